This is an optimization exercise on Yosys and OpenROAD, whose aim is small area, a short achievable clock period and few clock cycles per item, not a production implementation.
RTL that was checked went through simulation tests only; none was proved equivalent to the original.
Order is by start time. A run may have started before the one above it ended, and the first run may already hold edits.
The series may have gaps, and a smaller design here may also do less where the tests do not look.
Only the layout flow was run in runs 1 to 10, 12 to 16, 21, 22, 26 and 30; the RTL was not checked for function there.
Power is estimated from default activity; no workload was simulated.

[flow/design.v]
module non_rest #(parameter n=16, s=16) (output wire [s-1:0] QUOTIENT, REMAINDER, output wire done,
    input wire [n-1:0] x, y, input wire clk, reset, start);
    reg [s-1:0] Q, M;
    reg [s:0] R;
    integer count;
    reg finish_tk;
    assign QUOTIENT = Q;
    assign REMAINDER = R[s-1:0];
    assign done = finish_tk;
    always @(posedge clk, posedge reset) 
		begin
			if (reset) 
				begin 
					count = 0; finish_tk = 1'b0; Q = 0; R = 0; 
				end
			else if (start) 
				begin 
					Q = x; M = y; R = 0; count = 1; finish_tk = 1'b0; 
				end 
			else if (count > 0) 
				begin 
					if (R[s] == 1) 
						begin  
							R = R << 1;             
							R[0] = Q[s-1];          
							Q = Q << 1;             
							R = R + M; 
						end
					else 
						begin    
							R = R << 1;           
							R[0] = Q[s-1];        
							Q = Q << 1;           
							R = R - M;  
						end
			if (R[s] == 1) 
				begin 
					Q[0] = 0; 
				end 
			else 
				begin 
					Q[0] = 1; 
				end             
			 count = count + 1; 
			 if (count==s+1) 
    begin 
		count = 0;
		if (R[s] == 1) 
			begin 
				R = R + M; 
			end  
		finish_tk = 1'b1;
	end
	end
    end
endmodule
[flow/run.sh]
#!/bin/bash
# synth_recipe.tcl (not shown) runs the flow's synth.tcl, then flattens the netlist and writes it again
# the make line also repeats each setting of config.mk as NAME=value (left out here)
make -C /OpenROAD-flow-scripts/flow DESIGN_CONFIG=/design/flow/config.mk WORK_HOME=/design/flow/orfs CLKGATE_MAP_FILE= SYNTH_SCRIPT=/design/flow/synth_recipe.tcl finish
[flow/config.mk]
export PLATFORM = sky130hd
export DESIGN_NAME = non_rest
export DESIGN_NICKNAME = non_rest
export VERILOG_FILES = /design/flow/design.v
export SDC_FILE = /design/flow/constraint.sdc
export NUM_CORES = 4
export LEC_CHECK = 0
export CAP_MARGIN = 20
export CORE_MARGIN = 2
export CORE_UTILIZATION = 40
export SLEW_MARGIN = 20
[flow/constraint.sdc]
create_clock -name core_clock -period 6.0 [get_ports {clk}]
set_input_delay 1.2000 -clock core_clock [delete_from_list [all_inputs] [get_ports {clk}]]
set_output_delay 1.2000 -clock core_clock [all_outputs]
set_load 0.01 [all_outputs]
==> flow_summary.yaml, run 1 <==
outcome:
  outcome: "timing/DRC/antenna clean"
drt:
  route.detailed.vias_per_inst: 6.08
  detailedRoute.firstPassIterationCount: 6
  ant_nets: 0
  drtIter0Drc: 545
  totalWireLength_um: 19700
  via_count: 6255
  remaining_drc_errors: 0
  wl_per_cell_um: 19.2
critical_path:
  critical_path.max_stage_delay_ns: 0.49
  worstPathRequired_ns: 6.26
  crit_path_frequent_cell: "ha_1"
  worst-path-max-fanout: 5
  worst_setup_path_start_kind: "flop"
  worst_setup_path_end_kind: "flop"
  critPathSlowestCell: "or3b_2"
  crit_path_cell_trace: "inv_1 -> ha_1 -> or3b_2 -> nor3_1 -> nor2_1 -> xnor2_1 -> ha_1 -> and2_1 -> a22o_1 -> a31oi_1 -> a21boi_0 -> ha_1 -> a2111o_1 -> o2111ai_1 -> a21oi_1 -> o31ai_1 -> a21o_1 -> a21oi_1 -> a211oi_1"
  worst_ep_arrival_time_ns: 5.66
  classification_of_the_worst_setup_path: "flop to flop"
layout:
  fillers: 1610
  finalNonFillerCells: 1028
  mostFrequentLayoutCells: "clkdlybuf4s50_1, dfrtp_1, nand2_1, nor2_1, o21ai_0"
  postLayoutCoreUtil_pct: 46.4
  area_delta_synth_final_pct: 13.7
  final_cell_area_um2: 7660
  nets: 878
  antennaDiodeCount: 0
  final_layout_size_suffix_gt1_share_pct: 6.81
  final_common_cell: "clkdlybuf4s50_1"
logic_synthesis:
  synth-seq-cells: 82
  syn_area_per_cell_um2: 8.57
  synth_edf_count: 16
  synth_ff_type: "dfrtp_1"
  async_set_or_reset_flop_fraction_in_the_synthesized_netlist_pct: 80.5
  synth_top_cells_by_area: "dfrtp_1, edfxtp_1, ha_1"
  synth.yosys.seq_area_share_pct: 31.6
  yosys.area.top_type: "dfrtp_1"
  synth-warning-count: 1
  syn-num-nets: 861
  mappedNetlistArea_um2: 6740
  number_of_distinct_library_cells_after_synthesis: 73
  synth_largest_type_area_fraction_pct: 24.5
  post_synthesis_cells: 786
sta:
  report.final.slew_viol_count: 0
  period_minus_slack_ns: 5.40
  final_hold_vios: 0
  fin_tns_setup_ns: 0
  count_of_final_setup_violators: 0
  timing.final.crit_share_pct: 90.0
  timing_worst_slew_pin_value_ns: 1.02
  post-route-worst-setup-slack_ns: 0.599
  unrepaired_setup_endpoints_after_global_routing: "false"
  timing.slew.headroom_pct: 32.2
  finClkSkew_ns: 0.00890
  max_freq_mhz: 185
placement:
  gpl.final_weighted_congestion: 0.949
  port_buffers: 67
  place.detailed.instances: 1012
  total_cell_area_at_the_placement_stage_um2: 7370
  place_ws_ns: 0.529
  detailed_place_hpwl_um: 14000
clock_network:
  post-cts-setup-buffers: 0
  clock_sinks: 82
  cts_made_buffers: 9
  clock_slew_at_the_register_clock_pins_of_the_worst_setup_and_hold_paths_ns: 0.07
  htree_levels: 3
  cts_tree: "done"
  cts_root_buffer: "clkbuf_16"
  worstSkewPairLatency_ns: 0.36
  cts_max_path_buffers: 2
floorplanning:
  floorplan.die.height_um: 134
  num_io_pins: 68
  placement_rows: 47
  coreArea_um2: 16500
  initial_core_util_pct: 40.8
  die-width_um: 134
  die_area_um2: 17900
hold_path:
  timing.hold.worst.class: "flop to flop"
flow_run:
  max_cap_violations: 0
grt:
  grt_first_pass_wirelength_um: 32200
  grtUsageTotal_pct: 22.5
  pin_count_of_the_biggest_net_entering_global_routing: 46
  number_of_antenna_violations_at_the_first_check_in_global_routing: 0
  global_route.overflow_total: 0
  number_of_global_route_vias_before_repair: 6051
pwr:
  power_per_cell_area_nw_per_um2: 497
  worst_ir_drop_vdd_mv: 0.242
  power.static_leakage_nw: 3.03
[cells by family (layout without fill, tap and decap cells)]
logic type,after synthesis,after routing,share of synthesized area (%)
buf+inv,93,115,6.83
fa+ha+maj,40,40,7.65
mux,17,17,2.54
flops,82,82,31.6
simple gates,296,296,23.9
xor+xnor,47,47,6.11
compound gates,211,211,21.3
[Yosys cell counts (7+ instances only)]
| master | n |
|---|---|
| nand2b_1 | 8 |
| a211oi_1 | 12 |
| a21oi_1 | 25 |
| and4_1 | 8 |
| nor2_1 | 59 |
| nor4_1 | 12 |
| and3_1 | 11 |
| nand2_1 | 64 |
| clkbuf_1 | 35 |
| or4_1 | 10 |
| or3_1 | 10 |
| a21o_1 | 13 |
| xnor2_1 | 27 |
| a31oi_1 | 27 |
| o21a_1 | 7 |
| nand3_1 | 26 |
| inv_1 | 25 |
| xor2_1 | 20 |
| o2111ai_1 | 7 |
| buf_2 | 7 |
| nand4_1 | 19 |
| o21ai_0 | 54 |
| dfrtp_1 | 66 |
| o211ai_1 | 10 |
| nor3_1 | 32 |
| buf_4 | 19 |
| o31ai_1 | 12 |
| ha_1 | 38 |
| edfxtp_1 | 16 |
| mux2i_1 | 16 |
| a311oi_1 | 7 |
[metal layers]
layer  global-route usage [%]  part of all wire, %  vias to the layer above
met5                        0                    0                        -
met4                     8.57                  2.0                        0
met3                     3.25                  6.2                       25
met2                     35.5                   45                      231
met1                     31.4                   47                     3024
li1                         -                    -                     2975
[per-stage QoR]
step	power (W)	hold WS (ns)
after global placement	0.00316	0.489
after CTS	0.00378	0.513
final	0.00381	0.505
after detailed placement	0.00322	0.497
after floorplan	0.00263	0.497
after global routing	0.00411	0.554
[worst max-delay path, delay by kind of cell, from the launching register on]
family | cells | cell delay (ns)
adders and majority gates | 3 | 0.87
buffers and inverters | 1 | 0.14
AOI/OAI and AO/OA | 10 | 2.74
and+or+nand+nor | 4 | 0.96
xor gates and xnor gates | 1 | 0.15
DFF | 1 | 0.44
[flip-flops by register name, indices dropped and copies added, names as in the netlist]
| name | cells |
|---|---|
| M | 16 |
| Q | 16 |
| R | 17 |
| count | 32 |
| finish_tk | 1 |
[where the power goes]
| group | leakage, nW | switching [W] | internal [W] | total [W] |
|---|---|---|---|---|
| logic | 1.88 | 0.00141 | 0.00106 | 0.00247 |
| registers | 1.02 | 0.000132 | 0.000661 | 0.000794 |
| clock network | 0.138 | 0.000260 | 0.000286 | 0.000546 |
[area by class of cell]
| class | instances | area, um^2 | area share (%) |
|---|---|---|---|
| Timing Repair Buffer | 74 | 723 | 9.44 |
| Sequential cell | 82 | 2130 | 27.8 |
| Tap cell | 220 | 275 | 3.59 |
| Clock inverter | 6 | 48.8 | 0.637 |
| Inverter | 25 | 93.8 | 1.23 |
| Clock buffer | 10 | 229 | 2.99 |
| Multi-Input combinational cell | 611 | 4160 | 54.3 |
[final timing paths]
| check | from | to | slack [ns] | depth (start not counted) |
|---|---|---|---|---|
| min in group asynchronous | reset | count[3]$_DFFE_PP0P_ | 1.26 | 2 |
| max reg2reg | M[1]$_DFFE_PP_ | R[14]$_DFFE_PP0P_ | 0.60 | 19 |
| max in group asynchronous | reset | Q[7]$_DFFE_PP0P_ | 3.73 | 3 |
| min reg2reg | finish_tk$_DFFE_PP0P_ | finish_tk$_DFFE_PP0P_ | 0.50 | 2 |
| min | finish_tk$_DFFE_PP0P_ | finish_tk$_DFFE_PP0P_ | 0.50 | 2 |
| max | M[1]$_DFFE_PP_ | R[14]$_DFFE_PP0P_ | 0.60 | 19 |
[what timing repair did]
action | 4_1_cts | 5_1_grt
gates resized for setup | 0 | 1
setup endpoints to repair | 0 | 1
hold buffers | 0 | 0
==> run 2: changes to the inputs <==
==> flow/design.v (replaced) <==
module non_rest #(parameter n=16, s=16) (output wire [s-1:0] QUOTIENT, REMAINDER, output wire done,
    input wire [n-1:0] x, y, input wire clk, reset, start);
    reg [15:0] Q, R, M;
    reg [3:0]  cnt;
    reg        fin;
    assign QUOTIENT  = Q;
    assign REMAINDER = R;
    assign done      = fin;
    wire        busy = |cnt;
    wire [16:0] T    = {R, Q[15]};
    wire [17:0] D    = {1'b0, T} - {2'b0, M};
    wire        qb   = ~D[17];
    wire y_le1 = ~|y[15:1];
    wire q0    = y_le1 & (~y[0] | x[15]);
    wire r0    = x[15] & ~(y_le1 & y[0]);
    always @(posedge clk, posedge reset)
        if (reset) begin
            cnt <= 4'd0; fin <= 1'b0;
        end else if (start) begin
            cnt <= 4'd15; fin <= 1'b0;
        end else if (busy) begin
            cnt <= cnt - 4'd1;
            if (cnt == 4'd1) fin <= 1'b1;
        end
    always @(posedge clk)
        if (start) begin
            M <= y;
            R <= {15'd0, r0};
            Q <= {x[14:0], q0};
        end else if (busy) begin
            R <= qb ? D[15:0] : T[15:0];
            Q <= {Q[14:0], qb};
        end
endmodule
==> run 2 against run 1 <==
Compared with the run above: critical endpoint is now Q[8]$_DFFE_PP_; still clean; area after synthesis is 51% lower; worst hold slack better by 0.0024 ns; global-route usage is 4.0 points lower; core utilization is 3.9 points higher.
==> flow_summary.yaml, run 2 <==
outcome:
  outcome: "timing/DRC/antenna clean"
sta:
  report.final.slew_viol_count: 0
  fin_tns_setup_ns: 0
  timing.final.crit_share_pct: 47.5
  finClkSkew_ns: 0.0123
  timing_worst_slew_pin_value_ns: 0.982
  period_minus_slack_ns: 2.85
  final_hold_vios: 0
  count_of_final_setup_violators: 0
  timing.slew.headroom_pct: 34.5
  max_freq_mhz: 351
  unrepaired_setup_endpoints_after_global_routing: "false"
pwr:
  total_switching_power_w: 0.000380
  netSwitchingFraction_pct: 34.9
  seq_power_share_pct: 43.0
  pwr-share-comb_pct: 37.3
  worst_ir_drop_vdd_mv: 0.118
  power.share.clock_pct: 19.7
  power.total_w: 0.00109
  power_per_cell_area_nw_per_um2: 267
  intPower_w: 0.000711
  power.static_leakage_nw: 1.60
drt:
  totalWireLength_um: 8170
  route.detailed.vias_per_inst: 5.58
  wl_per_cell_um: 16.5
  via_count: 2767
  detailedRoute.firstPassIterationCount: 4
  remaining_drc_errors: 0
  ant_nets: 0
  drtIter0Drc: 142
clock_network:
  cts_made_buffers: 5
  cts_resized: 0
  cts_tree: "done"
  clock_slew_at_the_register_clock_pins_of_the_worst_setup_and_hold_paths_ns: 0.10
  cts_root_buffer: "clkbuf_8"
  htree_levels: 2
  hold_buffers: 0
  worstSkewPairLatency_ns: 0.32
  clock_sinks: 53
  post-cts-setup-buffers: 0
  cts_max_path_buffers: 2
floorplanning:
  coreArea_um2: 8130
  placement_rows: 33
  die-width_um: 95.0
  initial_core_util_pct: 40.7
  die_area_um2: 9020
  num_io_pins: 68
  floorplan.die.height_um: 95.0
logic_synthesis:
  post_synthesis_cells: 335
  synth.yosys.seq_area_share_pct: 42.8
  async_set_or_reset_flop_fraction_in_the_synthesized_netlist_pct: 9.43
  number_of_distinct_library_cells_after_synthesis: 63
  synth-seq-cells: 53
  synth-warning-count: 1
  most_common_cell_in_the_synthesized_netlist: "edfxtp_1"
  synth_ff_type: "edfxtp_1"
  syn-num-nets: 390
  yosys.area.top_type: "edfxtp_1"
  post_synth_most_frequent_cells: "edfxtp_1, inv_1, o21ai_0"
  synth_largest_type_area_fraction_pct: 29.9
  mappedNetlistArea_um2: 3310
  synth_top_cells_by_area: "edfxtp_1, dfxtp_1, ha_1"
  syn_area_per_cell_um2: 9.88
  synth_edf_count: 33
layout:
  antennaDiodeCount: 0
  fillers: 756
  final_cell_area_um2: 4090
  final_layout_size_suffix_gt1_share_pct: 9.21
  mostFrequentLayoutCells: "clkdlybuf4s50_1, edfxtp_1, inv_1, o21ai_0"
  nets: 445
  multi_input_area_um2: 1680
  final_common_cell: "clkdlybuf4s50_1"
  register_area_um2: 1420
  area_delta_synth_final_pct: 23.5
  postLayoutCoreUtil_pct: 50.2
grt:
  grt_first_pass_wirelength_um: 12900
  global_route.overflow_total: 0
  grtUsageTotal_pct: 18.5
  number_of_global_route_vias_before_repair: 2522
  number_of_antenna_violations_at_the_first_check_in_global_routing: 0
  pin_count_of_the_biggest_net_entering_global_routing: 43
critical_path:
  worst_setup_path_end_kind: "flop"
  worst_ep_arrival_time_ns: 2.80
  worst_setup_path_start_kind: "input port"
  worst-path-max-fanout: 42
  classification_of_the_worst_setup_path: "input port to flop"
  worstPathRequired_ns: 5.96
placement:
  gpl.final_weighted_congestion: 0.877
  port_buffers: 67
  total_cell_area_at_the_placement_stage_um2: 4000
  detailed_place_hpwl_um: 5950
hold_path:
  timing.hold.worst.class: "flop to flop"
flow_run:
  max_cap_violations: 0
-- run 2: path summary, 6_finish.rpt --
| check | start | end | slack (ns) | cells past startpoint |
|---|---|---|---|---|
| setup / recovery | start | Q[8]$_DFFE_PP_ | 3.15 | 4 |
| hold / removal | R[15]$_SDFFE_PP0P_ | R[15]$_SDFFE_PP0P_ | 0.51 | 2 |
| setup reg to reg | R[9]$_SDFFE_PP0P_ | R[8]$_SDFFE_PP0P_ | 3.31 | 7 |
| hold reg to reg | R[15]$_SDFFE_PP0P_ | R[15]$_SDFFE_PP0P_ | 0.51 | 2 |
| max in group asynchronous | reset | cnt[1]$_DFFE_PP0P_ | 4.75 | 2 |
| min in group asynchronous | reset | cnt[2]$_DFFE_PP0P_ | 1.07 | 2 |
-- run 2: area by class of cell --
cell class | count | share of cell area [%]
clock buffer | 6 | 1.78
clock inverter | 2 | 0.337
inverter | 27 | 2.48
multi-input combinational | 235 | 41.1
sequential | 53 | 34.7
tap | 105 | 3.21
timing repair buffer | 68 | 16.5
-- run 2: metrics by stage --
| stage | instances | hold WS (ns) | worst slack (ns) |
|---|---|---|---|
| 3_3_place_gp | 488 | 0.495 | 2.87 |
| 2_1_floorplan | 335 | 0.499 | 3.43 |
| 6_report | 496 | 0.507 | 3.15 |
| 5_1_grt | 496 | 0.563 | 2.99 |
| 4_1_cts | 496 | 0.511 | 3.15 |
| 3_5_place_dp | 488 | 0.495 | 2.80 |
-- run 2: worst max-delay path, cell delays in order --
cell and delay (ns):
buf_2 0.07, buf_4 0.45, inv_1 0.41, nand2_1 0.64
-- run 2: metal layers --
metal  share of wire [%]  global-route usage [%]  up-vias
met2                  48                    30.7       62
li1                    -                       -     1358
met5                   0                       0        -
met4                 1.4                    4.71        0
met3                 3.5                    2.95        9
met1                  47                    25.2     1338
-- run 2: kinds of logic after synthesis --
group | after synthesis | share of synthesized area, %
flops | 53 | 42.8
mux | 17 | 5.71
fa+ha+maj | 20 | 7.79
buf+inv | 47 | 6.50
compound gates | 106 | 22.3
simple gates | 85 | 13.1
xor+xnor | 7 | 1.85
-- run 2: power by group through the flow --
stage | Combinational, W | Sequential [W] | Clock (W)
5_1_grt | 0.000448 | 0.000475 | 0.000235
2_1_floorplan | 0.000256 | 0.000479 | 0
4_1_cts | 0.000407 | 0.000470 | 0.000221
3_5_place_dp | 0.000404 | 0.000477 | 0
6_report | 0.000407 | 0.000469 | 0.000215
3_3_place_gp | 0.000398 | 0.000478 | 0
==> run 3: changes to the inputs <==
--- a/flow/design.v
+++ b/flow/design.v
@@ -2,4 +2,4 @@
     input wire [n-1:0] x, y, input wire clk, reset, start);
-    reg [15:0] Q, R, M;
-    reg [3:0]  cnt;
+    reg [15:0] Q, R, M;    
+    reg [3:0]  cnt;        
     reg        fin;
@@ -12,2 +12,6 @@
     wire        qb   = ~D[17];
+    wire        z4   = (cnt >= 4'd4) & ({R, Q[15:12]} < {4'd0, M});
+    wire        z2   = (cnt >= 4'd2) & ({R, Q[15:14]} < {2'd0, M});
+    wire l4    = ({12'd0, x[15:12]} < y);
+    wire l2    = ({14'd0, x[15:14]} < y);
     wire y_le1 = ~|y[15:1];
@@ -19,6 +23,7 @@
         end else if (start) begin
-            cnt <= 4'd15; fin <= 1'b0;
+            cnt <= l4 ? 4'd12 : l2 ? 4'd14 : 4'd15;
+            fin <= 1'b0;
         end else if (busy) begin
-            cnt <= cnt - 4'd1;
-            if (cnt == 4'd1) fin <= 1'b1;
+            cnt <= cnt - (z4 ? 4'd4 : z2 ? 4'd2 : 4'd1);
+            if (cnt == 4'd1 || (z2 && cnt == 4'd2) || (z4 && cnt == 4'd4)) fin <= 1'b1;
         end
@@ -27,7 +32,18 @@
             M <= y;
-            R <= {15'd0, r0};
-            Q <= {x[14:0], q0};
+            if (l4) begin
+                R <= {12'd0, x[15:12]}; Q <= {x[11:0], 4'd0};
+            end else if (l2) begin
+                R <= {14'd0, x[15:14]}; Q <= {x[13:0], 2'd0};
+            end else begin
+                R <= {15'd0, r0};       Q <= {x[14:0], q0};
+            end
         end else if (busy) begin
-            R <= qb ? D[15:0] : T[15:0];
-            Q <= {Q[14:0], qb};
+            if (z4) begin
+                R <= {R[11:0], Q[15:12]}; Q <= {Q[11:0], 4'd0};
+            end else if (z2) begin
+                R <= {R[13:0], Q[15:14]}; Q <= {Q[13:0], 2'd0};
+            end else begin
+                R <= qb ? D[15:0] : T[15:0];
+                Q <= {Q[14:0], qb};
+            end
         end
==> run 3 against run 2 <==
Compared with the run above: fmax down 20%; design area up 40%; clock skew down 0.0030 ns; core utilization down 0.46 points; critical endpoint is now R[3]$_DFFE_PP_; wire length up 58%; clock power up 57%; non-clock buffer count up 6; worst hold slack better by 0.0047 ns; largest cell class unchanged; count of clock-buffer cells in the layout unchanged; sequential cell count unchanged.
==> flow_summary.yaml, run 3 <==
placement:
  detailed_place_hpwl_um: 9720
  place_ws_ns: 2.15
  gpl.final_weighted_congestion: 0.816
  port_buffers: 67
hold_path:
  hold_path_depth: 1
  min_delay_worst_endpoint: "fin$_DFFE_PP0P_"
  timing.hold.worst.class: "flop to flop"
  worst_hold_startpoint: "fin$_DFFE_PP0P_"
floorplanning:
  die_area_um2: 12800
  placement_rows: 39
  die-width_um: 113
  num_io_pins: 68
  floorplan.die.height_um: 113
  initial_core_util_pct: 41.3
  coreArea_um2: 11500
sta:
  period_minus_slack_ns: 3.56
  final_hold_vios: 0
  fin_tns_setup_ns: 0
  post-route-worst-setup-slack_ns: 2.44
  count_of_final_setup_violators: 0
  finClkSkew_ns: 0.00931
  report.final.slew_viol_count: 0
  unrepaired_setup_endpoints_after_global_routing: "false"
  timing_worst_slew_pin_value_ns: 0.818
  max_freq_mhz: 281
  timing.final.crit_share_pct: 59.3
  timing.slew.headroom_pct: 45.1
drt:
  totalWireLength_um: 12900
  via_count: 4114
  detailedRoute.firstPassIterationCount: 15
  route.detailed.vias_per_inst: 5.83
  ant_nets: 0
  drtIter0Drc: 254
  wl_per_cell_um: 18.3
  remaining_drc_errors: 0
critical_path:
  regToRegStartpoint: "R[6]$_SDFFCE_PP0P_"
  critPathSlowestCell: "nor3_1"
  worst-path-max-fanout: 45
  reg2reg_setup_slack_ns: 2.44
  crit_path_cell_trace: "ha_1 -> nand4_1 -> nor4_1 -> a21oi_1 -> a21oi_4 -> buf_4 -> nand2_1 -> nor3_1 -> a32oi_1"
  critPathBufInv: 1
  classification_of_the_worst_setup_path: "flop to flop"
  worstRegToRegCells: 9
  critical_path.max_stage_delay_ns: 0.68
  worst_ep_arrival_time_ns: 3.57
  worstReg2RegEnd: "R[3]$_DFFE_PP_"
  cp_top_family: "simple AND/OR/NAND/NOR gates"
  worstPathRequired_ns: 6.01
  worst_setup_path_start_kind: "flop"
  worst_setup_path_end_kind: "flop"
layout:
  final_common_cell: "clkdlybuf4s50_1"
  nets: 652
  mostFrequentLayoutCells: "clkdlybuf4s50_1, ha_1, edfxtp_1, nand2_1, mux2i_1"
  register_area_um2: 1570
  fillers: 1110
  multi_input_area_um2: 2970
  antennaDiodeCount: 0
  final_layout_size_suffix_gt1_share_pct: 5.51
  area_delta_synth_final_pct: 20.6
logic_synthesis:
  synth_ff_type: "edfxtp_1"
  synth-warning-count: 1
  mappedNetlistArea_um2: 4750
  post_synthesis_cells: 500
  synthXorXnorAreaFrac_pct: 2.03
  syn_area_per_cell_um2: 9.51
  synth_top_cells_by_area: "edfxtp_1, ha_1, mux2i_1"
  most_common_cell_in_the_synthesized_netlist: "ha_1"
  synth.yosys.seq_area_share_pct: 33.0
  area_share_of_fa_ha_maj_cells_after_synthesis_pct: 14.8
  muxShareOfSynthArea_pct: 8.79
  synth_edf_count: 48
  yosys.area.top_type: "edfxtp_1"
  syn-num-nets: 590
  synthSimpleGateAreaFrac_pct: 14.8
  post_synth_most_frequent_cells: "ha_1, edfxtp_1, nand2_1, mux2i_1, nor2_1"
  number_of_distinct_library_cells_after_synthesis: 71
  async_set_or_reset_flop_fraction_in_the_synthesized_netlist_pct: 9.43
  synth-seq-cells: 53
  share_of_the_synthesized_area_in_compound_gates_ao_oa_aoi_oai_pct: 21.7
  synth_top_family_by_area: "compound AO/OA/AOI/OAI gates"
  synth_largest_type_area_fraction_pct: 30.3
pwr:
  worst_ir_drop_vdd_mv: 0.264
  power.static_leakage_nw: 2.34
  power_per_cell_area_nw_per_um2: 541
outcome:
  outcome: "timing/DRC/antenna clean"
clock_network:
  cts_max_path_buffers: 2
  cts_root_buffer: "clkbuf_16"
  cts_tree: "done"
  worstSkewPairLatency_ns: 0.30
  post-cts-setup-buffers: 0
  clock_sinks: 53
  htree_levels: 2
  cts_made_buffers: 5
  clock_slew_at_the_register_clock_pins_of_the_worst_setup_and_hold_paths_ns: 0.08
  hold_buffers: 0
  cts_resized: 0
grt:
  pin_count_of_the_biggest_net_entering_global_routing: 48
  grtUsageTotal_pct: 20.7
  grt_first_pass_wirelength_um: 21200
  number_of_global_route_vias_before_repair: 4043
  number_of_antenna_violations_at_the_first_check_in_global_routing: 0
  global_route.overflow_total: 0
flow_run:
  max_cap_violations: 0
==> run 3: changes by cell type in the layout (fill, tap and decap cells not counted), moves of 13 or more <==
cell and delta:
mux2_2 -13, edfxtp_1 +15, nor2_1 +18, a211o_1 +14, dfxtp_1 -15, mux2i_1 +36
nand2_1 +28, ha_1 +34
==> run 3: cell families after synthesis <==
family                   after synthesis
buffers and inverters                 55
multiplexers                          41
adder cells (fa/ha/maj)               55
XOR/XNOR                              11
flip-flops                            53
AND/OR/NAND/NOR                      143
AO/OA/AOI/OAI                        142
==> run 3: per-stage QoR <==
stage / area (um^2) / std cells / util [%] / hold WS [ns] / power [W]
2_1_floorplan: 4750 / 500 / - / 0.532 / 0.00215
3_3_place_gp: 5560 / 698 / 48.3 / 0.501 / 0.00272
3_5_place_dp: 5560 / 698 / 48.3 / 0.502 / 0.00275
4_1_cts: 5730 / 706 / 49.8 / 0.524 / 0.00310
5_1_grt: 5730 / 706 / 49.8 / 0.567 / 0.00336
6_report: 5730 / 706 / 49.8 / 0.512 / 0.00310
==> run 3: layout make-up <==
type | instances | share of cell area [%]
Clock buffer | 6 | 2.25
Timing Repair Buffer | 74 | 12.5
Tap cell | 143 | 3.12
Sequential cell | 53 | 27.3
Inverter | 36 | 2.36
Multi-Input combinational cell | 392 | 51.7
Clock inverter | 2 | 0.677
==> run 3: routing by layer <==
layer	global-route usage, %	wire length, um
met5	0	0
met4	7.07	229
met3	2.25	528
met2	34.3	6150
met1	28.3	5990
==> run 3: worst max path at each step <==
| stage | startpoint | to | slack, ns | cells past startpoint |
|---|---|---|---|---|
| global placement | R[5]$_SDFFCE_PP0P_ | cnt[3]$_DFFE_PP0P_ | 2.24 | 11 |
| detailed placement | R[5]$_SDFFCE_PP0P_ | cnt[3]$_DFFE_PP0P_ | 2.15 | 11 |
| global route | R[6]$_SDFFCE_PP0P_ | R[15]$_SDFFCE_PP0P_ | 2.14 | 10 |
| CTS | R[5]$_SDFFCE_PP0P_ | cnt[3]$_DFFE_PP0P_ | 2.14 | 11 |
| floorplan | y[1] | Q[12]$_DFFE_PP_ | 2.74 | 10 |
| finish | R[6]$_SDFFCE_PP0P_ | R[3]$_DFFE_PP_ | 2.44 | 9 |
==> run 3: power by group <==
part           switching, W  internal, W  leakage [nW]
logic               0.00110     0.000910          1.67
clock network      0.000139     0.000198        0.0810
registers          0.000184     0.000572         0.582
total               0.00142      0.00168          2.34
==> run 4: changes to the inputs <==
==> flow/design.v (replaced) <==
module non_rest #(parameter n=16, s=16) (output wire [s-1:0] QUOTIENT, REMAINDER, output wire done,
    input wire [n-1:0] x, y, input wire clk, reset, start);
    reg [15:0] Q, R, M;
    reg [3:0]  cnt;
    reg        fin;
    assign QUOTIENT  = Q;
    assign REMAINDER = R;
    assign done      = fin;
    wire        busy = |cnt;
    wire [16:0] T    = {R, Q[15]};
    wire [17:0] D    = {1'b0, T} - {2'b0, M};
    wire        qb   = ~D[17];
    wire y_le1 = ~|y[15:1];
    wire q0    = y_le1 & (~y[0] | x[15]);
    wire r0    = x[15] & ~(y_le1 & y[0]);
    always @(posedge clk, posedge reset)
        if (reset) begin
            cnt <= 4'd0; fin <= 1'b0;
        end else if (start) begin
            cnt <= 4'd15; fin <= 1'b0;
        end else if (busy) begin
            cnt <= cnt - 4'd1;
            if (cnt == 4'd1) fin <= 1'b1;
        end
    always @(posedge clk)
        if (start) begin
            M <= y;
            R <= {15'd0, r0};
            Q <= {x[14:0], q0};
        end else if (busy) begin
            R <= qb ? D[15:0] : T[15:0];
            Q <= {Q[14:0], qb};
        end
endmodule
--- a/flow/config.mk
+++ b/flow/config.mk
@@ -10,2 +10,3 @@
 export CORE_UTILIZATION = 40
+export SETUP_SLACK_MARGIN = 3.5
 export SLEW_MARGIN = 20
==> run 4 against run 3 <==
Compared with the run above: non-clock buffer count fell by 1; via count fell by 31%; critical path depth fell by 4; design area fell by 26%; register-to-register slack improved by 1.1 ns; cell count fell by 29%; still clean on timing, DRC and antenna; wire length fell by 35%; largest cell class unchanged; worst hold slack got worse by 0.0038 ns; critical path type is now input port to flop; global-route usage fell by 2.2 points; core utilization rose by 2.2 points; clock power fell by 38%; count of clock-buffer cells in the layout did not move.
==> flow_summary.yaml, run 4 <==
floorplanning:
  die-width_um: 95.0
  num_io_pins: 68
  initial_core_util_pct: 40.7
  die_area_um2: 9020
  placement_rows: 33
  floorplan.die.height_um: 95.0
  coreArea_um2: 8130
clock_network:
  worstSkewPairLatency_ns: 0.31
  cts_tree: "done"
  htree_levels: 2
  clock_slew_at_the_register_clock_pins_of_the_worst_setup_and_hold_paths_ns: 0.10
  hold_buffers: 0
  clock_sinks: 53
  cts_root_buffer: "clkbuf_8"
  cts_made_buffers: 5
  cts_max_path_buffers: 2
outcome:
  outcome: "timing/DRC/antenna clean"
logic_synthesis:
  syn_area_per_cell_um2: 9.88
  async_set_or_reset_flop_fraction_in_the_synthesized_netlist_pct: 9.43
  synth_ff_type: "edfxtp_1"
  syn-num-nets: 390
  mappedNetlistArea_um2: 3310
  number_of_distinct_library_cells_after_synthesis: 63
  synth-warning-count: 1
  synth.yosys.seq_area_share_pct: 42.8
  synth_edf_count: 33
  synth-seq-cells: 53
  post_synth_most_frequent_cells: "edfxtp_1, inv_1, o21ai_0"
  most_common_cell_in_the_synthesized_netlist: "edfxtp_1"
  post_synthesis_cells: 335
  yosys.area.top_type: "edfxtp_1"
  synth_top_cells_by_area: "edfxtp_1, dfxtp_1, ha_1"
  synth_largest_type_area_fraction_pct: 29.9
sta:
  timing.slew.headroom_pct: 56.9
  unrepaired_setup_endpoints_after_global_routing: "true"
  max_freq_mhz: 397
  final_hold_vios: 0
  report.final.slew_viol_count: 0
  finClkSkew_ns: 0.00700
  count_of_final_setup_violators: 0
  fin_tns_setup_ns: 0
  timing_worst_slew_pin_value_ns: 0.644
  timing.final.crit_share_pct: 42.0
  period_minus_slack_ns: 2.52
layout:
  area_delta_synth_final_pct: 27.8
  final_layout_size_suffix_gt1_share_pct: 17.4
  antennaDiodeCount: 0
  nets: 450
  finalNonFillerCells: 501
  mostFrequentLayoutCells: "clkdlybuf4s50_1, edfxtp_1, o21ai_0, inv_1, ha_1"
  final_common_cell: "clkdlybuf4s50_1"
drt:
  remaining_drc_errors: 0
  drtIter0Drc: 145
  ant_nets: 0
  detailedRoute.firstPassIterationCount: 4
  via_count: 2836
  wl_per_cell_um: 16.6
  totalWireLength_um: 8340
  route.detailed.vias_per_inst: 5.66
hold_path:
  timing.hold.worst.class: "flop to flop"
  hold_path_depth: 2
pwr:
  worst_ir_drop_vdd_mv: 0.107
  power_per_cell_area_nw_per_um2: 262
  power.total_w: 0.00111
  power.static_leakage_nw: 1.66
grt:
  pin_count_of_the_biggest_net_entering_global_routing: 43
  grtUsageTotal_pct: 18.5
  number_of_antenna_violations_at_the_first_check_in_global_routing: 0
  grt_first_pass_wirelength_um: 12900
  global_route.overflow_total: 0
  number_of_global_route_vias_before_repair: 2579
  grtUsageMet2_pct: 31.4
  gr-usage-met3_pct: 2.87
  grt_busiest_layer: "met2"
  grtUsageMet1_pct: 25.0
placement:
  gpl.final_weighted_congestion: 0.888
  detailed_place_hpwl_um: 5890
  port_buffers: 67
  place.detailed.instances: 490
critical_path:
  worstPathRequired_ns: 6.06
  worst_setup_path_end_kind: "flop"
  classification_of_the_worst_setup_path: "input port to flop"
  worst_ep_arrival_time_ns: 2.58
  worst_setup_path_start_kind: "input port"
  worst-path-max-fanout: 2
  worstRegToRegCells: 7
flow_run:
  max_cap_violations: 0
==> run 4: final timing paths <==
path                                     from            endpoint  slack [ns]
min in group asynchronous               reset     fin$_DFFE_PP0P_        1.08
setup reg to reg               R[0]$_DFFE_PP_  R[13]$_SDFFE_PP0P_        3.54
hold reg to reg            R[15]$_SDFFE_PP0P_  R[15]$_SDFFE_PP0P_        0.51
setup / recovery                         y[7]      R[0]$_DFFE_PP_        3.48
max in group asynchronous               reset  cnt[0]$_DFFE_PP0P_        4.75
hold / removal             R[15]$_SDFFE_PP0P_  R[15]$_SDFFE_PP0P_        0.51
==> run 4: critical path, stage by stage <==
cell and delay [ns]:
clkdlybuf4s50_1 0.45, nor4_2 0.40, nand4_1 0.22, o211ai_1 0.21, o31ai_1 0.09
==> run 4: layout make-up <==
type	count	area, um^2
clock inverter	2	15.0
sequential	53	1430
inverter	27	105
tap	105	131
timing repair buffer	73	714
fill	733	3910
clock buffer	6	72.6
multi-input combinational	235	1760
==> run 4: logic make-up (layout without fill, tap and decap cells) <==
logic type | Yosys count | in the layout | share of synthesized area (%)
AO/OA/AOI/OAI | 106 | 106 | 22.3
AND/OR/NAND/NOR | 85 | 85 | 13.1
flip-flops | 53 | 53 | 42.8
buffers and inverters | 47 | 108 | 6.50
adder cells (fa/ha/maj) | 20 | 20 | 7.79
multiplexers | 17 | 17 | 5.71
XOR/XNOR | 7 | 7 | 1.85
==> run 4: per-layer routing <==
layer,wire length [um],part of all wire (%)
met1,3770,45
met2,4100,49
met3,341,4.1
met4,120,1.4
met5,0,0
==> run 4: timing repair <==
item,4_1_cts,5_1_grt
cloned,0,0
setup buffers,1,2
endpoints found under the setup margin,39,34
gates resized for setup,19,17
==> run 4: where the power goes <==
group          internal, W  switching, W
Combinational     0.000204      0.000223
Clock            0.0000827      0.000128
Sequential        0.000436     0.0000366
Total             0.000723      0.000388
==> run 4: metrics by stage <==
stage               hold slack (ns)  utilization (%)  cell area [um^2]  setup slack, ns
floorplan                     0.499                -              3310             3.58
global placement              0.496             49.4              4020             3.08
detailed placement            0.499             49.4              4020             3.04
CTS                           0.513             51.1              4150             3.50
global route                  0.540             52.0              4230             3.41
finish                        0.508             52.0              4230             3.48
==> run 5: changes to the inputs <==
--- a/flow/config.mk
+++ b/flow/config.mk
@@ -10,3 +10,3 @@
 export CORE_UTILIZATION = 40
-export SETUP_SLACK_MARGIN = 3.5
+export SETUP_SLACK_MARGIN = 4.2
 export SLEW_MARGIN = 20
==> run 5 against run 4 <==
Compared with the run above: combinational power is 36% higher; count of clock-buffer cells in the layout is 1 lower; design area is 19% higher; clock skew is 0.0056 ns higher; via count is 9.7% higher; critical endpoint is now R[8]$_SDFFE_PP0P_.
==> flow_summary.yaml, run 5 <==
grt:
  pin_count_of_the_biggest_net_entering_global_routing: 43
  global_route.overflow_total: 0
  grt_first_pass_wirelength_um: 15000
  grtUsageTotal_pct: 21.6
  number_of_antenna_violations_at_the_first_check_in_global_routing: 0
  number_of_global_route_vias_before_repair: 3008
logic_synthesis:
  yosys.area.top_type: "edfxtp_1"
  synth-warning-count: 1
  post_synth_most_frequent_cells: "edfxtp_1, inv_1, o21ai_0"
  async_set_or_reset_flop_fraction_in_the_synthesized_netlist_pct: 9.43
  synth_edf_count: 33
  post_synthesis_cells: 335
  number_of_distinct_library_cells_after_synthesis: 63
  syn-num-nets: 390
  synth_top_cells_by_area: "edfxtp_1, dfxtp_1, ha_1"
  synth_largest_type_area_fraction_pct: 29.9
  mappedNetlistArea_um2: 3310
  most_common_cell_in_the_synthesized_netlist: "edfxtp_1"
  synth.yosys.seq_area_share_pct: 42.8
  synth-seq-cells: 53
  syn_area_per_cell_um2: 9.88
  synth_ff_type: "edfxtp_1"
critical_path:
  worstPathRequired_ns: 6.21
  worst_setup_path_start_kind: "flop"
  critical_path.max_stage_delay_ns: 0.47
  worst_ep_arrival_time_ns: 2.55
  cp_top_family: "compound AO/OA/AOI/OAI gates"
  worst_setup_path_startpoint: "Q[15]$_DFFE_PP_"
  classification_of_the_worst_setup_path: "flop to flop"
  worst_setup_path_end_kind: "flop"
  critPathBufInv: 2
  regToRegStartpoint: "Q[15]$_DFFE_PP_"
  crit_path_cell_trace: "inv_2 -> ha_4 -> fa_2 -> nor2b_4 -> o2111ai_4 -> buf_4 -> a21oi_2 -> or3_1 -> a221o_1 -> o311a_1"
  critPathSlowestCell: "edfxtp_1"
  worst-path-max-fanout: 4
clock_network:
  hold_buffers: 0
  worstSkewPairLatency_ns: 0.32
  cts_tree: "done"
  clock_slew_at_the_register_clock_pins_of_the_worst_setup_and_hold_paths_ns: 0.10
  cts_max_path_buffers: 2
  cts_made_buffers: 5
  cts_root_buffer: "clkbuf_8"
  htree_levels: 2
  clock_sinks: 53
sta:
  period_minus_slack_ns: 2.33
  unrepaired_setup_endpoints_after_global_routing: "true"
  fin_tns_setup_ns: 0
  count_of_final_setup_violators: 0
  timing_worst_slew_pin_value_ns: 0.562
  report.final.slew_viol_count: 0
  post-route-worst-setup-slack_ns: 3.67
  final_hold_vios: 0
  timing.slew.headroom_pct: 62.4
  max_freq_mhz: 429
  timing.final.crit_share_pct: 38.9
  finClkSkew_ns: 0.0126
pwr:
  power_per_cell_area_nw_per_um2: 252
  power.static_leakage_nw: 2.07
  worst_ir_drop_vdd_mv: 0.151
drt:
  wl_per_cell_um: 17.8
  remaining_drc_errors: 0
  ant_nets: 0
  detailedRoute.firstPassIterationCount: 5
  route.detailed.vias_per_inst: 5.68
  via_count: 3112
  drtIter0Drc: 237
  totalWireLength_um: 9760
placement:
  place_ws_ns: 3.12
  port_buffers: 67
  place.detailed.instances: 487
  gpl.final_weighted_congestion: 0.891
  detailed_place_hpwl_um: 5920
outcome:
  outcome: "timing/DRC/antenna clean"
floorplanning:
  die_area_um2: 9020
  floorplan.die.height_um: 95.0
  coreArea_um2: 8130
  die-width_um: 95.0
  placement_rows: 33
  num_io_pins: 68
  initial_core_util_pct: 40.7
flow_run:
  max_cap_violations: 0
layout:
  nets: 497
  fillers: 676
  mostFrequentLayoutCells: "buf_4, edfxtp_1, inv_1, o21ai_0, buf_6"
  area_delta_synth_final_pct: 52.1
  finalNonFillerCells: 548
  antennaDiodeCount: 0
  final_common_cell: "buf_4"
  postLayoutCoreUtil_pct: 61.9
  final_layout_size_suffix_gt1_share_pct: 45.4
hold_path:
  worst_hold_startpoint: "fin$_DFFE_PP0P_"
  timing.hold.worst.class: "flop to flop"
run 5: cell count changes in the layout (fill, tap and decap cells not counted), sizes merged, moves of 2 or more:
cell | before | now
buf | 7 | 83
clkdlybuf4s15 | 0 | 7
clkdlybuf4s50 | 63 | 18
clkinv | 0 | 3
dlygate4sd2 | 1 | 8
clkinvlp | 3 | 0
dlymetal6s2s | 2 | 0
run 5: final timing paths:
path,to,slack [ns],cells past startpoint
max in group asynchronous,cnt[1]$_DFFE_PP0P_,4.76,2
setup / recovery,R[8]$_SDFFE_PP0P_,3.67,10
setup reg to reg,R[8]$_SDFFE_PP0P_,3.67,10
hold reg to reg,fin$_DFFE_PP0P_,0.51,2
min in group asynchronous,fin$_DFFE_PP0P_,1.07,2
hold / removal,fin$_DFFE_PP0P_,0.51,2
run 5: routing by layer:
layer	wire length [um]	part of all wire [%]	GRT usage [%]
met1	4490	46	29.1
met4	252	2.6	8.09
met3	418	4.3	3.11
met2	4600	47	35.3
met5	0	0	0
run 5: layout make-up:
type / instances / area (um^2) / area share, %
Sequential cell: 53 / 1450 / 28.9
Tap cell: 105 / 131 / 2.61
Timing Repair Buffer: 116 / 1040 / 20.7
Clock buffer: 5 / 68.8 / 1.37
Inverter: 27 / 109 / 2.16
Multi-Input combinational cell: 239 / 2210 / 44.0
Clock inverter: 3 / 17.5 / 0.348
run 5: timing repair:
action | in CTS | in global routing
resized for setup | 233 | 37
setup buffers | 39 | 10
endpoints found under the setup margin | 103 | 69
pin swaps | 33 | 29
gates cloned | 4 | 0
run 5: worst min-delay path: stages, from the launching register on:
cell and delay [ns]:
dfrtp_1 0.36, nor2_1 0.05, nor2_1 0.08
run 5: cells by family after synthesis:
family	count (synthesis)	share of synthesized area, %
AOI/OAI and AO/OA	106	22.3
xor gates and xnor gates	7	1.85
adders and majority gates	20	7.79
buffers and inverters	47	6.50
DFF	53	42.8
muxes	17	5.71
and+or+nand+nor	85	13.1
run 5: report_power, final:
group	leakage [nW]	total, W	switching [W]	internal, W
clock network	0.0455	0.000210	0.000129	0.0000813
logic	1.50	0.000580	0.000291	0.000289
registers	0.524	0.000477	0.0000391	0.000438
total	2.07	0.00127	0.000459	0.000808
run 5: stage by stage:
step | instance area, um^2 | hold WS [ns] | power, W
6_report | 5030 | 0.515 | 0.00127
5_1_grt | 5030 | 0.551 | 0.00133
4_1_cts | 4830 | 0.501 | 0.00122
3_5_place_dp | 4210 | 0.506 | 0.000915
3_3_place_gp | 4210 | 0.489 | 0.000914
2_1_floorplan | 3640 | 0.498 | 0.000785
==> run 6: changes to the inputs <==
--- a/flow/design.v
+++ b/flow/design.v
@@ -2,4 +2,5 @@
     input wire [n-1:0] x, y, input wire clk, reset, start);
-    reg [15:0] Q, R, M;
-    reg [3:0]  cnt;
+    localparam LD = 3;
+    reg [15:0] Q, R, M;    
+    reg [3:0]  cnt;        
     reg        fin;
@@ -12,5 +13,14 @@
     wire        qb   = ~D[17];
-    wire y_le1 = ~|y[15:1];
-    wire q0    = y_le1 & (~y[0] | x[15]);
-    wire r0    = x[15] & ~(y_le1 & y[0]);
+    wire            ysmall = ~|y[15:LD];
+    reg  [LD-1:0]   lr, lq;
+    reg  [LD:0]     lt;
+    integer i;
+    always @* begin
+        lr = 0; lq = 0;
+        for (i = LD-1; i >= 0; i = i - 1) begin
+            lt = {lr, x[16-LD+i]};
+            lq[i] = ysmall && (lt >= {1'b0, y[LD-1:0]});
+            lr = lq[i] ? lt - {1'b0, y[LD-1:0]} : lt;
+        end
+    end
     always @(posedge clk, posedge reset)
@@ -19,3 +29,3 @@
         end else if (start) begin
-            cnt <= 4'd15; fin <= 1'b0;
+            cnt <= 16 - LD; fin <= 1'b0;
         end else if (busy) begin
@@ -27,4 +37,4 @@
             M <= y;
-            R <= {15'd0, r0};
-            Q <= {x[14:0], q0};
+            R <= {{(16-LD){1'b0}}, lr};
+            Q <= {x[15-LD:0], lq};
         end else if (busy) begin
--- a/flow/config.mk
+++ b/flow/config.mk
@@ -10,3 +10,3 @@
 export CORE_UTILIZATION = 40
-export SETUP_SLACK_MARGIN = 4.2
+export SETUP_SLACK_MARGIN = 3.5
 export SLEW_MARGIN = 20
==> run 6 against run 5 <==
Compared with the run above: still clean; core utilization down 3.0 points; worst hold slack worse by 0.0083 ns; sequential share of layout area up 1.4 points; design area down 4.4%; clock skew down 0.00092 ns; global-route usage down 2.5 points; synthesized cell count down 3.6%; area after synthesis up 0.95%; die area up 0.90%; count of clock-buffer cells in the layout unchanged; total power up 42%; combinational power up 74%; highest routed layer unchanged.
==> flow_summary.yaml, run 6 <==
sta:
  post-route-worst-setup-slack_ns: 1.44
  timing.slew.headroom_pct: 46.6
  final_hold_vios: 0
  timing.final.crit_share_pct: 76.0
  unrepaired_setup_endpoints_after_global_routing: "true"
  period_minus_slack_ns: 4.56
  max_freq_mhz: 219
  count_of_final_setup_violators: 0
  finClkSkew_ns: 0.0116
  timing_worst_slew_pin_value_ns: 0.799
  fin_tns_setup_ns: 0
  report.final.slew_viol_count: 0
grt:
  number_of_antenna_violations_at_the_first_check_in_global_routing: 0
  grtUsageTotal_pct: 19.1
  number_of_global_route_vias_before_repair: 2830
  pin_count_of_the_biggest_net_entering_global_routing: 47
  grt_first_pass_wirelength_um: 13400
  global_route.overflow_total: 0
drt:
  ant_nets: 0
  detailedRoute.firstPassIterationCount: 4
  remaining_drc_errors: 0
  totalWireLength_um: 8620
  wl_per_cell_um: 16.3
  via_count: 2858
  drtIter0Drc: 107
  route.detailed.vias_per_inst: 5.39
clock_network:
  cts_made_buffers: 5
  cts_tree: "done"
  htree_levels: 2
  clock_sinks: 53
  cts_max_path_buffers: 2
  cts_root_buffer: "clkbuf_8"
  clock_slew_at_the_register_clock_pins_of_the_worst_setup_and_hold_paths_ns: 0.11
  worstSkewPairLatency_ns: 0.32
pwr:
  worst_ir_drop_vdd_mv: 0.247
  power.static_leakage_nw: 2.04
  power_per_cell_area_nw_per_um2: 373
logic_synthesis:
  async_set_or_reset_flop_fraction_in_the_synthesized_netlist_pct: 9.43
  synth_largest_type_area_fraction_pct: 31.5
  post_synth_most_frequent_cells: "inv_1, edfxtp_1, ha_1, nor2_1"
  post_synthesis_cells: 323
  synth_ff_type: "edfxtp_1"
  synth_top_cells_by_area: "edfxtp_1, ha_1, dfxtp_1"
  synth.yosys.seq_area_share_pct: 43.0
  syn_area_per_cell_um2: 10.3
  number_of_distinct_library_cells_after_synthesis: 53
  yosys.area.top_type: "edfxtp_1"
  syn-num-nets: 388
  mappedNetlistArea_um2: 3340
  synth-seq-cells: 53
  synth-warning-count: 1
  synth_edf_count: 35
  most_common_cell_in_the_synthesized_netlist: "inv_1"
layout:
  mostFrequentLayoutCells: "clkdlybuf4s50_1, edfxtp_1, inv_1, buf_4, nor2_1"
  antennaDiodeCount: 0
  final_common_cell: "clkdlybuf4s50_1"
  area_delta_synth_final_pct: 44.1
  final_cell_area_um2: 4810
  nets: 489
  final_layout_size_suffix_gt1_share_pct: 32.0
placement:
  gpl.final_weighted_congestion: 0.851
  place_ws_ns: 0.592
  port_buffers: 67
  total_cell_area_at_the_placement_stage_um2: 4150
  detailed_place_hpwl_um: 5600
hold_path:
  timing.hold.worst.class: "flop to flop"
floorplanning:
  floorplan.die.height_um: 95.4
  die_area_um2: 9100
  placement_rows: 33
  initial_core_util_pct: 40.9
  coreArea_um2: 8180
  num_io_pins: 68
  die-width_um: 95.4
critical_path:
  worst-path-max-fanout: 5
  reg2reg_setup_slack_ns: 3.41
  worst_setup_path_start_kind: "input port"
  worst_setup_path_end_kind: "flop"
  classification_of_the_worst_setup_path: "input port to flop"
  worst_ep_arrival_time_ns: 4.65
  worstPathRequired_ns: 6.09
outcome:
  outcome: "timing/DRC/antenna clean"
flow_run:
  max_cap_violations: 0
-- run 6: cell count changes after synthesis, sizes merged, moves of 7 or more --
cell / delta
o21ai: -18
ha: +8
buf: -7
mux2i: +11
nand3: -8
nor2: +7
inv: +10
-- run 6: logic make-up (layout without fill, tap and decap cells) --
group,Yosys count,count (layout),share of synthesized area [%]
buffers and inverters,46,147,5.99
multiplexers,28,28,8.95
AO/OA/AOI/OAI,76,76,15.7
XOR/XNOR,13,13,3.41
flip-flops,53,53,43.0
adder cells (fa/ha/maj),30,30,11.9
AND/OR/NAND/NOR,77,78,11.1
-- run 6: critical path, stage by stage --
cell and delay [ns]:
buf_6 0.10, nor4_4 0.26, nand4_1 0.24, or2_4 0.35, o21ai_4 0.16, ha_4 0.22
nand2_2 0.06, nand2_2 0.06, a221oi_4 0.40, buf_4 0.18, mux2i_1 0.25, o22a_1 0.25
ha_4 0.24, a21oi_4 0.14, a31o_4 0.20, mux2i_1 0.08, mux2_4 0.26
-- run 6: report_power, final --
group          switching [W]  leakage, nW  internal [W]
registers          0.0000822        0.533      0.000481
clock network       0.000138       0.0423     0.0000853
logic               0.000457         1.46      0.000550
-- run 6: worst paths after layout --
| check | from | to | cells past startpoint |
|---|---|---|---|
| worst min-delay path | R[7]$_SDFFE_PP0P_ | R[7]$_SDFFE_PP0P_ | 2 |
| max in group asynchronous | reset | cnt[1]$_DFFE_PP0P_ | 2 |
| worst min register to register | R[7]$_SDFFE_PP0P_ | R[7]$_SDFFE_PP0P_ | 2 |
| min in group asynchronous | reset | cnt[2]$_DFFE_PP0P_ | 2 |
| worst max-delay path | y[5] | R[0]$_DFFE_PP_ | 17 |
| worst max register to register | R[1]$_DFFE_PP_ | R[3]$_SDFFE_PP0P_ | 10 |
-- run 6: routing by layer --
| metal | wire length (um) | share of wire, % | GRT usage [%] |
|---|---|---|---|
| met2 | 4280 | 50 | 32.2 |
| met4 | 128 | 1.5 | 6.31 |
| met5 | 0 | 0 | 0 |
| met1 | 3860 | 45 | 25.1 |
| met3 | 352 | 4.1 | 3.08 |
-- run 6: repair_timing --
action | in CTS | in global routing
pin swaps | 31 | 32
hold buffers | 0 | 0
hold endpoints to repair | 0 | 0
endpoints found under the setup margin | 45 | 27
setup buffers | 20 | 14
resized for setup | 95 | 37
gates cloned | 1 | 0
-- run 6: through the flow --
step,total power (W),hold slack (ns),utilization [%],instances
after global routing,0.00191,0.539,58.9,530
after floorplan,0.00105,0.508,-,323
after CTS,0.00168,0.518,55.9,516
final,0.00179,0.507,58.9,530
after global placement,0.00129,0.481,50.7,487
after detailed placement,0.00130,0.491,50.7,487
-- run 6: area by class of cell --
cell class                      count  area (um^2)
Sequential cell                    53         1460
Clock buffer                        5         68.8
Multi-Input combinational cell    225         2070
Inverter                           37          139
Tap cell                          105          131
Clock inverter                      3         26.3
Timing Repair Buffer              102          918
Fill cell                         732         3360
==> run 7: changes to the inputs <==
--- a/flow/design.v
+++ b/flow/design.v
@@ -2,3 +2,6 @@
     input wire [n-1:0] x, y, input wire clk, reset, start);
-    localparam LD = 3;
+    localparam K  = 1;
+    localparam LD = 1;
+    localparam S1 = 8;     
+    localparam S2 = 4;     
     reg [15:0] Q, R, M;    
@@ -9,6 +12,16 @@
     assign done      = fin;
-    wire        busy = |cnt;
-    wire [16:0] T    = {R, Q[15]};
-    wire [17:0] D    = {1'b0, T} - {2'b0, M};
-    wire        qb   = ~D[17];
+    wire busy = |cnt;
+    reg [15:0] sr, sq;
+    reg [16:0] st;
+    reg [17:0] sd;
+    integer j;
+    always @* begin
+        sr = R; sq = Q;
+        for (j = 0; j < K; j = j + 1) begin
+            st = {sr, sq[15]};
+            sd = {1'b0, st} - {2'b0, M};
+            sr = sd[17] ? st[15:0] : sd[15:0];
+            sq = {sq[14:0], ~sd[17]};
+        end
+    end
     wire            ysmall = ~|y[15:LD];
@@ -25,2 +38,6 @@
     end
+    wire u1 = (S1 > 0) && (y >= (17'd1 << S1));
+    wire u2 = (S2 > 0) && !u1 && (y >= (17'd1 << S2));
+    wire [31:0] xs1 = {16'd0, x} << S1;
+    wire [31:0] xs2 = {16'd0, x} << S2;
     always @(posedge clk, posedge reset)
@@ -29,3 +46,4 @@
         end else if (start) begin
-            cnt <= 16 - LD; fin <= 1'b0;
+            cnt <= u1 ? (16 - S1) / K : u2 ? (16 - S2) / K : (16 - LD) / K;
+            fin <= 1'b0;
         end else if (busy) begin
@@ -37,7 +55,8 @@
             M <= y;
-            R <= {{(16-LD){1'b0}}, lr};
-            Q <= {x[15-LD:0], lq};
+            if (u1)      begin R <= xs1[31:16]; Q <= xs1[15:0]; end
+            else if (u2) begin R <= xs2[31:16]; Q <= xs2[15:0]; end
+            else         begin R <= {{(16-LD){1'b0}}, lr}; Q <= {x[15-LD:0], lq}; end
         end else if (busy) begin
-            R <= qb ? D[15:0] : T[15:0];
-            Q <= {Q[14:0], qb};
+            R <= sr;
+            Q <= sq;
         end
==> run 7 against run 6 <==
Compared with the run above: via count grew 11%; register-to-register slack gained 0.096 ns; first-iteration DRC count grew 60%.
==> flow_summary.yaml, run 7 <==
logic_synthesis:
  muxShareOfSynthArea_pct: 6.57
  synthSimpleGateAreaFrac_pct: 12.0
  synth_top_family_by_area: "compound AO/OA/AOI/OAI gates"
  number_of_distinct_library_cells_after_synthesis: 62
  most_common_cell_in_the_synthesized_netlist: "edfxtp_1"
  share_of_the_synthesized_area_in_compound_gates_ao_oa_aoi_oai_pct: 21.5
  synth-seq-cells: 53
  synth_top_cells_by_area: "edfxtp_1, ha_1, mux2i_1"
  post_synthesis_cells: 357
  synth-warning-count: 1
  async_set_or_reset_flop_fraction_in_the_synthesized_netlist_pct: 9.43
  synth.yosys.seq_area_share_pct: 42.8
  synth_edf_count: 48
  mappedNetlistArea_um2: 3660
  synth_ff_type: "edfxtp_1"
  syn-num-nets: 413
  post_synth_most_frequent_cells: "edfxtp_1, inv_1, nand2_1, a21oi_1, o21ai_0"
  synth_largest_type_area_fraction_pct: 39.4
  synthXorXnorAreaFrac_pct: 1.92
  syn_area_per_cell_um2: 10.2
  area_share_of_fa_ha_maj_cells_after_synthesis_pct: 7.39
  yosys.area.top_type: "edfxtp_1"
clock_network:
  htree_levels: 2
  cts_tree: "done"
  clock_slew_at_the_register_clock_pins_of_the_worst_setup_and_hold_paths_ns: 0.11
  hold_buffers: 0
  cts_root_buffer: "clkbuf_8"
  clock_sinks: 53
  worstSkewPairLatency_ns: 0.31
  cts_max_path_buffers: 2
  cts_made_buffers: 5
flow_run:
  max_cap_violations: 0
placement:
  place.detailed.instances: 516
  port_buffers: 67
  gpl.final_weighted_congestion: 0.894
  total_cell_area_at_the_placement_stage_um2: 4330
  detailed_place_hpwl_um: 6560
layout:
  finalNonFillerCells: 555
  mostFrequentLayoutCells: "edfxtp_1, clkdlybuf4s50_1, inv_1, nand2_1, buf_4"
  final_cell_area_um2: 4820
  area_delta_synth_final_pct: 31.8
  antennaDiodeCount: 0
  multi_input_area_um2: 2010
  fillers: 785
  final_layout_size_suffix_gt1_share_pct: 19.9
  nets: 502
  final_common_cell: "edfxtp_1"
  register_area_um2: 1570
floorplanning:
  die_area_um2: 9920
  die-width_um: 99.6
  num_io_pins: 68
  floorplan.die.height_um: 99.6
  initial_core_util_pct: 41.5
  coreArea_um2: 8810
  placement_rows: 34
grt:
  grt_first_pass_wirelength_um: 15700
  pin_count_of_the_biggest_net_entering_global_routing: 70
  number_of_global_route_vias_before_repair: 3057
  number_of_antenna_violations_at_the_first_check_in_global_routing: 0
  global_route.overflow_total: 0
  grtUsageTotal_pct: 20.0
critical_path:
  worst_setup_path_startpoint: "R[11]$_SDFFCE_PP0P_"
  classification_of_the_worst_setup_path: "flop to flop"
  worst_ep_arrival_time_ns: 2.52
  regToRegStartpoint: "R[11]$_SDFFCE_PP0P_"
  worstPathRequired_ns: 6.03
  worst-path-max-fanout: 13
  worst_setup_path_end_kind: "flop"
  worst_setup_path_start_kind: "flop"
sta:
  count_of_final_setup_violators: 0
  period_minus_slack_ns: 2.49
  timing_worst_slew_pin_value_ns: 0.795
  fin_tns_setup_ns: 0
  report.final.slew_viol_count: 0
  final_hold_vios: 0
  timing.slew.headroom_pct: 46.9
  unrepaired_setup_endpoints_after_global_routing: "true"
  finClkSkew_ns: 0.0141
  timing.final.crit_share_pct: 41.6
  max_freq_mhz: 401
outcome:
  outcome: "timing/DRC/antenna clean"
hold_path:
  worst_hold_startpoint: "fin$_DFFE_PP0P_"
  timing.hold.worst.class: "flop to flop"
drt:
  drtIter0Drc: 171
  route.detailed.vias_per_inst: 5.72
  remaining_drc_errors: 0
  detailedRoute.firstPassIterationCount: 4
  totalWireLength_um: 10200
  via_count: 3176
  wl_per_cell_um: 18.3
  ant_nets: 0
pwr:
  power_per_cell_area_nw_per_um2: 389
  worst_ir_drop_vdd_mv: 0.170
  power.static_leakage_nw: 1.99
[run 7: final cells by class]
class / instances / area share [%]
Tap cell: 108 / 2.80
Multi-Input combinational cell: 256 / 41.6
Sequential cell: 53 / 32.5
Timing Repair Buffer: 98 / 18.8
Inverter: 32 / 2.49
Clock inverter: 1 / 0.156
Clock buffer: 7 / 1.58
[run 7: cells by family (layout without fill, tap and decap cells)]
kind of cell | count (synthesis) | count (layout)
buffers and inverters | 51 | 138
flip-flops | 53 | 53
adder cells (fa/ha/maj) | 21 | 21
multiplexers | 23 | 23
XOR/XNOR | 8 | 8
AO/OA/AOI/OAI | 114 | 115
AND/OR/NAND/NOR | 87 | 89
[run 7: worst paths after layout]
check	endpoint	slack, ns	cells after the start
min in group asynchronous	cnt[3]$_DFFE_PP0P_	1.10	2
worst max register to register	R[3]$_DFFE_PP_	3.51	9
max in group asynchronous	cnt[1]$_DFFE_PP0P_	4.73	2
worst min register to register	fin$_DFFE_PP0P_	0.51	2
worst min-delay path	fin$_DFFE_PP0P_	0.51	2
worst max-delay path	R[3]$_DFFE_PP_	3.51	9
[run 7: metal layers]
metal | wire (um) | GRT usage (%) | share of wire (%) | vias up
met1 | 4470 | 26.5 | 44 | 1535
met5 | 0 | 0 | 0 | -
met4 | 173 | 5.69 | 1.7 | 0
met2 | 4900 | 33.5 | 48 | 101
met3 | 611 | 4.08 | 6.0 | 14
li1 | - | - | - | 1526
[run 7: timing repair]
action,in CTS,in global routing
gates resized for setup,43,25
buffers inserted,15,12
setup endpoints to repair,74,36
pin swaps,7,10
cloned,3,1
hold endpoints to repair,0,0
[run 7: stage by stage]
| step | hold WS (ns) | utilization (%) | setup slack (ns) | total power (W) |
|---|---|---|---|---|
| finish | 0.508 | 54.7 | 3.51 | 0.00188 |
| detailed placement | 0.492 | 49.1 | 2.54 | 0.00156 |
| global route | 0.574 | 54.7 | 3.43 | 0.00201 |
| floorplan | 0.507 | - | 3.51 | 0.00126 |
| CTS | 0.514 | 52.9 | 3.45 | 0.00181 |
| global placement | 0.480 | 49.1 | 2.55 | 0.00155 |
[run 7: critical path, stage by stage, from the launching register on]
cell      delay (ns)
edfxtp_1        0.46
ha_2            0.42
nand2_2         0.12
o21ai_4         0.21
o2111a_2        0.33
o31ai_4         0.11
buf_12          0.17
buf_4           0.13
a31oi_1         0.17
a22oi_1         0.08
[run 7: power breakdown]
part	internal, W	switching (W)	total, W
registers	0.000533	0.0000782	0.000611
logic	0.000499	0.000559	0.00106
clock network	0.0000832	0.000124	0.000207
==> run 8: changes to the inputs <==
--- a/flow/design.v
+++ b/flow/design.v
@@ -2,4 +2,4 @@
     input wire [n-1:0] x, y, input wire clk, reset, start);
-    localparam K  = 1;
-    localparam LD = 1;
+    localparam K  = 2;
+    localparam LD = 2;
     localparam S1 = 8;     
==> run 8 against run 7 <==
Compared with the run above: still clean on timing, DRC and antenna; non-clock buffer count rose by 28; clock skew fell by 0.0078 ns; sequential power rose by 4.4%; combinational power rose to 2.6 times the previous value; highest routed layer unchanged.
==> flow_summary.yaml, run 8 <==
pwr:
  power.share.clock_pct: 6.2
  power.static_leakage_nw: 2.78
  seq_power_share_pct: 17.6
  intPower_w: 0.00206
  total_switching_power_w: 0.00157
  worst_ir_drop_vdd_mv: 0.236
  power_per_cell_area_nw_per_um2: 579
  pwr-share-comb_pct: 76.2
  power.total_w: 0.00362
  netSwitchingFraction_pct: 43.2
logic_synthesis:
  mappedNetlistArea_um2: 4440
  number_of_distinct_library_cells_after_synthesis: 63
  syn-num-nets: 542
  async_set_or_reset_flop_fraction_in_the_synthesized_netlist_pct: 9.43
  most_common_cell_in_the_synthesized_netlist: "edfxtp_1"
  synth_largest_type_area_fraction_pct: 32.5
  synth.yosys.seq_area_share_pct: 35.3
  synth_edf_count: 48
  post_synth_most_frequent_cells: "edfxtp_1, ha_1, o21ai_0, nand2_1, inv_1"
  synth_ff_type: "edfxtp_1"
  syn_area_per_cell_um2: 9.53
  synth_top_cells_by_area: "edfxtp_1, ha_1, mux2i_1"
  yosys.area.top_type: "edfxtp_1"
  synth-seq-cells: 53
  synth-warning-count: 1
  post_synthesis_cells: 466
grt:
  number_of_antenna_violations_at_the_first_check_in_global_routing: 0
  pin_count_of_the_biggest_net_entering_global_routing: 51
  number_of_global_route_vias_before_repair: 3994
  global_route.overflow_total: 0
  grtUsageTotal_pct: 21.9
  grt_first_pass_wirelength_um: 20300
clock_network:
  cts_made_buffers: 5
  worstSkewPairLatency_ns: 0.32
  htree_levels: 2
  cts_max_path_buffers: 2
  clock_slew_at_the_register_clock_pins_of_the_worst_setup_and_hold_paths_ns: 0.11
  clock_sinks: 53
  hold_buffers: 0
  cts_tree: "done"
  cts_root_buffer: "clkbuf_8"
sta:
  timing_worst_slew_pin_value_ns: 0.802
  timing.slew.headroom_pct: 46.4
  unrepaired_setup_endpoints_after_global_routing: "true"
  timing.final.crit_share_pct: 77.8
  count_of_final_setup_violators: 0
  period_minus_slack_ns: 4.67
  fin_tns_setup_ns: 0
  final.hold.worst_slack_ns: 0.543
  max_freq_mhz: 214
  finClkSkew_ns: 0.00626
  final_hold_vios: 0
  report.final.slew_viol_count: 0
critical_path:
  worst_setup_path_start_kind: "flop"
  worstPathRequired_ns: 6.15
  worst_ep_arrival_time_ns: 4.82
  worst-path-max-fanout: 5
  classification_of_the_worst_setup_path: "flop to flop"
  worst_setup_path_end_kind: "flop"
floorplanning:
  num_io_pins: 68
  coreArea_um2: 10800
  die_area_um2: 12000
  die-width_um: 109
  initial_core_util_pct: 41.0
  floorplan.die.height_um: 109
  placement_rows: 38
placement:
  port_buffers: 67
  detailed_place_hpwl_um: 8830
  gpl.final_weighted_congestion: 0.841
layout:
  antennaDiodeCount: 0
  area_delta_synth_final_pct: 40.9
  final_common_cell: "edfxtp_1"
  fillers: 944
  nets: 665
  mostFrequentLayoutCells: "edfxtp_1, buf_4, nand2_1, inv_1, clkdlybuf4s50_1"
  final_layout_size_suffix_gt1_share_pct: 24.9
hold_path:
  timing.hold.worst.class: "flop to flop"
drt:
  route.detailed.vias_per_inst: 5.59
  via_count: 4082
  remaining_drc_errors: 0
  totalWireLength_um: 13200
  wl_per_cell_um: 18.1
  ant_nets: 0
  drtIter0Drc: 167
  detailedRoute.firstPassIterationCount: 4
outcome:
  outcome: "timing/DRC/antenna clean"
flow_run:
  max_cap_violations: 0
## run 8: changes by cell type in the layout (fill, tap and decap cells not counted), moves of 10 or more
cell	delta
ha_1	+15
dlymetal6s2s_1	+13
o22ai_1	-10
nor2_1	+16
xnor2_1	+12
clkdlybuf4s50_1	-14
buf_4	+16
## run 8: final timing paths
| path | start | cells past startpoint | slack, ns | to |
|---|---|---|---|---|
| hold reg to reg | fin$_DFFE_PP0P_ | 2 | 0.54 | fin$_DFFE_PP0P_ |
| setup / recovery | R[0]$_DFFE_PP_ | 19 | 1.33 | R[3]$_DFFE_PP_ |
| min in group asynchronous | reset | 2 | 1.07 | cnt[2]$_DFFE_PP0P_ |
| setup reg to reg | R[0]$_DFFE_PP_ | 19 | 1.33 | R[3]$_DFFE_PP_ |
| max in group asynchronous | reset | 2 | 4.76 | cnt[0]$_DFFE_PP0P_ |
| hold / removal | fin$_DFFE_PP0P_ | 2 | 0.54 | fin$_DFFE_PP0P_ |
## run 8: final cells by class
class / count / area, um^2 / area share [%]
clock buffers: 5 / 68.8 / 1.10
flip-flops and latches: 53 / 1570 / 25.0
multi-input cells: 366 / 3040 / 48.6
clock inverters: 3 / 25.0 / 0.400
repair buffers: 126 / 1240 / 19.8
well taps: 140 / 175 / 2.80
inverters: 37 / 140 / 2.24
## run 8: power by group through the flow
stage | combinational [W] | sequential [W] | clock [W]
3_5_place_dp | 0.00219 | 0.000650 | 0
5_1_grt | 0.00300 | 0.000649 | 0.000240
6_report | 0.00276 | 0.000638 | 0.000223
2_1_floorplan | 0.00166 | 0.000668 | 0
4_1_cts | 0.00251 | 0.000643 | 0.000226
3_3_place_gp | 0.00217 | 0.000651 | 0
## run 8: through the flow
stage	std cells	setup WS [ns]	cell area (um^2)	util (%)
2_1_floorplan	466	1.60	4620	-
3_3_place_gp	662	0.946	5380	49.7
3_5_place_dp	662	0.884	5380	49.7
4_1_cts	704	1.34	5890	54.3
5_1_grt	730	1.14	6260	57.7
6_report	730	1.33	6260	57.7
## run 8: timing repair
action,4_1_cts,5_1_grt
pin swaps,15,9
buffers inserted,29,24
endpoints found under the setup margin,35,46
gates resized for setup,53,60
gates cloned,5,2
## run 8: kinds of logic (layout without fill, tap and decap cells)
| kind of cell | Yosys count | after routing | share of synthesized area [%] |
|---|---|---|---|
| mux | 39 | 39 | 9.18 |
| flops | 53 | 53 | 35.3 |
| compound gates | 137 | 137 | 21.0 |
| fa+ha+maj | 41 | 41 | 11.9 |
| buf+inv | 51 | 171 | 4.76 |
| xor+xnor | 23 | 23 | 4.54 |
| simple gates | 122 | 126 | 13.4 |
## run 8: worst max-delay path, stage by stage, from the launching register on
cell and delay, ns:
edfxtp_1 0.43, ha_1 0.29, nor2b_4 0.13, o31a_1 0.30
a21o_2 0.26, o311ai_4 0.30, buf_6 0.16, and2_4 0.18
mux2_4 0.34, ha_4 0.30, o21ai_1 0.10, a221oi_2 0.28
o211ai_1 0.18, a31oi_2 0.19, and2_4 0.19, a311oi_4 0.05
buf_6 0.18, buf_16 0.13, a211o_2 0.30, a22oi_1 0.21
## run 8: per-layer routing
layer | wire (um) | vias to the layer above | track usage, %
met1 | 6070 | 1937 | 30.4
li1 | - | 1997 | -
met4 | 287 | 0 | 5.88
met5 | 0 | - | 0
met3 | 650 | 25 | 2.96
met2 | 6210 | 123 | 36.1
==> run 9: changes to the inputs <==
==> flow/design.v (replaced) <==
module non_rest #(parameter n=16, s=16) (output wire [s-1:0] QUOTIENT, REMAINDER, output wire done,
    input wire [n-1:0] x, y, input wire clk, reset, start);
    reg [15:0] Q, R, M;
    reg [3:0]  cnt;
    reg        fin;
    assign QUOTIENT  = Q;
    assign REMAINDER = R;
    assign done      = fin;
    wire        busy = |cnt;
    wire [16:0] T    = {R, Q[15]};
    wire [17:0] D    = {1'b0, T} - {2'b0, M};
    wire        qb   = ~D[17];
    wire y_le1 = ~|y[15:1];
    wire q0    = y_le1 & (~y[0] | x[15]);
    wire r0    = x[15] & ~(y_le1 & y[0]);
    always @(posedge clk, posedge reset)
        if (reset) begin
            cnt <= 4'd0; fin <= 1'b0;
        end else if (start) begin
            cnt <= 4'd15; fin <= 1'b0;
        end else if (busy) begin
            cnt <= cnt - 4'd1;
            if (cnt == 4'd1) fin <= 1'b1;
        end
    always @(posedge clk)
        if (start) begin
            M <= y;
            R <= {15'd0, r0};
            Q <= {x[14:0], q0};
        end else if (busy) begin
            R <= qb ? D[15:0] : T[15:0];
            Q <= {Q[14:0], qb};
        end
endmodule
==> flow/flow/run.sh (new file) <==
#!/bin/bash
# Standard layout, with the port buffers made from buf_1 cells instead of the
# default choice; the resizer still upsizes any of them that timing needs.
set -euo pipefail
bash standard.sh "BUFFER_PORTS_ARGS=-buffer_cell sky130_fd_sc_hd__buf_1" finish > orfs_make.log 2>&1
==> flow/standard.sh (new file) <==
#!/bin/bash
# synth_recipe.tcl (not shown) runs the flow's synth.tcl, then flattens the netlist and writes it again
# the make line also repeats each setting of config.mk as NAME=value (left out here)
make -C /OpenROAD-flow-scripts/flow DESIGN_CONFIG=/design/flow/config.mk WORK_HOME=/design/flow/orfs CLKGATE_MAP_FILE= SYNTH_SCRIPT=/design/flow/synth_recipe.tcl "${@:-finish}"
removed: flow/run.sh
==> run 9 against run 8 <==
Compared with the run above: clock skew is 0.0018 ns lower; largest cell class unchanged; core utilization down 11 points; design area is 39% lower.
==> flow_summary.yaml, run 9 <==
outcome:
  outcome: "timing/DRC/antenna clean"
layout:
  final_layout_size_suffix_gt1_share_pct: 14.3
  mostFrequentLayoutCells: "buf_1, edfxtp_1, o21ai_0, inv_1, ha_1"
  antennaDiodeCount: 0
  final_common_cell: "buf_1"
  area_delta_synth_final_pct: 15.1
  final_cell_area_um2: 3810
  postLayoutCoreUtil_pct: 46.8
  nets: 453
pwr:
  seq_power_share_pct: 44.1
  power.static_leakage_nw: 1.48
  netSwitchingFraction_pct: 36.2
  power_per_cell_area_nw_per_um2: 278
  intPower_w: 0.000676
  total_switching_power_w: 0.000384
  worst_ir_drop_vdd_mv: 0.114
  pwr-share-comb_pct: 36.1
  power.total_w: 0.00106
  power.share.clock_pct: 19.9
critical_path:
  crit_path_cell_trace: "ha_1 -> nand4_1 -> nor2_2 -> nand2_1 -> a21o_4 -> a211o_1 -> a311oi_2"
  worst_setup_path_start_kind: "flop"
  critPathSlowestCell: "ha_1"
  classification_of_the_worst_setup_path: "flop to flop"
  worstRegToRegCells: 7
  worst_setup_path_end_kind: "flop"
  reg2reg_setup_slack_ns: 3.63
  critical_path.max_stage_delay_ns: 0.45
  worstPathRequired_ns: 6.23
  worstReg2RegEnd: "R[12]$_SDFFE_PP0P_"
  critPathBufInv: 0
  regToRegStartpoint: "R[10]$_SDFFE_PP0P_"
  worst-path-max-fanout: 18
  worst_ep_arrival_time_ns: 2.59
  cp_top_family: "compound AO/OA/AOI/OAI gates"
drt:
  via_count: 2743
  met3_wire_length_um: 275
  wl_per_cell_um: 15.4
  detailedRoute.firstPassIterationCount: 4
  drtIter0Drc: 145
  wl_met1_um: 3570
  ant_nets: 0
  route.detailed.vias_per_inst: 5.44
  totalWireLength_um: 7780
  met2_length_um: 3800
  remaining_drc_errors: 0
  highest_layer: "met4"
floorplanning:
  placement_rows: 33
  coreArea_um2: 8130
  floorplan.die.height_um: 95.0
  die-width_um: 95.0
  num_io_pins: 68
  initial_core_util_pct: 40.7
  die_area_um2: 9020
grt:
  grtUsageTotal_pct: 17.7
  number_of_global_route_vias_before_repair: 2511
  global_route.overflow_total: 0
  grt_first_pass_wirelength_um: 12200
  pin_count_of_the_biggest_net_entering_global_routing: 43
  number_of_antenna_violations_at_the_first_check_in_global_routing: 0
sta:
  count_of_final_setup_violators: 0
  post-route-worst-setup-slack_ns: 3.63
  finClkSkew_ns: 0.00450
  timing.slew.headroom_pct: 43.8
  timing_worst_slew_pin_value_ns: 0.841
  final_hold_vios: 0
  max_freq_mhz: 423
  period_minus_slack_ns: 2.37
  unrepaired_setup_endpoints_after_global_routing: "false"
  timing.final.crit_share_pct: 39.4
  report.final.slew_viol_count: 0
  fin_tns_setup_ns: 0
hold_path:
  min_delay_worst_endpoint: "R[15]$_SDFFE_PP0P_"
  worst_hold_startpoint: "R[15]$_SDFFE_PP0P_"
  timing.hold.worst.class: "flop to flop"
  hold_path_depth: 2
logic_synthesis:
  synth-seq-cells: 53
  mappedNetlistArea_um2: 3310
  post_synth_most_frequent_cells: "edfxtp_1, inv_1, o21ai_0"
  synth_ff_type: "edfxtp_1"
  synth_edf_count: 33
  most_common_cell_in_the_synthesized_netlist: "edfxtp_1"
  post_synthesis_cells: 335
  synth-warning-count: 1
  yosys.area.top_type: "edfxtp_1"
  synth_top_cells_by_area: "edfxtp_1, dfxtp_1, ha_1"
  number_of_distinct_library_cells_after_synthesis: 63
  syn_area_per_cell_um2: 9.88
  synth.yosys.seq_area_share_pct: 42.8
  async_set_or_reset_flop_fraction_in_the_synthesized_netlist_pct: 9.43
  synth_largest_type_area_fraction_pct: 29.9
  syn-num-nets: 390
clock_network:
  clock_slew_at_the_register_clock_pins_of_the_worst_setup_and_hold_paths_ns: 0.10
  cts_root_buffer: "clkbuf_8"
  cts_made_buffers: 5
  clock_sinks: 53
  cts_max_path_buffers: 2
  htree_levels: 2
  worstSkewPairLatency_ns: 0.31
  hold_buffers: 0
  cts_tree: "done"
placement:
  place_ws_ns: 3.05
  detailed_place_hpwl_um: 5690
  total_cell_area_at_the_placement_stage_um2: 3590
  gpl.final_weighted_congestion: 0.822
  port_buffers: 67
flow_run:
  max_cap_violations: 0
==> run 9: how the worst max path moves through the flow <==
stage	depth (start not counted)	startpoint	to
6_report	7	R[10]$_SDFFE_PP0P_	R[12]$_SDFFE_PP0P_
5_1_grt	7	R[10]$_SDFFE_PP0P_	R[12]$_SDFFE_PP0P_
4_1_cts	6	start	R[14]$_SDFFE_PP0P_
3_5_place_dp	4	start	Q[3]$_DFFE_PP_
3_3_place_gp	4	start	Q[4]$_DFFE_PP_
2_1_floorplan	3	start	Q[10]$_DFFE_PP_
==> run 9: routing by layer <==
layer,vias up,track usage [%]
li1,1375,-
met1,1302,24.0
met4,0,4.71
met2,57,29.1
met5,-,0
met3,9,2.95
==> run 9: kinds of logic after synthesis <==
group,Yosys count,share of synthesized area (%)
buf+inv,47,6.50
simple gates,85,13.1
xor+xnor,7,1.85
flops,53,42.8
compound gates,106,22.3
mux,17,5.71
fa+ha+maj,20,7.79
==> run 9: final cells by class <==
class	count	area, um^2
clock buffer	6	72.6
fill	809	4320
sequential	53	1420
clock inverter	2	13.8
inverter	27	105
timing repair buffer	76	320
tap	105	131
multi-input combinational	235	1750
==> run 9: stage by stage <==
stage | hold WS [ns] | cells
final | 0.509 | 504
after global routing | 0.569 | 504
after CTS | 0.521 | 497
after detailed placement | 0.496 | 488
after global placement | 0.487 | 488
after floorplan | 0.499 | 335
==> run 9: power groups by stage <==
| stage | combinational, W | sequential [W] | clock (W) |
|---|---|---|---|
| final | 0.000383 | 0.000468 | 0.000211 |
| after floorplan | 0.000256 | 0.000479 | 0 |
| after CTS | 0.000358 | 0.000469 | 0.000217 |
| after detailed placement | 0.000351 | 0.000477 | 0 |
| after global routing | 0.000422 | 0.000474 | 0.000232 |
| after global placement | 0.000347 | 0.000477 | 0 |
==> run 9: tightest hold or removal path, cell delays in order (launching register included) <==
cell and delay [ns]:
dfxtp_1 0.34, nand3_1 0.07, nand3_1 0.06
==> run 9: repair_timing <==
| action | in CTS | in global routing |
|---|---|---|
| pin swaps | 0 | 1 |
| setup endpoints to repair | 27 | 28 |
| resized for setup | 6 | 13 |
| setup buffers | 1 | 7 |
==> run 10: changes to the inputs <==
--- a/flow/design.v
+++ b/flow/design.v
@@ -2,4 +2,4 @@
     input wire [n-1:0] x, y, input wire clk, reset, start);
-    reg [15:0] Q, R, M;
-    reg [3:0]  cnt;
+    reg [15:0] Q, R, M;    
+    reg [3:0]  cnt;        
     reg        fin;
@@ -15,2 +15,6 @@
     wire r0    = x[15] & ~(y_le1 & y[0]);
+    wire c16 = (x < y);
+    wire c12 = (|y[15:12]) | (x[15:4] < y[11:0]);
+    wire c8 = (|y[15:8]) | (x[15:8] < y[7:0]);
+    wire c4 = (|y[15:4]) | (x[15:12] < y[3:0]);
     always @(posedge clk, posedge reset)
@@ -19,3 +23,7 @@
         end else if (start) begin
-            cnt <= 4'd15; fin <= 1'b0;
+            if (c16) begin cnt <= 4'd0; fin <= 1'b1; end
+            else if (c12) begin cnt <= 4'd4; fin <= 1'b0; end
+            else if (c8) begin cnt <= 4'd8; fin <= 1'b0; end
+            else if (c4) begin cnt <= 4'd12; fin <= 1'b0; end
+            else begin cnt <= 4'd15; fin <= 1'b0; end
         end else if (busy) begin
@@ -27,4 +35,7 @@
             M <= y;
-            R <= {15'd0, r0};
-            Q <= {x[14:0], q0};
+            if (c16) begin R <= x; Q <= 16'd0; end
+            else if (c12) begin R <= {4'd0, x[15:4]}; Q <= {x[3:0], 12'd0}; end
+            else if (c8) begin R <= {8'd0, x[15:8]}; Q <= {x[7:0], 8'd0}; end
+            else if (c4) begin R <= {12'd0, x[15:12]}; Q <= {x[11:0], 4'd0}; end
+            else begin R <= {15'd0, r0}; Q <= {x[14:0], q0}; end
         end else if (busy) begin
==> run 10 against run 9 <==
Compared with the run above: global-route usage up 4.5 points; clock power grew 58%; design area is 72% higher; still clean on timing, DRC and antenna; sequential power is 45% higher; setup slack lost 0.62 ns; count of clock-buffer cells in the layout down 1; sequential share of layout area shrank 13 points; via count grew 61%; combinational power rose to 3.2 times the previous value; core utilization increased by 11 points; worst hold slack better by 0.038 ns; first-iteration DRC count rose to 3.1 times the previous value.
==> flow_summary.yaml, run 10 <==
outcome:
  outcome: "timing/DRC/antenna clean"
placement:
  place.detailed.instances: 687
  detailed_place_hpwl_um: 9880
  gpl.final_weighted_congestion: 0.889
  place_ws_ns: 1.92
  port_buffers: 67
floorplanning:
  die_area_um2: 12400
  floorplan.die.height_um: 112
  placement_rows: 39
  num_io_pins: 68
  coreArea_um2: 11400
  initial_core_util_pct: 40.7
  die-width_um: 112
logic_synthesis:
  synthSimpleGateAreaFrac_pct: 14.7
  synth_top_family_by_area: "compound AO/OA/AOI/OAI gates"
  post_synthesis_cells: 489
  synthXorXnorAreaFrac_pct: 2.46
  synth.yosys.seq_area_share_pct: 33.9
  synth-warning-count: 1
  number_of_distinct_library_cells_after_synthesis: 64
  async_set_or_reset_flop_fraction_in_the_synthesized_netlist_pct: 9.43
  yosys.area.top_type: "edfxtp_1"
  synth_ff_type: "edfxtp_1"
  syn_area_per_cell_um2: 9.45
  synth_largest_type_area_fraction_pct: 31.2
  mappedNetlistArea_um2: 4620
  synth-seq-cells: 53
  most_common_cell_in_the_synthesized_netlist: "ha_1"
  syn-num-nets: 580
  area_share_of_fa_ha_maj_cells_after_synthesis_pct: 15.3
  share_of_the_synthesized_area_in_compound_gates_ao_oa_aoi_oai_pct: 21.7
  synth_top_cells_by_area: "edfxtp_1, ha_1, mux2i_1"
  muxShareOfSynthArea_pct: 5.20
  synth_edf_count: 48
  post_synth_most_frequent_cells: "ha_1, inv_1, edfxtp_1, nand2_1, nor2_1"
layout:
  fillers: 978
  final_layout_size_suffix_gt1_share_pct: 31.6
  final_common_cell: "edfxtp_1"
  mostFrequentLayoutCells: "edfxtp_1, inv_1, buf_1, ha_1, buf_4"
  finalNonFillerCells: 734
  antennaDiodeCount: 0
  nets: 681
  area_delta_synth_final_pct: 41.5
critical_path:
  critPathBufInv: 2
  regToRegStartpoint: "R[13]$_DFFE_PP_"
  worstPathRequired_ns: 6.10
  worst-path-max-fanout: 9
  worst_setup_path_endpoint: "Q[6]$_DFFE_PP_"
  reg2reg_setup_slack_ns: 3.30
  cp_num_cells: 10
  worstRegToRegCells: 8
  worst_ep_arrival_time_ns: 3.09
  worst_setup_path_end_kind: "flop"
  worst_setup_path_startpoint: "x[14]"
  worstReg2RegEnd: "R[4]$_DFFE_PP_"
  crit_path_cell_trace: "buf_8 -> ha_4 -> nand4_1 -> nor3_2 -> o311a_1 -> nor2_4 -> buf_12 -> nor2_4 -> nand2b_4 -> o32ai_1"
  crit_path_frequent_cell: "nor2_4"
  critPathSlowestCell: "o32ai_1"
  cp_top_family: "simple AND/OR/NAND/NOR gates"
  classification_of_the_worst_setup_path: "input port to flop"
  worst_setup_path_start_kind: "input port"
  critical_path.max_stage_delay_ns: 0.33
drt:
  totalWireLength_um: 14900
  drtIter0Drc: 450
  wl_per_cell_um: 20.3
  detailedRoute.firstPassIterationCount: 6
  via_count: 4420
  route.detailed.vias_per_inst: 6.02
  remaining_drc_errors: 0
  ant_nets: 0
flow_run:
  max_cap_violations: 0
pwr:
  netSwitchingFraction_pct: 42.4
  total_switching_power_w: 0.000955
  power.total_w: 0.00225
  pwr-share-comb_pct: 55.0
  worst_ir_drop_vdd_mv: 0.163
  power_per_cell_area_nw_per_um2: 344
  power.static_leakage_nw: 2.60
  seq_power_share_pct: 30.2
  power.share.clock_pct: 14.8
  intPower_w: 0.00130
sta:
  timing.slew.headroom_pct: 64.5
  timing.final.crit_share_pct: 49.8
  count_of_final_setup_violators: 0
  fin_tns_setup_ns: 0
  max_freq_mhz: 334
  post-route-worst-setup-slack_ns: 3.01
  report.final.slew_viol_count: 0
  final_hold_vios: 0
  period_minus_slack_ns: 2.99
  finClkSkew_ns: 0.00709
  timing_worst_slew_pin_value_ns: 0.530
  unrepaired_setup_endpoints_after_global_routing: "true"
clock_network:
  cts_tree: "done"
  clock_slew_at_the_register_clock_pins_of_the_worst_setup_and_hold_paths_ns: 0.07
  cts_max_path_buffers: 2
  cts_made_buffers: 5
  worstSkewPairLatency_ns: 0.30
  cts_root_buffer: "clkbuf_16"
  clock_sinks: 53
  htree_levels: 2
grt:
  number_of_antenna_violations_at_the_first_check_in_global_routing: 0
  pin_count_of_the_biggest_net_entering_global_routing: 50
  grt_first_pass_wirelength_um: 22200
  grtUsageTotal_pct: 22.1
  number_of_global_route_vias_before_repair: 4274
  global_route.overflow_total: 0
hold_path:
  worst_hold_startpoint: "fin$_DFFE_PP0P_"
  timing.hold.worst.class: "flop to flop"
run 10: cell families (layout without fill, tap and decap cells):
kind of cell / Yosys count / in the layout
AOI/OAI and AO/OA: 139 / 140
buffers and inverters: 71 / 169
adders and majority gates: 56 / 56
DFF: 53 / 53
xor gates and xnor gates: 13 / 13
muxes: 24 / 24
and+or+nand+nor: 133 / 136
run 10: power groups by stage:
stage          Sequential, W  Clock [W]  Combinational, W
2_1_floorplan       0.000715          0          0.000754
3_3_place_gp        0.000685          0           0.00105
3_5_place_dp        0.000690          0           0.00106
4_1_cts             0.000679   0.000337           0.00115
5_1_grt             0.000695   0.000351           0.00135
6_report            0.000679   0.000333           0.00124
run 10: stage by stage:
stage          utilization, %  hold slack, ns  area [um^2]
2_1_floorplan               -           0.520         4910
3_3_place_gp             45.9           0.526         5220
3_5_place_dp             45.9           0.536         5220
4_1_cts                  53.0           0.553         6030
5_1_grt                  57.5           0.577         6540
6_report                 57.5           0.547         6540
run 10: final cells by class:
| type | count | area, um^2 | area share, % |
|---|---|---|---|
| clock buffers | 5 | 125 | 1.91 |
| clock inverters | 3 | 43.8 | 0.669 |
| inverters | 54 | 267 | 4.07 |
| multi-input cells | 369 | 3440 | 52.6 |
| flip-flops and latches | 53 | 1570 | 23.9 |
| well taps | 143 | 179 | 2.73 |
| repair buffers | 107 | 921 | 14.1 |
run 10: layer usage:
| metal | share of wire (%) | GRT usage [%] | wire length [um] | up-vias |
|---|---|---|---|---|
| li1 | - | - | - | 2065 |
| met1 | 44 | 30.4 | 6490 | 2129 |
| met2 | 48 | 36.3 | 7120 | 185 |
| met3 | 5.8 | 2.50 | 860 | 41 |
| met4 | 2.7 | 8.07 | 400 | 0 |
| met5 | 0 | 0 | 0 | - |
run 10: worst reg2reg max path, stage by stage, from the launching register on:
cell       delay (ns)
edfxtp_1         0.43
ha_1             0.40
a21oi_1          0.18
nor2_1           0.07
a2111oi_2        0.42
nand2_1          0.21
or2_2            0.43
o21a_1           0.15
o32ai_1          0.23
run 10: worst min path at each step:
stage                         endpoint  slack [ns]  depth (start not counted)
floorplan           cnt[1]$_DFFE_PP0P_        0.52                          2
global placement       fin$_DFFE_PP0P_        0.53                          2
detailed placement     fin$_DFFE_PP0P_        0.54                          2
CTS                    fin$_DFFE_PP0P_        0.55                          2
global route           fin$_DFFE_PP0P_        0.58                          2
finish                 fin$_DFFE_PP0P_        0.55                          2
run 10: timing repair:
action / 4_1_cts / 5_1_grt
setup endpoints to repair: 69 / 69
pin swaps: 21 / 35
endpoints found under the hold margin: 0 / 0
hold buffers: 0 / 0
buffers inserted: 22 / 9
gates resized for setup: 110 / 93
cloned: 5 / 3
==> run 11: changes to the inputs <==
--- a/flow/design.v
+++ b/flow/design.v
@@ -15,6 +15,4 @@
     wire r0    = x[15] & ~(y_le1 & y[0]);
-    wire c16 = (x < y);
-    wire c12 = (|y[15:12]) | (x[15:4] < y[11:0]);
-    wire c8 = (|y[15:8]) | (x[15:8] < y[7:0]);
-    wire c4 = (|y[15:4]) | (x[15:12] < y[3:0]);
+    wire c8 = |y[15:8];
+    wire c4 = |y[15:4];
     always @(posedge clk, posedge reset)
@@ -23,5 +21,3 @@
         end else if (start) begin
-            if (c16) begin cnt <= 4'd0; fin <= 1'b1; end
-            else if (c12) begin cnt <= 4'd4; fin <= 1'b0; end
-            else if (c8) begin cnt <= 4'd8; fin <= 1'b0; end
+            if (c8) begin cnt <= 4'd8; fin <= 1'b0; end
             else if (c4) begin cnt <= 4'd12; fin <= 1'b0; end
@@ -35,5 +31,3 @@
             M <= y;
-            if (c16) begin R <= x; Q <= 16'd0; end
-            else if (c12) begin R <= {4'd0, x[15:4]}; Q <= {x[3:0], 12'd0}; end
-            else if (c8) begin R <= {8'd0, x[15:8]}; Q <= {x[7:0], 8'd0}; end
+            if (c8) begin R <= {8'd0, x[15:8]}; Q <= {x[7:0], 8'd0}; end
             else if (c4) begin R <= {12'd0, x[15:12]}; Q <= {x[11:0], 4'd0}; end
==> run 11 against run 10 <==
Compared with the run above: design area down 40%; largest cell class unchanged; sequential power down 8.2%; clock skew up 0.0012 ns; clock power shrank 35%; critical endpoint is now R[12]$_SDFFCE_PP0P_; still clean on timing, DRC and antenna; sequential cell count stayed put; fmax up 20%; sequential share of layout area rose by 16 points; cell count decreased by 31%; core utilization down 9.5 points; register-to-register slack improved by 0.20 ns; largest power group unchanged; non-clock buffer count down 38.
==> flow_summary.yaml, run 11 <==
clock_network:
  worstSkewPairLatency_ns: 0.31
  cts_root_buffer: "clkbuf_8"
  cts_max_path_buffers: 2
  htree_levels: 2
  clock_slew_at_the_register_clock_pins_of_the_worst_setup_and_hold_paths_ns: 0.10
  clock_sinks: 53
  cts_tree: "done"
  cts_made_buffers: 5
logic_synthesis:
  syn_area_per_cell_um2: 10.1
  async_set_or_reset_flop_fraction_in_the_synthesized_netlist_pct: 9.43
  synth.yosys.seq_area_share_pct: 46.1
  most_common_cell_in_the_synthesized_netlist: "edfxtp_1"
  syn-num-nets: 390
  synth_edf_count: 48
  mappedNetlistArea_um2: 3390
  yosys.area.top_type: "edfxtp_1"
  synth-warning-count: 1
  post_synthesis_cells: 335
  number_of_distinct_library_cells_after_synthesis: 47
  post_synth_most_frequent_cells: "edfxtp_1, nand2_1, a21oi_1, inv_1, o21ai_0"
  synth_top_cells_by_area: "edfxtp_1, ha_1, nand2_1"
  synth_largest_type_area_fraction_pct: 42.5
  synth-seq-cells: 53
  synth_ff_type: "edfxtp_1"
critical_path:
  worstRegToRegCells: 6
  worst_setup_path_start_kind: "flop"
  classification_of_the_worst_setup_path: "flop to flop"
  reg2reg_setup_slack_ns: 3.50
  critical_path.max_stage_delay_ns: 0.50
  worst_setup_path_startpoint: "R[7]$_DFFE_PP_"
  critPathSlowestCell: "edfxtp_1"
  crit_path_cell_trace: "ha_4 -> nand2_1 -> o21a_1 -> or4_4 -> and3_4 -> o41ai_2"
  worst_setup_path_end_kind: "flop"
  regToRegStartpoint: "R[7]$_DFFE_PP_"
  worstReg2RegEnd: "R[12]$_SDFFCE_PP0P_"
  worst_ep_arrival_time_ns: 2.60
  worst-path-max-fanout: 13
  worstPathRequired_ns: 6.11
sta:
  unrepaired_setup_endpoints_after_global_routing: "true"
  max_freq_mhz: 400
  timing_worst_slew_pin_value_ns: 1.05
  finClkSkew_ns: 0.00831
  count_of_final_setup_violators: 0
  timing.final.crit_share_pct: 41.6
  timing.slew.headroom_pct: 29.7
  fin_tns_setup_ns: 0
  period_minus_slack_ns: 2.50
  report.final.slew_viol_count: 0
  final_hold_vios: 0
hold_path:
  timing.hold.worst.class: "flop to flop"
  worst_hold_startpoint: "fin$_DFFE_PP0P_"
  hold_path_depth: 2
  min_delay_worst_endpoint: "fin$_DFFE_PP0P_"
floorplanning:
  floorplan.die.height_um: 96.1
  die-width_um: 96.1
  placement_rows: 33
  num_io_pins: 68
  initial_core_util_pct: 41.3
  die_area_um2: 9240
  coreArea_um2: 8220
layout:
  final_cell_area_um2: 3950
  area_delta_synth_final_pct: 16.4
  final_common_cell: "buf_1"
  finalNonFillerCells: 503
  mostFrequentLayoutCells: "buf_1, edfxtp_1, nand2_1, a21oi_1, inv_1"
  final_layout_size_suffix_gt1_share_pct: 11.6
  antennaDiodeCount: 0
  nets: 452
drt:
  via_count: 2819
  wl_per_cell_um: 16.9
  met2_length_um: 4040
  totalWireLength_um: 8510
  detailedRoute.firstPassIterationCount: 4
  route.detailed.vias_per_inst: 5.60
  ant_nets: 0
  highest_layer: "met4"
  drtIter0Drc: 140
  remaining_drc_errors: 0
  wl_met1_um: 3970
  met3_wire_length_um: 433
pwr:
  power.static_leakage_nw: 1.47
  worst_ir_drop_vdd_mv: 0.167
  power_per_cell_area_nw_per_um2: 413
  power.total_w: 0.00163
placement:
  detailed_place_hpwl_um: 6030
  total_cell_area_at_the_placement_stage_um2: 3720
  gpl.final_weighted_congestion: 0.880
  place.detailed.instances: 493
  port_buffers: 67
grt:
  number_of_antenna_violations_at_the_first_check_in_global_routing: 0
  grt_first_pass_wirelength_um: 13300
  number_of_global_route_vias_before_repair: 2641
  pin_count_of_the_biggest_net_entering_global_routing: 47
  grtUsageTotal_pct: 18.8
  global_route.overflow_total: 0
outcome:
  outcome: "timing/DRC/antenna clean"
flow_run:
  max_cap_violations: 0
## run 11: changes by cell type in the layout (fill, tap and decap cells not counted), sizes merged, moves of 9 or more
cell	delta
buf	-33
ha	-36
inv	-27
mux2i	-10
nand2	+9
nor2	-20
## run 11: critical path: cells and delay by family, from the launching register on
| family | cells | cell delay, ns |
|---|---|---|
| simple gates | 3 | 0.80 |
| compound gates | 2 | 0.63 |
| fa+ha+maj | 1 | 0.35 |
| flops | 1 | 0.50 |
## run 11: worst max path at each step
| stage | endpoint | slack, ns | depth (start not counted) |
|---|---|---|---|
| 6_report | R[12]$_SDFFCE_PP0P_ | 3.50 | 6 |
| 5_1_grt | R[12]$_SDFFCE_PP0P_ | 3.41 | 5 |
| 4_1_cts | R[10]$_SDFFCE_PP0P_ | 3.50 | 4 |
| 3_5_place_dp | R[1]$_DFFE_PP_ | 2.70 | 6 |
| 3_3_place_gp | R[1]$_DFFE_PP_ | 2.72 | 6 |
| 2_1_floorplan | Q[14]$_DFFE_PP_ | 3.39 | 6 |
## run 11: area by class of cell
type / instances / area, um^2
clock inverters: 3 / 26.3
inverters: 25 / 93.8
fillers: 792 / 4270
well taps: 105 / 131
repair buffers: 69 / 272
multi-input cells: 243 / 1790
flip-flops and latches: 53 / 1570
clock buffers: 5 / 68.8
## run 11: metal layers
| layer | vias up | global-route usage, % |
|---|---|---|
| met5 | - | 0 |
| met4 | 0 | 3.45 |
| met3 | 9 | 3.05 |
| met2 | 79 | 29.8 |
| met1 | 1364 | 27.3 |
| li1 | 1367 | - |
## run 11: repair_timing
action	CTS	global route
gates resized for setup	14	12
buffers inserted	0	0
endpoints found under the setup margin	61	50
pin swaps	1	2
cloned	1	1
hold buffers	0	0
## run 11: cell families (layout without fill, tap and decap cells)
group	Yosys count	count (layout)	share of synthesized area, %
multiplexers	22	22	6.78
flip-flops	53	53	46.1
AO/OA/AOI/OAI	93	93	17.9
buffers and inverters	41	102	5.09
XOR/XNOR	10	10	2.58
AND/OR/NAND/NOR	96	98	13.9
adder cells (fa/ha/maj)	20	20	7.59
## run 11: report_power, final
part	switching, W	leakage, nW	internal (W)
registers	0.0000896	0.576	0.000533
logic	0.000469	0.852	0.000322
clock network	0.000132	0.0423	0.0000852
total	0.000692	1.47	0.000940
## run 11: per-stage QoR
stage                     hold WS [ns]  worst slack (ns)  utilization (%)
after CTS                        0.540              3.50             47.6
after detailed placement         0.515              2.70             45.3
after floorplan                  0.489              3.39                -
final                            0.519              3.50             48.1
after global placement           0.494              2.72             45.3
after global routing             0.581              3.41             48.1
Testbench counts for the RTL of run 11, summed over its fixed seeds: cycles 19,649, divisions 1,600.
==> run 12: changes to the inputs <==
--- a/flow/design.v
+++ b/flow/design.v
@@ -15,2 +15,3 @@
     wire r0    = x[15] & ~(y_le1 & y[0]);
+    wire c12 = |y[15:12];
     wire c8 = |y[15:8];
@@ -21,3 +22,4 @@
         end else if (start) begin
-            if (c8) begin cnt <= 4'd8; fin <= 1'b0; end
+            if (c12) begin cnt <= 4'd4; fin <= 1'b0; end
+            else if (c8) begin cnt <= 4'd8; fin <= 1'b0; end
             else if (c4) begin cnt <= 4'd12; fin <= 1'b0; end
@@ -31,3 +33,4 @@
             M <= y;
-            if (c8) begin R <= {8'd0, x[15:8]}; Q <= {x[7:0], 8'd0}; end
+            if (c12) begin R <= {4'd0, x[15:4]}; Q <= {x[3:0], 12'd0}; end
+            else if (c8) begin R <= {8'd0, x[15:8]}; Q <= {x[7:0], 8'd0}; end
             else if (c4) begin R <= {12'd0, x[15:12]}; Q <= {x[11:0], 4'd0}; end
==> run 12 against run 11 <==
Compared with the run above: setup slack worse by 0.021 ns; sequential cell count stayed put; critical path depth is 1 lower; global-route usage hardly changed; still clean on timing, DRC and antenna; count of clock-buffer cells in the layout is 1 higher.
==> flow_summary.yaml, run 12 <==
logic_synthesis:
  synth_edf_count: 48
  post_synth_most_frequent_cells: "edfxtp_1, a21oi_1, nor2_1, inv_1, mux2i_1"
  synth_top_family_by_area: "compound AO/OA/AOI/OAI gates"
  area_share_of_fa_ha_maj_cells_after_synthesis_pct: 7.38
  synth-seq-cells: 53
  synthXorXnorAreaFrac_pct: 3.51
  synth_largest_type_area_fraction_pct: 41.3
  number_of_distinct_library_cells_after_synthesis: 58
  post_synthesis_cells: 335
  synth-warning-count: 1
  muxShareOfSynthArea_pct: 6.31
  synth_ff_type: "edfxtp_1"
  async_set_or_reset_flop_fraction_in_the_synthesized_netlist_pct: 9.43
  synth.yosys.seq_area_share_pct: 44.9
  syn-num-nets: 390
  most_common_cell_in_the_synthesized_netlist: "edfxtp_1"
  mappedNetlistArea_um2: 3490
  syn_area_per_cell_um2: 10.4
  synth_top_cells_by_area: "edfxtp_1, ha_1, mux2i_1"
  yosys.area.top_type: "edfxtp_1"
  share_of_the_synthesized_area_in_compound_gates_ao_oa_aoi_oai_pct: 20.5
  synthSimpleGateAreaFrac_pct: 12.2
placement:
  port_buffers: 67
  detailed_place_hpwl_um: 6400
  gpl.final_weighted_congestion: 0.894
  place_ws_ns: 2.61
drt:
  via_count: 2915
  drtIter0Drc: 205
  route.detailed.vias_per_inst: 5.58
  wl_per_cell_um: 17.6
  detailedRoute.firstPassIterationCount: 5
  remaining_drc_errors: 0
  ant_nets: 0
  totalWireLength_um: 9180
layout:
  final_common_cell: "buf_1"
  register_area_um2: 1570
  fillers: 822
  multi_input_area_um2: 1890
  area_delta_synth_final_pct: 20.6
  nets: 468
  final_layout_size_suffix_gt1_share_pct: 14.7
  antennaDiodeCount: 0
  mostFrequentLayoutCells: "buf_1, edfxtp_1, a21oi_1, nor2_1, inv_1"
grt:
  grtUsageTotal_pct: 18.7
  number_of_antenna_violations_at_the_first_check_in_global_routing: 0
  global_route.overflow_total: 0
  pin_count_of_the_biggest_net_entering_global_routing: 53
  number_of_global_route_vias_before_repair: 2793
  grt_first_pass_wirelength_um: 14400
critical_path:
  worst-path-max-fanout: 6
  worstReg2RegEnd: "R[0]$_DFFE_PP_"
  worst_ep_arrival_time_ns: 2.57
  regToRegStartpoint: "R[13]$_SDFFCE_PP0P_"
  worst_setup_path_start_kind: "input port"
  classification_of_the_worst_setup_path: "input port to flop"
  reg2reg_setup_slack_ns: 3.60
  worstRegToRegCells: 7
  worstPathRequired_ns: 6.05
  worst_setup_path_end_kind: "flop"
sta:
  timing_worst_slew_pin_value_ns: 0.776
  finClkSkew_ns: 0.0192
  timing.final.crit_share_pct: 42.0
  unrepaired_setup_endpoints_after_global_routing: "true"
  final_hold_vios: 0
  max_freq_mhz: 397
  period_minus_slack_ns: 2.52
  post-route-worst-setup-slack_ns: 3.48
  report.final.slew_viol_count: 0
  count_of_final_setup_violators: 0
  timing.slew.headroom_pct: 48.2
  fin_tns_setup_ns: 0
clock_network:
  cts_made_buffers: 5
  hold_buffers: 0
  htree_levels: 2
  cts_max_path_buffers: 2
  clock_slew_at_the_register_clock_pins_of_the_worst_setup_and_hold_paths_ns: 0.09
  clock_sinks: 53
  worstSkewPairLatency_ns: 0.32
  cts_root_buffer: "clkbuf_8"
  cts_tree: "done"
floorplanning:
  initial_core_util_pct: 40.6
  num_io_pins: 68
  die_area_um2: 9490
  floorplan.die.height_um: 97.4
  coreArea_um2: 8590
  placement_rows: 34
  die-width_um: 97.4
hold_path:
  hold_path_depth: 2
  min_delay_worst_endpoint: "fin$_DFFE_PP0P_"
  timing.hold.worst.class: "flop to flop"
  worst_hold_startpoint: "fin$_DFFE_PP0P_"
outcome:
  outcome: "timing/DRC/antenna clean"
pwr:
  power_per_cell_area_nw_per_um2: 421
  power.static_leakage_nw: 1.60
  worst_ir_drop_vdd_mv: 0.164
  power.total_w: 0.00177
flow_run:
  max_cap_violations: 0
==> run 12: cell types whose count changed after synthesis, moves of 4 or more <==
cell | previous run | this run
nand2_1 | 43 | 18
o21ai_0 | 21 | 3
nor2_1 | 11 | 28
a21oi_1 | 27 | 40
mux2_2 | 8 | 0
mux2i_1 | 14 | 22
clkbuf_1 | 4 | 11
o21ai_1 | 1 | 6
xor2_1 | 0 | 5
a221oi_1 | 0 | 4
and3_1 | 1 | 5
buf_1 | 4 | 0
nor3_1 | 7 | 3
==> run 12: worst max-delay path, cell delays in order <==
cell and delay [ns]:
buf_1 0.12, or4_4 0.60, a221o_1 0.37, o211ai_1 0.14, o311ai_1 0.14
==> run 12: through the flow <==
step	hold slack, ns	utilization [%]	cells	cell area [um^2]
floorplan	0.525	-	335	3600
global placement	0.487	45.3	499	3890
CTS	0.526	47.7	514	4100
global route	0.553	49.0	522	4210
finish	0.516	49.0	522	4210
detailed placement	0.507	45.3	499	3890
==> run 12: where the power goes <==
part           switching (W)  leakage [nW]  internal, W
Combinational       0.000529         0.968     0.000375
Clock               0.000122        0.0574     0.000136
Sequential         0.0000802         0.574     0.000532
==> run 12: kinds of logic after synthesis <==
| logic type | Yosys count |
|---|---|
| adder cells (fa/ha/maj) | 20 |
| AO/OA/AOI/OAI | 103 |
| flip-flops | 53 |
| XOR/XNOR | 14 |
| multiplexers | 22 |
| buffers and inverters | 40 |
| AND/OR/NAND/NOR | 83 |
==> run 12: worst max-delay path by stage <==
stage	start	end	slack [ns]	cells past startpoint
global placement	start	Q[0]$_DFFE_PP_	2.62	4
CTS	y[12]	R[7]$_DFFE_PP_	3.49	4
global route	y[8]	R[2]$_DFFE_PP_	3.45	5
detailed placement	start	Q[15]$_DFFE_PP_	2.61	4
floorplan	y[10]	R[3]$_DFFE_PP_	3.35	5
finish	y[8]	R[2]$_DFFE_PP_	3.48	5
==> run 12: final cells by class <==
| type | count | share of cell area, % |
|---|---|---|
| Timing Repair inverter | 1 | 0.178 |
| Clock inverter | 2 | 0.891 |
| Sequential cell | 53 | 37.2 |
| Multi-Input combinational cell | 244 | 44.8 |
| Inverter | 25 | 2.32 |
| Timing Repair Buffer | 83 | 9.41 |
| Tap cell | 108 | 3.21 |
| Clock buffer | 6 | 1.96 |
==> run 12: routing by layer <==
| metal | GRT usage [%] | up-vias | wire length, um |
|---|---|---|---|
| met3 | 2.45 | 5 | 441 |
| met1 | 26.0 | 1400 | 4160 |
| met2 | 31.7 | 87 | 4510 |
| li1 | - | 1423 | - |
| met4 | 3.85 | 0 | 64 |
| met5 | 0 | - | 0 |
==> run 12: what timing repair did <==
| action | CTS | global route |
|---|---|---|
| setup buffers | 5 | 7 |
| endpoints found under the setup margin | 59 | 16 |
| hold endpoints to repair | 0 | 0 |
| pin swaps | 2 | 1 |
| resized for setup | 7 | 12 |
| cloned | 2 | 1 |
==> run 13: changes to the inputs <==
--- a/flow/design.v
+++ b/flow/design.v
@@ -10,4 +10,26 @@
     wire [16:0] T    = {R, Q[15]};
-    wire [17:0] D    = {1'b0, T} - {2'b0, M};
-    wire        qb   = ~D[17];
+    wire [16:0] nm = {1'b1, ~M};
+    wire [16:0] pg = T ^ nm;
+    wire [16:0] gg = T & nm;
+    wire [16:0] gi = {gg[16:1], gg[0] | pg[0]};    
+    wire [16:0] pp = T | nm;
+    wire [16:0] G [0:5];
+    wire [16:0] P [0:5];
+    assign G[0] = gi;
+    assign P[0] = pp;
+    genvar l, b;
+    generate for (l = 0; l < 5; l = l + 1) begin : lv
+        for (b = 0; b < 17; b = b + 1) begin : bt
+            if ((b >> l) & 1) begin : c
+                assign G[l+1][b] = G[l][b] | (P[l][b] & G[l][((b >> l) << l) - 1]);
+                assign P[l+1][b] = P[l][b] & P[l][((b >> l) << l) - 1];
+            end else begin : p
+                assign G[l+1][b] = G[l][b];
+                assign P[l+1][b] = P[l][b];
+            end
+        end
+    end endgenerate
+    wire [17:0] cy = {G[5], 1'b1};    
+    wire [16:0] D  = pg ^ cy[16:0];
+    wire        qb = cy[17];
     wire y_le1 = ~|y[15:1];
@@ -15,5 +37,11 @@
     wire r0    = x[15] & ~(y_le1 & y[0]);
-    wire c12 = |y[15:12];
     wire c8 = |y[15:8];
     wire c4 = |y[15:4];
+    wire       ysm = ~|y[15:2];
+    wire [2:0] t1  = {2'd0, x[15]};
+    wire       a1  = ysm & (t1 >= {1'b0, y[1:0]});
+    wire [1:0] r1  = a1 ? t1[1:0] - y[1:0] : t1[1:0];
+    wire [2:0] t2  = {r1, x[14]};
+    wire       a2  = ysm & (t2 >= {1'b0, y[1:0]});
+    wire [1:0] r2  = a2 ? t2[1:0] - y[1:0] : t2[1:0];
     always @(posedge clk, posedge reset)
@@ -22,6 +50,5 @@
         end else if (start) begin
-            if (c12) begin cnt <= 4'd4; fin <= 1'b0; end
-            else if (c8) begin cnt <= 4'd8; fin <= 1'b0; end
+            if (c8) begin cnt <= 4'd8; fin <= 1'b0; end
             else if (c4) begin cnt <= 4'd12; fin <= 1'b0; end
-            else begin cnt <= 4'd15; fin <= 1'b0; end
+            else begin cnt <= 4'd14; fin <= 1'b0; end
         end else if (busy) begin
@@ -33,6 +60,5 @@
             M <= y;
-            if (c12) begin R <= {4'd0, x[15:4]}; Q <= {x[3:0], 12'd0}; end
-            else if (c8) begin R <= {8'd0, x[15:8]}; Q <= {x[7:0], 8'd0}; end
+            if (c8) begin R <= {8'd0, x[15:8]}; Q <= {x[7:0], 8'd0}; end
             else if (c4) begin R <= {12'd0, x[15:12]}; Q <= {x[11:0], 4'd0}; end
-            else begin R <= {15'd0, r0}; Q <= {x[14:0], q0}; end
+            else begin R <= {14'd0, r2}; Q <= {x[13:0], a1, a2}; end
         end else if (busy) begin
==> run 13 against run 12 <==
Compared with the run above: still clean; cell count is 5.2% higher; combinational power is 3.7% lower; area after synthesis up 6.4%; count of clock-buffer cells in the layout grew 1; sequential power shrank 7.2%; total power decreased by 7.3%; clock skew decreased by 0.0022 ns; global-route usage up 0.067 points; sequential cell count unchanged; first-iteration DRC count fell by 20%; largest power group unchanged; highest routed layer unchanged.
==> flow_summary.yaml, run 13 <==
outcome:
  outcome: "timing/DRC/antenna clean"
grt:
  global_route.overflow_total: 0
  number_of_antenna_violations_at_the_first_check_in_global_routing: 0
  number_of_global_route_vias_before_repair: 2924
  grt_first_pass_wirelength_um: 14700
  grtUsageTotal_pct: 18.8
  pin_count_of_the_biggest_net_entering_global_routing: 55
critical_path:
  classification_of_the_worst_setup_path: "input port to flop"
  worst_setup_path_start_kind: "input port"
  worst_ep_arrival_time_ns: 3.53
  reg2reg_setup_slack_ns: 3.19
  worst-path-max-fanout: 3
  worstPathRequired_ns: 6.01
  worst_setup_path_end_kind: "flop"
sta:
  count_of_final_setup_violators: 0
  report.final.slew_viol_count: 0
  period_minus_slack_ns: 3.52
  timing_worst_slew_pin_value_ns: 0.810
  timing.final.crit_share_pct: 58.7
  max_freq_mhz: 284
  timing.slew.headroom_pct: 45.9
  finClkSkew_ns: 0.0170
  fin_tns_setup_ns: 0
  unrepaired_setup_endpoints_after_global_routing: "true"
  final_hold_vios: 0
pwr:
  worst_ir_drop_vdd_mv: 0.131
  power_per_cell_area_nw_per_um2: 356
  power.static_leakage_nw: 1.90
logic_synthesis:
  synth_edf_count: 48
  async_set_or_reset_flop_fraction_in_the_synthesized_netlist_pct: 9.43
  post_synth_most_frequent_cells: "inv_1, edfxtp_1, ha_1, nor2_1, nand2_1"
  synth_ff_type: "edfxtp_1"
  synth-warning-count: 1
  syn_area_per_cell_um2: 10.6
  most_common_cell_in_the_synthesized_netlist: "inv_1"
  synth_top_cells_by_area: "edfxtp_1, ha_1, mux2i_1"
  post_synthesis_cells: 350
  number_of_distinct_library_cells_after_synthesis: 53
  synth_largest_type_area_fraction_pct: 38.8
  syn-num-nets: 425
  mappedNetlistArea_um2: 3720
  synth-seq-cells: 53
  yosys.area.top_type: "edfxtp_1"
  synth.yosys.seq_area_share_pct: 42.2
drt:
  wl_per_cell_um: 16.9
  detailedRoute.firstPassIterationCount: 4
  drtIter0Drc: 164
  remaining_drc_errors: 0
  totalWireLength_um: 9290
  via_count: 2920
  route.detailed.vias_per_inst: 5.32
  ant_nets: 0
layout:
  antennaDiodeCount: 0
  area_delta_synth_final_pct: 24.4
  nets: 512
  fillers: 845
  final_layout_size_suffix_gt1_share_pct: 21.0
  multi_input_area_um2: 2100
  final_common_cell: "buf_1"
  final_cell_area_um2: 4620
  register_area_um2: 1570
  mostFrequentLayoutCells: "buf_1, edfxtp_1, inv_1, ha_1, nand2_1"
clock_network:
  cts_made_buffers: 5
  hold_buffers: 0
  cts_root_buffer: "clkbuf_8"
  worstSkewPairLatency_ns: 0.31
  htree_levels: 2
  cts_tree: "done"
  clock_slew_at_the_register_clock_pins_of_the_worst_setup_and_hold_paths_ns: 0.09
  clock_sinks: 53
  cts_max_path_buffers: 2
placement:
  gpl.final_weighted_congestion: 0.840
  detailed_place_hpwl_um: 6260
  total_cell_area_at_the_placement_stage_um2: 4130
  port_buffers: 67
floorplanning:
  die_area_um2: 10100
  num_io_pins: 68
  floorplan.die.height_um: 100
  coreArea_um2: 9110
  die-width_um: 100
  initial_core_util_pct: 40.8
  placement_rows: 35
flow_run:
  max_cap_violations: 0
hold_path:
  timing.hold.worst.class: "flop to flop"
## run 13: where the power goes
group          leakage, nW  internal, W  total, W  switching [W]
Clock               0.0385    0.0000831  0.000205       0.000122
Sequential           0.577     0.000503  0.000569      0.0000660
Combinational         1.28     0.000410  0.000871       0.000461
Total                 1.90     0.000996   0.00164       0.000649
## run 13: metrics by stage
stage | setup WS, ns | utilization, % | power [W] | std cells | hold slack (ns)
floorplan | 2.35 | - | 0.00110 | 350 | 0.485
global placement | 1.49 | 45.4 | 0.00124 | 518 | 0.494
detailed placement | 1.37 | 45.4 | 0.00126 | 518 | 0.496
CTS | 2.45 | 49.2 | 0.00160 | 542 | 0.519
global route | 2.39 | 50.8 | 0.00176 | 549 | 0.565
finish | 2.48 | 50.8 | 0.00164 | 549 | 0.513
## run 13: final cells by class
class / instances / area share, %
clock inverters: 1 / 0.162
inverters: 51 / 4.22
clock buffers: 7 / 1.65
flip-flops and latches: 53 / 33.9
multi-input cells: 235 / 45.5
repair buffers: 91 / 11.6
well taps: 111 / 3.00
## run 13: routing by layer
layer / part of all wire, % / GRT usage, % / up-vias
met5: 0 / 0 / -
met4: 1.8 / 5.69 / 0
met3: 4.9 / 3.62 / 15
met2: 49 / 31.6 / 77
met1: 44 / 24.6 / 1397
li1: - / - / 1431
## run 13: critical path, cell delays in order
cell,delay (ns)
buf_4,0.11
inv_2,0.04
ha_2,0.16
inv_2,0.05
ha_2,0.17
a21o_1,0.11
or4b_4,0.46
a32o_2,0.26
ha_4,0.23
a221oi_4,0.23
nor2b_2,0.10
mux2i_1,0.12
o21ai_1,0.18
a311oi_2,0.11
## run 13: path summary, 6_finish.rpt
path / depth (start not counted) / from / to
min in group asynchronous: 2 / reset / fin$_DFFE_PP0P_
max in group asynchronous: 2 / reset / cnt[1]$_DFFE_PP0P_
setup reg to reg: 11 / M[0]$_DFFE_PP_ / R[4]$_DFFE_PP_
hold reg to reg: 2 / fin$_DFFE_PP0P_ / fin$_DFFE_PP0P_
setup / recovery: 14 / x[15] / R[0]$_DFFE_PP_
hold / removal: 2 / fin$_DFFE_PP0P_ / fin$_DFFE_PP0P_
## run 13: repair_timing
action,CTS,global route
resized for setup,26,23
gates cloned,4,0
setup buffers,12,7
pin swaps,12,7
endpoints found under the setup margin,64,60
## run 13: cell families (layout without fill, tap and decap cells)
kind of cell / count (synthesis) / after routing / synth area share (%)
simple gates: 83 / 84 / 11.2
compound gates: 72 / 72 / 15.2
buf+inv: 63 / 150 / 6.80
flops: 53 / 53 / 42.2
fa+ha+maj: 40 / 40 / 14.3
mux: 28 / 28 / 7.85
xor+xnor: 11 / 11 / 2.59
==> run 14: changes to the inputs <==
--- a/flow/design.v
+++ b/flow/design.v
@@ -10,26 +10,4 @@
     wire [16:0] T    = {R, Q[15]};
-    wire [16:0] nm = {1'b1, ~M};
-    wire [16:0] pg = T ^ nm;
-    wire [16:0] gg = T & nm;
-    wire [16:0] gi = {gg[16:1], gg[0] | pg[0]};    
-    wire [16:0] pp = T | nm;
-    wire [16:0] G [0:5];
-    wire [16:0] P [0:5];
-    assign G[0] = gi;
-    assign P[0] = pp;
-    genvar l, b;
-    generate for (l = 0; l < 5; l = l + 1) begin : lv
-        for (b = 0; b < 17; b = b + 1) begin : bt
-            if ((b >> l) & 1) begin : c
-                assign G[l+1][b] = G[l][b] | (P[l][b] & G[l][((b >> l) << l) - 1]);
-                assign P[l+1][b] = P[l][b] & P[l][((b >> l) << l) - 1];
-            end else begin : p
-                assign G[l+1][b] = G[l][b];
-                assign P[l+1][b] = P[l][b];
-            end
-        end
-    end endgenerate
-    wire [17:0] cy = {G[5], 1'b1};    
-    wire [16:0] D  = pg ^ cy[16:0];
-    wire        qb = cy[17];
+    wire [17:0] D    = {1'b0, T} - {2'b0, M};
+    wire        qb   = ~D[17];
     wire y_le1 = ~|y[15:1];
@@ -37,2 +15,3 @@
     wire r0    = x[15] & ~(y_le1 & y[0]);
+    wire c12 = |y[15:12];
     wire c8 = |y[15:8];
@@ -50,3 +29,4 @@
         end else if (start) begin
-            if (c8) begin cnt <= 4'd8; fin <= 1'b0; end
+            if (c12) begin cnt <= 4'd4; fin <= 1'b0; end
+            else if (c8) begin cnt <= 4'd8; fin <= 1'b0; end
             else if (c4) begin cnt <= 4'd12; fin <= 1'b0; end
@@ -60,3 +40,4 @@
             M <= y;
-            if (c8) begin R <= {8'd0, x[15:8]}; Q <= {x[7:0], 8'd0}; end
+            if (c12) begin R <= {4'd0, x[15:4]}; Q <= {x[3:0], 12'd0}; end
+            else if (c8) begin R <= {8'd0, x[15:8]}; Q <= {x[7:0], 8'd0}; end
             else if (c4) begin R <= {12'd0, x[15:12]}; Q <= {x[11:0], 4'd0}; end
==> run 14 against run 13 <==
Compared with the run above: wire length grew 21%; still clean; critical endpoint unchanged; core utilization increased by 6.4 points; die area shrank 1.2%; critical path type unchanged.
==> flow_summary.yaml, run 14 <==
outcome:
  outcome: "timing/DRC/antenna clean"
critical_path:
  worst_setup_path_start_kind: "input port"
  critPathBufInv: 1
  worst-path-max-fanout: 4
  critical_path.max_stage_delay_ns: 0.40
  classification_of_the_worst_setup_path: "input port to flop"
  worst_ep_arrival_time_ns: 3.34
  critPathSlowestCell: "nor4_4"
  worst_setup_path_end_kind: "flop"
  crit_path_cell_trace: "buf_8 -> nor4_4 -> nand4_1 -> o21ai_2 -> o21ai_4 -> ha_4 -> a21oi_4 -> a21oi_4 -> mux2_4 -> a21oi_2 -> mux2_4"
  worstPathRequired_ns: 6.07
  cp_top_family: "simple AND/OR/NAND/NOR gates"
layout:
  area_delta_synth_final_pct: 37.1
  nets: 533
  final_layout_size_suffix_gt1_share_pct: 30.3
  multi_input_area_um2: 2340
  final_common_cell: "buf_1"
  final_cell_area_um2: 5030
  antennaDiodeCount: 0
  fillers: 767
  mostFrequentLayoutCells: "buf_1, edfxtp_1, buf_4, nor2_1, inv_1"
  register_area_um2: 1570
logic_synthesis:
  synth_top_cells_by_area: "edfxtp_1, ha_1, mux2i_1"
  syn-num-nets: 418
  synth.yosys.seq_area_share_pct: 42.7
  async_set_or_reset_flop_fraction_in_the_synthesized_netlist_pct: 9.43
  synth_edf_count: 48
  mappedNetlistArea_um2: 3670
  synth-warning-count: 1
  post_synth_most_frequent_cells: "edfxtp_1, nor2_1, inv_1, ha_1, a21oi_1"
  synth_ff_type: "edfxtp_1"
  synth-seq-cells: 53
  yosys.area.top_type: "edfxtp_1"
  number_of_distinct_library_cells_after_synthesis: 62
  most_common_cell_in_the_synthesized_netlist: "edfxtp_1"
  synth_largest_type_area_fraction_pct: 39.3
  post_synthesis_cells: 359
  syn_area_per_cell_um2: 10.2
grt:
  number_of_antenna_violations_at_the_first_check_in_global_routing: 0
  grtUsageTotal_pct: 21.6
  number_of_global_route_vias_before_repair: 3277
  global_route.overflow_total: 0
  pin_count_of_the_biggest_net_entering_global_routing: 47
  grt_first_pass_wirelength_um: 16800
sta:
  period_minus_slack_ns: 3.28
  max_freq_mhz: 305
  fin_tns_setup_ns: 0
  count_of_final_setup_violators: 0
  final_hold_vios: 0
  timing.final.crit_share_pct: 54.6
  timing.slew.headroom_pct: 41.2
  report.final.slew_viol_count: 0
  timing_worst_slew_pin_value_ns: 0.879
  finClkSkew_ns: 0.0197
  unrepaired_setup_endpoints_after_global_routing: "true"
pwr:
  power.static_leakage_nw: 1.92
  power_per_cell_area_nw_per_um2: 385
  worst_ir_drop_vdd_mv: 0.160
clock_network:
  cts_max_path_buffers: 2
  cts_made_buffers: 5
  htree_levels: 2
  cts_root_buffer: "clkbuf_8"
  worstSkewPairLatency_ns: 0.32
  clock_sinks: 53
  cts_tree: "done"
  hold_buffers: 0
  clock_slew_at_the_register_clock_pins_of_the_worst_setup_and_hold_paths_ns: 0.10
drt:
  route.detailed.vias_per_inst: 5.82
  ant_nets: 0
  wl_per_cell_um: 19.3
  remaining_drc_errors: 0
  totalWireLength_um: 11300
  detailedRoute.firstPassIterationCount: 5
  drtIter0Drc: 201
  via_count: 3395
floorplanning:
  num_io_pins: 68
  placement_rows: 34
  floorplan.die.height_um: 99.8
  die-width_um: 99.8
  coreArea_um2: 8810
  die_area_um2: 9960
  initial_core_util_pct: 41.7
flow_run:
  max_cap_violations: 0
placement:
  gpl.final_weighted_congestion: 0.851
  port_buffers: 67
  total_cell_area_at_the_placement_stage_um2: 4080
  detailed_place_hpwl_um: 7160
hold_path:
  timing.hold.worst.class: "flop to flop"
[run 14: cell types whose count changed after synthesis, sizes merged, moves of 5 or more]
cell	delta
a21oi	+8
a31oi	+5
ha	-13
inv	-21
mux2	-7
nand2	-6
nor2	+8
nor3	+6
o21a	+7
o2bb2ai	+5
xnor2	-5
[run 14: logic make-up after synthesis]
family | synth area share [%]
and+or+nand+nor | 15.0
adders and majority gates | 8.39
muxes | 4.81
xor gates and xnor gates | 2.15
DFF | 42.7
buffers and inverters | 4.94
AOI/OAI and AO/OA | 22.0
[run 14: routing by layer]
layer  vias to the layer above  wire, um  share of wire [%]  track usage (%)
met3                        16       527                4.7             3.62
met2                       103      5390                 48             35.9
met5                         -         0                  0                0
met1                      1663      5130                 46             29.4
met4                         0       201                1.8             5.90
li1                       1613         -                  -                -
[run 14: per-stage QoR]
step / cells / total power [W] / hold WS (ns) / utilization, % / setup slack [ns]
final: 583 / 0.00194 / 0.526 / 57.1 / 2.72
after global routing: 583 / 0.00206 / 0.576 / 57.1 / 2.70
after CTS: 569 / 0.00176 / 0.523 / 53.1 / 2.82
after detailed placement: 523 / 0.00134 / 0.501 / 46.3 / 1.72
after global placement: 523 / 0.00133 / 0.490 / 46.3 / 1.84
after floorplan: 359 / 0.00114 / 0.529 / - / 2.58
[run 14: final timing paths]
check,slack (ns),end,cells after the start,startpoint
worst min-delay path,0.53,fin$_DFFE_PP0P_,2,fin$_DFFE_PP0P_
worst min register to register,0.53,fin$_DFFE_PP0P_,2,fin$_DFFE_PP0P_
max in group asynchronous,5.04,cnt[0]$_DFFE_PP0P_,2,reset
min in group asynchronous,0.77,cnt[2]$_DFFE_PP0P_,2,reset
worst max register to register,3.37,R[7]$_DFFE_PP_,8,R[11]$_DFFE_PP_
worst max-delay path,2.72,R[0]$_DFFE_PP_,11,y[12]
[run 14: final cells by class]
cell class / count / area share [%]
clock inverter: 3 / 0.348
clock buffer: 5 / 1.37
sequential: 53 / 31.1
inverter: 30 / 2.24
multi-input combinational: 262 / 46.4
tap: 108 / 2.69
timing repair buffer: 122 / 15.8
[run 14: repair_timing]
item | 4_1_cts | 5_1_grt
cloned | 1 | 1
setup endpoints to repair | 60 | 49
buffers inserted | 37 | 13
pin swaps | 22 | 25
gates resized for setup | 47 | 49
[run 14: tightest hold or removal path: stages, from the launching register on]
cell,delay [ns]
dfrtp_1,0.37
a31oi_1,0.05
nor2_1,0.08
[run 14: where the power goes]
group          internal [W]  switching, W
clock network     0.0000811      0.000130
logic              0.000565      0.000577
registers          0.000511     0.0000740
total               0.00116      0.000781
==> run 15: changes to the inputs <==
--- a/flow/design.v
+++ b/flow/design.v
@@ -15,12 +15,17 @@
     wire r0    = x[15] & ~(y_le1 & y[0]);
-    wire c12 = |y[15:12];
     wire c8 = |y[15:8];
     wire c4 = |y[15:4];
-    wire       ysm = ~|y[15:2];
-    wire [2:0] t1  = {2'd0, x[15]};
-    wire       a1  = ysm & (t1 >= {1'b0, y[1:0]});
-    wire [1:0] r1  = a1 ? t1[1:0] - y[1:0] : t1[1:0];
-    wire [2:0] t2  = {r1, x[14]};
-    wire       a2  = ysm & (t2 >= {1'b0, y[1:0]});
-    wire [1:0] r2  = a2 ? t2[1:0] - y[1:0] : t2[1:0];
+    wire ysm = ~|y[15:2];
+    reg  a1, a2;
+    reg  [1:0] r2;
+    always @* begin
+        a1 = 1'b0; a2 = 1'b0; r2 = x[15:14];
+        if (ysm)
+            case (y[1:0])
+                2'd0: begin a1 = 1'b1;  a2 = 1'b1; end
+                2'd1: begin a1 = x[15]; a2 = x[14]; r2 = 2'd0; end
+                2'd2: begin a2 = x[15]; r2 = {1'b0, x[14]}; end
+                2'd3: begin a2 = x[15] & x[14]; if (x[15] & x[14]) r2 = 2'd0; end
+            endcase
+    end
     always @(posedge clk, posedge reset)
@@ -29,4 +34,3 @@
         end else if (start) begin
-            if (c12) begin cnt <= 4'd4; fin <= 1'b0; end
-            else if (c8) begin cnt <= 4'd8; fin <= 1'b0; end
+            if (c8) begin cnt <= 4'd8; fin <= 1'b0; end
             else if (c4) begin cnt <= 4'd12; fin <= 1'b0; end
@@ -40,4 +44,3 @@
             M <= y;
-            if (c12) begin R <= {4'd0, x[15:4]}; Q <= {x[3:0], 12'd0}; end
-            else if (c8) begin R <= {8'd0, x[15:8]}; Q <= {x[7:0], 8'd0}; end
+            if (c8) begin R <= {8'd0, x[15:8]}; Q <= {x[7:0], 8'd0}; end
             else if (c4) begin R <= {12'd0, x[15:12]}; Q <= {x[11:0], 4'd0}; end
==> run 15 against run 14 <==
Compared with the run above: combinational power is 17% lower; clock skew is 0.0024 ns lower; cell count decreased by 5.5%; area after synthesis down 2.1%; critical endpoint is now R[1]$_DFFE_PP_; global-route usage shrank 2.0 points; clock power about the same.
==> flow_summary.yaml, run 15 <==
outcome:
  outcome: "timing/DRC/antenna clean"
grt:
  global_route.overflow_total: 0
  grtUsageTotal_pct: 19.6
  number_of_global_route_vias_before_repair: 3131
  grt_first_pass_wirelength_um: 15600
  pin_count_of_the_biggest_net_entering_global_routing: 49
  number_of_antenna_violations_at_the_first_check_in_global_routing: 0
logic_synthesis:
  post_synth_most_frequent_cells: "edfxtp_1, nand2_1, inv_1, a21oi_1, o21ai_0"
  synthSimpleGateAreaFrac_pct: 14.0
  area_share_of_fa_ha_maj_cells_after_synthesis_pct: 7.18
  synth_largest_type_area_fraction_pct: 40.1
  synth.yosys.seq_area_share_pct: 43.6
  synth-seq-cells: 53
  synth_top_family_by_area: "compound AO/OA/AOI/OAI gates"
  number_of_distinct_library_cells_after_synthesis: 57
  async_set_or_reset_flop_fraction_in_the_synthesized_netlist_pct: 9.43
  syn-num-nets: 408
  post_synthesis_cells: 353
  share_of_the_synthesized_area_in_compound_gates_ao_oa_aoi_oai_pct: 20.8
  synth-warning-count: 1
  synth_ff_type: "edfxtp_1"
  synth_top_cells_by_area: "edfxtp_1, ha_1, mux2i_1"
  synth_edf_count: 48
  yosys.area.top_type: "edfxtp_1"
  syn_area_per_cell_um2: 10.2
  synthXorXnorAreaFrac_pct: 2.44
  muxShareOfSynthArea_pct: 6.97
  mappedNetlistArea_um2: 3590
  most_common_cell_in_the_synthesized_netlist: "edfxtp_1"
drt:
  via_count: 3163
  remaining_drc_errors: 0
  ant_nets: 0
  totalWireLength_um: 9690
  route.detailed.vias_per_inst: 5.74
  detailedRoute.firstPassIterationCount: 4
  drtIter0Drc: 119
  wl_per_cell_um: 17.6
critical_path:
  worst_ep_arrival_time_ns: 2.68
  worstPathRequired_ns: 6.07
  classification_of_the_worst_setup_path: "input port to flop"
  regToRegStartpoint: "R[13]$_SDFFCE_PP0P_"
  worstRegToRegCells: 5
  worst-path-max-fanout: 3
  worst_setup_path_start_kind: "input port"
  reg2reg_setup_slack_ns: 3.49
  worstReg2RegEnd: "R[2]$_DFFE_PP_"
  worst_setup_path_end_kind: "flop"
clock_network:
  worstSkewPairLatency_ns: 0.32
  hold_buffers: 0
  cts_root_buffer: "clkbuf_8"
  cts_tree: "done"
  cts_made_buffers: 5
  clock_sinks: 53
  cts_max_path_buffers: 2
  htree_levels: 2
  clock_slew_at_the_register_clock_pins_of_the_worst_setup_and_hold_paths_ns: 0.10
placement:
  port_buffers: 67
  total_cell_area_at_the_placement_stage_um2: 3940
  detailed_place_hpwl_um: 6710
  gpl.final_weighted_congestion: 0.847
sta:
  fin_tns_setup_ns: 0
  finClkSkew_ns: 0.0173
  report.final.slew_viol_count: 0
  timing.slew.headroom_pct: 30.4
  final_hold_vios: 0
  unrepaired_setup_endpoints_after_global_routing: "true"
  timing_worst_slew_pin_value_ns: 1.04
  max_freq_mhz: 384
  count_of_final_setup_violators: 0
  timing.final.crit_share_pct: 43.4
  period_minus_slack_ns: 2.61
layout:
  area_delta_synth_final_pct: 25.9
  mostFrequentLayoutCells: "buf_1, edfxtp_1, nand2_1, inv_1, buf_4"
  nets: 497
  fillers: 777
  postLayoutCoreUtil_pct: 51.8
  antennaDiodeCount: 0
  final_layout_size_suffix_gt1_share_pct: 20.1
  final_common_cell: "buf_1"
  final_cell_area_um2: 4520
pwr:
  power_per_cell_area_nw_per_um2: 390
  power.static_leakage_nw: 1.79
  worst_ir_drop_vdd_mv: 0.176
flow_run:
  max_cap_violations: 0
floorplanning:
  placement_rows: 34
  die-width_um: 98.8
  die_area_um2: 9750
  initial_core_util_pct: 41.2
  coreArea_um2: 8720
  num_io_pins: 68
  floorplan.die.height_um: 98.8
hold_path:
  timing.hold.worst.class: "flop to flop"
  min_delay_worst_endpoint: "fin$_DFFE_PP0P_"
  worst_hold_startpoint: "fin$_DFFE_PP0P_"
  hold_path_depth: 2
[run 15: cell type report]
cell class	count	area, um^2	share of cell area (%)
clock inverters	3	21.3	0.471
clock buffers	5	68.8	1.52
repair buffers	96	522	11.5
inverters	26	103	2.27
flip-flops and latches	53	1570	34.7
well taps	108	135	2.99
multi-input cells	260	2100	46.5
[run 15: how the worst max path moves through the flow]
stage | slack (ns) | depth (start not counted) | from | end
CTS | 3.45 | 6 | y[6] | R[1]$_DFFE_PP_
detailed placement | 2.13 | 4 | start | R[2]$_DFFE_PP_
global route | 3.36 | 9 | M[1]$_DFFE_PP_ | R[0]$_DFFE_PP_
floorplan | 3.22 | 5 | y[5] | R[1]$_DFFE_PP_
global placement | 2.23 | 4 | start | Q[15]$_DFFE_PP_
finish | 3.39 | 6 | y[4] | R[1]$_DFFE_PP_
[run 15: through the flow]
step	hold WS [ns]	total power, W	worst slack (ns)	cells
finish	0.503	0.00176	3.39	551
global route	0.577	0.00188	3.36	551
CTS	0.512	0.00171	3.45	543
detailed placement	0.491	0.00140	2.13	515
global placement	0.484	0.00140	2.23	515
floorplan	0.489	0.00119	3.22	353
[run 15: cells by family after synthesis]
family          after synthesis
fa+ha+maj                    20
flops                        53
simple gates                100
buf+inv                      41
compound gates              105
mux                          24
xor+xnor                     10
[run 15: layer usage]
metal	wire length (um)	GRT usage, %	share of wire [%]	vias to the layer above
li1	-	-	-	1524
met4	121	5.58	1.2	0
met3	439	2.62	4.5	10
met2	4530	31.5	47	87
met1	4600	27.9	47	1542
met5	0	0	0	-
[run 15: power breakdown]
group / total, W / internal, W / switching [W]
combinational: 0.000950 / 0.000413 / 0.000537
clock: 0.000210 / 0.0000832 / 0.000126
sequential: 0.000604 / 0.000527 / 0.0000764
total: 0.00176 / 0.00102 / 0.000740
[run 15: critical path: stages]
cell and delay (ns):
buf_8 0.10, or4_4 0.57, or4_4 0.45, o21ai_2 0.15, o21ai_1 0.08, o31a_1 0.12
[run 15: timing repair]
action / 4_1_cts / 5_1_grt
cloned: 1 / 0
buffers inserted: 19 / 8
gates resized for setup: 40 / 27
endpoints found under the setup margin: 66 / 22
pin swaps: 13 / 12
==> run 16: changes to the inputs <==
--- a/flow/design.v
+++ b/flow/design.v
@@ -10,4 +10,26 @@
     wire [16:0] T    = {R, Q[15]};
-    wire [17:0] D    = {1'b0, T} - {2'b0, M};
-    wire        qb   = ~D[17];
+    wire [16:0] nm = {1'b1, ~M};
+    wire [16:0] pg = T ^ nm;
+    wire [16:0] gg = T & nm;
+    wire [16:0] gi = {gg[16:1], gg[0] | pg[0]};    
+    wire [16:0] pp = T | nm;
+    wire [16:0] G [0:5];
+    wire [16:0] P [0:5];
+    assign G[0] = gi;
+    assign P[0] = pp;
+    genvar l, b;
+    generate for (l = 0; l < 5; l = l + 1) begin : lv
+        for (b = 0; b < 17; b = b + 1) begin : bt
+            if ((b >> l) & 1) begin : c
+                assign G[l+1][b] = G[l][b] | (P[l][b] & G[l][((b >> l) << l) - 1]);
+                assign P[l+1][b] = P[l][b] & P[l][((b >> l) << l) - 1];
+            end else begin : p
+                assign G[l+1][b] = G[l][b];
+                assign P[l+1][b] = P[l][b];
+            end
+        end
+    end endgenerate
+    wire [17:0] cy = {G[5], 1'b1};    
+    wire [16:0] D  = pg ^ cy[16:0];
+    wire        qb = cy[17];
     wire y_le1 = ~|y[15:1];
==> run 16 against run 15 <==
Compared with the run above: register-to-register slack lost 0.06 ns; cell count shrank 4.7%; design area shrank 4.7%; setup slack gained 0.036 ns; die area shrank 2.4%; first-iteration DRC count grew 18%; clock power grew about 20%; combinational power shrank 2.4%; critical path type is now flop to flop; sequential power shrank 1%; core utilization shrank 1.7 points; largest power group unchanged.
==> flow_summary.yaml, run 16 <==
outcome:
  outcome: "timing/DRC/antenna clean"
critical_path:
  classification_of_the_worst_setup_path: "flop to flop"
  worstReg2RegEnd: "R[5]$_DFFE_PP_"
  worst_ep_arrival_time_ns: 2.64
  reg2reg_setup_slack_ns: 3.43
  worstRegToRegCells: 10
  critPathSlowestCell: "edfxtp_1"
  regToRegStartpoint: "M[0]$_DFFE_PP_"
  worstPathRequired_ns: 6.07
  crit_path_cell_trace: "ha_2 -> fa_2 -> nor2_4 -> o311ai_4 -> a21oi_2 -> o211ai_4 -> a32oi_4 -> buf_12 -> mux2i_1 -> a21oi_1"
  worst-path-max-fanout: 6
  worst_setup_path_start_kind: "flop"
  worst_setup_path_startpoint: "M[0]$_DFFE_PP_"
  critical_path.max_stage_delay_ns: 0.39
  worst_setup_path_end_kind: "flop"
logic_synthesis:
  synth_edf_count: 48
  number_of_distinct_library_cells_after_synthesis: 44
  synth_largest_type_area_fraction_pct: 41.2
  post_synth_most_frequent_cells: "edfxtp_1, inv_1, ha_1, nor2_1, nand2_1"
  synth_ff_type: "edfxtp_1"
  synth.yosys.seq_area_share_pct: 44.7
  async_set_or_reset_flop_fraction_in_the_synthesized_netlist_pct: 9.43
  yosys.area.top_type: "edfxtp_1"
  syn_area_per_cell_um2: 10.6
  post_synthesis_cells: 329
  synth-warning-count: 1
  synth_top_cells_by_area: "edfxtp_1, ha_1, mux2i_1"
  mappedNetlistArea_um2: 3500
  syn-num-nets: 400
  most_common_cell_in_the_synthesized_netlist: "edfxtp_1"
  synth-seq-cells: 53
floorplanning:
  die-width_um: 97.6
  num_io_pins: 68
  placement_rows: 34
  coreArea_um2: 8590
  initial_core_util_pct: 40.8
  floorplan.die.height_um: 97.6
  die_area_um2: 9520
sta:
  period_minus_slack_ns: 2.57
  final_hold_vios: 0
  timing.slew.headroom_pct: 58.8
  fin_tns_setup_ns: 0
  timing_worst_slew_pin_value_ns: 0.613
  timing.final.crit_share_pct: 42.8
  finClkSkew_ns: 0.00192
  max_freq_mhz: 389
  report.final.slew_viol_count: 0
  unrepaired_setup_endpoints_after_global_routing: "true"
  count_of_final_setup_violators: 0
grt:
  pin_count_of_the_biggest_net_entering_global_routing: 50
  number_of_global_route_vias_before_repair: 2797
  number_of_antenna_violations_at_the_first_check_in_global_routing: 0
  grtUsageTotal_pct: 18.0
  global_route.overflow_total: 0
  grt_first_pass_wirelength_um: 13800
layout:
  nets: 487
  antennaDiodeCount: 0
  mostFrequentLayoutCells: "buf_1, edfxtp_1, inv_1, ha_1, nor2_1"
  final_common_cell: "buf_1"
  fillers: 812
  final_layout_size_suffix_gt1_share_pct: 15.1
  postLayoutCoreUtil_pct: 50.1
  area_delta_synth_final_pct: 23.0
pwr:
  total_switching_power_w: 0.000700
  power.share.clock_pct: 14.2
  netSwitchingFraction_pct: 39.4
  intPower_w: 0.00108
  power_per_cell_area_nw_per_um2: 413
  worst_ir_drop_vdd_mv: 0.131
  seq_power_share_pct: 33.6
  power.static_leakage_nw: 1.71
  pwr-share-comb_pct: 52.2
hold_path:
  hold_path_depth: 2
  worst_hold_startpoint: "fin$_DFFE_PP0P_"
  timing.hold.worst.class: "flop to flop"
  min_delay_worst_endpoint: "fin$_DFFE_PP0P_"
drt:
  ant_nets: 0
  totalWireLength_um: 8630
  detailedRoute.firstPassIterationCount: 4
  via_count: 2797
  remaining_drc_errors: 0
  route.detailed.vias_per_inst: 5.33
  drtIter0Drc: 141
  wl_per_cell_um: 16.4
clock_network:
  htree_levels: 2
  cts_max_path_buffers: 2
  cts_made_buffers: 5
  clock_slew_at_the_register_clock_pins_of_the_worst_setup_and_hold_paths_ns: 0.10
  cts_root_buffer: "clkbuf_8"
  worstSkewPairLatency_ns: 0.31
  clock_sinks: 53
  cts_tree: "done"
flow_run:
  max_cap_violations: 0
placement:
  detailed_place_hpwl_um: 5620
  port_buffers: 67
  gpl.final_weighted_congestion: 0.789
-- run 16: worst max-delay path by stage --
stage                          endpoint  depth (start not counted)  slack [ns]
detailed placement  R[15]$_SDFFCE_PP0P_                          4        2.75
global placement        Q[15]$_DFFE_PP_                          4        2.81
floorplan               Q[12]$_DFFE_PP_                          5        3.26
CTS                      R[4]$_DFFE_PP_                         10        3.39
global route         R[8]$_SDFFCE_PP0P_                         11        3.30
finish                   R[5]$_DFFE_PP_                         10        3.43
-- run 16: timing repair --
item | 4_1_cts | 5_1_grt
gates resized for setup | 17 | 12
hold buffers | 0 | 0
pin swaps | 6 | 12
gates cloned | 4 | 0
buffers inserted | 9 | 9
endpoints found under the setup margin | 65 | 62
endpoints found under the hold margin | 0 | 0
-- run 16: worst max-delay path: cells and delay by family (launching register included) --
family                   cells  cell delay (ns)
multiplexers                 1             0.22
buffers and inverters        1             0.16
adder cells (fa/ha/maj)      2             0.57
AND/OR/NAND/NOR              1             0.13
flip-flops                   1             0.39
AO/OA/AOI/OAI                5             0.85
-- run 16: routing by layer --
layer | share of wire (%) | GRT usage [%] | wire length (um) | vias to the layer above
li1 | - | - | - | 1349
met1 | 44 | 24.1 | 3790 | 1349
met2 | 49 | 30.5 | 4250 | 90
met3 | 5.5 | 2.95 | 473 | 9
met4 | 1.4 | 4.38 | 124 | 0
met5 | 0 | 0 | 0 | -
-- run 16: power by group through the flow --
stage	clock network, W	registers, W	logic [W]
after global routing	0.000266	0.000614	0.00102
final	0.000252	0.000598	0.000927
after floorplan	0	0.000622	0.000528
after CTS	0.000254	0.000598	0.000859
after global placement	0	0.000606	0.000700
after detailed placement	0	0.000606	0.000716
-- run 16: logic make-up (layout without fill, tap and decap cells) --
group                    after synthesis  after routing  synth area share, %
adder cells (fa/ha/maj)               36             36                 13.7
AND/OR/NAND/NOR                       77             79                 10.4
XOR/XNOR                              12             12                 3.00
AO/OA/AOI/OAI                         68             69                 13.4
flip-flops                            53             53                 44.7
buffers and inverters                 55            140                 6.47
multiplexers                          28             28                 8.32
-- run 16: final cells by class --
class | count | area [um^2] | area share, %
clock inverters | 2 | 33.8 | 0.784
repair buffers | 87 | 430 | 9.99
inverters | 44 | 169 | 3.92
well taps | 108 | 135 | 3.14
flip-flops and latches | 53 | 1570 | 36.4
repair inverters | 1 | 5.00 | 0.116
clock buffers | 6 | 72.6 | 1.68
multi-input cells | 224 | 1900 | 44.0
-- run 16: metrics by stage --
| step | hold WS [ns] | total power, W | area, um^2 | worst slack, ns | instances |
|---|---|---|---|---|---|
| floorplan | 0.485 | 0.00115 | 3520 | 3.26 | 329 |
| global placement | 0.506 | 0.00131 | 3860 | 2.81 | 495 |
| detailed placement | 0.513 | 0.00132 | 3860 | 2.75 | 495 |
| CTS | 0.538 | 0.00171 | 4190 | 3.39 | 516 |
| global route | 0.545 | 0.00190 | 4310 | 3.30 | 525 |
| finish | 0.524 | 0.00178 | 4310 | 3.43 | 525 |
==> run 17: changes to the inputs <==
==> flow/design.v (replaced) <==
module non_rest #(parameter n=16, s=16) (output wire [s-1:0] QUOTIENT, REMAINDER, output wire done,
    input wire [n-1:0] x, y, input wire clk, reset, start);
    reg [15:0] Q, R, M;    
    reg [3:0]  cnt;        
    reg        fin;
    assign QUOTIENT  = Q;
    assign REMAINDER = R;
    assign done      = fin;
    wire        busy = |cnt;
    wire [16:0] T    = {R, Q[15]};
    wire [17:0] D    = {1'b0, T} - {2'b0, M};
    wire        qb   = ~D[17];
    wire y_le1 = ~|y[15:1];
    wire q0    = y_le1 & (~y[0] | x[15]);
    wire r0    = x[15] & ~(y_le1 & y[0]);
    wire c8 = |y[15:8];
    wire c4 = |y[15:4];
    always @(posedge clk, posedge reset)
        if (reset) begin
            cnt <= 4'd0; fin <= 1'b0;
        end else if (start) begin
            if (c8) begin cnt <= 4'd8; fin <= 1'b0; end
            else if (c4) begin cnt <= 4'd12; fin <= 1'b0; end
            else begin cnt <= 4'd15; fin <= 1'b0; end
        end else if (busy) begin
            cnt <= cnt - 4'd1;
            if (cnt == 4'd1) fin <= 1'b1;
        end
    always @(posedge clk)
        if (start) begin
            M <= y;
            if (c8) begin R <= {8'd0, x[15:8]}; Q <= {x[7:0], 8'd0}; end
            else if (c4) begin R <= {12'd0, x[15:12]}; Q <= {x[11:0], 4'd0}; end
            else begin R <= {15'd0, r0}; Q <= {x[14:0], q0}; end
        end else if (busy) begin
            R <= qb ? D[15:0] : T[15:0];
            Q <= {Q[14:0], qb};
        end
endmodule
--- a/flow/config.mk
+++ b/flow/config.mk
@@ -10,3 +10,3 @@
 export CORE_UTILIZATION = 40
-export SETUP_SLACK_MARGIN = 3.5
+export SETUP_SLACK_MARGIN = 3.0
 export SLEW_MARGIN = 20
==> run 17 against run 16 <==
Compared with the run above: fmax is 5.7% lower; count of clock-buffer cells in the layout is 1 lower; clock skew is 0.011 ns higher; total power is 11% lower; still clean; critical endpoint is now R[1]$_DFFE_PP_; die area is 3.0% lower; wire length is 4.8% lower.
==> flow_summary.yaml, run 17 <==
drt:
  totalWireLength_um: 8220
  via_count: 2785
  detailedRoute.firstPassIterationCount: 4
  route.detailed.vias_per_inst: 5.55
  drtIter0Drc: 173
  ant_nets: 0
  wl_per_cell_um: 16.4
  remaining_drc_errors: 0
logic_synthesis:
  post_synthesis_cells: 335
  mappedNetlistArea_um2: 3390
  synth_ff_type: "edfxtp_1"
  synth-seq-cells: 53
  post_synth_most_frequent_cells: "edfxtp_1, nand2_1, a21oi_1, inv_1, o21ai_0"
  syn_area_per_cell_um2: 10.1
  synth_edf_count: 48
  synth-warning-count: 1
  synth_largest_type_area_fraction_pct: 42.5
  syn-num-nets: 390
  number_of_distinct_library_cells_after_synthesis: 47
  synth.yosys.seq_area_share_pct: 46.1
  most_common_cell_in_the_synthesized_netlist: "edfxtp_1"
  synth_top_cells_by_area: "edfxtp_1, ha_1, nand2_1"
  yosys.area.top_type: "edfxtp_1"
  async_set_or_reset_flop_fraction_in_the_synthesized_netlist_pct: 9.43
layout:
  register_area_um2: 1570
  mostFrequentLayoutCells: "buf_1, edfxtp_1, nand2_1, a21oi_1, inv_1"
  area_delta_synth_final_pct: 12.7
  final_cell_area_um2: 3820
  final_layout_size_suffix_gt1_share_pct: 7.81
  nets: 451
  final_common_cell: "buf_1"
  antennaDiodeCount: 0
  fillers: 822
  multi_input_area_um2: 1660
sta:
  timing_worst_slew_pin_value_ns: 0.599
  finClkSkew_ns: 0.0134
  fin_tns_setup_ns: 0
  report.final.slew_viol_count: 0
  max_freq_mhz: 367
  unrepaired_setup_endpoints_after_global_routing: "false"
  final_hold_vios: 0
  timing.final.crit_share_pct: 45.4
  post-route-worst-setup-slack_ns: 3.27
  count_of_final_setup_violators: 0
  period_minus_slack_ns: 2.73
  timing.slew.headroom_pct: 60.0
pwr:
  intPower_w: 0.000914
  worst_ir_drop_vdd_mv: 0.160
  netSwitchingFraction_pct: 42.3
  power_per_cell_area_nw_per_um2: 414
  power.share.clock_pct: 13.8
  power.static_leakage_nw: 1.45
  total_switching_power_w: 0.000671
  pwr-share-comb_pct: 47.3
  seq_power_share_pct: 38.9
placement:
  gpl.final_weighted_congestion: 0.881
  port_buffers: 67
  place_ws_ns: 2.73
  detailed_place_hpwl_um: 6090
  total_cell_area_at_the_placement_stage_um2: 3730
floorplanning:
  num_io_pins: 68
  initial_core_util_pct: 41.3
  floorplan.die.height_um: 96.1
  placement_rows: 33
  die_area_um2: 9240
  die-width_um: 96.1
  coreArea_um2: 8220
critical_path:
  worst_setup_path_end_kind: "flop"
  worst-path-max-fanout: 29
  worst_setup_path_start_kind: "input port"
  crit_path_cell_trace: "buf_1 -> nor4_1 -> nand2_2 -> nor3b_1 -> a211oi_1 -> a311oi_1"
  worstPathRequired_ns: 6.15
  critPathBufInv: 1
  classification_of_the_worst_setup_path: "input port to flop"
  worst_ep_arrival_time_ns: 2.87
  reg2reg_setup_slack_ns: 3.33
  critical_path.max_stage_delay_ns: 0.49
  critPathSlowestCell: "nor4_1"
  cp_top_family: "simple AND/OR/NAND/NOR gates"
grt:
  grtUsageTotal_pct: 18.1
  number_of_antenna_violations_at_the_first_check_in_global_routing: 0
  global_route.overflow_total: 0
  number_of_global_route_vias_before_repair: 2550
  grt_first_pass_wirelength_um: 12900
  pin_count_of_the_biggest_net_entering_global_routing: 47
clock_network:
  clock_sinks: 53
  cts_root_buffer: "clkbuf_8"
  cts_max_path_buffers: 2
  cts_tree: "done"
  worstSkewPairLatency_ns: 0.32
  clock_slew_at_the_register_clock_pins_of_the_worst_setup_and_hold_paths_ns: 0.11
  hold_buffers: 0
  cts_made_buffers: 5
  htree_levels: 2
outcome:
  outcome: "timing/DRC/antenna clean"
hold_path:
  timing.hold.worst.class: "flop to flop"
flow_run:
  max_cap_violations: 0
run 17: metal layers:
layer  part of all wire (%)  track usage (%)  routed length [um]  up-vias
met3                    4.6             2.43                 377        6
met5                      0                0                   0        -
met4                   0.82             3.93                  67        0
met2                     46             29.6                3800       77
li1                       -                -                   -     1364
met1                     48             25.6                3970     1338
run 17: what timing repair did:
| action | in CTS | in global routing |
|---|---|---|
| buffers inserted | 0 | 0 |
| gates resized for setup | 0 | 1 |
| endpoints found under the setup margin | 0 | 15 |
run 17: cell type report:
| cell class | instances | share of cell area [%] |
|---|---|---|
| timing repair buffer | 70 | 7.20 |
| sequential | 53 | 41.0 |
| multi-input combinational | 241 | 43.5 |
| tap | 105 | 3.43 |
| clock inverter | 3 | 0.654 |
| inverter | 25 | 2.45 |
| clock buffer | 5 | 1.80 |
run 17: worst paths after layout:
check,cells past startpoint,to,start
max in group asynchronous,2,cnt[0]$_DFFE_PP0P_,reset
worst min register to register,2,fin$_DFFE_PP0P_,fin$_DFFE_PP0P_
worst max register to register,9,R[12]$_SDFFCE_PP0P_,Q[15]$_DFFE_PP_
min in group asynchronous,2,fin$_DFFE_PP0P_,reset
worst min-delay path,2,fin$_DFFE_PP0P_,fin$_DFFE_PP0P_
worst max-delay path,6,R[1]$_DFFE_PP_,y[9]
run 17: stage by stage:
step / hold WS, ns / instances / util (%) / total power [W]
floorplan: 0.489 / 335 / - / 0.00117
global route: 0.579 / 502 / 46.6 / 0.00170
CTS: 0.539 / 502 / 46.5 / 0.00159
global placement: 0.495 / 494 / 45.4 / 0.00136
detailed placement: 0.513 / 494 / 45.4 / 0.00137
finish: 0.527 / 502 / 46.6 / 0.00158
run 17: worst register-to-register path, stage by stage, from the launching register on:
cell      delay (ns)
edfxtp_1        0.42
inv_1           0.06
ha_1            0.19
fa_1            0.38
nand2b_1        0.22
a21oi_1         0.24
o211ai_1        0.17
a21boi_0        0.30
nor3_1          0.09
o41ai_2         0.38
run 17: power groups by stage:
stage	Sequential, W	Clock (W)	Combinational, W
after CTS	0.000619	0.000221	0.000750
after global routing	0.000629	0.000232	0.000835
after global placement	0.000627	0	0.000737
after detailed placement	0.000627	0	0.000747
final	0.000617	0.000219	0.000749
after floorplan	0.000636	0	0.000531
run 17: logic make-up (layout without fill, tap and decap cells):
| group | after synthesis | after routing | synth area share, % |
|---|---|---|---|
| and+or+nand+nor | 96 | 96 | 13.9 |
| AOI/OAI and AO/OA | 93 | 93 | 17.9 |
| DFF | 53 | 53 | 46.1 |
| buffers and inverters | 41 | 103 | 5.09 |
| muxes | 22 | 22 | 6.78 |
| adders and majority gates | 20 | 20 | 7.59 |
| xor gates and xnor gates | 10 | 10 | 2.58 |
Testbench counts for the RTL of run 17, summed over its fixed seeds: cycles 19,649, divisions 1,600.
==> run 18: changes to the inputs <==
--- a/flow/config.mk
+++ b/flow/config.mk
@@ -10,3 +10,3 @@
 export CORE_UTILIZATION = 40
-export SETUP_SLACK_MARGIN = 3.0
+export SETUP_SLACK_MARGIN = 3.8
 export SLEW_MARGIN = 20
==> run 18 against run 17 <==
Compared with the run above: via count rose by 11%; worst hold slack worse by 0.0018 ns; clock skew hardly changed; non-clock buffer count grew 47; sequential share of layout area is 7.7 points lower; critical path type unchanged.
==> flow_summary.yaml, run 18 <==
layout:
  final_common_cell: "buf_1"
  final_layout_size_suffix_gt1_share_pct: 30.1
  postLayoutCoreUtil_pct: 57.3
  final_cell_area_um2: 4710
  fillers: 716
  antennaDiodeCount: 0
  area_delta_synth_final_pct: 38.7
  multi_input_area_um2: 2080
  finalNonFillerCells: 550
  nets: 499
  mostFrequentLayoutCells: "buf_1, edfxtp_1, buf_4, nand2_1, inv_1"
  register_area_um2: 1570
sta:
  count_of_final_setup_violators: 0
  timing_worst_slew_pin_value_ns: 0.564
  max_freq_mhz: 428
  fin_tns_setup_ns: 0
  timing.final.crit_share_pct: 38.9
  timing.slew.headroom_pct: 62.2
  finClkSkew_ns: 0.0136
  report.final.slew_viol_count: 0
  period_minus_slack_ns: 2.34
  unrepaired_setup_endpoints_after_global_routing: "true"
  final_hold_vios: 0
placement:
  gpl.final_weighted_congestion: 0.891
  total_cell_area_at_the_placement_stage_um2: 3820
  port_buffers: 67
  place.detailed.instances: 493
  detailed_place_hpwl_um: 6030
clock_network:
  clock_slew_at_the_register_clock_pins_of_the_worst_setup_and_hold_paths_ns: 0.11
  cts_made_buffers: 5
  cts_max_path_buffers: 2
  cts_root_buffer: "clkbuf_8"
  worstSkewPairLatency_ns: 0.32
  cts_tree: "done"
  clock_sinks: 53
  hold_buffers: 0
  htree_levels: 2
grt:
  grtUsageTotal_pct: 20.4
  grt_first_pass_wirelength_um: 14400
  number_of_global_route_vias_before_repair: 2905
  pin_count_of_the_biggest_net_entering_global_routing: 47
  number_of_antenna_violations_at_the_first_check_in_global_routing: 0
  global_route.overflow_total: 0
logic_synthesis:
  most_common_cell_in_the_synthesized_netlist: "edfxtp_1"
  synth_edf_count: 48
  yosys.area.top_type: "edfxtp_1"
  synth-seq-cells: 53
  synth_ff_type: "edfxtp_1"
  syn-num-nets: 390
  number_of_distinct_library_cells_after_synthesis: 47
  synth.yosys.seq_area_share_pct: 46.1
  syn_area_per_cell_um2: 10.1
  mappedNetlistArea_um2: 3390
  async_set_or_reset_flop_fraction_in_the_synthesized_netlist_pct: 9.43
  synth_top_cells_by_area: "edfxtp_1, ha_1, nand2_1"
  post_synthesis_cells: 335
  post_synth_most_frequent_cells: "edfxtp_1, nand2_1, a21oi_1, inv_1, o21ai_0"
  synth-warning-count: 1
  synth_largest_type_area_fraction_pct: 42.5
pwr:
  power_per_cell_area_nw_per_um2: 426
  power.total_w: 0.00201
  worst_ir_drop_vdd_mv: 0.203
  power.static_leakage_nw: 1.81
drt:
  totalWireLength_um: 9480
  via_count: 3083
  ant_nets: 0
  remaining_drc_errors: 0
  wl_per_cell_um: 17.2
  route.detailed.vias_per_inst: 5.61
  detailedRoute.firstPassIterationCount: 5
  drtIter0Drc: 244
floorplanning:
  coreArea_um2: 8220
  num_io_pins: 68
  initial_core_util_pct: 41.3
  die-width_um: 96.1
  floorplan.die.height_um: 96.1
  die_area_um2: 9240
  placement_rows: 33
hold_path:
  timing.hold.worst.class: "flop to flop"
critical_path:
  worst-path-max-fanout: 6
  worst_setup_path_start_kind: "input port"
  worst_ep_arrival_time_ns: 2.42
  classification_of_the_worst_setup_path: "input port to flop"
  worst_setup_path_end_kind: "flop"
  worstPathRequired_ns: 6.08
flow_run:
  max_cap_violations: 0
outcome:
  outcome: "timing/DRC/antenna clean"
-- run 18: timing repair --
item,4_1_cts,5_1_grt
buffers inserted,37,10
hold endpoints to repair,0,0
resized for setup,48,57
gates cloned,1,1
pin swaps,21,16
endpoints found under the setup margin,67,75
-- run 18: kinds of logic (layout without fill, tap and decap cells) --
logic type | after synthesis | in the layout | synth area share, %
muxes | 22 | 22 | 6.78
xor gates and xnor gates | 10 | 10 | 2.58
DFF | 53 | 53 | 46.1
adders and majority gates | 20 | 20 | 7.59
buffers and inverters | 41 | 150 | 5.09
and+or+nand+nor | 96 | 97 | 13.9
AOI/OAI and AO/OA | 93 | 93 | 17.9
-- run 18: layer usage --
metal	wire length (um)	up-vias	track usage, %
met4	202	0	5.95
met1	4220	1493	28.3
met3	525	17	3.21
met2	4540	114	32.9
met5	0	-	0
li1	-	1459	-
-- run 18: stage by stage --
| stage | hold WS, ns | setup WS (ns) |
|---|---|---|
| 2_1_floorplan | 0.489 | 3.49 |
| 3_3_place_gp | 0.503 | 2.92 |
| 3_5_place_dp | 0.507 | 2.89 |
| 4_1_cts | 0.532 | 3.68 |
| 5_1_grt | 0.564 | 3.59 |
| 6_report | 0.525 | 3.66 |
-- run 18: final cells by class --
cell class / count / share of cell area [%]
clock inverters: 3 / 0.532
flip-flops and latches: 53 / 33.3
well taps: 105 / 2.79
clock buffers: 5 / 1.46
repair buffers: 117 / 15.7
multi-input cells: 242 / 44.2
inverters: 25 / 2.05
-- run 18: final timing paths --
kind	start	endpoint	slack, ns	cells past startpoint
min in group asynchronous	reset	fin$_DFFE_PP0P_	0.73	2
hold reg to reg	fin$_DFFE_PP0P_	fin$_DFFE_PP0P_	0.52	2
setup / recovery	y[6]	Q[8]$_DFFE_PP_	3.66	6
setup reg to reg	R[11]$_SDFFCE_PP0P_	R[2]$_DFFE_PP_	3.70	7
hold / removal	fin$_DFFE_PP0P_	fin$_DFFE_PP0P_	0.52	2
max in group asynchronous	reset	cnt[2]$_DFFE_PP0P_	5.11	2
-- run 18: where the power goes --
part,total (W),internal (W),leakage [nW],switching (W)
registers,0.000630,0.000533,0.576,0.0000970
logic,0.00116,0.000571,1.19,0.000589
clock network,0.000217,0.0000847,0.0447,0.000133
total,0.00201,0.00119,1.81,0.000818
-- run 18: critical path, cell delays in order --
cell and delay [ns]:
buf_8 0.10, nor4_4 0.34, buf_4 0.23, mux2i_1 0.20, o21ai_0 0.08, mux2_2 0.26
==> run 19: changes to the inputs <==
--- a/flow/config.mk
+++ b/flow/config.mk
@@ -9,4 +9,4 @@
 export CORE_MARGIN = 2
-export CORE_UTILIZATION = 40
-export SETUP_SLACK_MARGIN = 3.8
+export CORE_UTILIZATION = 60
+export SETUP_SLACK_MARGIN = 3.5
 export SLEW_MARGIN = 20
==> run 19 against run 18 <==
Compared with the run above: still clean on timing, DRC and antenna; non-clock buffer count fell by 40; global-route usage rose by 5.9 points; fmax fell by 3.9%; design area fell by 16%; register-to-register slack got worse by 0.13 ns; cell count fell by 13%; setup slack got worse by 0.094 ns; via count fell by 8.9%; largest cell class unchanged; largest power group unchanged; highest routed layer unchanged.
==> flow_summary.yaml, run 19 <==
clock_network:
  clock_sinks: 53
  hold_buffers: 0
  worstSkewPairLatency_ns: 0.31
  cts_made_buffers: 5
  clock_slew_at_the_register_clock_pins_of_the_worst_setup_and_hold_paths_ns: 0.10
  htree_levels: 2
  cts_tree: "done"
  cts_max_path_buffers: 2
  cts_root_buffer: "clkbuf_8"
floorplanning:
  die_area_um2: 6280
  num_io_pins: 68
  coreArea_um2: 5470
  floorplan.die.height_um: 79.2
  placement_rows: 27
  die-width_um: 79.2
  initial_core_util_pct: 62.0
hold_path:
  timing.hold.worst.class: "flop to flop"
  hold_path_depth: 2
  min_delay_worst_endpoint: "fin$_DFFE_PP0P_"
  worst_hold_startpoint: "fin$_DFFE_PP0P_"
sta:
  report.final.slew_viol_count: 0
  timing.final.crit_share_pct: 40.5
  timing_worst_slew_pin_value_ns: 1.07
  period_minus_slack_ns: 2.43
  count_of_final_setup_violators: 0
  finClkSkew_ns: 0.0115
  fin_tns_setup_ns: 0
  max_freq_mhz: 412
  unrepaired_setup_endpoints_after_global_routing: "true"
  final_hold_vios: 0
  timing.slew.headroom_pct: 28.6
critical_path:
  worst_setup_path_end_kind: "flop"
  reg2reg_setup_slack_ns: 3.57
  worst_setup_path_start_kind: "flop"
  worstRegToRegCells: 5
  worst-path-max-fanout: 13
  worstPathRequired_ns: 6.11
  regToRegStartpoint: "R[13]$_SDFFCE_PP0P_"
  worst_ep_arrival_time_ns: 2.54
  classification_of_the_worst_setup_path: "flop to flop"
  worstReg2RegEnd: "R[13]$_SDFFCE_PP0P_"
placement:
  gpl.final_weighted_congestion: 0.846
  detailed_place_hpwl_um: 5640
  place.detailed.instances: 460
  total_cell_area_at_the_placement_stage_um2: 3680
  port_buffers: 67
logic_synthesis:
  synth_largest_type_area_fraction_pct: 42.5
  synth_top_cells_by_area: "edfxtp_1, ha_1, nand2_1"
  yosys.area.top_type: "edfxtp_1"
  post_synthesis_cells: 335
  syn_area_per_cell_um2: 10.1
  mappedNetlistArea_um2: 3390
  synth_ff_type: "edfxtp_1"
  post_synth_most_frequent_cells: "edfxtp_1, nand2_1, a21oi_1, inv_1, o21ai_0"
  synth-warning-count: 1
  synth-seq-cells: 53
  synth.yosys.seq_area_share_pct: 46.1
  number_of_distinct_library_cells_after_synthesis: 47
  async_set_or_reset_flop_fraction_in_the_synthesized_netlist_pct: 9.43
  synth_edf_count: 48
  most_common_cell_in_the_synthesized_netlist: "edfxtp_1"
  syn-num-nets: 390
drt:
  remaining_drc_errors: 0
  ant_nets: 0
  route.detailed.vias_per_inst: 5.89
  wl_per_cell_um: 17.0
  totalWireLength_um: 8120
  drtIter0Drc: 161
  detailedRoute.firstPassIterationCount: 4
  via_count: 2809
grt:
  global_route.overflow_total: 0
  pin_count_of_the_biggest_net_entering_global_routing: 47
  grtUsageTotal_pct: 26.3
  grt_first_pass_wirelength_um: 12900
  number_of_global_route_vias_before_repair: 2643
  number_of_antenna_violations_at_the_first_check_in_global_routing: 0
layout:
  mostFrequentLayoutCells: "buf_1, edfxtp_1, nand2_1, a21oi_1, inv_1"
  postLayoutCoreUtil_pct: 72.5
  finalNonFillerCells: 477
  final_common_cell: "buf_1"
  final_cell_area_um2: 3970
  nets: 459
  final_layout_size_suffix_gt1_share_pct: 13.1
  area_delta_synth_final_pct: 16.9
  antennaDiodeCount: 0
pwr:
  power.static_leakage_nw: 1.49
  worst_ir_drop_vdd_mv: 0.238
  power.total_w: 0.00164
  power_per_cell_area_nw_per_um2: 413
flow_run:
  max_cap_violations: 0
outcome:
  outcome: "timing/DRC/antenna clean"
run 19: cell types whose count changed in the layout (fill, tap and decap cells not counted), sizes merged:
cell,previous run,this run
clkbuf,9,6
clkinv,1,0
buf,113,76
inv,26,27
run 19: worst max-delay path by stage:
stage	cells after the start	end	slack, ns	startpoint
floorplan	6	Q[14]$_DFFE_PP_	3.39	y[5]
global placement	4	R[4]$_DFFE_PP_	2.77	start
detailed placement	6	R[1]$_DFFE_PP_	2.70	y[8]
CTS	7	R[1]$_DFFE_PP_	3.48	y[13]
global route	7	R[4]$_DFFE_PP_	3.48	R[13]$_SDFFCE_PP0P_
finish	5	R[13]$_SDFFCE_PP0P_	3.57	R[13]$_SDFFCE_PP0P_
run 19: cell families (layout without fill, tap and decap cells):
family,after synthesis,in the layout,share of synthesized area [%]
mux,22,22,6.78
simple gates,96,97,13.9
compound gates,93,93,17.9
fa+ha+maj,20,20,7.59
buf+inv,41,110,5.09
xor+xnor,10,10,2.58
flops,53,53,46.1
run 19: final cells by class:
| cell class | count | area [um^2] |
|---|---|---|
| timing repair buffer | 77 | 335 |
| clock buffer | 5 | 68.8 |
| fill | 445 | 1500 |
| inverter | 25 | 93.8 |
| clock inverter | 3 | 25.0 |
| multi-input combinational | 242 | 1790 |
| tap | 72 | 90.1 |
| sequential | 53 | 1570 |
run 19: timing repair:
action | in CTS | in global routing
cloned | 1 | 0
endpoints found under the setup margin | 59 | 20
pin swaps | 1 | 4
resized for setup | 8 | 21
buffers inserted | 3 | 5
run 19: power by group:
part	switching, W	internal (W)	total (W)
Clock	0.000127	0.0000853	0.000213
Combinational	0.000471	0.000338	0.000809
Sequential	0.0000861	0.000533	0.000619
run 19: worst max-delay path, stage by stage (launching register included):
cell	delay, ns
edfxtp_1	0.47
ha_1	0.44
nand3_1	0.14
or4_4	0.56
and3_4	0.25
o41ai_2	0.37
run 19: metrics by stage:
step / hold WS [ns] / worst slack, ns
final: 0.549 / 3.57
after global routing: 0.577 / 3.48
after CTS: 0.546 / 3.48
after detailed placement: 0.522 / 2.70
after global placement: 0.483 / 2.77
after floorplan: 0.489 / 3.39
run 19: layer usage:
layer	GRT usage, %	part of all wire [%]	routed length [um]	up-vias
met5	0	0	0	-
met4	5.86	0.66	54	0
met3	3.75	5.6	451	7
met2	42.3	48	3890	99
met1	38.2	46	3720	1328
li1	-	-	-	1375
==> run 20: changes to the inputs <==
--- a/flow/config.mk
+++ b/flow/config.mk
@@ -7,5 +7,6 @@
 export LEC_CHECK = 0
+export ABC_AREA = 1
 export CAP_MARGIN = 20
 export CORE_MARGIN = 2
-export CORE_UTILIZATION = 60
+export CORE_UTILIZATION = 40
 export SETUP_SLACK_MARGIN = 3.5
==> run 20 against run 19 <==
Compared with the run above: clock power decreased by 4%; sequential power decreased by 4.2%; sequential cell count unchanged; total power increased by 4.7%; clock skew decreased by 0.0044 ns; synthesized cell count increased by 44%; sequential share of layout area decreased by 2.9 points; register-to-register slack improved by 0.11 ns; critical path depth increased by 4; setup slack improved by 0.091 ns; global-route usage decreased by 7.1 points; count of clock-buffer cells in the layout unchanged; highest routed layer unchanged.
==> flow_summary.yaml, run 20 <==
logic_synthesis:
  synth_top_cells_by_area: "edfxtp_1, nand2_1, inv_1"
  most_common_cell_in_the_synthesized_netlist: "nand2_1"
  synth_ff_type: "edfxtp_1"
  syn-num-nets: 538
  post_synth_most_frequent_cells: "nand2_1, inv_1, edfxtp_1, nor2_1, nand3_1"
  number_of_distinct_library_cells_after_synthesis: 33
  synth.yosys.seq_area_share_pct: 41.9
  synth-seq-cells: 53
  yosys.area.top_type: "edfxtp_1"
  mappedNetlistArea_um2: 3740
  async_set_or_reset_flop_fraction_in_the_synthesized_netlist_pct: 9.43
  synth_edf_count: 48
  post_synthesis_cells: 483
  syn_area_per_cell_um2: 7.75
  synth_largest_type_area_fraction_pct: 38.5
  synth-warning-count: 1
sta:
  period_minus_slack_ns: 2.34
  post-route-worst-setup-slack_ns: 3.66
  unrepaired_setup_endpoints_after_global_routing: "false"
  final_hold_vios: 0
  max_freq_mhz: 428
  timing_worst_slew_pin_value_ns: 0.504
  fin_tns_setup_ns: 0
  timing.final.crit_share_pct: 39.0
  final.hold.worst_slack_ns: 0.536
  report.final.slew_viol_count: 0
  count_of_final_setup_violators: 0
  timing.slew.headroom_pct: 66.4
  finClkSkew_ns: 0.00704
critical_path:
  worst_setup_path_start_kind: "input port"
  regToRegStartpoint: "R[4]$_DFFE_PP_"
  critical_path.max_stage_delay_ns: 0.22
  crit_path_cell_trace: "buf_1 -> nor2_1 -> nand2_1 -> nor2_4 -> nand2_2 -> inv_1 -> nor2_1 -> o211ai_1 -> nand2_1"
  cp_num_cells: 9
  worstRegToRegCells: 10
  worst-path-max-fanout: 8
  worst_setup_path_endpoint: "R[2]$_DFFE_PP_"
  worst_setup_path_startpoint: "y[15]"
  critPathBufInv: 2
  reg2reg_setup_slack_ns: 3.68
  classification_of_the_worst_setup_path: "input port to flop"
  critPathSlowestCell: "nor2_4"
  worstPathRequired_ns: 6.06
  worstReg2RegEnd: "R[8]$_SDFFCE_PP0P_"
  worst_ep_arrival_time_ns: 2.40
  worst_setup_path_end_kind: "flop"
  cp_top_family: "simple AND/OR/NAND/NOR gates"
clock_network:
  hold_buffers: 0
  cts_max_path_buffers: 2
  cts_made_buffers: 5
  cts_root_buffer: "clkbuf_8"
  cts_tree: "done"
  worstSkewPairLatency_ns: 0.30
  clock_slew_at_the_register_clock_pins_of_the_worst_setup_and_hold_paths_ns: 0.10
  clock_sinks: 53
  htree_levels: 2
grt:
  grt_first_pass_wirelength_um: 15400
  grtUsageMet1_pct: 24.5
  number_of_global_route_vias_before_repair: 3266
  grtUsageTotal_pct: 19.2
  gr-usage-met3_pct: 2.22
  pin_count_of_the_biggest_net_entering_global_routing: 40
  grt_busiest_layer: "met2"
  grtUsageMet2_pct: 33.5
  number_of_antenna_violations_at_the_first_check_in_global_routing: 0
  global_route.overflow_total: 0
placement:
  gpl.final_weighted_congestion: 0.823
  place_ws_ns: 2.68
  detailed_place_hpwl_um: 7510
  port_buffers: 67
floorplanning:
  initial_core_util_pct: 40.9
  die_area_um2: 10100
  floorplan.die.height_um: 101
  placement_rows: 35
  num_io_pins: 68
  coreArea_um2: 9150
  die-width_um: 101
drt:
  ant_nets: 0
  remaining_drc_errors: 0
  via_count: 3407
  wl_per_cell_um: 14.3
  drtIter0Drc: 134
  totalWireLength_um: 9580
  detailedRoute.firstPassIterationCount: 5
  route.detailed.vias_per_inst: 5.09
flow_run:
  max_cap_violations: 0
layout:
  multi_input_area_um2: 1820
  register_area_um2: 1570
  final_layout_size_suffix_gt1_share_pct: 9.66
  final_common_cell: "nand2_1"
  nets: 613
  fillers: 936
  area_delta_synth_final_pct: 14.5
  mostFrequentLayoutCells: "nand2_1, inv_1, buf_1, edfxtp_1, nor2_1"
  antennaDiodeCount: 0
  postLayoutCoreUtil_pct: 46.8
pwr:
  worst_ir_drop_vdd_mv: 0.131
  power.total_w: 0.00172
  power_per_cell_area_nw_per_um2: 401
  power.static_leakage_nw: 2.06
outcome:
  outcome: "timing/DRC/antenna clean"
hold_path:
  timing.hold.worst.class: "flop to flop"
## run 20: cell types whose count changed after synthesis, moves of 8 or more
cell      before  now
nand2_2        0    8
mux2_2         8    0
nand2_1       43  127
inv_1         24   83
nor2_1        11   43
mux2i_1       14    0
nand3_2        0   10
a211oi_1       8    0
nand2b_1       8    0
nand3_1        9   34
o21ai_0       21   29
## run 20: power by group
| group | switching, W | leakage (nW) | internal, W |
|---|---|---|---|
| clock network | 0.000121 | 0.0445 | 0.0000831 |
| registers | 0.0000742 | 0.577 | 0.000519 |
| logic | 0.000582 | 1.44 | 0.000339 |
| total | 0.000777 | 2.06 | 0.000940 |
## run 20: final cells by class
type	count	area share, %
clock inverter	3	0.497
timing repair buffer	78	7.98
sequential	53	36.6
tap	111	3.24
multi-input combinational	336	42.6
clock buffer	5	1.61
inverter	84	7.51
## run 20: logic make-up after synthesis
group	count (synthesis)	share of synthesized area, %
AO/OA/AOI/OAI	64	9.26
flip-flops	53	41.9
adder cells (fa/ha/maj)	20	6.89
buffers and inverters	94	10.3
AND/OR/NAND/NOR	245	30.1
XOR/XNOR	7	1.64
## run 20: timing repair
item / in CTS / in global routing
endpoints found under the setup margin: 58 / 17
pin swaps: 0 / 2
setup buffers: 0 / 10
hold endpoints to repair: 0 / 0
resized for setup: 4 / 8
## run 20: worst register-to-register path, stage by stage (launching register included)
cell      delay (ns)
edfxtp_1        0.46
ha_1            0.39
nand2_1         0.13
nor2_1          0.16
nand3_1         0.15
nand3_2         0.14
nand2_4         0.15
nand2_8         0.18
inv_1           0.12
nor2_1          0.15
nor2_2          0.05
## run 20: worst min path at each step
| stage | from | end | slack, ns | depth (start not counted) |
|---|---|---|---|---|
| 2_1_floorplan | fin$_DFFE_PP0P_ | fin$_DFFE_PP0P_ | 0.55 | 2 |
| 3_3_place_gp | fin$_DFFE_PP0P_ | fin$_DFFE_PP0P_ | 0.51 | 2 |
| 3_5_place_dp | fin$_DFFE_PP0P_ | fin$_DFFE_PP0P_ | 0.53 | 2 |
| 4_1_cts | fin$_DFFE_PP0P_ | fin$_DFFE_PP0P_ | 0.54 | 2 |
| 5_1_grt | fin$_DFFE_PP0P_ | fin$_DFFE_PP0P_ | 0.59 | 2 |
| 6_report | fin$_DFFE_PP0P_ | fin$_DFFE_PP0P_ | 0.54 | 2 |
## run 20: metal layers
| layer | routed length, um | share of wire, % | up-vias |
|---|---|---|---|
| met4 | 187 | 2.0 | 0 |
| met5 | 0 | 0 | - |
| met2 | 4780 | 50 | 68 |
| li1 | - | - | 1715 |
| met3 | 340 | 3.6 | 12 |
| met1 | 4270 | 45 | 1612 |
## run 20: stage by stage
step | std cells | area (um^2)
CTS | 660 | 4180
finish | 670 | 4280
global placement | 652 | 4080
floorplan | 483 | 3750
detailed placement | 652 | 4080
global route | 670 | 4280
==> run 21: changes to the inputs <==
==> flow/design.v (replaced) <==
module non_rest #(parameter n=16, s=16) (output wire [s-1:0] QUOTIENT, REMAINDER, output wire done,
    input wire [n-1:0] x, y, input wire clk, reset, start);
    reg [15:0] Q, R, M;    
    reg [17:0] M3;         
    reg [2:0]  cnt;        
    reg        fin;
    assign QUOTIENT  = Q;
    assign REMAINDER = R;
    assign done      = fin;
    wire busy = |cnt;
    wire [17:0] U  = {R, Q[15:14]};
    wire [18:0] D1 = {1'b0, U} - {3'd0, M};
    wire [18:0] D2 = {1'b0, U} - {2'd0, M, 1'b0};
    wire [18:0] D3 = {1'b0, U} - {1'b0, M3};
    wire ge1 = ~D1[18], ge2 = ~D2[18], ge3 = ~D3[18];
    wire [1:0]  qd = ge3 ? 2'd3 : ge2 ? 2'd2 : ge1 ? 2'd1 : 2'd0;
    wire [15:0] rn = ge3 ? D3[15:0] : ge2 ? D2[15:0] : ge1 ? D1[15:0] : U[15:0];
    wire       ysm = ~|y[15:2];
    wire [2:0] t1  = {2'd0, x[15]};
    wire       a1  = ysm & (t1 >= {1'b0, y[1:0]});
    wire [1:0] r1  = a1 ? t1[1:0] - y[1:0] : t1[1:0];
    wire [2:0] t2  = {r1, x[14]};
    wire       a2  = ysm & (t2 >= {1'b0, y[1:0]});
    wire [1:0] r2  = a2 ? t2[1:0] - y[1:0] : t2[1:0];
    wire c12 = |y[15:12];
    wire c8  = |y[15:8];
    wire c4  = |y[15:4];
    always @(posedge clk, posedge reset)
        if (reset) begin
            cnt <= 3'd0; fin <= 1'b0;
        end else if (start) begin
            cnt <= c12 ? 3'd2 : c8 ? 3'd4 : c4 ? 3'd6 : 3'd7;
            fin <= 1'b0;
        end else if (busy) begin
            cnt <= cnt - 3'd1;
            if (cnt == 3'd1) fin <= 1'b1;
        end
    always @(posedge clk)
        if (start) begin
            M  <= y;
            M3 <= {2'd0, y} + {1'b0, y, 1'b0};
            if (c12)     begin R <= {4'd0, x[15:4]};   Q <= {x[3:0], 12'd0};  end
            else if (c8) begin R <= {8'd0, x[15:8]};   Q <= {x[7:0], 8'd0};   end
            else if (c4) begin R <= {12'd0, x[15:12]}; Q <= {x[11:0], 4'd0};  end
            else         begin R <= {14'd0, r2};       Q <= {x[13:0], a1, a2}; end
        end else if (busy) begin
            R <= rn;
            Q <= {Q[13:0], qd};
        end
endmodule
--- a/flow/config.mk
+++ b/flow/config.mk
@@ -7,3 +7,2 @@
 export LEC_CHECK = 0
-export ABC_AREA = 1
 export CAP_MARGIN = 20
==> run 21 against run 20 <==
Compared with the run above: cell count is 70% higher; sequential power is 43% higher; non-clock buffer count is 73 higher; critical endpoint is now R[0]$_DFFE_PP_; largest power group unchanged; highest routed layer unchanged; sequential cell count is 16 higher; fmax is 35% lower; design area is 120% higher; register-to-register slack worse by 0.62 ns; area after synthesis is 82% higher; total power grew to 2.9 times the previous value; clock power grew to 3.0 times the previous value; count of clock-buffer cells in the layout is 4 higher; die area is 78% higher.
==> flow_summary.yaml, run 21 <==
logic_synthesis:
  mappedNetlistArea_um2: 6810
  post_synth_most_frequent_cells: "ha_1, inv_1, edfxtp_1, a21oi_1, nand2_1"
  synth_top_cells_by_area: "edfxtp_1, ha_1, a21oi_1"
  synth_edf_count: 65
  yosys.area.top_type: "edfxtp_1"
  syn-num-nets: 886
  number_of_distinct_library_cells_after_synthesis: 79
  post_synthesis_cells: 767
  synth_ff_type: "edfxtp_1"
  async_set_or_reset_flop_fraction_in_the_synthesized_netlist_pct: 5.80
  synth-seq-cells: 69
  synth-warning-count: 1
  synth.yosys.seq_area_share_pct: 30.1
  most_common_cell_in_the_synthesized_netlist: "ha_1"
  synth_largest_type_area_fraction_pct: 28.7
  syn_area_per_cell_um2: 8.88
clock_network:
  cts_made_buffers: 9
  htree_levels: 3
  clock_sinks: 69
  cts_tree: "done"
  clock_slew_at_the_register_clock_pins_of_the_worst_setup_and_hold_paths_ns: 0.06
  cts_max_path_buffers: 2
  cts_root_buffer: "clkbuf_16"
  worstSkewPairLatency_ns: 0.34
  hold_buffers: 0
floorplanning:
  die-width_um: 135
  die_area_um2: 18100
  num_io_pins: 68
  initial_core_util_pct: 40.9
  placement_rows: 47
  coreArea_um2: 16600
  floorplan.die.height_um: 135
drt:
  remaining_drc_errors: 0
  drtIter0Drc: 429
  route.detailed.vias_per_inst: 5.82
  ant_nets: 0
  via_count: 6617
  wl_per_cell_um: 19.7
  detailedRoute.firstPassIterationCount: 6
  totalWireLength_um: 22400
grt:
  pin_count_of_the_biggest_net_entering_global_routing: 81
  grt_first_pass_wirelength_um: 34600
  grtUsageTotal_pct: 24.4
  number_of_antenna_violations_at_the_first_check_in_global_routing: 0
  number_of_global_route_vias_before_repair: 6516
  global_route.overflow_total: 0
critical_path:
  worst_setup_path_end_kind: "flop"
  worst_ep_arrival_time_ns: 3.65
  worst-path-max-fanout: 5
  worstRegToRegCells: 11
  crit_path_cell_trace: "buf_6 -> inv_1 -> ha_2 -> inv_2 -> ha_4 -> nand2b_1 -> a41oi_2 -> ha_1 -> a21boi_4 -> o311ai_4 -> buf_4 -> buf_6 -> nor2_4 -> a211oi_2 -> o311ai_1 -> o211ai_1 -> o31ai_1"
  crit_path_frequent_cell: "buf_6"
  critical_path.max_stage_delay_ns: 0.32
  critPathSlowestCell: "o311ai_4"
  classification_of_the_worst_setup_path: "input port to flop"
  worst_setup_path_start_kind: "input port"
  worstPathRequired_ns: 6.06
sta:
  post-route-worst-setup-slack_ns: 2.41
  timing_worst_slew_pin_value_ns: 0.690
  timing.slew.headroom_pct: 54.0
  period_minus_slack_ns: 3.59
  fin_tns_setup_ns: 0
  max_freq_mhz: 278
  report.final.slew_viol_count: 0
  finClkSkew_ns: 0.00635
  unrepaired_setup_endpoints_after_global_routing: "true"
  final_hold_vios: 0
  count_of_final_setup_violators: 0
  timing.final.crit_share_pct: 59.9
placement:
  gpl.final_weighted_congestion: 0.891
  port_buffers: 67
  total_cell_area_at_the_placement_stage_um2: 7610
  detailed_place_hpwl_um: 15100
  place_ws_ns: 1.55
layout:
  final_cell_area_um2: 9530
  fillers: 1408
  final_layout_size_suffix_gt1_share_pct: 31.4
  largest_register_ffs: 18
  multi_input_area_um2: 5400
  final_common_cell: "edfxtp_1"
  mostFrequentLayoutCells: "edfxtp_1, buf_4, nand2_1, ha_1, nor2_1"
  antennaDiodeCount: 0
  area_delta_synth_final_pct: 39.9
  nets: 1031
  register_area_um2: 2050
flow_run:
  max_cap_violations: 0
pwr:
  total_switching_power_w: 0.00221
  netSwitchingFraction_pct: 44.9
  worst_ir_drop_vdd_mv: 0.212
  intPower_w: 0.00271
  power_per_cell_area_nw_per_um2: 516
  pwr-share-comb_pct: 70.2
  seq_power_share_pct: 17.3
  power.share.clock_pct: 12.5
  power.static_leakage_nw: 3.98
hold_path:
  timing.hold.worst.class: "flop to flop"
  hold_path_depth: 2
outcome:
  outcome: "timing/DRC/antenna clean"
-- run 21: changes by cell type in the layout (fill, tap and decap cells not counted), moves of 25 or more --
cell     before  now
nand2_1     125   56
buf_4        11   61
ha_1         18   55
inv_1        81   51
a21oi_1      24   51
buf_6         1   26
-- run 21: kinds of logic after synthesis --
| group | count (synthesis) | synth area share, % |
|---|---|---|
| AO/OA/AOI/OAI | 245 | 25.5 |
| XOR/XNOR | 39 | 5.01 |
| adder cells (fa/ha/maj) | 84 | 15.9 |
| buffers and inverters | 93 | 5.53 |
| flip-flops | 69 | 30.1 |
| multiplexers | 12 | 1.76 |
| AND/OR/NAND/NOR | 225 | 16.2 |
-- run 21: power groups by stage --
stage / sequential [W] / clock (W) / combinational (W)
after global placement: 0.000888 / 0 / 0.00242
final: 0.000848 / 0.000615 / 0.00345
after global routing: 0.000865 / 0.000641 / 0.00369
after detailed placement: 0.000888 / 0 / 0.00247
after CTS: 0.000851 / 0.000625 / 0.00310
after floorplan: 0.000873 / 0 / 0.00192
-- run 21: layout make-up --
| type | count | area share (%) |
|---|---|---|
| tap | 220 | 2.89 |
| sequential | 69 | 21.5 |
| multi-input combinational | 609 | 56.7 |
| clock buffer | 9 | 2.36 |
| clock inverter | 7 | 1.19 |
| inverter | 72 | 3.28 |
| timing repair buffer | 151 | 12.1 |
-- run 21: layer usage --
layer  vias to the layer above  global-route usage [%]  wire length, um
li1                       3154                       -                -
met1                      3208                    31.5             9830
met2                       216                    42.2            11000
met3                        39                    3.38             1100
met4                         0                    7.66              488
met5                         -                       0                0
-- run 21: worst paths after layout --
path,start,endpoint,slack (ns)
setup / recovery,x[15],R[0]$_DFFE_PP_,2.41
hold / removal,fin$_DFFE_PP0P_,fin$_DFFE_PP0P_,0.50
setup reg to reg,Q[14]$_DFFE_PP_,R[1]$_DFFE_PP_,3.06
hold reg to reg,fin$_DFFE_PP0P_,fin$_DFFE_PP0P_,0.50
max in group asynchronous,reset,cnt[2]$_DFFE_PP0P_,5.15
min in group asynchronous,reset,cnt[0]$_DFFE_PP0P_,0.70
-- run 21: critical path, delay by kind of cell --
family | cells | cell delay (ns)
buffers and inverters | 5 | 0.49
adder cells (fa/ha/maj) | 3 | 0.61
AND/OR/NAND/NOR | 2 | 0.20
AO/OA/AOI/OAI | 7 | 1.15
-- run 21: timing repair --
action	4_1_cts	5_1_grt
gates cloned	5	0
buffers inserted	54	27
endpoints found under the setup margin	64	33
pin swaps	81	72
gates resized for setup	146	71
-- run 21: metrics by stage --
step / hold WS, ns / total power [W] / instances / util, %
floorplan: 0.526 / 0.00280 / 767 / -
global placement: 0.485 / 0.00331 / 1035 / 45.7
detailed placement: 0.491 / 0.00336 / 1035 / 45.7
CTS: 0.515 / 0.00457 / 1110 / 54.2
global route: 0.561 / 0.00520 / 1137 / 57.3
finish: 0.503 / 0.00492 / 1137 / 57.3
==> run 22: changes to the inputs <==
--- a/flow/config.mk
+++ b/flow/config.mk
@@ -10,3 +10,3 @@
 export CORE_UTILIZATION = 40
-export SETUP_SLACK_MARGIN = 3.5
+export SETUP_SLACK_MARGIN = 3.0
 export SLEW_MARGIN = 20
==> run 22 against run 21 <==
Compared with the run above: still clean; combinational power decreased by 19%; sequential cell count unchanged; total power fell by 15%; die area unchanged; wire length down 11%; synthesized cell count is the same; clock power is 13% lower; design area fell by 8.5%; global-route usage shrank 2.6 points; worst hold slack improved by 0.033 ns; critical path type unchanged; critical endpoint unchanged; highest routed layer unchanged.
==> flow_summary.yaml, run 22 <==
logic_synthesis:
  synth_ff_type: "edfxtp_1"
  synth-warning-count: 1
  yosys.area.top_type: "edfxtp_1"
  async_set_or_reset_flop_fraction_in_the_synthesized_netlist_pct: 5.80
  synth-seq-cells: 69
  syn-num-nets: 886
  synth.yosys.seq_area_share_pct: 30.1
  mappedNetlistArea_um2: 6810
  synth_top_cells_by_area: "edfxtp_1, ha_1, a21oi_1"
  post_synth_most_frequent_cells: "ha_1, inv_1, edfxtp_1, a21oi_1, nand2_1"
  most_common_cell_in_the_synthesized_netlist: "ha_1"
  number_of_distinct_library_cells_after_synthesis: 79
  syn_area_per_cell_um2: 8.88
  synth_largest_type_area_fraction_pct: 28.7
  synth_edf_count: 65
  post_synthesis_cells: 767
drt:
  via_count: 6233
  wl_per_cell_um: 18.1
  drtIter0Drc: 432
  remaining_drc_errors: 0
  route.detailed.vias_per_inst: 5.64
  totalWireLength_um: 20000
  detailedRoute.firstPassIterationCount: 5
  ant_nets: 0
sta:
  report.final.slew_viol_count: 0
  finClkSkew_ns: 0.00902
  unrepaired_setup_endpoints_after_global_routing: "true"
  max_freq_mhz: 266
  timing_worst_slew_pin_value_ns: 0.626
  count_of_final_setup_violators: 0
  fin_tns_setup_ns: 0
  period_minus_slack_ns: 3.76
  timing.slew.headroom_pct: 58.3
  timing.final.crit_share_pct: 62.7
  final_hold_vios: 0
clock_network:
  cts_tree: "done"
  clock_slew_at_the_register_clock_pins_of_the_worst_setup_and_hold_paths_ns: 0.06
  htree_levels: 3
  cts_made_buffers: 9
  cts_max_path_buffers: 2
  hold_buffers: 0
  worstSkewPairLatency_ns: 0.34
  clock_sinks: 69
  cts_root_buffer: "clkbuf_16"
placement:
  gpl.final_weighted_congestion: 0.893
  detailed_place_hpwl_um: 14400
  port_buffers: 67
layout:
  largest_register_ffs: 18
  mostFrequentLayoutCells: "edfxtp_1, ha_1, nand2_1, inv_1, nor2_1"
  postLayoutCoreUtil_pct: 52.4
  final_layout_size_suffix_gt1_share_pct: 22.9
  final_common_cell: "edfxtp_1"
  antennaDiodeCount: 0
  area_delta_synth_final_pct: 28.0
  nets: 1000
floorplanning:
  die_area_um2: 18100
  die-width_um: 135
  initial_core_util_pct: 40.9
  placement_rows: 47
  coreArea_um2: 16600
  floorplan.die.height_um: 135
  num_io_pins: 68
grt:
  grtUsageTotal_pct: 21.8
  number_of_global_route_vias_before_repair: 5856
  grt_first_pass_wirelength_um: 31100
  global_route.overflow_total: 0
  number_of_antenna_violations_at_the_first_check_in_global_routing: 0
  pin_count_of_the_biggest_net_entering_global_routing: 52
critical_path:
  worst_setup_path_start_kind: "input port"
  critPathSlowestCell: "o311ai_1"
  worstRegToRegCells: 9
  worst_setup_path_end_kind: "flop"
  worstPathRequired_ns: 6.16
  crit_path_cell_trace: "buf_12 -> clkinv_8 -> ha_4 -> and4_4 -> a41oi_2 -> a41oi_2 -> ha_1 -> a21boi_4 -> o311ai_4 -> buf_4 -> buf_6 -> buf_6 -> a211oi_2 -> o311ai_1 -> o211ai_1 -> o31ai_1"
  critical_path.max_stage_delay_ns: 0.33
  worst-path-max-fanout: 5
  classification_of_the_worst_setup_path: "input port to flop"
  worst_ep_arrival_time_ns: 3.93
pwr:
  power.static_leakage_nw: 3.70
  worst_ir_drop_vdd_mv: 0.201
  power.total_w: 0.00420
  power_per_cell_area_nw_per_um2: 482
hold_path:
  hold_path_depth: 2
  timing.hold.worst.class: "flop to flop"
outcome:
  outcome: "timing/DRC/antenna clean"
flow_run:
  max_cap_violations: 0
-- run 22: power breakdown --
part	internal (W)	switching, W
clock	0.000320	0.000212
combinational	0.00125	0.00155
sequential	0.000715	0.000157
-- run 22: repair_timing --
item	CTS	global route
pin swaps	25	44
setup buffers	27	23
endpoints found under the setup margin	55	24
cloned	2	1
resized for setup	74	76
-- run 22: kinds of logic (layout without fill, tap and decap cells) --
| group | Yosys count | in the layout | synth area share, % |
|---|---|---|---|
| multiplexers | 12 | 12 | 1.76 |
| AND/OR/NAND/NOR | 225 | 228 | 16.2 |
| XOR/XNOR | 39 | 39 | 5.01 |
| buffers and inverters | 93 | 209 | 5.53 |
| adder cells (fa/ha/maj) | 84 | 84 | 15.9 |
| flip-flops | 69 | 69 | 30.1 |
| AO/OA/AOI/OAI | 245 | 245 | 25.5 |
-- run 22: final cells by class --
cell class / instances / area (um^2)
multi-input combinational: 608 / 4960
fill: 1521 / 7920
sequential: 69 / 2050
clock inverter: 7 / 65.1
clock buffer: 9 / 225
tap: 220 / 275
inverter: 72 / 309
timing repair buffer: 121 / 835
-- run 22: final timing paths --
check / from / endpoint / slack [ns]
setup / recovery: y[15] / R[0]$_DFFE_PP_ / 2.24
hold / removal: fin$_DFFE_PP0P_ / fin$_DFFE_PP0P_ / 0.54
setup reg to reg: Q[15]$_DFFE_PP_ / R[9]$_DFFE_PP_ / 2.99
hold reg to reg: fin$_DFFE_PP0P_ / fin$_DFFE_PP0P_ / 0.54
max in group asynchronous: reset / fin$_DFFE_PP0P_ / 5.15
min in group asynchronous: reset / cnt[0]$_DFFE_PP0P_ / 0.71
-- run 22: critical path: cells and delay by family --
kind	cells	cell delay, ns
AO/OA/AOI/OAI	8	1.49
buffers and inverters	5	0.51
adder cells (fa/ha/maj)	2	0.45
AND/OR/NAND/NOR	1	0.26
-- run 22: through the flow --
step | area, um^2 | hold WS [ns] | setup WS (ns) | cells
2_1_floorplan | 7000 | 0.526 | 2.36 | 767
3_3_place_gp | 7450 | 0.499 | 1.71 | 1037
3_5_place_dp | 7450 | 0.503 | 1.65 | 1037
4_1_cts | 8200 | 0.530 | 2.49 | 1082
5_1_grt | 8720 | 0.583 | 2.21 | 1106
6_report | 8720 | 0.537 | 2.24 | 1106
-- run 22: routing by layer --
layer	vias up	global-route usage (%)	wire (um)
met5	-	0	0
met4	0	5.26	327
met3	22	2.97	898
met2	170	35.7	9500
met1	2944	30.5	9270
li1	3097	-	-
==> run 23: changes to the inputs <==
==> flow/design.v (replaced) <==
module non_rest #(parameter n=16, s=16) (output wire [s-1:0] QUOTIENT, REMAINDER, output wire done,
    input wire [n-1:0] x, y, input wire clk, reset, start);
    reg [15:0] Q, R, M;    
    reg [3:0]  cnt;        
    reg        fin;
    assign QUOTIENT  = Q;
    assign REMAINDER = R;
    assign done      = fin;
    wire        busy = |cnt;
    wire [16:0] T    = {R, Q[15]};
    wire [17:0] D    = {1'b0, T} - {2'b0, M};
    wire        qb   = ~D[17];
    wire y_le1 = ~|y[15:1];
    wire q0    = y_le1 & (~y[0] | x[15]);
    wire r0    = x[15] & ~(y_le1 & y[0]);
    wire c8 = |y[15:8];
    wire c4 = |y[15:4];
    always @(posedge clk, posedge reset)
        if (reset) begin
            cnt <= 4'd0; fin <= 1'b0;
        end else if (start) begin
            if (c8) begin cnt <= 4'd8; fin <= 1'b0; end
            else if (c4) begin cnt <= 4'd12; fin <= 1'b0; end
            else begin cnt <= 4'd15; fin <= 1'b0; end
        end else if (busy) begin
            cnt <= cnt - 4'd1;
            if (cnt == 4'd1) fin <= 1'b1;
        end
    always @(posedge clk)
        if (start) begin
            M <= y;
            if (c8) begin R <= {8'd0, x[15:8]}; Q <= {x[7:0], 8'd0}; end
            else if (c4) begin R <= {12'd0, x[15:12]}; Q <= {x[11:0], 4'd0}; end
            else begin R <= {15'd0, r0}; Q <= {x[14:0], q0}; end
        end else if (busy) begin
            R <= qb ? D[15:0] : T[15:0];
            Q <= {Q[14:0], qb};
        end
endmodule
==> flow/flow/run.sh (replaced) <==
#!/bin/bash
# Standard layout, with the port buffers made from buf_1 cells instead of the
# default choice (the resizer still upsizes any of them that timing needs),
# and power recovery (downsizing gates off the critical paths) after global
# routing's timing repair.
set -euo pipefail
bash standard.sh "BUFFER_PORTS_ARGS=-buffer_cell sky130_fd_sc_hd__buf_1" "RECOVER_POWER=100" finish > orfs_make.log 2>&1
--- a/flow/config.mk
+++ b/flow/config.mk
@@ -10,3 +10,3 @@
 export CORE_UTILIZATION = 40
-export SETUP_SLACK_MARGIN = 3.0
+export SETUP_SLACK_MARGIN = 3.5
 export SLEW_MARGIN = 20
==> run 23 against run 22 <==
Compared with the run above: die area down 49%; sequential share of layout area up 17 points; first-iteration DRC count down 56%; critical path depth down 12; combinational power down 73%; sequential power down 28%; clock skew down 0.0017 ns; total power down 62%; global-route usage down 3.0 points; still clean; register-to-register slack better by 0.16 ns.
==> flow_summary.yaml, run 23 <==
sta:
  report.final.slew_viol_count: 0
  timing.final.crit_share_pct: 59.0
  max_freq_mhz: 283
  final_hold_vios: 0
  period_minus_slack_ns: 3.54
  timing.slew.headroom_pct: 7.67
  count_of_final_setup_violators: 0
  unrepaired_setup_endpoints_after_global_routing: "true"
  finClkSkew_ns: 0.00732
  timing_worst_slew_pin_value_ns: 1.38
  post-route-worst-setup-slack_ns: 2.46
  fin_tns_setup_ns: 0
  final.hold.worst_slack_ns: 0.519
pwr:
  power_per_cell_area_nw_per_um2: 416
  worst_ir_drop_vdd_mv: 0.168
  power.total_w: 0.00161
  power.static_leakage_nw: 1.43
logic_synthesis:
  syn_area_per_cell_um2: 10.1
  mappedNetlistArea_um2: 3390
  synth_largest_type_area_fraction_pct: 42.5
  most_common_cell_in_the_synthesized_netlist: "edfxtp_1"
  async_set_or_reset_flop_fraction_in_the_synthesized_netlist_pct: 9.43
  synth_ff_type: "edfxtp_1"
  synth.yosys.seq_area_share_pct: 46.1
  yosys.area.top_type: "edfxtp_1"
  number_of_distinct_library_cells_after_synthesis: 47
  synth-seq-cells: 53
  post_synthesis_cells: 335
  post_synth_most_frequent_cells: "edfxtp_1, nand2_1, a21oi_1, inv_1, o21ai_0"
  synth_edf_count: 48
  synth-warning-count: 1
  syn-num-nets: 390
  synth_top_cells_by_area: "edfxtp_1, ha_1, nand2_1"
drt:
  drtIter0Drc: 188
  remaining_drc_errors: 0
  detailedRoute.firstPassIterationCount: 4
  highest_layer: "met4"
  wl_met1_um: 4070
  wl_per_cell_um: 16.8
  route.detailed.vias_per_inst: 5.58
  met2_length_um: 3990
  met3_wire_length_um: 337
  ant_nets: 0
  via_count: 2809
  totalWireLength_um: 8460
placement:
  place_ws_ns: 2.70
  detailed_place_hpwl_um: 6030
  gpl.final_weighted_congestion: 0.880
  total_cell_area_at_the_placement_stage_um2: 3720
  port_buffers: 67
layout:
  area_delta_synth_final_pct: 13.9
  final_layout_size_suffix_gt1_share_pct: 8.79
  antennaDiodeCount: 0
  nets: 452
  final_cell_area_um2: 3860
  mostFrequentLayoutCells: "buf_1, edfxtp_1, nand2_1, inv_1, a21oi_1"
  final_common_cell: "buf_1"
hold_path:
  timing.hold.worst.class: "flop to flop"
  worst_hold_startpoint: "fin$_DFFE_PP0P_"
clock_network:
  post-cts-setup-buffers: 0
  htree_levels: 2
  cts_root_buffer: "clkbuf_8"
  clock_sinks: 53
  worstSkewPairLatency_ns: 0.32
  cts_tree: "done"
  hold_buffers: 0
  cts_made_buffers: 5
  cts_max_path_buffers: 2
  clock_slew_at_the_register_clock_pins_of_the_worst_setup_and_hold_paths_ns: 0.11
flow_run:
  max_cap_violations: 0
critical_path:
  regToRegStartpoint: "R[9]$_SDFFCE_PP0P_"
  critical_path.max_stage_delay_ns: 1.06
  worstPathRequired_ns: 5.74
  critPathSlowestCell: "nand2_1"
  worst_setup_path_end_kind: "flop"
  worst_ep_arrival_time_ns: 3.28
  worst-path-max-fanout: 46
  cp_top_family: "simple AND/OR/NAND/NOR gates"
  critPathBufInv: 3
  worst_setup_path_start_kind: "input port"
  worst_setup_path_startpoint: "start"
  crit_path_cell_trace: "clkbuf_2 -> buf_6 -> inv_1 -> nand2_1"
  classification_of_the_worst_setup_path: "input port to flop"
floorplanning:
  die_area_um2: 9240
  floorplan.die.height_um: 96.1
  initial_core_util_pct: 41.3
  die-width_um: 96.1
  coreArea_um2: 8220
  num_io_pins: 68
  placement_rows: 33
grt:
  grtUsageTotal_pct: 18.8
  pin_count_of_the_biggest_net_entering_global_routing: 47
  grt_first_pass_wirelength_um: 13300
  number_of_antenna_violations_at_the_first_check_in_global_routing: 0
  global_route.overflow_total: 0
  number_of_global_route_vias_before_repair: 2641
outcome:
  outcome: "timing/DRC/antenna clean"
==> run 23: cell count changes in the layout (fill, tap and decap cells not counted), sizes merged, moves of 12 or more <==
cell	previous run	this run
ha	80	19
buf	119	68
nor2	59	11
inv	71	26
a21oi	66	29
o21ai	43	22
nand2	64	44
xnor2	28	10
edfxtp	65	48
a21o	17	2
nor3	20	7
nor2b	13	1
==> run 23: layout make-up <==
| type | instances | area [um^2] |
|---|---|---|
| clock inverters | 3 | 26.3 |
| multi-input cells | 243 | 1710 |
| flip-flops and latches | 53 | 1570 |
| inverters | 25 | 93.8 |
| clock buffers | 5 | 68.8 |
| well taps | 105 | 131 |
| fillers | 808 | 4350 |
| repair buffers | 69 | 272 |
==> run 23: timing repair <==
item | in CTS | in global routing
pin swaps | 1 | 2
endpoints found under the setup margin | 61 | 50
gates cloned | 1 | 1
gates resized for setup | 14 | 12
==> run 23: through the flow <==
stage / util, % / std cells
floorplan: - / 335
global placement: 45.3 / 493
detailed placement: 45.3 / 493
CTS: 47.6 / 502
global route: 47.0 / 503
finish: 47.0 / 503
==> run 23: routing by layer <==
layer,GRT usage (%),up-vias
li1,-,1367
met1,27.3,1374
met2,29.8,60
met3,3.05,8
met4,3.45,0
met5,0,-
==> run 23: logic make-up (layout without fill, tap and decap cells) <==
kind of cell | count (synthesis) | after routing | share of synthesized area [%]
AOI/OAI and AO/OA | 93 | 93 | 17.9
muxes | 22 | 22 | 6.78
buffers and inverters | 41 | 102 | 5.09
xor gates and xnor gates | 10 | 10 | 2.58
DFF | 53 | 53 | 46.1
and+or+nand+nor | 96 | 98 | 13.9
adders and majority gates | 20 | 20 | 7.59
==> run 23: path summary, 6_finish.rpt <==
path	end	slack, ns	depth (start not counted)
setup reg to reg	R[12]$_SDFFCE_PP0P_	3.15	6
hold reg to reg	fin$_DFFE_PP0P_	0.52	2
max in group asynchronous	cnt[1]$_DFFE_PP0P_	5.10	2
hold / removal	fin$_DFFE_PP0P_	0.52	2
setup / recovery	R[11]$_SDFFCE_PP0P_	2.46	4
min in group asynchronous	fin$_DFFE_PP0P_	0.73	2
==> run 23: worst register-to-register path, stage by stage (launching register included) <==
cell	delay, ns
edfxtp_1	0.45
ha_1	0.47
a21oi_1	0.15
o21ai_0	0.32
a41oi_1	0.27
and3_1	0.38
o41ai_1	0.57
==> run 23: power by group <==
group	switching [W]	total, W	internal [W]
clock network	0.000133	0.000218	0.0000852
logic	0.000456	0.000764	0.000308
registers	0.0000893	0.000624	0.000535
Testbench counts for the RTL of run 23, summed over its fixed seeds: cycles 19,649, divisions 1,600.
==> run 24: changes to the inputs <==
==> flow/flow/run.sh (replaced) <==
#!/bin/bash
# Standard layout, with the port buffers made from buf_1 cells instead of the
# default choice; the resizer still upsizes any of them that timing needs.
set -euo pipefail
bash standard.sh "BUFFER_PORTS_ARGS=-buffer_cell sky130_fd_sc_hd__buf_1" finish > orfs_make.log 2>&1
--- a/flow/config.mk
+++ b/flow/config.mk
@@ -10,3 +10,3 @@
 export CORE_UTILIZATION = 40
-export SETUP_SLACK_MARGIN = 3.5
+export SETUP_SLACK_MARGIN = 3.6
 export SLEW_MARGIN = 20
==> run 24 against run 23 <==
Compared with the run above: area after synthesis unchanged; total power is 15% higher; non-clock buffer count grew 21; via count up 7.5%; worst hold slack better by 0.0071 ns; register-to-register slack better by 0.41 ns; clock power about the same; highest routed layer unchanged; sequential cell count stayed put; critical path depth rose by 3; still clean; synthesized cell count unchanged; wire length is 14% higher.
==> flow_summary.yaml, run 24 <==
outcome:
  outcome: "timing/DRC/antenna clean"
pwr:
  worst_ir_drop_vdd_mv: 0.200
  power.static_leakage_nw: 1.64
  power_per_cell_area_nw_per_um2: 424
logic_synthesis:
  synth_top_cells_by_area: "edfxtp_1, ha_1, nand2_1"
  synth-seq-cells: 53
  synth_top_family_by_area: "compound AO/OA/AOI/OAI gates"
  synth_edf_count: 48
  area_share_of_fa_ha_maj_cells_after_synthesis_pct: 7.59
  syn_area_per_cell_um2: 10.1
  yosys.area.top_type: "edfxtp_1"
  synth.yosys.seq_area_share_pct: 46.1
  synth_ff_type: "edfxtp_1"
  number_of_distinct_library_cells_after_synthesis: 47
  synthXorXnorAreaFrac_pct: 2.58
  post_synth_most_frequent_cells: "edfxtp_1, nand2_1, a21oi_1, inv_1, o21ai_0"
  muxShareOfSynthArea_pct: 6.78
  most_common_cell_in_the_synthesized_netlist: "edfxtp_1"
  async_set_or_reset_flop_fraction_in_the_synthesized_netlist_pct: 9.43
  synthSimpleGateAreaFrac_pct: 13.9
  syn-num-nets: 390
  synth_largest_type_area_fraction_pct: 42.5
  synth-warning-count: 1
  post_synthesis_cells: 335
  share_of_the_synthesized_area_in_compound_gates_ao_oa_aoi_oai_pct: 17.9
  mappedNetlistArea_um2: 3390
clock_network:
  cts_max_path_buffers: 2
  clock_sinks: 53
  htree_levels: 2
  cts_tree: "done"
  clock_slew_at_the_register_clock_pins_of_the_worst_setup_and_hold_paths_ns: 0.11
  worstSkewPairLatency_ns: 0.32
  hold_buffers: 0
  cts_root_buffer: "clkbuf_8"
  cts_made_buffers: 5
grt:
  number_of_global_route_vias_before_repair: 2696
  number_of_antenna_violations_at_the_first_check_in_global_routing: 0
  grtUsageTotal_pct: 20.6
  global_route.overflow_total: 0
  grt_first_pass_wirelength_um: 14200
  pin_count_of_the_biggest_net_entering_global_routing: 47
critical_path:
  worst_setup_path_end_kind: "flop"
  worst-path-max-fanout: 5
  worst_setup_path_start_kind: "flop"
  classification_of_the_worst_setup_path: "flop to flop"
  worst_ep_arrival_time_ns: 2.50
  worstPathRequired_ns: 6.07
layout:
  antennaDiodeCount: 0
  final_layout_size_suffix_gt1_share_pct: 20.0
  mostFrequentLayoutCells: "buf_1, edfxtp_1, nand2_1, inv_1, a21oi_1"
  area_delta_synth_final_pct: 27.9
  nets: 475
  final_cell_area_um2: 4340
  final_common_cell: "buf_1"
floorplanning:
  placement_rows: 33
  coreArea_um2: 8220
  num_io_pins: 68
  die_area_um2: 9240
  floorplan.die.height_um: 96.1
  die-width_um: 96.1
  initial_core_util_pct: 41.3
sta:
  report.final.slew_viol_count: 0
  finClkSkew_ns: 0.0109
  unrepaired_setup_endpoints_after_global_routing: "true"
  count_of_final_setup_violators: 0
  max_freq_mhz: 411
  timing_worst_slew_pin_value_ns: 1.01
  timing.slew.headroom_pct: 32.4
  period_minus_slack_ns: 2.44
  fin_tns_setup_ns: 0
  timing.final.crit_share_pct: 40.6
  final_hold_vios: 0
drt:
  remaining_drc_errors: 0
  wl_per_cell_um: 18.3
  via_count: 3020
  ant_nets: 0
  drtIter0Drc: 229
  detailedRoute.firstPassIterationCount: 5
  totalWireLength_um: 9620
  route.detailed.vias_per_inst: 5.74
placement:
  total_cell_area_at_the_placement_stage_um2: 3730
  detailed_place_hpwl_um: 6090
  port_buffers: 67
  gpl.final_weighted_congestion: 0.880
hold_path:
  timing.hold.worst.class: "flop to flop"
flow_run:
  max_cap_violations: 0
## run 24: cell counts after synthesis
No cell type changed its count.
## run 24: critical path, cell delays in order (launching register included)
cell	delay, ns
edfxtp_1	0.50
ha_4	0.35
a21oi_4	0.07
o21a_1	0.23
or4_4	0.55
and3_2	0.26
nand3_1	0.13
o41ai_4	0.10
## run 24: power by group
part / total [W] / internal, W / switching [W]
combinational: 0.000991 / 0.000435 / 0.000556
clock: 0.000219 / 0.0000834 / 0.000136
sequential: 0.000631 / 0.000533 / 0.0000979
total: 0.00184 / 0.00105 / 0.000789
## run 24: final timing paths
check,depth (start not counted),slack (ns),from,endpoint
worst max register to register,7,3.56,R[5]$_DFFE_PP_,R[12]$_SDFFCE_PP0P_
max in group asynchronous,2,5.10,reset,fin$_DFFE_PP0P_
worst max-delay path,7,3.56,R[5]$_DFFE_PP_,R[12]$_SDFFCE_PP0P_
min in group asynchronous,2,0.73,reset,cnt[0]$_DFFE_PP0P_
worst min-delay path,2,0.53,fin$_DFFE_PP0P_,fin$_DFFE_PP0P_
worst min register to register,2,0.53,fin$_DFFE_PP0P_,fin$_DFFE_PP0P_
## run 24: what timing repair did
item / CTS / global route
endpoints found under the setup margin: 67 / 53
resized for setup: 32 / 32
pin swaps: 3 / 16
gates cloned: 3 / 2
buffers inserted: 7 / 13
## run 24: routing by layer
layer  routed length, um  GRT usage (%)  vias to the layer above
met2                4650           32.3                      110
li1                    -              -                     1416
met4                 136           6.19                        0
met5                   0              0                        -
met3                 502           3.13                       14
met1                4330           29.4                     1480
## run 24: kinds of logic after synthesis
family                     count (synthesis)
AOI/OAI and AO/OA                         93
xor gates and xnor gates                  10
adders and majority gates                 20
buffers and inverters                     41
DFF                                       53
muxes                                     22
and+or+nand+nor                           96
## run 24: through the flow
stage	total power, W	cells	hold WS (ns)	util (%)	setup WS (ns)
2_1_floorplan	0.00117	335	0.489	-	3.48
3_3_place_gp	0.00136	493	0.484	45.4	2.76
3_5_place_dp	0.00138	493	0.513	45.4	2.71
4_1_cts	0.00170	511	0.537	49.3	3.59
5_1_grt	0.00196	526	0.559	52.9	3.54
6_report	0.00184	526	0.526	52.9	3.56
## run 24: cell type report
type / count / area, um^2
clock buffers: 5 / 68.8
repair buffers: 90 / 462
well taps: 105 / 131
clock inverters: 3 / 22.5
fillers: 767 / 3870
inverters: 25 / 96.3
multi-input cells: 245 / 2000
flip-flops and latches: 53 / 1570
==> run 25: changes to the inputs <==
--- a/flow/config.mk
+++ b/flow/config.mk
@@ -10,3 +10,3 @@
 export CORE_UTILIZATION = 40
-export SETUP_SLACK_MARGIN = 3.6
+export SETUP_SLACK_MARGIN = 3.3
 export SLEW_MARGIN = 20
==> run 25 against run 24 <==
Compared with the run above: count of clock-buffer cells in the layout increased by 2; fmax decreased by 6.6%; highest routed layer unchanged; register-to-register slack got worse by 0.17 ns; via count decreased by 7.3%; core utilization decreased by 5.8 points; combinational power decreased by 24%; synthesized cell count unchanged; wire length decreased by 14%.
==> flow_summary.yaml, run 25 <==
sta:
  period_minus_slack_ns: 2.61
  timing_worst_slew_pin_value_ns: 0.598
  fin_tns_setup_ns: 0
  timing.slew.headroom_pct: 60.0
  final_hold_vios: 0
  max_freq_mhz: 383
  timing.final.crit_share_pct: 43.5
  unrepaired_setup_endpoints_after_global_routing: "false"
  report.final.slew_viol_count: 0
  finClkSkew_ns: 0.0121
  count_of_final_setup_violators: 0
  final.hold.worst_slack_ns: 0.531
placement:
  port_buffers: 67
  gpl.final_weighted_congestion: 0.886
  detailed_place_hpwl_um: 6010
  place.detailed.instances: 494
grt:
  grtUsageTotal_pct: 18.2
  pin_count_of_the_biggest_net_entering_global_routing: 47
  number_of_antenna_violations_at_the_first_check_in_global_routing: 0
  grt_first_pass_wirelength_um: 12900
  number_of_global_route_vias_before_repair: 2487
  global_route.overflow_total: 0
clock_network:
  cts_root_buffer: "clkbuf_8"
  worstSkewPairLatency_ns: 0.31
  post-cts-setup-buffers: 0
  cts_max_path_buffers: 2
  clock_slew_at_the_register_clock_pins_of_the_worst_setup_and_hold_paths_ns: 0.10
  clock_sinks: 53
  cts_made_buffers: 5
  htree_levels: 2
  hold_buffers: 0
  cts_tree: "done"
logic_synthesis:
  number_of_distinct_library_cells_after_synthesis: 47
  synth-seq-cells: 53
  syn-num-nets: 390
  mappedNetlistArea_um2: 3390
  synth-warning-count: 1
  post_synthesis_cells: 335
  yosys.area.top_type: "edfxtp_1"
  most_common_cell_in_the_synthesized_netlist: "edfxtp_1"
  syn_area_per_cell_um2: 10.1
  synth_ff_type: "edfxtp_1"
  post_synth_most_frequent_cells: "edfxtp_1, nand2_1, a21oi_1, inv_1, o21ai_0"
  synth.yosys.seq_area_share_pct: 46.1
  async_set_or_reset_flop_fraction_in_the_synthesized_netlist_pct: 9.43
  synth_top_cells_by_area: "edfxtp_1, ha_1, nand2_1"
  synth_edf_count: 48
  synth_largest_type_area_fraction_pct: 42.5
layout:
  final_common_cell: "buf_1"
  nets: 452
  finalNonFillerCells: 503
  area_delta_synth_final_pct: 14.0
  fillers: 792
  final_layout_size_suffix_gt1_share_pct: 8.54
  mostFrequentLayoutCells: "buf_1, edfxtp_1, nand2_1, a21oi_1, inv_1"
  postLayoutCoreUtil_pct: 47.1
  antennaDiodeCount: 0
floorplanning:
  num_io_pins: 68
  initial_core_util_pct: 41.3
  coreArea_um2: 8220
  die_area_um2: 9240
  floorplan.die.height_um: 96.1
  die-width_um: 96.1
  placement_rows: 33
drt:
  remaining_drc_errors: 0
  drtIter0Drc: 165
  via_count: 2801
  ant_nets: 0
  wl_per_cell_um: 16.5
  route.detailed.vias_per_inst: 5.57
  detailedRoute.firstPassIterationCount: 4
  totalWireLength_um: 8320
critical_path:
  critPathBufInv: 0
  worst_ep_arrival_time_ns: 2.69
  worst_setup_path_end_kind: "flop"
  crit_path_cell_trace: "ha_1 -> a21oi_2 -> o21a_1 -> or4_4 -> and3_4 -> o41ai_2"
  worstRegToRegCells: 6
  worst_setup_path_start_kind: "flop"
  worstPathRequired_ns: 6.08
  critical_path.max_stage_delay_ns: 0.47
  worst-path-max-fanout: 13
  critPathSlowestCell: "edfxtp_1"
  cp_num_cells: 6
  classification_of_the_worst_setup_path: "flop to flop"
  cp_top_family: "compound AO/OA/AOI/OAI gates"
pwr:
  pwr-share-comb_pct: 47.5
  power.total_w: 0.00159
  power_per_cell_area_nw_per_um2: 410
  power.static_leakage_nw: 1.46
  worst_ir_drop_vdd_mv: 0.172
  total_switching_power_w: 0.000660
  intPower_w: 0.000925
  power.share.clock_pct: 13.7
  seq_power_share_pct: 38.8
  netSwitchingFraction_pct: 41.6
flow_run:
  max_cap_violations: 0
outcome:
  outcome: "timing/DRC/antenna clean"
hold_path:
  timing.hold.worst.class: "flop to flop"
  hold_path_depth: 2
==> run 25: final cells by class <==
class,instances,area (um^2),area share (%)
inverters,25,93.8,2.43
multi-input cells,242,1700,44.0
well taps,105,131,3.40
flip-flops and latches,53,1570,40.5
repair buffers,70,279,7.21
clock inverters,1,7.51,0.194
clock buffers,7,86.3,2.23
==> run 25: cells by family (layout without fill, tap and decap cells) <==
kind of cell | Yosys count | in the layout | share of synthesized area (%)
simple gates | 96 | 97 | 13.9
compound gates | 93 | 93 | 17.9
flops | 53 | 53 | 46.1
buf+inv | 41 | 103 | 5.09
mux | 22 | 22 | 6.78
fa+ha+maj | 20 | 20 | 7.59
xor+xnor | 10 | 10 | 2.58
==> run 25: routing by layer <==
layer  vias to the layer above  global-route usage (%)  share of wire [%]  routed length, um
met5                         -                       0                  0                  0
met4                         0                    3.93                1.4                115
met3                         9                    2.90                5.0                414
met2                        68                    28.7                 47               3920
met1                      1359                    26.2                 46               3860
li1                       1365                       -                  -                  -
==> run 25: worst paths after layout <==
path,startpoint,end,slack (ns)
setup / recovery,R[5]$_DFFE_PP_,R[12]$_SDFFCE_PP0P_,3.39
hold / removal,fin$_DFFE_PP0P_,fin$_DFFE_PP0P_,0.53
setup reg to reg,R[5]$_DFFE_PP_,R[12]$_SDFFCE_PP0P_,3.39
hold reg to reg,fin$_DFFE_PP0P_,fin$_DFFE_PP0P_,0.53
max in group asynchronous,reset,cnt[0]$_DFFE_PP0P_,5.06
min in group asynchronous,reset,cnt[3]$_DFFE_PP0P_,0.76
==> run 25: repair_timing <==
item | 4_1_cts | 5_1_grt
pin swaps | 0 | 2
endpoints found under the setup margin | 56 | 21
resized for setup | 2 | 7
gates cloned | 0 | 1
==> run 25: through the flow <==
step / instance area [um^2] / worst slack, ns
floorplan: 3400 / 3.33
CTS: 3830 / 3.27
global route: 3870 / 3.32
finish: 3870 / 3.39
detailed placement: 3730 / 2.71
global placement: 3730 / 2.73
==> run 25: power groups by stage <==
stage          Combinational [W]  Clock [W]  Sequential, W
2_1_floorplan           0.000531          0       0.000636
3_3_place_gp            0.000737          0       0.000627
5_1_grt                 0.000848   0.000235       0.000628
3_5_place_dp            0.000746          0       0.000625
4_1_cts                 0.000751   0.000222       0.000617
6_report                0.000753   0.000217       0.000615
==> run 25: worst min-delay path, delay by kind of cell, from the launching register on <==
family           cells  cell delay (ns)
flip-flops           1             0.36
AND/OR/NAND/NOR      1             0.09
AO/OA/AOI/OAI        1             0.04
==> run 26: changes to the inputs <==
==> flow/design.v (replaced) <==
module non_rest #(parameter n=16, s=16) (output wire [s-1:0] QUOTIENT, REMAINDER, output wire done,
    input wire [n-1:0] x, y, input wire clk, reset, start);
    reg [15:0] Q, M;       
    reg [16:0] R;          
    reg [3:0]  cnt;        
    reg        fix;        
    reg        fin;
    assign QUOTIENT  = Q;
    assign REMAINDER = R[15:0];
    assign done      = fin;
    wire        busy = |cnt;
    wire        neg  = R[16];
    wire [16:0] A    = fix ? R : {R[15:0], Q[15]};
    wire [16:0] B    = neg ? {1'b0, M} : {1'b1, ~M};
    wire [16:0] S    = A + B + {16'd0, ~neg};
    wire y_le1 = ~|y[15:1];
    wire q0    = y_le1 & (~y[0] | x[15]);
    wire r0    = x[15] & ~(y_le1 & y[0]);
    wire c8    = |y[15:8];
    wire c4    = |y[15:4];
    always @(posedge clk, posedge reset)
        if (reset) begin
            cnt <= 4'd0; fix <= 1'b0; fin <= 1'b0;
        end else if (start) begin
            cnt <= c8 ? 4'd8 : c4 ? 4'd12 : 4'd15;
            fix <= 1'b0; fin <= 1'b0;
        end else if (busy) begin
            cnt <= cnt - 4'd1;
            if (cnt == 4'd1) begin
                fix <= S[16];
                fin <= ~S[16];
            end
        end else if (fix) begin
            fix <= 1'b0; fin <= 1'b1;
        end
    always @(posedge clk)
        if (start) begin
            if (c8)      begin R <= {9'd0, x[15:8]};   Q <= {x[7:0], 8'd0};  end
            else if (c4) begin R <= {13'd0, x[15:12]}; Q <= {x[11:0], 4'd0}; end
            else         begin R <= {16'd0, r0};       Q <= {x[14:0], q0};   end
        end else if (busy | fix) begin
            R <= S;
            if (!fix) Q <= {Q[14:0], ~S[16]};
        end
    always @(posedge clk)
        if (!(busy | fix)) M <= y;
endmodule
--- a/flow/config.mk
+++ b/flow/config.mk
@@ -10,3 +10,3 @@
 export CORE_UTILIZATION = 40
-export SETUP_SLACK_MARGIN = 3.3
+export SETUP_SLACK_MARGIN = 3.5
 export SLEW_MARGIN = 20
==> run 26 against run 25 <==
Compared with the run above: design area grew 23%; worst hold slack gained 0.035 ns; still clean; sequential share of layout area shrank 6.2 points; wire length grew 18%; via count grew 8.1%; non-clock buffer count grew 27; clock power grew 2%; count of clock-buffer cells in the layout is the same; critical path depth grew 4; largest cell class unchanged; area after synthesis grew 6.2%.
==> flow_summary.yaml, run 26 <==
drt:
  wl_per_cell_um: 18.4
  drtIter0Drc: 125
  detailedRoute.firstPassIterationCount: 5
  ant_nets: 0
  via_count: 3028
  remaining_drc_errors: 0
  totalWireLength_um: 9840
  route.detailed.vias_per_inst: 5.67
sta:
  unrepaired_setup_endpoints_after_global_routing: "true"
  final_hold_vios: 0
  count_of_final_setup_violators: 0
  period_minus_slack_ns: 2.70
  timing.final.crit_share_pct: 45.0
  timing.slew.headroom_pct: 71.8
  max_freq_mhz: 370
  final.hold.worst_slack_ns: 0.566
  fin_tns_setup_ns: 0
  report.final.slew_viol_count: 0
  finClkSkew_ns: 0.0130
  timing_worst_slew_pin_value_ns: 0.420
floorplanning:
  die-width_um: 98.9
  placement_rows: 34
  num_io_pins: 68
  initial_core_util_pct: 41.3
  floorplan.die.height_um: 98.9
  die_area_um2: 9790
  coreArea_um2: 8720
grt:
  number_of_global_route_vias_before_repair: 3117
  pin_count_of_the_biggest_net_entering_global_routing: 37
  grtUsageTotal_pct: 20.1
  number_of_antenna_violations_at_the_first_check_in_global_routing: 0
  global_route.overflow_total: 0
  grt_first_pass_wirelength_um: 15600
layout:
  antennaDiodeCount: 0
  final_layout_size_suffix_gt1_share_pct: 27.7
  final_common_cell: "buf_1"
  mostFrequentLayoutCells: "buf_1, edfxtp_1, nand2_1"
  area_delta_synth_final_pct: 31.6
  largest_register_ffs: 17
  final_cell_area_um2: 4740
  nets: 478
logic_synthesis:
  number_of_distinct_library_cells_after_synthesis: 50
  syn_area_per_cell_um2: 10.7
  synth_top_cells_by_area: "edfxtp_1, mux2_2, ha_1"
  synth-seq-cells: 55
  syn-num-nets: 391
  mappedNetlistArea_um2: 3610
  synth.yosys.seq_area_share_pct: 45.0
  yosys.area.top_type: "edfxtp_1"
  synth_edf_count: 49
  post_synthesis_cells: 338
  most_common_cell_in_the_synthesized_netlist: "edfxtp_1"
  async_set_or_reset_flop_fraction_in_the_synthesized_netlist_pct: 10.9
  post_synth_most_frequent_cells: "edfxtp_1, nand2_1, o21ai_0, mux2_2, xnor2_1"
  synth_largest_type_area_fraction_pct: 40.8
  synth-warning-count: 1
  synth_ff_type: "edfxtp_1"
pwr:
  power.share.clock_pct: 7.3
  pwr-share-comb_pct: 69.1
  intPower_w: 0.00169
  total_switching_power_w: 0.00133
  power_per_cell_area_nw_per_um2: 635
  seq_power_share_pct: 23.6
  power.static_leakage_nw: 1.72
  netSwitchingFraction_pct: 44.0
  worst_ir_drop_vdd_mv: 0.237
  power.total_w: 0.00301
placement:
  total_cell_area_at_the_placement_stage_um2: 4040
  detailed_place_hpwl_um: 6410
  port_buffers: 67
  gpl.final_weighted_congestion: 0.891
clock_network:
  cts_made_buffers: 5
  clock_sinks: 55
  htree_levels: 2
  cts_max_path_buffers: 2
  clock_slew_at_the_register_clock_pins_of_the_worst_setup_and_hold_paths_ns: 0.10
  cts_tree: "done"
  cts_root_buffer: "clkbuf_8"
  worstSkewPairLatency_ns: 0.31
hold_path:
  hold_path_depth: 1
  timing.hold.worst.class: "flop to flop"
critical_path:
  worstRegToRegCells: 10
  worst_setup_path_end_kind: "flop"
  worstPathRequired_ns: 6.08
  worst_setup_path_start_kind: "flop"
  classification_of_the_worst_setup_path: "flop to flop"
  worst-path-max-fanout: 5
  worst_ep_arrival_time_ns: 2.78
flow_run:
  max_cap_violations: 0
outcome:
  outcome: "timing/DRC/antenna clean"
run 26: worst max-delay path, cell delays in order (launching register included):
cell,delay [ns]
dfrtp_4,0.51
buf_6,0.15
mux2_4,0.33
buf_4,0.14
fa_2,0.36
a21oi_4,0.17
o211ai_2,0.11
nand3_2,0.13
o31ai_4,0.09
xor2_4,0.22
a32o_1,0.24
run 26: layout make-up:
type	instances	area [um^2]
Tap cell	108	135
Sequential cell	55	1630
Multi-Input combinational cell	257	2320
Timing Repair Buffer	97	533
Fill cell	778	3980
Clock buffer	7	86.3
Clock inverter	1	5.00
Inverter	9	35.0
run 26: routing by layer:
metal	vias up	share of wire [%]	track usage, %
met4	0	3.4	7.80
met5	-	0	0
li1	1435	-	-
met2	112	48	33.2
met1	1459	43	26.4
met3	22	5.6	3.48
run 26: worst paths after layout:
path,start,to,slack [ns]
worst max-delay path,fix$_DFFE_PP0P_,Q[0]$_DFFE_PP_,3.30
worst min register to register,Q[6]$_DFFE_PP_,Q[7]$_DFFE_PP_,0.57
max in group asynchronous,reset,fix$_DFFE_PP0P_,5.01
worst max register to register,fix$_DFFE_PP0P_,Q[0]$_DFFE_PP_,3.30
worst min-delay path,Q[6]$_DFFE_PP_,Q[7]$_DFFE_PP_,0.57
min in group asynchronous,reset,fix$_DFFE_PP0P_,0.77
run 26: cells by family (layout without fill, tap and decap cells):
group                    after synthesis  after routing  share of synthesized area, %
buffers and inverters                 27            114                          3.09
AO/OA/AOI/OAI                         79             79                          14.3
AND/OR/NAND/NOR                       88             89                          11.6
adder cells (fa/ha/maj)               18             18                          6.45
multiplexers                          39             39                          11.8
flip-flops                            55             55                          45.0
XOR/XNOR                              32             32                          7.77
run 26: power by group through the flow:
stage	combinational [W]	sequential [W]	clock [W]
4_1_cts	0.00193	0.000714	0.000225
5_1_grt	0.00224	0.000731	0.000241
6_report	0.00208	0.000712	0.000221
2_1_floorplan	0.00119	0.000735	0
3_5_place_dp	0.00147	0.000745	0
3_3_place_gp	0.00145	0.000744	0
run 26: what timing repair did:
action	CTS	global route
cloned	1	0
buffers inserted	22	5
endpoints found under the setup margin	71	32
gates resized for setup	50	12
hold buffers	0	0
pin swaps	29	13
run 26: through the flow:
step / instances / setup WS, ns / utilization (%)
after floorplan: 338 / 3.41 / -
after global placement: 498 / 2.72 / 46.4
after detailed placement: 498 / 2.63 / 46.4
after CTS: 529 / 3.34 / 53.3
after global routing: 534 / 3.21 / 54.4
final: 534 / 3.30 / 54.4
==> run 27: changes to the inputs <==
==> flow/design.v (replaced) <==
module non_rest #(parameter n=16, s=16) (output wire [s-1:0] QUOTIENT, REMAINDER, output wire done,
    input wire [n-1:0] x, y, input wire clk, reset, start);
    reg [15:0] Q, R, M;    
    reg [3:0]  cnt;        
    reg        fin;
    assign QUOTIENT  = Q;
    assign REMAINDER = R;
    assign done      = fin;
    wire        busy = |cnt;
    wire [16:0] T    = {R, Q[15]};
    wire [17:0] D    = {1'b0, T} - {2'b0, M};
    wire        qb   = ~D[17];
    wire y_le1 = ~|y[15:1];
    wire q0    = y_le1 & (~y[0] | x[15]);
    wire r0    = x[15] & ~(y_le1 & y[0]);
    wire c8 = |y[15:8];
    wire c4 = |y[15:4];
    always @(posedge clk, posedge reset)
        if (reset) begin
            cnt <= 4'd0; fin <= 1'b0;
        end else if (start) begin
            if (c8) begin cnt <= 4'd8; fin <= 1'b0; end
            else if (c4) begin cnt <= 4'd12; fin <= 1'b0; end
            else begin cnt <= 4'd15; fin <= 1'b0; end
        end else if (busy) begin
            cnt <= cnt - 4'd1;
            if (cnt == 4'd1) fin <= 1'b1;
        end
    always @(posedge clk)
        if (start) begin
            M <= y;
            if (c8) begin R <= {8'd0, x[15:8]}; Q <= {x[7:0], 8'd0}; end
            else if (c4) begin R <= {12'd0, x[15:12]}; Q <= {x[11:0], 4'd0}; end
            else begin R <= {15'd0, r0}; Q <= {x[14:0], q0}; end
        end else if (busy) begin
            R <= qb ? D[15:0] : T[15:0];
            Q <= {Q[14:0], qb};
        end
endmodule
--- a/flow/config.mk
+++ b/flow/config.mk
@@ -10,2 +10,3 @@
 export CORE_UTILIZATION = 40
+export PLACE_DENSITY = 0.8
 export SETUP_SLACK_MARGIN = 3.5
==> run 27 against run 26 <==
Compared with the run above: still clean; register-to-register slack better by 0.23 ns; sequential cell count down 2; area after synthesis shrank 5.9%; clock power decreased by 4%; via count decreased by 2.8%; core utilization decreased by 4.8 points; synthesized cell count is 0.89% lower; wire length down 11%; die area down 5.6%; design area shrank 14%; global-route usage fell by 1.3 points; non-clock buffer count down 24; critical path type unchanged; highest routed layer unchanged.
==> flow_summary.yaml, run 27 <==
outcome:
  outcome: "timing/DRC/antenna clean"
floorplanning:
  num_io_pins: 68
  coreArea_um2: 8220
  die_area_um2: 9240
  die-width_um: 96.1
  initial_core_util_pct: 41.3
  placement_rows: 33
  floorplan.die.height_um: 96.1
drt:
  route.detailed.vias_per_inst: 5.78
  totalWireLength_um: 8780
  ant_nets: 0
  detailedRoute.firstPassIterationCount: 5
  remaining_drc_errors: 0
  wl_per_cell_um: 17.2
  drtIter0Drc: 250
  via_count: 2944
placement:
  detailed_place_hpwl_um: 6140
  gpl.final_weighted_congestion: 0.915
  port_buffers: 67
  place.detailed.instances: 493
  total_cell_area_at_the_placement_stage_um2: 3720
sta:
  max_freq_mhz: 405
  finClkSkew_ns: 0.0124
  timing.slew.headroom_pct: 27.7
  final_hold_vios: 0
  count_of_final_setup_violators: 0
  fin_tns_setup_ns: 0
  unrepaired_setup_endpoints_after_global_routing: "true"
  period_minus_slack_ns: 2.47
  timing_worst_slew_pin_value_ns: 1.08
  timing.final.crit_share_pct: 41.1
  report.final.slew_viol_count: 0
pwr:
  worst_ir_drop_vdd_mv: 0.144
  power.total_w: 0.00169
  power.static_leakage_nw: 1.51
  power_per_cell_area_nw_per_um2: 416
layout:
  final_layout_size_suffix_gt1_share_pct: 13.6
  area_delta_synth_final_pct: 20.2
  nets: 458
  finalNonFillerCells: 509
  final_cell_area_um2: 4080
  multi_input_area_um2: 1890
  mostFrequentLayoutCells: "buf_1, edfxtp_1, nand2_1, a21oi_1, inv_1"
  register_area_um2: 1570
  fillers: 768
  final_common_cell: "buf_1"
  antennaDiodeCount: 0
  postLayoutCoreUtil_pct: 49.6
grt:
  grtUsageMet1_pct: 25.6
  number_of_antenna_violations_at_the_first_check_in_global_routing: 0
  grt_busiest_layer: "met2"
  gr-usage-met3_pct: 2.98
  number_of_global_route_vias_before_repair: 2720
  grtUsageMet2_pct: 30.3
  pin_count_of_the_biggest_net_entering_global_routing: 47
  grt_first_pass_wirelength_um: 13500
  global_route.overflow_total: 0
  grtUsageTotal_pct: 18.8
clock_network:
  cts_made_buffers: 5
  htree_levels: 2
  worstSkewPairLatency_ns: 0.31
  hold_buffers: 0
  clock_slew_at_the_register_clock_pins_of_the_worst_setup_and_hold_paths_ns: 0.11
  cts_root_buffer: "clkbuf_8"
  clock_sinks: 53
  cts_tree: "done"
  cts_max_path_buffers: 2
logic_synthesis:
  synth-warning-count: 1
  syn-num-nets: 390
  synth-seq-cells: 53
  synth_largest_type_area_fraction_pct: 42.5
  number_of_distinct_library_cells_after_synthesis: 47
  synth.yosys.seq_area_share_pct: 46.1
  mappedNetlistArea_um2: 3390
  post_synthesis_cells: 335
  most_common_cell_in_the_synthesized_netlist: "edfxtp_1"
  async_set_or_reset_flop_fraction_in_the_synthesized_netlist_pct: 9.43
  synth_edf_count: 48
  synth_ff_type: "edfxtp_1"
  synth_top_cells_by_area: "edfxtp_1, ha_1, nand2_1"
  post_synth_most_frequent_cells: "edfxtp_1, nand2_1, a21oi_1, inv_1, o21ai_0"
  yosys.area.top_type: "edfxtp_1"
  syn_area_per_cell_um2: 10.1
critical_path:
  classification_of_the_worst_setup_path: "flop to flop"
  worst_setup_path_start_kind: "flop"
  worstPathRequired_ns: 6.13
  worst_ep_arrival_time_ns: 2.59
  worst-path-max-fanout: 6
  worst_setup_path_end_kind: "flop"
hold_path:
  timing.hold.worst.class: "flop to flop"
flow_run:
  max_cap_violations: 0
[run 27: cell types whose count changed in the layout (fill, tap and decap cells not counted), moves of 6 or more]
cell and delta:
xnor2_1 -9, xor2_1 -8, nor2_1 -6, a211oi_1 +6, a31oi_1 +6, buf_4 -19
a21oi_1 +15, mux2_2 -15, nand2_1 +13, inv_1 +16, ha_1 +6
[run 27: stage by stage]
| stage | worst slack, ns | hold WS (ns) |
|---|---|---|
| after floorplan | 3.39 | 0.489 |
| after global placement | 2.82 | 0.487 |
| after detailed placement | 2.75 | 0.493 |
| after CTS | 3.49 | 0.518 |
| after global routing | 3.49 | 0.540 |
| final | 3.53 | 0.510 |
[run 27: area by class of cell]
class	count	share of cell area (%)
well taps	105	3.22
multi-input cells	245	46.3
clock buffers	5	1.69
clock inverters	3	0.613
repair buffers	73	7.48
flip-flops and latches	53	38.4
inverters	25	2.30
[run 27: path summary, 6_finish.rpt]
path | from | endpoint | slack, ns | depth (start not counted)
min | fin$_DFFE_PP0P_ | fin$_DFFE_PP0P_ | 0.51 | 2
max reg2reg | R[5]$_DFFE_PP_ | R[13]$_SDFFCE_PP0P_ | 3.53 | 6
max in group asynchronous | reset | cnt[1]$_DFFE_PP0P_ | 5.09 | 2
max | R[5]$_DFFE_PP_ | R[13]$_SDFFCE_PP0P_ | 3.53 | 6
min reg2reg | fin$_DFFE_PP0P_ | fin$_DFFE_PP0P_ | 0.51 | 2
min in group asynchronous | reset | fin$_DFFE_PP0P_ | 0.74 | 2
[run 27: repair_timing]
action,4_1_cts,5_1_grt
gates resized for setup,7,31
buffers inserted,1,3
pin swaps,2,5
endpoints found under the setup margin,60,55
gates cloned,1,3
[run 27: cell families after synthesis]
family / after synthesis / synth area share, %
buffers and inverters: 41 / 5.09
DFF: 53 / 46.1
and+or+nand+nor: 96 / 13.9
AOI/OAI and AO/OA: 93 / 17.9
muxes: 22 / 6.78
xor gates and xnor gates: 10 / 2.58
adders and majority gates: 20 / 7.59
[run 27: worst max-delay path, cell delays in order (launching register included)]
cell and delay (ns):
edfxtp_1 0.49, ha_4 0.36, a21oi_2 0.08, o21a_1 0.22
or4_4 0.51, and3_2 0.28, o41ai_2 0.35
[run 27: layer usage]
| layer | vias to the layer above | part of all wire, % |
|---|---|---|
| met2 | 126 | 49 |
| met5 | - | 0 |
| met3 | 17 | 7.9 |
| met1 | 1421 | 42 |
| li1 | 1380 | - |
| met4 | 0 | 1.8 |
[run 27: where the power goes]
part / internal (W) / total [W] / switching (W)
clock: 0.0000845 / 0.000212 / 0.000127
sequential: 0.000534 / 0.000630 / 0.0000962
combinational: 0.000358 / 0.000854 / 0.000496
Testbench counts for the RTL of run 27, summed over its fixed seeds: cycles 19,649, divisions 1,600.
==> run 28: changes to the inputs <==
--- a/flow/design.v
+++ b/flow/design.v
@@ -30,3 +30,2 @@
         if (start) begin
-            M <= y;
             if (c8) begin R <= {8'd0, x[15:8]}; Q <= {x[7:0], 8'd0}; end
@@ -38,2 +37,4 @@
         end
+    always @(posedge clk)
+        if (!busy) M <= y;
 endmodule
--- a/flow/config.mk
+++ b/flow/config.mk
@@ -10,3 +10,2 @@
 export CORE_UTILIZATION = 40
-export PLACE_DENSITY = 0.8
 export SETUP_SLACK_MARGIN = 3.5
==> run 28 against run 27 <==
Compared with the run above: wire length shrank 0.14%; critical endpoint is now R[12]$_SDFFCE_PP0P_; critical path type unchanged; global-route usage shrank 1.0 points; cell count grew 0.98%.
==> flow_summary.yaml, run 28 <==
outcome:
  outcome: "timing/DRC/antenna clean"
layout:
  final_cell_area_um2: 4160
  fillers: 770
  antennaDiodeCount: 0
  area_delta_synth_final_pct: 24.0
  mostFrequentLayoutCells: "buf_1, edfxtp_1, nand2_1, inv_1, a21oi_1"
  final_common_cell: "buf_1"
  nets: 463
  final_layout_size_suffix_gt1_share_pct: 17.6
sta:
  timing.final.crit_share_pct: 40.7
  count_of_final_setup_violators: 0
  timing.slew.headroom_pct: 61.6
  period_minus_slack_ns: 2.44
  max_freq_mhz: 409
  post-route-worst-setup-slack_ns: 3.56
  report.final.slew_viol_count: 0
  unrepaired_setup_endpoints_after_global_routing: "false"
  timing_worst_slew_pin_value_ns: 0.576
  final_hold_vios: 0
  fin_tns_setup_ns: 0
  finClkSkew_ns: 0.00835
  final.hold.worst_slack_ns: 0.548
logic_synthesis:
  muxShareOfSynthArea_pct: 6.87
  post_synthesis_cells: 326
  synth_top_family_by_area: "compound AO/OA/AOI/OAI gates"
  number_of_distinct_library_cells_after_synthesis: 49
  synth_top_cells_by_area: "edfxtp_1, ha_1, nand2_1"
  synth_ff_type: "edfxtp_1"
  most_common_cell_in_the_synthesized_netlist: "edfxtp_1"
  syn-num-nets: 381
  synth_edf_count: 48
  synth-seq-cells: 53
  post_synth_most_frequent_cells: "edfxtp_1, nand2_1, inv_1, a21oi_1, ha_1"
  share_of_the_synthesized_area_in_compound_gates_ao_oa_aoi_oai_pct: 17.3
  synth.yosys.seq_area_share_pct: 46.7
  area_share_of_fa_ha_maj_cells_after_synthesis_pct: 7.69
  yosys.area.top_type: "edfxtp_1"
  synth_largest_type_area_fraction_pct: 43.0
  synthSimpleGateAreaFrac_pct: 13.5
  async_set_or_reset_flop_fraction_in_the_synthesized_netlist_pct: 9.43
  mappedNetlistArea_um2: 3350
  syn_area_per_cell_um2: 10.3
  synth-warning-count: 1
  synthXorXnorAreaFrac_pct: 3.14
floorplanning:
  die-width_um: 95.5
  num_io_pins: 68
  placement_rows: 33
  initial_core_util_pct: 41.0
  die_area_um2: 9130
  floorplan.die.height_um: 95.5
  coreArea_um2: 8180
placement:
  gpl.final_weighted_congestion: 0.815
  place_ws_ns: 2.79
  port_buffers: 67
  total_cell_area_at_the_placement_stage_um2: 3710
  detailed_place_hpwl_um: 5710
critical_path:
  classification_of_the_worst_setup_path: "flop to flop"
  worst_setup_path_start_kind: "flop"
  worst_setup_path_end_kind: "flop"
  worstPathRequired_ns: 6.06
  critical_path.max_stage_delay_ns: 0.47
  critPathSlowestCell: "edfxtp_1"
  worstReg2RegEnd: "R[12]$_SDFFCE_PP0P_"
  worst-path-max-fanout: 3
  worstRegToRegCells: 9
  crit_path_cell_trace: "ha_4 -> buf_12 -> nor2b_2 -> o2111ai_2 -> a21oi_2 -> o31a_1 -> or3_1 -> nand3_1 -> a21oi_1"
  reg2reg_setup_slack_ns: 3.56
  regToRegStartpoint: "R[1]$_DFFE_PP_"
  worst_ep_arrival_time_ns: 2.50
pwr:
  power_per_cell_area_nw_per_um2: 464
  power.total_w: 0.00193
  power.static_leakage_nw: 1.57
  worst_ir_drop_vdd_mv: 0.137
clock_network:
  worstSkewPairLatency_ns: 0.31
  clock_slew_at_the_register_clock_pins_of_the_worst_setup_and_hold_paths_ns: 0.10
  clock_sinks: 53
  hold_buffers: 0
  cts_max_path_buffers: 2
  cts_root_buffer: "clkbuf_8"
  htree_levels: 2
  cts_tree: "done"
  cts_made_buffers: 5
drt:
  remaining_drc_errors: 0
  drtIter0Drc: 175
  totalWireLength_um: 8770
  ant_nets: 0
  via_count: 2867
  route.detailed.vias_per_inst: 5.58
  detailedRoute.firstPassIterationCount: 5
  wl_per_cell_um: 17.1
hold_path:
  hold_path_depth: 2
  min_delay_worst_endpoint: "fin$_DFFE_PP0P_"
  worst_hold_startpoint: "fin$_DFFE_PP0P_"
  timing.hold.worst.class: "flop to flop"
grt:
  pin_count_of_the_biggest_net_entering_global_routing: 34
  grt_first_pass_wirelength_um: 12500
  number_of_antenna_violations_at_the_first_check_in_global_routing: 0
  global_route.overflow_total: 0
  grtUsageTotal_pct: 17.8
  number_of_global_route_vias_before_repair: 2518
flow_run:
  max_cap_violations: 0
run 28: cell types whose count changed after synthesis, moves of 4 or more:
cell | before | now
xor2_1 | 0 | 4
buf_1 | 4 | 0
clkbuf_1 | 4 | 9
o211ai_1 | 4 | 0
a21oi_1 | 27 | 23
a21o_1 | 2 | 6
nand2b_1 | 8 | 4
run 28: cell families after synthesis:
| kind of cell | count (synthesis) |
|---|---|
| muxes | 22 |
| and+or+nand+nor | 95 |
| AOI/OAI and AO/OA | 86 |
| DFF | 53 |
| xor gates and xnor gates | 12 |
| buffers and inverters | 38 |
| adders and majority gates | 20 |
run 28: cell type report:
type / count / area, um^2 / area share (%)
timing repair inverter: 1 / 7.51 / 0.181
inverter: 24 / 93.8 / 2.26
sequential: 53 / 1570 / 37.7
clock buffer: 6 / 72.6 / 1.75
timing repair buffer: 86 / 418 / 10.1
clock inverter: 2 / 10.0 / 0.241
tap: 105 / 131 / 3.16
multi-input combinational: 237 / 1860 / 44.7
run 28: worst max path at each step:
stage | cells past startpoint | from | endpoint | slack [ns]
2_1_floorplan | 6 | y[5] | Q[14]$_DFFE_PP_ | 3.47
3_3_place_gp | 4 | start | Q[11]$_DFFE_PP_ | 2.81
3_5_place_dp | 4 | start | Q[15]$_DFFE_PP_ | 2.79
4_1_cts | 8 | R[3]$_DFFE_PP_ | R[15]$_SDFFCE_PP0P_ | 3.51
5_1_grt | 9 | R[1]$_DFFE_PP_ | R[12]$_SDFFCE_PP0P_ | 3.49
6_report | 9 | R[1]$_DFFE_PP_ | R[12]$_SDFFCE_PP0P_ | 3.56
run 28: where the power goes:
group	internal (W)	switching (W)
sequential	0.000555	0.0000930
clock	0.0000814	0.000124
combinational	0.000475	0.000599
total	0.00111	0.000816
run 28: layer usage:
layer / share of wire, % / vias to the layer above / global-route usage, %
li1: - / 1369 / -
met1: 44 / 1373 / 25.7
met2: 49 / 117 / 27.7
met3: 6.6 / 8 / 2.77
met4: 1.0 / 0 / 4.76
met5: 0 / - / 0
run 28: critical path, delay by kind of cell (launching register included):
kind / cells / cell delay [ns]
flops: 1 / 0.47
compound gates: 4 / 0.74
buf+inv: 1 / 0.13
fa+ha+maj: 1 / 0.30
simple gates: 3 / 0.55
run 28: timing repair:
item | in CTS | in global routing
resized for setup | 9 | 29
gates cloned | 1 | 2
pin swaps | 1 | 13
setup endpoints to repair | 64 | 64
setup buffers | 0 | 16
run 28: per-stage QoR:
stage	cells	utilization, %
after floorplan	326	-
after global placement	486	45.4
after detailed placement	486	45.4
after CTS	495	46.9
after global routing	514	50.8
final	514	50.8
Testbench counts for the RTL of run 28, summed over its fixed seeds: cycles 19,649, divisions 1,600.
==> run 29: changes to the inputs <==
--- a/flow/config.mk
+++ b/flow/config.mk
@@ -9,3 +9,3 @@
 export CORE_MARGIN = 2
-export CORE_UTILIZATION = 40
+export CORE_UTILIZATION = 50
 export SETUP_SLACK_MARGIN = 3.5
==> run 29 against run 28 <==
Compared with the run above: die area down 19%; via count down 3.9%; critical path depth down 1; still clean on timing, DRC and antenna; sequential power down 0.6%; clock power about the same; clock skew up 0.0021 ns; wire length down 8.7%.
==> flow_summary.yaml, run 29 <==
outcome:
  outcome: "timing/DRC/antenna clean"
floorplanning:
  die_area_um2: 7370
  initial_core_util_pct: 52.2
  num_io_pins: 68
  placement_rows: 29
  floorplan.die.height_um: 85.9
  coreArea_um2: 6420
  die-width_um: 85.9
layout:
  nets: 451
  area_delta_synth_final_pct: 18.1
  register_area_um2: 1570
  final_layout_size_suffix_gt1_share_pct: 13.6
  fillers: 602
  mostFrequentLayoutCells: "buf_1, edfxtp_1, nand2_1, inv_1, a21oi_1"
  antennaDiodeCount: 0
  multi_input_area_um2: 1800
  postLayoutCoreUtil_pct: 61.6
  final_common_cell: "buf_1"
placement:
  gpl.final_weighted_congestion: 0.796
  port_buffers: 67
  detailed_place_hpwl_um: 5630
logic_synthesis:
  async_set_or_reset_flop_fraction_in_the_synthesized_netlist_pct: 9.43
  synthXorXnorAreaFrac_pct: 3.14
  share_of_the_synthesized_area_in_compound_gates_ao_oa_aoi_oai_pct: 17.3
  synth.yosys.seq_area_share_pct: 46.7
  most_common_cell_in_the_synthesized_netlist: "edfxtp_1"
  mappedNetlistArea_um2: 3350
  muxShareOfSynthArea_pct: 6.87
  synth-seq-cells: 53
  synthSimpleGateAreaFrac_pct: 13.5
  synth_edf_count: 48
  yosys.area.top_type: "edfxtp_1"
  syn-num-nets: 381
  syn_area_per_cell_um2: 10.3
  synth_top_cells_by_area: "edfxtp_1, ha_1, nand2_1"
  number_of_distinct_library_cells_after_synthesis: 49
  post_synth_most_frequent_cells: "edfxtp_1, nand2_1, inv_1, a21oi_1, ha_1"
  synth_ff_type: "edfxtp_1"
  area_share_of_fa_ha_maj_cells_after_synthesis_pct: 7.69
  synth-warning-count: 1
  synth_top_family_by_area: "compound AO/OA/AOI/OAI gates"
  post_synthesis_cells: 326
  synth_largest_type_area_fraction_pct: 43.0
drt:
  detailedRoute.firstPassIterationCount: 6
  wl_per_cell_um: 16.9
  totalWireLength_um: 8010
  ant_nets: 0
  remaining_drc_errors: 0
  via_count: 2756
  route.detailed.vias_per_inst: 5.81
  drtIter0Drc: 151
pwr:
  worst_ir_drop_vdd_mv: 0.197
  power.total_w: 0.00179
  power.static_leakage_nw: 1.50
  power_per_cell_area_nw_per_um2: 452
critical_path:
  worst_setup_path_end_kind: "flop"
  crit_path_cell_trace: "ha_2 -> nand2_2 -> a2111oi_4 -> nor2_1 -> nand2_2 -> a21oi_4 -> or3b_1 -> a21oi_2"
  critPathSlowestCell: "edfxtp_1"
  worstPathRequired_ns: 6.17
  worstReg2RegEnd: "R[13]$_SDFFCE_PP0P_"
  crit_path_frequent_cell: "nand2_2"
  critical_path.max_stage_delay_ns: 0.45
  regToRegStartpoint: "R[3]$_DFFE_PP_"
  worstRegToRegCells: 8
  worst_ep_arrival_time_ns: 2.59
  worst-path-max-fanout: 12
  reg2reg_setup_slack_ns: 3.58
  worst_setup_path_start_kind: "flop"
  classification_of_the_worst_setup_path: "flop to flop"
clock_network:
  clock_slew_at_the_register_clock_pins_of_the_worst_setup_and_hold_paths_ns: 0.10
  clock_sinks: 53
  cts_tree: "done"
  cts_made_buffers: 5
  worstSkewPairLatency_ns: 0.31
  htree_levels: 2
  cts_max_path_buffers: 2
  hold_buffers: 0
  cts_root_buffer: "clkbuf_8"
hold_path:
  worst_hold_startpoint: "fin$_DFFE_PP0P_"
  hold_path_depth: 2
  min_delay_worst_endpoint: "fin$_DFFE_PP0P_"
  timing.hold.worst.class: "flop to flop"
sta:
  final_hold_vios: 0
  fin_tns_setup_ns: 0
  timing_worst_slew_pin_value_ns: 0.412
  timing.slew.headroom_pct: 72.4
  max_freq_mhz: 414
  unrepaired_setup_endpoints_after_global_routing: "true"
  timing.final.crit_share_pct: 40.3
  count_of_final_setup_violators: 0
  finClkSkew_ns: 0.0105
  period_minus_slack_ns: 2.42
  report.final.slew_viol_count: 0
grt:
  grt_first_pass_wirelength_um: 12700
  global_route.overflow_total: 0
  pin_count_of_the_biggest_net_entering_global_routing: 34
  number_of_global_route_vias_before_repair: 2589
  number_of_antenna_violations_at_the_first_check_in_global_routing: 0
  grtUsageTotal_pct: 21.9
flow_run:
  max_cap_violations: 0
run 29: final cells by class:
cell class | count | share of cell area, %
Inverter | 24 | 2.37
Sequential cell | 53 | 39.6
Clock buffer | 6 | 1.83
Clock inverter | 2 | 0.253
Multi-Input combinational cell | 236 | 45.4
Timing Repair Buffer | 75 | 7.96
Timing Repair inverter | 1 | 0.126
Tap cell | 77 | 2.43
run 29: cells by family (layout without fill, tap and decap cells):
kind of cell	Yosys count	after routing
buf+inv	38	108
flops	53	53
fa+ha+maj	20	20
simple gates	95	96
mux	22	22
xor+xnor	12	12
compound gates	86	86
run 29: through the flow:
step / hold WS, ns / std cells / setup slack, ns / cell area [um^2]
global placement: 0.507 / 459 / 2.78 / 3680
global route: 0.553 / 474 / 3.46 / 3960
CTS: 0.520 / 469 / 3.47 / 3840
detailed placement: 0.497 / 459 / 2.77 / 3680
finish: 0.515 / 474 / 3.58 / 3960
floorplan: 0.535 / 326 / 3.47 / 3390
run 29: worst max-delay path: cells and delay by family, from the launching register on:
| family | cells | cell delay, ns |
|---|---|---|
| AO/OA/AOI/OAI | 3 | 0.63 |
| AND/OR/NAND/NOR | 4 | 0.77 |
| adder cells (fa/ha/maj) | 1 | 0.43 |
| flip-flops | 1 | 0.45 |
run 29: routing by layer:
layer	GRT usage [%]	share of wire (%)
met1	31.9	47
met4	5.92	1.3
met3	2.98	3.9
met5	0	0
met2	34.3	47
run 29: worst max path at each step:
stage                                from                  end
after floorplan                      y[5]      Q[14]$_DFFE_PP_
after global placement              start      Q[10]$_DFFE_PP_
final                      R[3]$_DFFE_PP_  R[13]$_SDFFCE_PP0P_
after CTS                  R[5]$_DFFE_PP_  R[13]$_SDFFCE_PP0P_
after global routing      Q[15]$_DFFE_PP_  R[14]$_SDFFCE_PP0P_
after detailed placement            start      Q[13]$_DFFE_PP_
run 29: what timing repair did:
item / 4_1_cts / 5_1_grt
resized for setup: 13 / 17
endpoints found under the setup margin: 64 / 27
pin swaps: 1 / 1
gates cloned: 2 / 0
buffers inserted: 0 / 5
hold endpoints to repair: 0 / 0
run 29: power by group:
part / switching, W / leakage (nW) / internal, W
clock: 0.000123 / 0.0450 / 0.0000815
sequential: 0.0000883 / 0.566 / 0.000555
combinational: 0.000545 / 0.888 / 0.000394
==> run 30: changes to the inputs <==
--- a/flow/design.v
+++ b/flow/design.v
@@ -15,4 +15,4 @@
     wire r0    = x[15] & ~(y_le1 & y[0]);
-    wire c8 = |y[15:8];
-    wire c4 = |y[15:4];
+    wire c10 = |y[15:10];
+    wire c5 = |y[15:5];
     always @(posedge clk, posedge reset)
@@ -21,4 +21,4 @@
         end else if (start) begin
-            if (c8) begin cnt <= 4'd8; fin <= 1'b0; end
-            else if (c4) begin cnt <= 4'd12; fin <= 1'b0; end
+            if (c10) begin cnt <= 4'd6; fin <= 1'b0; end
+            else if (c5) begin cnt <= 4'd11; fin <= 1'b0; end
             else begin cnt <= 4'd15; fin <= 1'b0; end
@@ -30,4 +30,4 @@
         if (start) begin
-            if (c8) begin R <= {8'd0, x[15:8]}; Q <= {x[7:0], 8'd0}; end
-            else if (c4) begin R <= {12'd0, x[15:12]}; Q <= {x[11:0], 4'd0}; end
+            if (c10) begin R <= {6'd0, x[15:6]}; Q <= {x[5:0], 10'd0}; end
+            else if (c5) begin R <= {11'd0, x[15:11]}; Q <= {x[10:0], 5'd0}; end
             else begin R <= {15'd0, r0}; Q <= {x[14:0], q0}; end
==> run 30 against run 29 <==
Compared with the run above: total power shrank 6.9%; first-iteration DRC count increased by 11%; count of clock-buffer cells in the layout unchanged; largest cell class unchanged; largest power group unchanged; cell count up 5.7%; register-to-register slack got worse by 0.10 ns; wire length is 13% higher.
==> flow_summary.yaml, run 30 <==
logic_synthesis:
  most_common_cell_in_the_synthesized_netlist: "edfxtp_1"
  synth.yosys.seq_area_share_pct: 46.6
  synth-warning-count: 1
  synth_ff_type: "edfxtp_1"
  number_of_distinct_library_cells_after_synthesis: 58
  syn-num-nets: 375
  mappedNetlistArea_um2: 3360
  yosys.area.top_type: "edfxtp_1"
  synth_edf_count: 48
  synth_top_cells_by_area: "edfxtp_1, ha_1, mux2i_1"
  synth-seq-cells: 53
  synth_largest_type_area_fraction_pct: 42.9
  async_set_or_reset_flop_fraction_in_the_synthesized_netlist_pct: 9.43
  post_synthesis_cells: 320
  syn_area_per_cell_um2: 10.5
  post_synth_most_frequent_cells: "edfxtp_1, a21oi_1, inv_1, nand2_1"
layout:
  final_layout_size_suffix_gt1_share_pct: 24.5
  area_delta_synth_final_pct: 32.0
  fillers: 492
  final_common_cell: "buf_1"
  mostFrequentLayoutCells: "buf_1, edfxtp_1, buf_4, nand2_1, a21oi_1"
  nets: 478
  antennaDiodeCount: 0
sta:
  unrepaired_setup_endpoints_after_global_routing: "true"
  finClkSkew_ns: 0.00877
  period_minus_slack_ns: 2.66
  timing.final.crit_share_pct: 44.3
  report.final.slew_viol_count: 0
  timing_worst_slew_pin_value_ns: 0.888
  final_hold_vios: 0
  timing.slew.headroom_pct: 40.7
  count_of_final_setup_violators: 0
  fin_tns_setup_ns: 0
  final.hold.worst_slack_ns: 0.519
  max_freq_mhz: 376
clock_network:
  cts_made_buffers: 5
  cts_root_buffer: "clkbuf_8"
  cts_max_path_buffers: 2
  clock_sinks: 53
  clock_slew_at_the_register_clock_pins_of_the_worst_setup_and_hold_paths_ns: 0.09
  htree_levels: 2
  hold_buffers: 0
  worstSkewPairLatency_ns: 0.31
  cts_tree: "done"
floorplanning:
  die-width_um: 86.0
  die_area_um2: 7400
  placement_rows: 29
  floorplan.die.height_um: 86.0
  initial_core_util_pct: 52.4
  num_io_pins: 68
  coreArea_um2: 6420
grt:
  number_of_antenna_violations_at_the_first_check_in_global_routing: 0
  gr-usage-met3_pct: 5.87
  global_route.overflow_total: 0
  grt_busiest_layer: "met2"
  pin_count_of_the_biggest_net_entering_global_routing: 33
  grtUsageMet1_pct: 33.8
  grt_first_pass_wirelength_um: 14200
  grtUsageMet2_pct: 38.6
  number_of_global_route_vias_before_repair: 2883
  grtUsageTotal_pct: 24.5
critical_path:
  worst-path-max-fanout: 7
  critical_path.max_stage_delay_ns: 0.55
  critPathSlowestCell: "or4_4"
  crit_path_cell_trace: "buf_6 -> or4_4 -> nor2_4 -> buf_12 -> mux2i_1 -> o21ai_0 -> mux2_2"
  worst_setup_path_end_kind: "flop"
  classification_of_the_worst_setup_path: "input port to flop"
  worst_ep_arrival_time_ns: 2.72
  worst_setup_path_start_kind: "input port"
  reg2reg_setup_slack_ns: 3.48
  worstPathRequired_ns: 6.07
pwr:
  power.total_w: 0.00166
  worst_ir_drop_vdd_mv: 0.217
  power.static_leakage_nw: 1.73
  power_per_cell_area_nw_per_um2: 375
outcome:
  outcome: "timing/DRC/antenna clean"
drt:
  ant_nets: 0
  totalWireLength_um: 9070
  drtIter0Drc: 167
  wl_per_cell_um: 18.1
  remaining_drc_errors: 0
  via_count: 2927
  detailedRoute.firstPassIterationCount: 4
  route.detailed.vias_per_inst: 5.84
placement:
  port_buffers: 67
  gpl.final_weighted_congestion: 0.791
  detailed_place_hpwl_um: 6020
flow_run:
  max_cap_violations: 0
hold_path:
  timing.hold.worst.class: "flop to flop"
-- run 30: cell types whose count changed after synthesis, sizes merged, moves of 4 or more --
| cell | change |
|---|---|
| a22o | +7 |
| and3 | +4 |
| nand2 | -21 |
| a221oi | +4 |
| nor2 | +9 |
| a31oi | -4 |
-- run 30: final timing paths --
path,start,depth (start not counted),to
max,y[7],7,Q[12]$_DFFE_PP_
min,fin$_DFFE_PP0P_,2,fin$_DFFE_PP0P_
max reg2reg,R[11]$_SDFFCE_PP0P_,7,R[12]$_SDFFCE_PP0P_
min reg2reg,fin$_DFFE_PP0P_,2,fin$_DFFE_PP0P_
max in group asynchronous,reset,2,cnt[3]$_DFFE_PP0P_
min in group asynchronous,reset,2,fin$_DFFE_PP0P_
-- run 30: logic make-up after synthesis --
logic type / synth area share (%)
DFF: 46.6
adders and majority gates: 7.66
buffers and inverters: 4.95
xor gates and xnor gates: 3.39
muxes: 7.11
AOI/OAI and AO/OA: 18.2
and+or+nand+nor: 12.1
-- run 30: worst max-delay path, delay by kind of cell --
family	cells	cell delay [ns]
muxes	2	0.45
and+or+nand+nor	2	0.74
buffers and inverters	2	0.24
AOI/OAI and AO/OA	1	0.10
-- run 30: layout make-up --
class | count | area [um^2] | share of cell area [%]
Clock buffer | 6 | 72.6 | 1.63
Inverter | 24 | 95.1 | 2.14
Tap cell | 77 | 96.3 | 2.17
Sequential cell | 53 | 1570 | 35.3
Multi-Input combinational cell | 231 | 1960 | 44.2
Timing Repair Buffer | 108 | 611 | 13.8
Clock inverter | 2 | 35.0 | 0.789
-- run 30: timing repair --
action                     4_1_cts  5_1_grt
setup buffers                   29       11
gates resized for setup         36       32
setup endpoints to repair       65       26
gates cloned                     2        1
pin swaps                       21       23
-- run 30: where the power goes --
group / switching [W] / internal, W
logic: 0.000461 / 0.000406
registers: 0.0000613 / 0.000493
clock network: 0.000119 / 0.000124
-- run 30: per-layer routing --
| layer | part of all wire (%) | wire, um |
|---|---|---|
| met1 | 46 | 4210 |
| met2 | 46 | 4200 |
| met3 | 6.1 | 554 |
| met4 | 1.2 | 112 |
| met5 | 0 | 0 |
-- run 30: stage by stage --
| step | utilization [%] | cells | area [um^2] | worst slack, ns |
|---|---|---|---|---|
| 6_report | 69.1 | 501 | 4440 | 3.34 |
| 5_1_grt | 69.1 | 501 | 4440 | 3.30 |
| 4_1_cts | 65.6 | 489 | 4210 | 3.39 |
| 3_5_place_dp | 58.0 | 450 | 3720 | 2.40 |
| 3_3_place_gp | 58.0 | 450 | 3720 | 2.39 |
| 2_1_floorplan | - | 320 | 3450 | 3.16 |
==> run 31: changes to the inputs <==
--- a/flow/design.v
+++ b/flow/design.v
@@ -15,4 +15,5 @@
     wire r0    = x[15] & ~(y_le1 & y[0]);
-    wire c10 = |y[15:10];
-    wire c5 = |y[15:5];
+    wire c12 = |y[15:12];
+    wire c8 = |y[15:8];
+    wire c4 = |y[15:4];
     always @(posedge clk, posedge reset)
@@ -21,4 +22,5 @@
         end else if (start) begin
-            if (c10) begin cnt <= 4'd6; fin <= 1'b0; end
-            else if (c5) begin cnt <= 4'd11; fin <= 1'b0; end
+            if (c12) begin cnt <= 4'd4; fin <= 1'b0; end
+            else if (c8) begin cnt <= 4'd8; fin <= 1'b0; end
+            else if (c4) begin cnt <= 4'd12; fin <= 1'b0; end
             else begin cnt <= 4'd15; fin <= 1'b0; end
@@ -30,4 +32,5 @@
         if (start) begin
-            if (c10) begin R <= {6'd0, x[15:6]}; Q <= {x[5:0], 10'd0}; end
-            else if (c5) begin R <= {11'd0, x[15:11]}; Q <= {x[10:0], 5'd0}; end
+            if (c12) begin R <= {4'd0, x[15:4]}; Q <= {x[3:0], 12'd0}; end
+            else if (c8) begin R <= {8'd0, x[15:8]}; Q <= {x[7:0], 8'd0}; end
+            else if (c4) begin R <= {12'd0, x[15:12]}; Q <= {x[11:0], 4'd0}; end
             else begin R <= {15'd0, r0}; Q <= {x[14:0], q0}; end
==> run 31 against run 30 <==
Compared with the run above: fmax increased by 7.2%; count of clock-buffer cells in the layout unchanged; sequential share of layout area rose by 3.2 points; register-to-register slack better by 0.12 ns; clock skew is 0.0018 ns higher; non-clock buffer count fell by 30; sequential cell count unchanged; sequential power rose by 19%; setup slack gained 0.18 ns; cell count fell by 3.2%; clock power down 3%; first-iteration DRC count fell by 9.6%.
==> flow_summary.yaml, run 31 <==
clock_network:
  hold_buffers: 0
  htree_levels: 2
  cts_max_path_buffers: 2
  clock_sinks: 53
  cts_root_buffer: "clkbuf_8"
  clock_slew_at_the_register_clock_pins_of_the_worst_setup_and_hold_paths_ns: 0.10
  worstSkewPairLatency_ns: 0.30
  cts_made_buffers: 5
  cts_tree: "done"
grt:
  grtUsageMet2_pct: 36.4
  global_route.overflow_total: 0
  grt_busiest_layer: "met2"
  grt_first_pass_wirelength_um: 13800
  pin_count_of_the_biggest_net_entering_global_routing: 34
  number_of_antenna_violations_at_the_first_check_in_global_routing: 0
  number_of_global_route_vias_before_repair: 2770
  grtUsageTotal_pct: 23.1
  gr-usage-met3_pct: 3.13
  grtUsageMet1_pct: 33.3
sta:
  count_of_final_setup_violators: 0
  unrepaired_setup_endpoints_after_global_routing: "true"
  timing_worst_slew_pin_value_ns: 0.929
  finClkSkew_ns: 0.0106
  max_freq_mhz: 404
  timing.slew.headroom_pct: 38.0
  timing.final.crit_share_pct: 41.3
  fin_tns_setup_ns: 0
  period_minus_slack_ns: 2.48
  report.final.slew_viol_count: 0
  final_hold_vios: 0
critical_path:
  classification_of_the_worst_setup_path: "input port to flop"
  worstReg2RegEnd: "R[12]$_SDFFCE_PP0P_"
  worst_setup_path_endpoint: "R[2]$_DFFE_PP_"
  worstPathRequired_ns: 6.06
  regToRegStartpoint: "Q[15]$_DFFE_PP_"
  reg2reg_setup_slack_ns: 3.60
  worst_setup_path_start_kind: "input port"
  worst_setup_path_end_kind: "flop"
  worst_setup_path_startpoint: "y[13]"
  worst_ep_arrival_time_ns: 2.53
  worst-path-max-fanout: 23
  worstRegToRegCells: 9
pwr:
  pwr-share-comb_pct: 54.3
  netSwitchingFraction_pct: 42.0
  intPower_w: 0.00114
  seq_power_share_pct: 33.6
  power_per_cell_area_nw_per_um2: 482
  power.total_w: 0.00196
  worst_ir_drop_vdd_mv: 0.209
  total_switching_power_w: 0.000824
  power.share.clock_pct: 12.1
  power.static_leakage_nw: 1.54
layout:
  area_delta_synth_final_pct: 16.7
  final_layout_size_suffix_gt1_share_pct: 12.1
  final_cell_area_um2: 4070
  mostFrequentLayoutCells: "buf_1, edfxtp_1, a21oi_1, mux2i_1, inv_1"
  antennaDiodeCount: 0
  nets: 459
  final_common_cell: "buf_1"
  finalNonFillerCells: 485
placement:
  gpl.final_weighted_congestion: 0.859
  place.detailed.instances: 467
  detailed_place_hpwl_um: 6350
  port_buffers: 67
  total_cell_area_at_the_placement_stage_um2: 3790
drt:
  ant_nets: 0
  via_count: 2826
  totalWireLength_um: 8420
  detailedRoute.firstPassIterationCount: 4
  route.detailed.vias_per_inst: 5.83
  drtIter0Drc: 151
  remaining_drc_errors: 0
  wl_per_cell_um: 17.4
logic_synthesis:
  async_set_or_reset_flop_fraction_in_the_synthesized_netlist_pct: 9.43
  syn-num-nets: 387
  mappedNetlistArea_um2: 3480
  synth-warning-count: 1
  synth_largest_type_area_fraction_pct: 41.4
  synth-seq-cells: 53
  yosys.area.top_type: "edfxtp_1"
  post_synthesis_cells: 332
  synth_edf_count: 48
  syn_area_per_cell_um2: 10.5
  post_synth_most_frequent_cells: "edfxtp_1, a21oi_1, nor2_1, inv_1, mux2i_1"
  synth_top_cells_by_area: "edfxtp_1, mux2i_1, ha_1"
  synth.yosys.seq_area_share_pct: 45.0
  most_common_cell_in_the_synthesized_netlist: "edfxtp_1"
  number_of_distinct_library_cells_after_synthesis: 55
  synth_ff_type: "edfxtp_1"
hold_path:
  worst_hold_startpoint: "fin$_DFFE_PP0P_"
  hold_path_depth: 2
  timing.hold.worst.class: "flop to flop"
flow_run:
  max_cap_violations: 0
floorplanning:
  die-width_um: 87.5
  initial_core_util_pct: 51.6
  placement_rows: 30
  floorplan.die.height_um: 87.5
  num_io_pins: 68
  coreArea_um2: 6760
  die_area_um2: 7650
outcome:
  outcome: "timing/DRC/antenna clean"
[run 31: what timing repair did]
item                       4_1_cts  5_1_grt
setup endpoints to repair       65       37
resized for setup               12        8
buffers inserted                 4        5
cloned                           1        0
pin swaps                        2        0
[run 31: final cells by class]
type	count	area, um^2
fill	624	2690
multi-input combinational	239	1840
sequential	53	1570
timing repair buffer	78	350
inverter	26	101
tap	80	100
clock buffer	6	72.6
clock inverter	2	33.8
timing repair inverter	1	7.51
[run 31: critical path, cell delays in order]
cell,delay [ns]
buf_1,0.11
or4_4,0.71
a221o_1,0.30
o21ai_0,0.11
mux2i_1,0.10
[run 31: cells by family after synthesis]
kind of cell / share of synthesized area, %
AOI/OAI and AO/OA: 20.1
and+or+nand+nor: 11.1
DFF: 45.0
buffers and inverters: 5.24
muxes: 7.47
adders and majority gates: 7.40
xor gates and xnor gates: 3.77
[run 31: per-stage QoR]
stage          util [%]  hold slack (ns)  worst slack, ns
2_1_floorplan         -            0.505             3.39
3_3_place_gp       56.1            0.520             2.47
3_5_place_dp       56.1            0.517             2.44
4_1_cts            59.2            0.538             3.50
5_1_grt            60.2            0.564             3.45
6_report           60.2            0.524             3.52
[run 31: how the worst min path moves through the flow]
stage | slack, ns | end
CTS | 0.54 | fin$_DFFE_PP0P_
global route | 0.56 | fin$_DFFE_PP0P_
floorplan | 0.50 | cnt[1]$_DFFE_PP0P_
global placement | 0.52 | fin$_DFFE_PP0P_
finish | 0.52 | fin$_DFFE_PP0P_
detailed placement | 0.52 | fin$_DFFE_PP0P_
[run 31: power by group through the flow]
stage	Combinational, W	Clock (W)	Sequential (W)
2_1_floorplan	0.000772	0	0.000689
3_3_place_gp	0.00103	0	0.000666
3_5_place_dp	0.00103	0	0.000668
4_1_cts	0.00105	0.000240	0.000659
5_1_grt	0.00119	0.000256	0.000676
6_report	0.00107	0.000236	0.000659
[run 31: per-layer routing]
| metal | vias to the layer above | wire length (um) |
|---|---|---|
| li1 | 1387 | - |
| met1 | 1355 | 4030 |
| met2 | 76 | 3960 |
| met3 | 8 | 300 |
| met4 | 0 | 130 |
| met5 | - | 0 |
Testbench counts for the RTL of run 31, summed over its fixed seeds: cycles 18,501, divisions 1,600.
==> run 32: changes to the inputs <==
--- a/flow/config.mk
+++ b/flow/config.mk
@@ -7,2 +7,3 @@
 export LEC_CHECK = 0
+export ABC_AREA = 1
 export CAP_MARGIN = 20
==> run 32 against run 31 <==
Compared with the run above: still clean on timing, DRC and antenna; sequential share of layout area fell by 3.2 points; critical path depth grew 6; cell count rose by 45%; via count grew 32%; total power grew 3.7%; critical path type unchanged; critical endpoint is now R[0]$_DFFE_PP_.
==> flow_summary.yaml, run 32 <==
outcome:
  outcome: "timing/DRC/antenna clean"
sta:
  final_hold_vios: 0
  unrepaired_setup_endpoints_after_global_routing: "false"
  finClkSkew_ns: 0.00454
  timing.slew.headroom_pct: 46.7
  count_of_final_setup_violators: 0
  timing.final.crit_share_pct: 40.5
  max_freq_mhz: 412
  timing_worst_slew_pin_value_ns: 0.799
  period_minus_slack_ns: 2.43
  fin_tns_setup_ns: 0
  report.final.slew_viol_count: 0
hold_path:
  worst_hold_startpoint: "fin$_DFFE_PP0P_"
  timing.hold.worst.class: "flop to flop"
logic_synthesis:
  synth-seq-cells: 53
  yosys.area.top_type: "edfxtp_1"
  mappedNetlistArea_um2: 3900
  syn-num-nets: 585
  synth-warning-count: 1
  synth_top_cells_by_area: "edfxtp_1, nand2_1, inv_1"
  async_set_or_reset_flop_fraction_in_the_synthesized_netlist_pct: 9.43
  synth_ff_type: "edfxtp_1"
  post_synth_most_frequent_cells: "nand2_1, inv_1, nand3_1, edfxtp_1, nor2_1"
  synth_largest_type_area_fraction_pct: 37.0
  synth.yosys.seq_area_share_pct: 40.2
  most_common_cell_in_the_synthesized_netlist: "nand2_1"
  syn_area_per_cell_um2: 7.36
  post_synthesis_cells: 530
  synth_edf_count: 48
  number_of_distinct_library_cells_after_synthesis: 35
drt:
  route.detailed.vias_per_inst: 5.31
  via_count: 3721
  remaining_drc_errors: 0
  ant_nets: 0
  totalWireLength_um: 10900
  wl_per_cell_um: 15.5
  detailedRoute.firstPassIterationCount: 5
  drtIter0Drc: 250
flow_run:
  max_cap_violations: 0
clock_network:
  clock_sinks: 53
  cts_root_buffer: "clkbuf_8"
  clock_slew_at_the_register_clock_pins_of_the_worst_setup_and_hold_paths_ns: 0.09
  cts_max_path_buffers: 2
  cts_made_buffers: 5
  cts_tree: "done"
  hold_buffers: 0
  worstSkewPairLatency_ns: 0.30
  htree_levels: 2
critical_path:
  regToRegStartpoint: "cnt[0]$_DFFE_PP0P_"
  worst_setup_path_end_kind: "flop"
  worstPathRequired_ns: 6.18
  worst_ep_arrival_time_ns: 2.61
  worst_setup_path_startpoint: "y[5]"
  worstReg2RegEnd: "cnt[0]$_DFFE_PP0P_"
  worstRegToRegCells: 6
  worst-path-max-fanout: 16
  worst_setup_path_start_kind: "input port"
  worst_setup_path_endpoint: "R[0]$_DFFE_PP_"
  classification_of_the_worst_setup_path: "input port to flop"
  reg2reg_setup_slack_ns: 3.69
grt:
  global_route.overflow_total: 0
  pin_count_of_the_biggest_net_entering_global_routing: 42
  number_of_global_route_vias_before_repair: 3494
  grtUsageTotal_pct: 25.6
  grt_first_pass_wirelength_um: 17200
  number_of_antenna_violations_at_the_first_check_in_global_routing: 0
pwr:
  power.static_leakage_nw: 2.14
  power.total_w: 0.00203
  netSwitchingFraction_pct: 47.7
  worst_ir_drop_vdd_mv: 0.209
  seq_power_share_pct: 32.7
  pwr-share-comb_pct: 57.5
  power_per_cell_area_nw_per_um2: 458
  power.share.clock_pct: 9.8
  total_switching_power_w: 0.000969
  intPower_w: 0.00106
placement:
  detailed_place_hpwl_um: 8140
  gpl.final_weighted_congestion: 0.891
  port_buffers: 67
  total_cell_area_at_the_placement_stage_um2: 4210
  place.detailed.instances: 684
layout:
  final_common_cell: "nand2_1"
  final_layout_size_suffix_gt1_share_pct: 6.34
  fillers: 778
  area_delta_synth_final_pct: 13.9
  final_cell_area_um2: 4440
  multi_input_area_um2: 2020
  register_area_um2: 1570
  finalNonFillerCells: 701
  nets: 653
  antennaDiodeCount: 0
  mostFrequentLayoutCells: "nand2_1, inv_1, buf_1, edfxtp_1, nand3_1"
floorplanning:
  coreArea_um2: 7650
  placement_rows: 32
  die_area_um2: 8520
  num_io_pins: 68
  die-width_um: 92.3
  floorplan.die.height_um: 92.3
  initial_core_util_pct: 51.0
-- run 32: worst max-delay path, cell delays in order --
cell and delay, ns:
buf_1 0.10, nor2_2 0.30, nand3_4 0.27, clkinvlp_4 0.20, buf_4 0.15, nor2_1 0.04
nor2_1 0.09, nand2_1 0.06, nand2_1 0.05, nand2_1 0.07, nand2_1 0.07
-- run 32: worst min path at each step --
stage	endpoint	slack [ns]	cells after the start
after floorplan	fin$_DFFE_PP0P_	0.53	2
after global placement	fin$_DFFE_PP0P_	0.50	2
after detailed placement	fin$_DFFE_PP0P_	0.49	2
after CTS	fin$_DFFE_PP0P_	0.51	2
after global routing	fin$_DFFE_PP0P_	0.57	2
final	fin$_DFFE_PP0P_	0.51	2
-- run 32: per-stage QoR --
step           worst slack, ns  utilization, %  hold slack, ns
2_1_floorplan             3.58               -           0.529
3_3_place_gp              2.61            55.0           0.496
3_5_place_dp              2.65            55.0           0.492
4_1_cts                   3.51            56.9           0.514
5_1_grt                   3.50            58.1           0.570
6_report                  3.57            58.1           0.509
-- run 32: routing by layer --
layer | global-route usage [%] | wire (um) | vias up
met3 | 3.17 | 565 | 12
li1 | - | - | 1875
met5 | 0 | 0 | -
met2 | 44.6 | 5510 | 103
met1 | 34.2 | 4660 | 1731
met4 | 5.60 | 135 | 0
-- run 32: power by group through the flow --
stage          clock (W)  combinational, W  sequential [W]
5_1_grt         0.000217           0.00133        0.000679
3_3_place_gp           0           0.00110        0.000671
4_1_cts         0.000206           0.00113        0.000665
3_5_place_dp           0           0.00111        0.000673
6_report        0.000199           0.00117        0.000665
2_1_floorplan          0          0.000812        0.000687
-- run 32: repair_timing --
action | CTS | global route
setup buffers | 0 | 6
pin swaps | 0 | 3
cloned | 0 | 3
gates resized for setup | 13 | 7
setup endpoints to repair | 67 | 30
-- run 32: final cells by class --
cell class	count	share of cell area, %
repair buffers	74	7.01
clock inverters	2	0.225
clock buffers	6	1.63
inverters	88	7.52
multi-input cells	376	45.5
well taps	102	2.87
flip-flops and latches	53	35.3
-- run 32: kinds of logic (layout without fill, tap and decap cells) --
group	after synthesis	in the layout	share of synthesized area [%]
AND/OR/NAND/NOR	288	291	32.2
buffers and inverters	104	170	10.6
AO/OA/AOI/OAI	56	56	8.44
flip-flops	53	53	40.2
adder cells (fa/ha/maj)	20	20	6.61
XOR/XNOR	9	9	2.02

-- static timing again, ports no longer ideal --
The results above use ideal ports. As a check the final layouts listed here were re-extracted and re-timed, cells and wires unchanged.
Step 1, drivers: a clkbuf_16 drives clk and a buf_2 each remaining input, both assumed.
Step 2 also shifts input and output timing later by t, the mid clock arrival at the registers, as if the neighbouring blocks saw the same clock.
Slacks: ideal ports / drivers / drivers and shift; pairs: ideal ports / drivers.
run	t, ns	setup slack, ns	worst setup path after step 2	clock arrival spread, ns	slew at the worst register clock pin (ns)
run 1	0.398	0.599 / 0.599 / 0.599	register to register	0.009 / 0.009	0.07 / 0.07
run 2	0.343	3.152 / 3.160 / 2.817	input to register	0.012 / 0.012	0.11 / 0.11
run 3	0.334	2.442 / 2.442 / 2.336	input to register	0.010 / 0.010	0.08 / 0.08
run 4	0.341	3.481 / 3.489 / 3.148	input to register	0.007 / 0.007	0.10 / 0.10
run 5	0.348	3.667 / 3.667 / 3.582	input to register	0.014 / 0.014	0.11 / 0.11
run 6	0.349	1.441 / 1.443 / 1.093	input to register	0.012 / 0.011	0.11 / 0.11
run 7	0.335	3.506 / 3.495 / 3.196	input to register	0.014 / 0.014	0.11 / 0.11
run 8	0.346	1.334 / 1.334 / 1.334	register to register	0.006 / 0.006	0.11 / 0.11
run 9	0.337	3.635 / 3.635 / 3.354	input to register	0.004 / 0.004	0.10 / 0.10
run 10	0.329	3.010 / 3.005 / 2.676	input to register	0.007 / 0.007	0.07 / 0.07
run 11	0.340	3.501 / 3.501 / 3.238	input to register	0.008 / 0.008	0.11 / 0.11
run 12	0.341	3.480 / 3.492 / 3.152	input to register	0.020 / 0.019	0.11 / 0.11
run 13	0.337	2.481 / 2.467 / 2.131	input to register	0.017 / 0.017	0.11 / 0.11
run 14	0.342	2.725 / 2.721 / 2.379	input to register	0.020 / 0.020	0.11 / 0.11
run 15	0.341	3.395 / 3.382 / 3.041	input to register	0.017 / 0.017	0.11 / 0.11
run 16	0.341	3.430 / 3.430 / 3.240	input to register	0.002 / 0.002	0.10 / 0.10
run 17	0.340	3.275 / 3.285 / 2.946	input to register	0.013 / 0.013	0.11 / 0.11
run 18	0.339	3.664 / 3.656 / 3.317	input to register	0.013 / 0.014	0.11 / 0.11
run 19	0.335	3.570 / 3.570 / 3.304	input to register	0.011 / 0.012	0.10 / 0.10
run 20	0.330	3.661 / 3.671 / 3.341	input to register	0.007 / 0.007	0.10 / 0.10
run 21	0.374	2.409 / 2.400 / 2.026	input to register	0.007 / 0.007	0.06 / 0.06
run 22	0.366	2.236 / 2.221 / 1.854	input to register	0.010 / 0.009	0.06 / 0.06
run 23	0.343	2.461 / 2.471 / 2.128	input to register	0.007 / 0.007	0.11 / 0.11
run 24	0.348	3.565 / 3.565 / 3.304	input to register	0.011 / 0.011	0.11 / 0.11
run 25	0.336	3.392 / 3.392 / 3.105	input to register	0.013 / 0.013	0.10 / 0.10
run 26	0.335	3.300 / 3.300 / 3.262	input to register	0.013 / 0.013	0.11 / 0.11
run 27	0.338	3.532 / 3.532 / 3.297	input to register	0.012 / 0.013	0.11 / 0.11
run 28	0.343	3.557 / 3.557 / 3.283	input to register	0.008 / 0.009	0.10 / 0.10
run 29	0.337	3.582 / 3.582 / 3.265	input to register	0.010 / 0.011	0.10 / 0.10
run 30	0.334	3.343 / 3.329 / 2.995	input to register	0.009 / 0.009	0.10 / 0.10
run 31	0.328	3.522 / 3.533 / 3.206	input to register	0.011 / 0.011	0.10 / 0.10
run 32	0.332	3.570 / 3.582 / 3.250	input to register	0.005 / 0.005	0.10 / 0.10
After both steps every run listed still meets setup and hold. The setup slack of run 21, which loses most, moves by -0.009 ns with the drivers and by -0.383 ns with both steps.
